Source: an optimization exercise on an open RTL-to-GDS flow (aim: small area, a short achievable clock period and few clock cycles). Production flows keep margins and buffers that such runs may drop.
In this exercise RTL edits were held to simulation tests only and were not proved equivalent to the original.
Order is by start time. A run may have started before the one above it ended, and the first run may already hold edits.
Some runs may be left out. An edit can pass the tests and still lose a function that they never use.
In runs 7 to 17 the design's own scripts or RTL, not TritonCTS, make the clock network.
The flow treats the clock pin as an ideal source. Dropping or thinning the clock tree relies on that and would not hold on a real chip.

===== flow/run.sh =====
#!/bin/bash
# synth_recipe.tcl (not shown) runs the flow's synth.tcl, then flattens the netlist and writes it again
# the make line also repeats each setting of config.mk as NAME=value (left out here)
make -C /OpenROAD-flow-scripts/flow DESIGN_CONFIG=/design/flow/config.mk WORK_HOME=/design/flow/orfs CLKGATE_MAP_FILE= SYNTH_SCRIPT=/design/flow/synth_recipe.tcl finish

===== flow/config.mk =====
export PLATFORM = sky130hd
export DESIGN_NAME = frequency_generation_stage
export DESIGN_NICKNAME = frequency_generation_stage
export VERILOG_FILES = /design/flow/design.v
export SDC_FILE = /design/flow/constraint.sdc
export NUM_CORES = 4
export LEC_CHECK = 0
export CAP_MARGIN = 20
export CORE_MARGIN = 2
export CORE_UTILIZATION = 40
export PLACE_DENSITY = 0.6
export SLEW_MARGIN = 20

===== flow/constraint.sdc =====
create_clock -name core_clock -period 8.5 [get_ports {clk}]
set_input_delay 1.7000 -clock core_clock [delete_from_list [all_inputs] [get_ports {clk}]]
set_output_delay 1.7000 -clock core_clock [all_outputs]
set_load 0.01 [all_outputs]

===== flow/design.v =====
module stream_sorter_oets #(
    parameter SYMBOLS = 16,
    parameter FREQ_WIDTH = 16,
    parameter SYMBOL_WIDTH = 5
)(
    input wire clk,
    input wire reset,
    input wire [SYMBOL_WIDTH-1:0] symbol_in,
    input wire valid_in,
    output wire ready_in,
    output reg [SYMBOLS*FREQ_WIDTH-1:0] sorted_frequencies_flat,
    output reg [SYMBOLS*SYMBOL_WIDTH-1:0] sorted_symbol_flat,
    output reg sorted_done
);
    localparam PAIR_WIDTH = FREQ_WIDTH + SYMBOL_WIDTH;
    reg [PAIR_WIDTH-1:0] buffer [0:SYMBOLS-1];
    reg [PAIR_WIDTH-1:0] buffer_next [0:SYMBOLS-1];
    reg [PAIR_WIDTH-1:0] temp;
    reg [4:0] input_count;  
    reg [5:0] pass_count;   
    reg [5:0] idle_count;   
    integer i;
    assign ready_in = 1;
    function [SYMBOL_WIDTH-1:0] lower_bits;
        input [31:0] value;
        begin
            lower_bits = value & ((1 << SYMBOL_WIDTH) - 1);
        end
    endfunction
    always @* begin
        for (i = 0; i < SYMBOLS; i = i + 1)
            buffer_next[i] = buffer[i];
        if (valid_in) begin
            for (i = 0; i < SYMBOLS; i = i + 1) begin
                if (buffer_next[i][SYMBOL_WIDTH-1:0] == symbol_in)
                    buffer_next[i][PAIR_WIDTH-1:SYMBOL_WIDTH] = 
                        buffer_next[i][PAIR_WIDTH-1:SYMBOL_WIDTH] + 1;
            end
        end
        for (i = 0; i < SYMBOLS-1; i = i + 2) begin
            if (buffer_next[i][PAIR_WIDTH-1:SYMBOL_WIDTH] > buffer_next[i+1][PAIR_WIDTH-1:SYMBOL_WIDTH]) begin
                temp = buffer_next[i];
                buffer_next[i] = buffer_next[i+1];
                buffer_next[i+1] = temp;
            end
        end
        for (i = 1; i < SYMBOLS-1; i = i + 2) begin
            if (buffer_next[i][PAIR_WIDTH-1:SYMBOL_WIDTH] > buffer_next[i+1][PAIR_WIDTH-1:SYMBOL_WIDTH]) begin
                temp = buffer_next[i];
                buffer_next[i] = buffer_next[i+1];
                buffer_next[i+1] = temp;
            end
        end
    end
    always @(posedge clk or posedge reset) begin
        if (reset) begin
            for (i = 0; i < SYMBOLS; i = i + 1)
                buffer[i] <= { {FREQ_WIDTH{1'b0}}, lower_bits(i) };
            input_count <= 0;
            pass_count <= 0;
            idle_count <= 0;
            sorted_done <= 0;
        end else begin
            for (i = 0; i < SYMBOLS; i = i + 1)
                buffer[i] <= buffer_next[i];
            if (valid_in) begin
                if (input_count != 5'd31)  
                    input_count <= input_count + 1;
                idle_count <= 0;  
            end else begin
                idle_count <= idle_count + 1;  
            end
            pass_count <= pass_count + 1;
            if (idle_count >= SYMBOLS + 4 && input_count > 0) begin
                sorted_done <= 1;
            end
        end
    end
    always @* begin
        for (i = 0; i < SYMBOLS; i = i + 1) begin
            sorted_frequencies_flat[i*FREQ_WIDTH +: FREQ_WIDTH] = 
                buffer[i][PAIR_WIDTH-1:SYMBOL_WIDTH];
            sorted_symbol_flat[i*SYMBOL_WIDTH +: SYMBOL_WIDTH] = 
                buffer[i][SYMBOL_WIDTH-1:0];
        end
    end
endmodule
module frequency_generation_stage #(
    parameter SYMBOL_WIDTH = 5,     
    parameter FREQ_WIDTH = 16,      
    parameter NUM_CELLS = 16        
) (
    input  wire clk,
    input  wire reset,
    input  wire [SYMBOL_WIDTH-1:0] symbol_in,   
    input  wire valid_in,                       
    output wire ready_in,                       
    output wire [NUM_CELLS*FREQ_WIDTH-1:0] sorted_frequencies,   
    output wire [NUM_CELLS*SYMBOL_WIDTH-1:0] sorted_symbols,     
    output wire sorted_done                     
);
    stream_sorter_oets #(
        .SYMBOLS(NUM_CELLS),
        .FREQ_WIDTH(FREQ_WIDTH),
        .SYMBOL_WIDTH(SYMBOL_WIDTH)
    ) sorter_inst (
        .clk(clk),
        .reset(reset),
        .symbol_in(symbol_in),
        .valid_in(valid_in),
        .ready_in(ready_in),
        .sorted_frequencies_flat(sorted_frequencies),
        .sorted_symbol_flat(sorted_symbols),
        .sorted_done(sorted_done)
    );
endmodule

==> results.json, run 1 <==
{
  "fin_nets": 4836,
  "synthDominantCellAreaShare": 0.2411,
  "dieArea_sq_mm": 0.08429,
  "antenna_found_initial": 1,
  "routed_wirelength_um": 135500,
  "syn2layout_area_growth_pct": 25.97,
  "max_slew.worst_pin.slew_ns": 1.277,
  "rows": 105,
  "dieWidth_um": 290.3,
  "use_met1": 0.4334,
  "fin_skew_ns": 0.03839,
  "crit_arrival_ns": 8.54,
  "fmax_ghz": 0.1242,
  "grt.overflow.total": 0,
  "yosys_warnings": 3,
  "cpPeakStageDelay_ns": 0.53,
  "crit_family": "compound AO/OA/AOI/OAI gates",
  "required_ns": 8.99,
  "ys_types": 101,
  "cts_buffer_depth": 3,
  "grt_max_degree": 145,
  "synth-async-reset-ratio": 1.000,
  "synth_seq_cells": 348,
  "crit_end": "sorter_inst.buffer[6][20]$_DFF_PP0_",
  "fin_crit_sh": 0.9473,
  "crit_buf_inv": 5,
  "cts_sinks": 348,
  "timing.rr.start": "sorter_inst.buffer[11][1]$_DFF_PP1_",
  "synth-seq-area-share": 0.2668,
  "cts_tree": "yes",
  "die_height_um": 290.3,
  "syn_area_sq_mm": 0.03279,
  "rsz0062_at_grt": "no",
  "grt_pass1_vias": 32710,
  "avgRoutedWirePerCell_um": 23.85,
  "max_slew_margin": 0.1489,
  "antenna_cells": 0,
  "numCtsBuffers": 46,
  "dr.pass1.iters": 6,
  "busiest_layer": "met2",
  "ff2ff_path_depth": 27,
  "postCtsSetupBuffers": 0,
  "gp_congestion": 0.9860,
  "clock_latency_ns": 0.63,
  "syn_inst": 4027,
  "grt_use_met2": 0.4886,
  "path_common_cell": "nand2_1",
  "start_kind": "input port",
  "r2r_end": "sorter_inst.buffer[12][20]$_DFF_PP0_",
  "status": "finished clean",
  "met3_usage": 0.04986,
  "whs_ns": 0.4839,
  "crit_slowest_cell": "nor2_1",
  "hold_violations": 0,
  "end_kind": "register",
  "drive_above_1_share": 0.1314,
  "clockRootBuffer": "clkbuf_16",
  "ant_nets": 0,
  "setup_tns_ns": 0,
  "crit_type": "in -> reg",
  "fin_crit_ns": 8.052,
  "drt_iter0_markers": 3579,
  "grtUsageTotal": 0.3095,
  "hold_class": "reg -> reg",
  "coreArea_sq_mm": 0.08158,
  "startpoint": "symbol_in[2]",
  "nFillCells": 7886,
  "worst-path-stages": 28,
  "critPathMaxFanout": 14,
  "r2r_setup_slack_ns": 1.18,
  "viasPerCell": 6.077,
  "finalSetupViolCount": 0,
  "synthTopCellsByArea": "dfrtp_1, ha_1, xnor2_1",
  "dp.final_hpwl_um": 106100,
  "ioPinCount": 346,
  "start_util": 0.4019,
  "clk_pin_slew_worst_paths_ns": 0.07,
  "htree_num_levels": 2,
  "yosys-top-cells-count": "nand2_1, dfrtp_1, nor2_1",
  "synth_ff_type": "dfrtp_1",
  "drc": 0,
  "port_buffers": 344,
  "synth-edff-count": 0,
  "synth.most_common_cell": "nand2_1",
  "vias": 34530,
  "drv_slew": 0,
  "avgSynthCellArea_sq_um": 8.143,
  "yosys.area.top_type": "dfrtp_1",
  "grt_pass1_wl_um": 204300,
  "drv_cap": 0
}
routing by layer:
| metal | vias to the layer above | wire [um] |
|---|---|---|
| met2 | 1692 | 59990 |
| met3 | 263 | 11330 |
| met5 | - | 14 |
| met1 | 16600 | 59760 |
| met4 | 2 | 4425 |
| li1 | 15970 | - |
what timing repair did:
action | in CTS | in global routing
setup endpoints to repair | 0 | 1
resized for setup | 0 | 1
hold buffers | 0 | 0
state kept, by name (all words and copies together) (netlist names):
register / cells
sorter_inst.buffer: 336
sorter_inst.idle_count: 6
sorter_inst.input_count: 5
sorter_inst.sorted_done: 1
per-stage QoR:
| stage | setup slack (ns) | utilization | std cells | area [sq um] |
|---|---|---|---|---|
| after floorplan | 0.2755 | - | 4027 | 32800 |
| after global placement | 0.02450 | 0.4866 | 5597 | 39700 |
| final | 0.4482 | 0.5063 | 5682 | 41310 |
| after global routing | 0.006432 | 0.5063 | 5682 | 41310 |
| after CTS | 0.6576 | 0.5063 | 5682 | 41300 |
| after detailed placement | 0.04369 | 0.4866 | 5597 | 39700 |
worst min path at each step:
stage	from	end	cells after the start
after floorplan	sorter_inst.idle_count[0]$_DFF_PP0_	sorter_inst.idle_count[0]$_DFF_PP0_	1
after global placement	sorter_inst.sorted_done$_DFFE_PP0P_	sorter_inst.sorted_done$_DFFE_PP0P_	1
after detailed placement	sorter_inst.sorted_done$_DFFE_PP0P_	sorter_inst.sorted_done$_DFFE_PP0P_	1
after CTS	sorter_inst.idle_count[0]$_DFF_PP0_	sorter_inst.idle_count[0]$_DFF_PP0_	1
after global routing	sorter_inst.sorted_done$_DFFE_PP0P_	sorter_inst.sorted_done$_DFFE_PP0P_	1
final	sorter_inst.sorted_done$_DFFE_PP0P_	sorter_inst.sorted_done$_DFFE_PP0P_	1
cells by family (layout without fill, tap and decap cells):
group,after synthesis,count (layout),share of synthesized area
simple gates,1302,1302,0.1932
compound gates,1173,1173,0.2400
buf+inv,438,1023,0.05708
flops,348,348,0.2668
xor+xnor,328,328,0.08829
fa+ha+maj,254,254,0.09688
mux,183,183,0.05765
other cells,1,1,0.0001144
cell type report:
| cell class | count | area, sq um | area share |
|---|---|---|---|
| Inverter | 211 | 795.8 | 0.01926 |
| Tap cell | 1070 | 1339 | 0.03241 |
| Clock inverter | 23 | 302.8 | 0.007330 |
| Sequential cell | 348 | 8748 | 0.2118 |
| Timing Repair Buffer | 727 | 6551 | 0.1586 |
| Clock buffer | 62 | 1303 | 0.03153 |
| Multi-Input combinational cell | 3241 | 22270 | 0.5391 |
cell usage in the layout (no fill, tap or decap), types with 12 or more instances in the layout:
cell / netlist / routed
clkbuf_16: 0 / 47
or3_1: 41 / 41
o21a_1: 46 / 44
o31ai_1: 17 / 16
xnor2_1: 178 / 178
a21o_1: 63 / 63
and4_1: 40 / 40
dfstp_2: 32 / 32
nor4_1: 13 / 12
nand4_1: 96 / 96
o22ai_1: 142 / 142
xor2_1: 147 / 147
o221ai_1: 68 / 68
dfrtp_1: 316 / 316
and2_1: 39 / 39
a21oi_1: 221 / 221
clkdlybuf4s50_1: 0 / 338
o22a_1: 18 / 18
mux2i_1: 139 / 139
nand3_1: 139 / 139
nor3_1: 74 / 74
mux2_2: 37 / 37
nand2b_1: 19 / 18
o32ai_1: 21 / 21
o211ai_1: 68 / 68
nor2_1: 314 / 311
nand2_1: 383 / 383
nor2b_1: 24 / 24
a31oi_1: 16 / 15
a211oi_1: 49 / 49
o21ai_1: 23 / 21
and3_1: 75 / 75
ha_1: 253 / 253
buf_4: 8 / 362
a221oi_1: 19 / 19
buf_12: 0 / 21
o21ai_0: 244 / 244
a22oi_1: 30 / 28
inv_1: 211 / 210
Testbench counts, summed over its fixed seeds: cycles 30,036.
Power of run 1 is not shown: default switching activity piles up to over one toggle a cycle in this logic, so the estimate is an artifact.
==> run 2: changes to the inputs <==
==> flow/design.v (replaced) <==
module stream_sorter_oets #(
    parameter SYMBOLS = 16,
    parameter FREQ_WIDTH = 16,
    parameter SYMBOL_WIDTH = 5
)(
    input wire clk,
    input wire reset,
    input wire [SYMBOL_WIDTH-1:0] symbol_in,
    input wire valid_in,
    output wire ready_in,
    output wire [SYMBOLS*FREQ_WIDTH-1:0] sorted_frequencies_flat,
    output wire [SYMBOLS*SYMBOL_WIDTH-1:0] sorted_symbol_flat,
    output reg sorted_done
);
    localparam N = 16;
    localparam W = FREQ_WIDTH;
    reg [W-1:0] cnt [0:N-1];
    reg [3:0]   tag [0:N-1];
    reg [3:0]   r;             
    reg         val_r;         
    reg [4:0]   sym_r;
    reg         any_in;        
    reg [4:0]   idle_cnt;      
    assign ready_in = 1'b1;
    wire       hit = val_r & ~sym_r[4];
    wire [3:0] last = r - 4'd1;           
    wire       rot = (r != 4'd0) & ~val_r;
    reg [N-1:0] match, eq, reach, j, inrun;
    reg [N-1:0] g, pr, g2, pr2;
    reg         wrap;
    integer p, s;
    always @* begin
        for (p = 0; p < N; p = p + 1) begin
            match[p] = hit & (tag[p] == sym_r[3:0]);
            eq[p] = (cnt[p] == cnt[(p + 1) % N]) & (last != p);
        end
        for (p = 0; p < N; p = p + 1) begin
            g[p] = match[p];
            pr[p] = eq[(p + N - 1) % N];
        end
        for (s = 1; s < N; s = s * 2) begin
            for (p = 0; p < N; p = p + 1) begin
                g2[p] = g[p] | (pr[p] & g[(p + N - s) % N]);
                pr2[p] = pr[p] & pr[(p + N - s) % N];
            end
            g = g2;
            pr = pr2;
        end
        reach = g;
        j = reach & ~eq;
        inrun = reach & eq;
        wrap = 1'b0;
        for (p = 0; p < N; p = p + 1)
            if (j[p] && (&cnt[p]))
                wrap = 1'b1;
    end
    always @(posedge clk or posedge reset) begin
        if (reset) begin
            for (p = 0; p < N; p = p + 1) begin
                cnt[p] <= {W{1'b0}};
                tag[p] <= p;
            end
            r <= 4'd0;
            val_r <= 1'b0;
            any_in <= 1'b0;
            idle_cnt <= 5'd0;
            sorted_done <= 1'b0;
        end else begin
            val_r <= valid_in;
            for (p = 0; p < N; p = p + 1) begin
                if (rot)
                    cnt[p] <= cnt[(p + 1) % N];
                else if (j[p])
                    cnt[p] <= cnt[p] + 1'b1;
                if (rot || inrun[p])
                    tag[p] <= tag[(p + 1) % N];
                else if (j[p])
                    tag[p] <= sym_r[3:0];
            end
            if (rot || wrap)
                r <= r - 4'd1;
            if (valid_in) begin
                any_in <= 1'b1;
                idle_cnt <= 5'd0;
            end else if (idle_cnt != 5'd31) begin
                idle_cnt <= idle_cnt + 5'd1;
            end
            if (!valid_in && any_in && idle_cnt >= 5'd19 && r == 4'd0)
                sorted_done <= 1'b1;
        end
    end
    always @(posedge clk)
        sym_r <= symbol_in;
    genvar k;
    generate
        for (k = 0; k < N; k = k + 1) begin : g_out
            assign sorted_frequencies_flat[k*W +: W] = cnt[k];
            assign sorted_symbol_flat[k*SYMBOL_WIDTH +: SYMBOL_WIDTH] = {1'b0, tag[k]};
        end
    endgenerate
endmodule
module frequency_generation_stage #(
    parameter SYMBOL_WIDTH = 5,     
    parameter FREQ_WIDTH = 16,      
    parameter NUM_CELLS = 16        
) (
    input  wire clk,
    input  wire reset,
    input  wire [SYMBOL_WIDTH-1:0] symbol_in,   
    input  wire valid_in,                       
    output wire ready_in,                       
    output wire [NUM_CELLS*FREQ_WIDTH-1:0] sorted_frequencies,   
    output wire [NUM_CELLS*SYMBOL_WIDTH-1:0] sorted_symbols,     
    output wire sorted_done                     
);
    stream_sorter_oets #(
        .SYMBOLS(NUM_CELLS),
        .FREQ_WIDTH(FREQ_WIDTH),
        .SYMBOL_WIDTH(SYMBOL_WIDTH)
    ) sorter_inst (
        .clk(clk),
        .reset(reset),
        .symbol_in(symbol_in),
        .valid_in(valid_in),
        .ready_in(ready_in),
        .sorted_frequencies_flat(sorted_frequencies),
        .sorted_symbol_flat(sorted_symbols),
        .sorted_done(sorted_done)
    );
endmodule
==> run 2 against run 1 <==
Net effect: still clean; non-clock buffer count decreased by 383; synthesized cell count decreased by 29%; worst setup slack improved by 2.9 ns; die area decreased by 27%; maximum frequency increased by 56%; routed wire length decreased by 37%; register-to-register slack improved by 2.2 ns; first-iteration DRC count decreased by 45%; via count decreased by 38%; global-route usage decreased by 3.7 points; sequential cell count decreased by 11; clock skew decreased by 0.017 ns.
==> results.json, run 2 <==
{
  "max_slew_margin": 0.3091,
  "port_buffers": 328,
  "crit_arrival_ns": 5.61,
  "antenna_cells": 0,
  "drc": 0,
  "avgSynthCellArea_sq_um": 8.264,
  "fin_crit_ns": 5.163,
  "crit_slowest_cell": "or4_1",
  "ff2ff_path_depth": 14,
  "dr.pass1.iters": 6,
  "clk_pin_slew_worst_paths_ns": 0.06,
  "synth_xor_xnor_area_share": 0.1908,
  "drt_iter0_markers": 1962,
  "drive_above_1_share": 0.05953,
  "hold_class": "reg -> reg",
  "max_slew.worst_pin.slew_ns": 1.027,
  "clock_latency_ns": 0.57,
  "clockRootBuffer": "clkbuf_16",
  "fin_skew_ns": 0.02174,
  "status": "finished clean",
  "fin_nets": 2988,
  "cts_sinks": 337,
  "critPathMaxFanout": 9,
  "yosys-top-cells-count": "nand2_1, xnor2_1, dfrtp_1",
  "muxShareOfSynthArea": 0.01389,
  "nFillCells": 5583,
  "top_regs": "sorter_inst.cnt x256, sorter_inst.tag x64",
  "crit_family": "simple AND/OR/NAND/NOR gates",
  "grtUsageTotal": 0.2721,
  "finalSetupViolCount": 0,
  "viasPerCell": 5.702,
  "crit_buf_inv": 1,
  "start_kind": "register",
  "syn2layout_area_growth_pct": 18.51,
  "synth.most_common_cell": "nand2_1",
  "drv_slew": 0,
  "regMostFlops": "sorter_inst.cnt",
  "ioPinCount": 346,
  "yosys_warnings": 3,
  "vias": 21460,
  "grt.overflow.total": 0,
  "rows": 89,
  "grt_max_degree": 162,
  "fmax_ghz": 0.1937,
  "numCtsBuffers": 42,
  "synthDominantCellAreaShare": 0.3156,
  "synth_top_family_by_area": "simple AND/OR/NAND/NOR gates",
  "final_common_cell": "nand2_1",
  "syn_inst": 2878,
  "setup_tns_ns": 0,
  "postCtsSetupBuffers": 0,
  "hold_depth": 1,
  "yosys.area.top_type": "dfrtp_1",
  "dieArea_sq_mm": 0.06143,
  "fin_crit_sh": 0.6074,
  "cts_resized": 0,
  "largest_register_ffs": 256,
  "synth-seq-area-share": 0.3552,
  "gp_congestion": 0.9145,
  "drv_cap": 0,
  "synthAdderAreaFrac": 0.01157,
  "hold_buffers": 0,
  "die_height_um": 247.8,
  "syn_area_sq_mm": 0.02378,
  "synth_compound_area_frac": 0.1398,
  "crit_chain": "inv_1 > ha_1 > and3_4 > or4_4 > nor4_4 > nand2_1 > nor4_1 > a22o_1 > a41oi_2 > or4_1 > nand4_1 > a311o_1 > o21ai_0 > xnor2_1",
  "rsz0062_at_grt": "no",
  "cts_buffer_depth": 3,
  "mostFrequentLayoutCells": "nand2_1, clkdlybuf4s50_1, xnor2_1",
  "antenna_found_initial": 0,
  "cpPeakStageDelay_ns": 0.71,
  "ys_types": 104,
  "synth-edff-count": 0,
  "worst-path-stages": 14,
  "start_util": 0.4038,
  "ant_nets": 0,
  "synth_ff_type": "dfrtp_1",
  "routed_wirelength_um": 85040,
  "dp.final_hpwl_um": 61930,
  "htree_num_levels": 2,
  "end_kind": "register",
  "crit_type": "reg -> reg",
  "dieWidth_um": 247.8,
  "synthTopCellsByArea": "dfrtp_1, xnor2_1, xor2_1",
  "hold_violations": 0,
  "required_ns": 8.95,
  "synth-simple-area-share": 0.2212,
  "cts_tree": "yes",
  "synth_seq_cells": 337,
  "avgRoutedWirePerCell_um": 22.60,
  "grt_pass1_wl_um": 129600,
  "coreArea_sq_mm": 0.05891,
  "grt_pass1_vias": 20650,
  "synth-async-reset-ratio": 0.9852
}
[run 2: kinds of logic after synthesis]
group                      after synthesis
xor gates and xnor gates               518
and+or+nand+nor                       1066
DFF                                    337
buffers and inverters                  363
adders and majority gates               22
other                                    2
muxes                                   33
AOI/OAI and AO/OA                      537
[run 2: per-layer routing]
layer / vias up / track usage / share of wire
met3: 135 / 0.04077 / 0.061
met4: 0 / 0.08049 / 0.028
met2: 728 / 0.4448 / 0.47
met1: 10570 / 0.3719 / 0.44
li1: 10020 / - / -
met5: - / 0 / 0
[run 2: final cells by class]
class,instances,area (sq um),area share
Multi-Input combinational cell,2193,13810,0.4899
Clock buffer,63,1231,0.04368
Inverter,40,153.9,0.005460
Sequential cell,337,8453,0.2999
Tap cell,773,967.2,0.03431
Clock inverter,13,143.9,0.005105
Timing Repair Buffer,344,3428,0.1216
[run 2: stage by stage]
stage / area (sq um) / utilization / cells / worst slack (ns) / hold slack, ns
finish: 28190 / 0.4785 / 3763 / 3.337 / 0.4675
global route: 28190 / 0.4785 / 3763 / 2.986 / 0.4870
CTS: 28190 / 0.4785 / 3763 / 3.374 / 0.4703
detailed placement: 26810 / 0.4552 / 3687 / 3.378 / 0.4547
global placement: 26810 / 0.4552 / 3687 / 3.466 / 0.4510
floorplan: 23840 / - / 2893 / 2.391 / 0.4367
[run 2: path summary, 6_finish.rpt]
| kind | startpoint | to | slack (ns) |
|---|---|---|---|
| max | sorter_inst.r[0]$_DFFE_PP0P_ | sorter_inst.r[2]$_DFFE_PP0P_ | 3.34 |
| min | sorter_inst.any_in$_DFFE_PP0P_ | sorter_inst.any_in$_DFFE_PP0P_ | 0.47 |
| max reg2reg | sorter_inst.r[0]$_DFFE_PP0P_ | sorter_inst.r[2]$_DFFE_PP0P_ | 3.34 |
| min reg2reg | sorter_inst.any_in$_DFFE_PP0P_ | sorter_inst.any_in$_DFFE_PP0P_ | 0.47 |
| max in group asynchronous | reset | sorter_inst.cnt[15][3]$_DFFE_PP0P_ | 5.60 |
| min in group asynchronous | reset | sorter_inst.cnt[8][8]$_DFFE_PP0P_ | 1.56 |
[run 2: worst reg2reg max path, cell delays in order, from the launching register on]
cell,delay (ns)
dfrtp_1,0.50
inv_1,0.11
ha_1,0.32
and3_4,0.23
or4_4,0.56
nor4_4,0.42
nand2_1,0.32
nor4_1,0.50
a22o_1,0.33
a41oi_2,0.32
or4_1,0.71
nand4_1,0.18
a311o_1,0.24
o21ai_0,0.13
xnor2_1,0.15
Testbench counts for the RTL of run 2, summed over its fixed seeds: cycles 29,972.
Power of run 2 is not shown: the default activity estimate is doubtful for this run.
==> run 3: changes to the inputs <==
--- a/flow/design.v
+++ b/flow/design.v
@@ -16,15 +16,14 @@
     localparam W = FREQ_WIDTH;
     reg [W-1:0] cnt [0:N-1];
     reg [3:0]   tag [0:N-1];
-    reg [3:0]   r;             
+    reg [N-1:0] lastm;         
     reg         val_r;         
     reg [4:0]   sym_r;
     reg         any_in;        
     reg [4:0]   idle_cnt;      
     assign ready_in = 1'b1;
     wire       hit = val_r & ~sym_r[4];
-    wire [3:0] last = r - 4'd1;           
-    wire       rot = (r != 4'd0) & ~val_r;
+    wire       rot = ~lastm[N-1] & ~val_r;   
     reg [N-1:0] match, eq, reach, j, inrun;
     reg [N-1:0] g, pr, g2, pr2;
     reg         wrap;
@@ -32,7 +31,7 @@
     always @* begin
         for (p = 0; p < N; p = p + 1) begin
             match[p] = hit & (tag[p] == sym_r[3:0]);
-            eq[p] = (cnt[p] == cnt[(p + 1) % N]) & (last != p);
+            eq[p] = (cnt[p] == cnt[(p + 1) % N]) & ~lastm[p];
         end
         for (p = 0; p < N; p = p + 1) begin
             g[p] = match[p];
@@ -51,7 +50,7 @@
         inrun = reach & eq;
         wrap = 1'b0;
         for (p = 0; p < N; p = p + 1)
-            if (j[p] && (&cnt[p]))
+            if (reach[p] && lastm[p] && (&cnt[p]))
                 wrap = 1'b1;
     end
     always @(posedge clk or posedge reset) begin
@@ -60,7 +59,7 @@
                 cnt[p] <= {W{1'b0}};
                 tag[p] <= p;
             end
-            r <= 4'd0;
+            lastm <= {1'b1, {(N-1){1'b0}}};
             val_r <= 1'b0;
             any_in <= 1'b0;
             idle_cnt <= 5'd0;
@@ -78,14 +77,14 @@
                     tag[p] <= sym_r[3:0];
             end
             if (rot || wrap)
-                r <= r - 4'd1;
+                lastm <= {lastm[0], lastm[N-1:1]};
             if (valid_in) begin
                 any_in <= 1'b1;
                 idle_cnt <= 5'd0;
             end else if (idle_cnt != 5'd31) begin
                 idle_cnt <= idle_cnt + 5'd1;
             end
-            if (!valid_in && any_in && idle_cnt >= 5'd19 && r == 4'd0)
+            if (!valid_in && any_in && idle_cnt >= 5'd19 && lastm[N-1])
                 sorted_done <= 1'b1;
         end
     end
--- a/flow/config.mk
+++ b/flow/config.mk
@@ -9,4 +9,5 @@
 export CORE_MARGIN = 2
 export CORE_UTILIZATION = 40
 export PLACE_DENSITY = 0.6
+export SETUP_SLACK_MARGIN = 5
 export SLEW_MARGIN = 20
==> run 3 against run 2 <==
Net effect: clock skew is 0.0099 ns lower; non-clock buffer count rose by 284; critical path depth is 11 lower; sequential cell count grew 12.
==> results.json, run 3 <==
{
  "status": "finished clean",
  "gp_congestion": 0.9012,
  "wl_met2_um": 43300,
  "drt_iter0_markers": 1942,
  "yosys-top-cells-count": "nand2_1, dfrtp_1, xor2_1",
  "grt_pass1_vias": 21990,
  "die_height_um": 250.1,
  "ys_types": 88,
  "crit_chain": "buf_4 > buf_4 > clkdlybuf4s50_1",
  "setup_tns_ns": 0,
  "nFillCells": 5430,
  "required_ns": 6.80,
  "clk_pin_slew_worst_paths_ns": 0.06,
  "crit_slowest_cell": "clkdlybuf4s50_1",
  "viasPerCell": 5.789,
  "max_slew_margin": 0.3254,
  "syn2layout_area_growth_pct": 35.30,
  "mostFrequentLayoutCells": "nand2_1, clkdlybuf4s50_1, xor2_1",
  "crit_family": "buffers and inverters",
  "fin_skew_ns": 0.01179,
  "drive_above_1_share": 0.2603,
  "cts_tree": "yes",
  "start_util": 0.4030,
  "fin_nets": 3280,
  "cpPeakStageDelay_ns": 0.52,
  "fmax_ghz": 0.2843,
  "grt_pass1_wl_um": 136500,
  "rows": 90,
  "crit_type": "reg -> out",
  "port_buffers": 328,
  "ioPinCount": 346,
  "avgSynthCellArea_sq_um": 8.421,
  "cts_sinks": 349,
  "met1_length_um": 39770,
  "dieWidth_um": 250.1,
  "clockRootBuffer": "clkbuf_16",
  "synth-async-reset-ratio": 0.9857,
  "placed_area_sq_mm": 0.02732,
  "synthTopCellsByArea": "dfrtp_1, xor2_1, xnor2_1",
  "numCtsBuffers": 43,
  "wl_met3_um": 5463,
  "hold_violations": 0,
  "hold_class": "reg -> reg",
  "routed_wirelength_um": 92060,
  "dieArea_sq_mm": 0.06257,
  "finalSetupViolCount": 0,
  "ant_nets": 0,
  "dr.pass1.iters": 7,
  "crit_buf_inv": 3,
  "rsz0062_at_grt": "yes",
  "antenna_found_initial": 0,
  "clock_latency_ns": 0.58,
  "top_regs": "sorter_inst.cnt x256, sorter_inst.tag x64, sorter_inst.lastm x16",
  "crit_arrival_ns": 1.82,
  "largest_register_ffs": 256,
  "cts_buffer_depth": 3,
  "path_common_cell": "buf_4",
  "synth-seq-area-share": 0.3610,
  "grt.overflow.total": 0,
  "timing.rr.start": "sorter_inst.cnt[7][6]$_DFFE_PP0P_",
  "htree_num_levels": 2,
  "hold_buffers": 0,
  "yosys.area.top_type": "dfrtp_1",
  "start_kind": "register",
  "startpoint": "sorter_inst.cnt[10][9]$_DFFE_PP0P_",
  "antenna_cells": 0,
  "synth-edff-count": 0,
  "min_from": "sorter_inst.any_in$_DFFE_PP0P_",
  "grtUsageTotal": 0.2774,
  "final_common_cell": "nand2_1",
  "vias": 23560,
  "fin_crit_sh": 0.4139,
  "yosys_warnings": 3,
  "synth.most_common_cell": "nand2_1",
  "regMostFlops": "sorter_inst.cnt",
  "coreArea_sq_mm": 0.06013,
  "syn_inst": 2878,
  "drv_slew": 0,
  "fin_crit_ns": 3.518,
  "top_layer": "met4",
  "synthDominantCellAreaShare": 0.3211,
  "avgRoutedWirePerCell_um": 22.62,
  "end_kind": "output port",
  "drc": 0,
  "drv_cap": 0,
  "grt_max_degree": 196,
  "max_slew.worst_pin.slew_ns": 1.003,
  "critPathMaxFanout": 7,
  "final_area_sq_mm": 0.03279,
  "synth_ff_type": "dfrtp_1",
  "synth_seq_cells": 349,
  "syn_area_sq_mm": 0.02423,
  "dp.final_hpwl_um": 61410
}
run 3: stage by stage:
step / std cells / setup WS (ns) / hold slack (ns) / utilization
2_1_floorplan: 2893 / 2.224 / 0.4367 / -
3_3_place_gp: 3706 / 3.866 / 0.4500 / 0.4544
3_5_place_dp: 3706 / 3.798 / 0.4535 / 0.4544
4_1_cts: 3878 / 4.921 / 0.4737 / 0.5040
5_1_grt: 4070 / 4.859 / 0.4897 / 0.5453
6_report: 4070 / 4.982 / 0.4709 / 0.5453
run 3: kinds of logic (layout without fill, tap and decap cells):
| logic type | count (synthesis) | in the layout | share of synthesized area |
|---|---|---|---|
| fa+ha+maj | 18 | 18 | 0.009293 |
| compound gates | 508 | 510 | 0.1322 |
| flops | 349 | 349 | 0.3610 |
| simple gates | 1074 | 1075 | 0.2214 |
| buf+inv | 357 | 749 | 0.06459 |
| other cells | 2 | 17 | 0.0003099 |
| mux | 79 | 79 | 0.03366 |
| xor+xnor | 491 | 491 | 0.1774 |
run 3: final timing paths:
kind                                                           end  slack [ns]  cells past startpoint
worst max-delay path                       sorted_frequencies[169]        4.98                      3
worst min-delay path                sorter_inst.any_in$_DFFE_PP0P_        0.47                      1
worst max register to register    sorter_inst.lastm[6]$_DFFE_PP0P_        5.01                     13
worst min register to register      sorter_inst.any_in$_DFFE_PP0P_        0.47                      1
max in group asynchronous       sorter_inst.cnt[15][1]$_DFFE_PP0P_        5.52                      3
min in group asynchronous        sorter_inst.cnt[7][3]$_DFFE_PP0P_        1.54                      2
run 3: final cells by class:
type / count / area [sq um] / area share
Clock buffer: 66 / 1315 / 0.04010
Clock inverter: 13 / 193.9 / 0.005914
Inverter: 42 / 161.4 / 0.004922
Multi-Input combinational cell: 2190 / 15310 / 0.4669
Sequential cell: 349 / 9015 / 0.2749
Tap cell: 782 / 978.4 / 0.02984
Timing Repair Buffer: 628 / 5816 / 0.1774
run 3: metal layers:
layer,global-route usage,vias to the layer above
li1,-,10690
met1,0.3827,11720
met2,0.4473,936
met3,0.03336,215
met4,0.1021,0
met5,0,-
run 3: timing repair:
item | 4_1_cts | 5_1_grt
endpoints found under the hold margin | 0 | 0
pin swaps | 36 | 86
endpoints found under the setup margin | 368 | 251
setup buffers | 93 | 189
gates resized for setup | 235 | 247
gates cloned | 0 | 3
Testbench counts for the RTL of run 3, summed over its fixed seeds: cycles 29,972.
Power of run 3 is not shown: the default activity estimate is doubtful for this run.
==> run 4: changes to the inputs <==
--- a/flow/design.v
+++ b/flow/design.v
@@ -17,24 +17,25 @@
     reg [W-1:0] cnt [0:N-1];
     reg [3:0]   tag [0:N-1];
     reg [N-1:0] lastm;         
+    reg [N-1:0] e_r;           
+    reg [N-1:0] m_r;           
     reg         val_r;         
-    reg [4:0]   sym_r;
+    reg [3:0]   sym_r;
     reg         any_in;        
     reg [4:0]   idle_cnt;      
     assign ready_in = 1'b1;
-    wire       hit = val_r & ~sym_r[4];
     wire       rot = ~lastm[N-1] & ~val_r;   
-    reg [N-1:0] match, eq, reach, j, inrun;
+    wire       hit_in = valid_in & ~symbol_in[4];
+    reg [N-1:0] eq, reach, j, inrun, mpre, g1;
     reg [N-1:0] g, pr, g2, pr2;
-    reg         wrap;
+    reg [W-1:0] inc [0:N-1];
+    reg [N-1:0] wrap;          
+    reg         same;
     integer p, s;
     always @* begin
+        eq = e_r & ~lastm;
         for (p = 0; p < N; p = p + 1) begin
-            match[p] = hit & (tag[p] == sym_r[3:0]);
-            eq[p] = (cnt[p] == cnt[(p + 1) % N]) & ~lastm[p];
-        end
-        for (p = 0; p < N; p = p + 1) begin
-            g[p] = match[p];
+            g[p] = m_r[p];
             pr[p] = eq[(p + N - 1) % N];
         end
         for (s = 1; s < N; s = s * 2) begin
@@ -48,10 +49,13 @@
         reach = g;
         j = reach & ~eq;
         inrun = reach & eq;
-        wrap = 1'b0;
-        for (p = 0; p < N; p = p + 1)
-            if (reach[p] && lastm[p] && (&cnt[p]))
-                wrap = 1'b1;
+        for (p = 0; p < N; p = p + 1) begin
+            inc[p] = cnt[p] + 1'b1;
+            g1[p] = (inc[p] == cnt[(p + 1) % N]);
+            mpre[p] = hit_in & (tag[p] == symbol_in[3:0]);
+            wrap[p] = reach[p] & lastm[p] & (&cnt[p]);
+        end
+        same = hit_in & (sym_r == symbol_in[3:0]);
     end
     always @(posedge clk or posedge reset) begin
         if (reset) begin
@@ -60,6 +64,8 @@
                 tag[p] <= p;
             end
             lastm <= {1'b1, {(N-1){1'b0}}};
+            e_r <= {N{1'b1}};
+            m_r <= {N{1'b0}};
             val_r <= 1'b0;
             any_in <= 1'b0;
             idle_cnt <= 5'd0;
@@ -70,14 +76,29 @@
                 if (rot)
                     cnt[p] <= cnt[(p + 1) % N];
                 else if (j[p])
-                    cnt[p] <= cnt[p] + 1'b1;
+                    cnt[p] <= inc[p];
                 if (rot || inrun[p])
                     tag[p] <= tag[(p + 1) % N];
                 else if (j[p])
-                    tag[p] <= sym_r[3:0];
+                    tag[p] <= sym_r;
+                if (rot)
+                    e_r[p] <= e_r[(p + 1) % N];
+                else if (j[p])
+                    e_r[p] <= g1[p];
+                else if (j[(p + 1) % N])
+                    e_r[p] <= 1'b0;
+                if (rot || inrun[p])
+                    m_r[p] <= mpre[(p + 1) % N];
+                else if (j[p])
+                    m_r[p] <= same;
+                else
+                    m_r[p] <= mpre[p];
             end
-            if (rot || wrap)
-                lastm <= {lastm[0], lastm[N-1:1]};
+            for (p = 0; p < N; p = p + 1)
+                if (rot)
+                    lastm[p] <= lastm[(p + 1) % N];
+                else
+                    lastm[p] <= (lastm[p] & ~wrap[p]) | wrap[(p + 1) % N];
             if (valid_in) begin
                 any_in <= 1'b1;
                 idle_cnt <= 5'd0;
@@ -89,7 +110,7 @@
         end
     end
     always @(posedge clk)
-        sym_r <= symbol_in;
+        sym_r <= symbol_in[3:0];
     genvar k;
     generate
         for (k = 0; k < N; k = k + 1) begin : g_out
==> flow/flow/run.sh (new file) <==
#!/bin/bash
# The standard layout (standard.sh, unchanged synthesis), with:
#  - port buffers of a plain buffer cell (buf_2) instead of the delay buffer
#    buffer_ports picks by default;
#  - timing repair aimed at a tighter setup margin, so that the layout is
#    optimised towards a shorter achieved period (the SDC is unchanged);
#  - larger clock-tree sink clusters (fewer leaf clock buffers).
set -euo pipefail
bash standard.sh \
  "BUFFER_PORTS_ARGS=-buffer_cell sky130_fd_sc_hd__buf_2" \
  SETUP_SLACK_MARGIN=5.4 \
  CTS_CLUSTER_SIZE=30 CTS_CLUSTER_DIAMETER=100 \
  finish > standard_flow.log 2>&1
==> flow/standard.sh (new file) <==
#!/bin/bash
# synth_recipe.tcl (not shown) runs the flow's synth.tcl, then flattens the netlist and writes it again
# the make line also repeats each setting of config.mk as NAME=value (left out here)
make -C /OpenROAD-flow-scripts/flow DESIGN_CONFIG=/design/flow/config.mk WORK_HOME=/design/flow/orfs CLKGATE_MAP_FILE= SYNTH_SCRIPT=/design/flow/synth_recipe.tcl "${@:-finish}"
--- a/flow/config.mk
+++ b/flow/config.mk
@@ -9,5 +9,4 @@
 export CORE_MARGIN = 2
 export CORE_UTILIZATION = 40
 export PLACE_DENSITY = 0.6
-export SETUP_SLACK_MARGIN = 5
 export SLEW_MARGIN = 20
removed: flow/run.sh
==> run 4 against run 3 <==
Net effect: worst setup slack improved by 0.44 ns; cell area rose by 1.1%; worst hold slack improved by 0.0098 ns; critical path depth fell by 2; still clean on timing, DRC and antenna; cell count rose by 16%; non-clock buffer count fell by 238; via count rose by 18%.
==> results.json, run 4 <==
{
  "status": "finished clean",
  "clock_latency_ns": 0.61,
  "fin_crit_ns": 3.077,
  "grt_max_degree": 178,
  "cts_tree": "yes",
  "finalSetupViolCount": 0,
  "clockRootBuffer": "clkbuf_16",
  "die_height_um": 277.7,
  "mostFrequentLayoutCells": "nand2_1, xnor2_1, buf_2",
  "routed_wirelength_um": 105700,
  "timing.rr.start": "sorter_inst.m_r[15]$_DFF_PP0_",
  "hold_class": "reg -> reg",
  "synth_ff_type": "dfrtp_1",
  "final_common_cell": "nand2_1",
  "yosys_warnings": 4,
  "max_slew_margin": 0.2634,
  "dieWidth_um": 277.7,
  "avgSynthCellArea_sq_um": 8.052,
  "gp_congestion": 0.9278,
  "fin_nets": 3780,
  "ant_nets": 0,
  "crit_arrival_ns": 1.38,
  "fin_skew_ns": 0.03969,
  "hold_depth": 1,
  "rows": 100,
  "dr.pass1.iters": 6,
  "synth-edff-count": 0,
  "crit_type": "reg -> out",
  "cts_buffer_depth": 3,
  "synth_seq_cells": 380,
  "crit_chain": "clkbuf_4",
  "dp.final_hpwl_um": 74480,
  "drive_above_1_share": 0.2171,
  "required_ns": 6.80,
  "synth-seq-area-share": 0.3187,
  "port_buffers": 328,
  "ff2ff_path_depth": 7,
  "largest_register_ffs": 256,
  "crit_buf_inv": 1,
  "startpoint": "sorter_inst.tag[7][2]$_DFFE_PP1P_",
  "cts_sinks": 380,
  "drt_iter0_markers": 2412,
  "antenna_found_initial": 4,
  "syn2layout_area_growth_pct": 10.65,
  "top_layer": "met5",
  "avgRoutedWirePerCell_um": 22.29,
  "ioPinCount": 346,
  "met1_length_um": 46230,
  "syn_area_sq_mm": 0.02997,
  "cpPeakStageDelay_ns": 0.59,
  "numCtsBuffers": 24,
  "hold_violations": 0,
  "coreArea_sq_mm": 0.07432,
  "fin_crit_sh": 0.3620,
  "start_kind": "register",
  "grtUsageTotal": 0.2640,
  "syn_inst": 3722,
  "synthDominantCellAreaShare": 0.2730,
  "antenna_cells": 0,
  "top_regs": "sorter_inst.cnt x256, sorter_inst.tag x64",
  "grt_pass1_vias": 26100,
  "vias": 27800,
  "instances_no_fill": 4741,
  "rsz0062_at_grt": "yes",
  "fmax_ghz": 0.3250,
  "drc": 0,
  "r2r_end": "sorter_inst.cnt[8][3]$_DFFE_PP0P_",
  "wl_met3_um": 6682,
  "crit_family": "flip-flops",
  "htree_num_levels": 1,
  "synth-async-reset-ratio": 0.9895,
  "yosys.area.top_type": "dfrtp_1",
  "synth.most_common_cell": "nand2_1",
  "end_kind": "output port",
  "clk_pin_slew_worst_paths_ns": 0.11,
  "viasPerCell": 5.864,
  "yosys-top-cells-count": "nand2_1, dfrtp_1, xnor2_1",
  "drv_slew": 0,
  "worst-path-stages": 1,
  "crit_slowest_cell": "dfstp_2",
  "dieArea_sq_mm": 0.07713,
  "r2r_setup_slack_ns": 5.44,
  "grt.overflow.total": 0,
  "placed_cells": 4660,
  "setup_tns_ns": 0,
  "start_util": 0.4033,
  "regMostFlops": "sorter_inst.cnt",
  "critPathMaxFanout": 4,
  "max_slew.worst_pin.slew_ns": 1.105,
  "crit_end": "sorted_symbols[37]",
  "whs_ns": 0.4807,
  "grt_pass1_wl_um": 162600,
  "ys_types": 112,
  "wl_met2_um": 49140,
  "drv_cap": 0,
  "synthTopCellsByArea": "dfrtp_1, xnor2_1, xor2_1"
}
[run 4: per-stage QoR]
step / area (sq um) / utilization / worst slack, ns
final: 33160 / 0.4462 / 5.423
after detailed placement: 31430 / 0.4229 / 4.456
after CTS: 32770 / 0.4410 / 5.369
after floorplan: 30040 / - / 1.790
after global placement: 31430 / 0.4229 / 4.502
after global routing: 33160 / 0.4462 / 5.392
[run 4: repair_timing]
item | 4_1_cts | 5_1_grt
cloned | 1 | 0
setup endpoints to repair | 452 | 144
setup buffers | 10 | 25
pin swaps | 4 | 1
gates resized for setup | 223 | 74
hold buffers | 0 | 0
[run 4: per-layer routing]
metal	up-vias	track usage
met2	917	0.4256
met1	13600	0.3599
met4	8	0.08829
met5	-	0
met3	171	0.04178
li1	13110	-
[run 4: worst min path at each step]
stage | from | endpoint | slack, ns
after CTS | sorter_inst.any_in$_DFFE_PP0P_ | sorter_inst.any_in$_DFFE_PP0P_ | 0.48
after global routing | sorter_inst.any_in$_DFFE_PP0P_ | sorter_inst.any_in$_DFFE_PP0P_ | 0.51
after detailed placement | sorter_inst.any_in$_DFFE_PP0P_ | sorter_inst.any_in$_DFFE_PP0P_ | 0.46
after global placement | sorter_inst.any_in$_DFFE_PP0P_ | sorter_inst.any_in$_DFFE_PP0P_ | 0.46
after floorplan | sorter_inst.any_in$_DFFE_PP0P_ | sorter_inst.any_in$_DFFE_PP0P_ | 0.44
final | sorter_inst.any_in$_DFFE_PP0P_ | sorter_inst.any_in$_DFFE_PP0P_ | 0.48
[run 4: logic make-up (layout without fill, tap and decap cells)]
family,Yosys count,after routing,share of synthesized area
and+or+nand+nor,1382,1382,0.2341
AOI/OAI and AO/OA,817,818,0.1793
xor gates and xnor gates,617,617,0.1808
buffers and inverters,464,498,0.06521
DFF,380,380,0.3187
muxes,42,42,0.01419
adders and majority gates,18,18,0.007515
other,2,17,0.0002506
[run 4: cell type report]
cell class                 instances  area [sq um]
timing repair buffer             390          2216
fill                            7522         41160
multi-input combinational       2894         18790
inverter                          64         247.7
clock inverter                    18         226.5
clock buffer                      26         639.4
tap                              969          1212
sequential                       380          9832
Testbench counts for the RTL of run 4, summed over its fixed seeds: cycles 29,972.
Power of run 4 is not shown: the default activity estimate is doubtful for this run.
==> run 5: changes to the inputs <==
==> flow/design.v (replaced) <==
module stream_sorter_oets #(
    parameter SYMBOLS = 16,
    parameter FREQ_WIDTH = 16,
    parameter SYMBOL_WIDTH = 5
)(
    input wire clk,
    input wire reset,
    input wire [SYMBOL_WIDTH-1:0] symbol_in,
    input wire valid_in,
    output wire ready_in,
    output wire [SYMBOLS*FREQ_WIDTH-1:0] sorted_frequencies_flat,
    output wire [SYMBOLS*SYMBOL_WIDTH-1:0] sorted_symbol_flat,
    output reg sorted_done
);
    localparam N = 16;
    localparam W = FREQ_WIDTH;
    reg [W-1:0] cnt [0:N-1];
    reg [3:0]   tag [0:N-1];
    reg         val_r;         
    reg [4:0]   sym_r;
    reg [3:0]   ph;            
    reg [4:0]   nph;           
    reg         any_in;        
    reg [4:0]   idle_cnt;      
    assign ready_in = 1'b1;
    wire sorted = nph[4] & (ph == 4'd0);
    wire sort = ~val_r & ~sorted;       
    wire hit = val_r & ~sym_r[4];
    reg [N/2-1:0] sw;          
    reg [N-1:0]   match;
    integer p, k;
    always @* begin
        for (k = 0; k < N/2; k = k + 1)
            sw[k] = sort & (cnt[2*k] > cnt[2*k+1]) & ~(ph[0] && ph[3:1] == k);
        for (p = 0; p < N; p = p + 1)
            match[p] = hit & (tag[p] == sym_r[3:0]);
    end
    always @(posedge clk or posedge reset) begin
        if (reset) begin
            for (p = 0; p < N; p = p + 1) begin
                cnt[p] <= {W{1'b0}};
                tag[p] <= p;
            end
            val_r <= 1'b0;
            ph <= 4'd0;
            nph <= 5'd16;
            any_in <= 1'b0;
            idle_cnt <= 5'd0;
            sorted_done <= 1'b0;
        end else begin
            val_r <= valid_in;
            for (k = 0; k < N/2; k = k + 1) begin
                if (sort) begin
                    if (!sw[k]) begin
                        cnt[2*k+1] <= cnt[2*k];
                        tag[2*k+1] <= tag[2*k];
                    end
                end else if (match[2*k+1]) begin
                    cnt[2*k+1] <= cnt[2*k+1] + 1'b1;
                end
                if (sort) begin
                    cnt[(2*k+2)%N] <= sw[k] ? cnt[2*k] : cnt[2*k+1];
                    tag[(2*k+2)%N] <= sw[k] ? tag[2*k] : tag[2*k+1];
                end else if (match[(2*k+2)%N]) begin
                    cnt[(2*k+2)%N] <= cnt[(2*k+2)%N] + 1'b1;
                end
            end
            if (sort)
                ph <= ph + 4'd1;
            if (hit)
                nph <= 5'd0;
            else if (sort && !nph[4])
                nph <= nph + 5'd1;
            if (valid_in) begin
                any_in <= 1'b1;
                idle_cnt <= 5'd0;
            end else if (idle_cnt != 5'd31) begin
                idle_cnt <= idle_cnt + 5'd1;
            end
            if (!valid_in && any_in && idle_cnt >= 5'd19 && sorted)
                sorted_done <= 1'b1;
        end
    end
    always @(posedge clk)
        sym_r <= symbol_in;
    genvar q;
    generate
        for (q = 0; q < N; q = q + 1) begin : g_out
            assign sorted_frequencies_flat[q*W +: W] = cnt[q];
            assign sorted_symbol_flat[q*SYMBOL_WIDTH +: SYMBOL_WIDTH] = {1'b0, tag[q]};
        end
    endgenerate
endmodule
module frequency_generation_stage #(
    parameter SYMBOL_WIDTH = 5,     
    parameter FREQ_WIDTH = 16,      
    parameter NUM_CELLS = 16        
) (
    input  wire clk,
    input  wire reset,
    input  wire [SYMBOL_WIDTH-1:0] symbol_in,   
    input  wire valid_in,                       
    output wire ready_in,                       
    output wire [NUM_CELLS*FREQ_WIDTH-1:0] sorted_frequencies,   
    output wire [NUM_CELLS*SYMBOL_WIDTH-1:0] sorted_symbols,     
    output wire sorted_done                     
);
    stream_sorter_oets #(
        .SYMBOLS(NUM_CELLS),
        .FREQ_WIDTH(FREQ_WIDTH),
        .SYMBOL_WIDTH(SYMBOL_WIDTH)
    ) sorter_inst (
        .clk(clk),
        .reset(reset),
        .symbol_in(symbol_in),
        .valid_in(valid_in),
        .ready_in(ready_in),
        .sorted_frequencies_flat(sorted_frequencies),
        .sorted_symbol_flat(sorted_symbols),
        .sorted_done(sorted_done)
    );
endmodule
--- a/flow/flow/run.sh
+++ b/flow/flow/run.sh
@@ -8,6 +8,6 @@
 set -euo pipefail
 bash standard.sh \
   "BUFFER_PORTS_ARGS=-buffer_cell sky130_fd_sc_hd__buf_2" \
-  SETUP_SLACK_MARGIN=5.4 \
+  SETUP_SLACK_MARGIN=5.5 \
   CTS_CLUSTER_SIZE=30 CTS_CLUSTER_DIAMETER=100 \
   finish > standard_flow.log 2>&1
==> run 5 against run 4 <==
Net effect: sequential share of layout area increased by 0.69 points; worst hold slack improved by 0.0027 ns; critical path type unchanged; cell count fell by 17%; utilization grew 3.3 points; highest routed layer is now met4; global-route usage increased by 2.9 points; routed wire length fell by 7.4%; area after synthesis shrank 18%; sequential cell count down 38; cell area shrank 13%; still clean on timing, DRC and antenna; non-clock buffer count is 97 higher; critical endpoint is now sorted_symbols[22]; critical path depth stayed put; maximum frequency grew 1.9%.
==> results.json, run 5 <==
{
  "syn_area_sq_mm": 0.02455,
  "crit_buf_inv": 1,
  "largest_register_ffs": 256,
  "required_ns": 6.80,
  "top_regs": "sorter_inst.cnt x256, sorter_inst.tag x64",
  "grt_max_degree": 160,
  "syn2layout_area_growth_pct": 18.14,
  "numCtsBuffers": 20,
  "grtUsageTotal": 0.2926,
  "syn_inst": 2785,
  "fin_skew_ns": 0.02261,
  "critPathMaxFanout": 5,
  "rsz0062_at_grt": "yes",
  "fmax_ghz": 0.3312,
  "clk_pin_slew_worst_paths_ns": 0.09,
  "drc": 0,
  "hold_buffers": 0,
  "port_buffers": 328,
  "dieArea_sq_mm": 0.06336,
  "final_common_cell": "buf_2",
  "clock_latency_ns": 0.57,
  "synth.most_common_cell": "dfrtp_1",
  "mostFrequentLayoutCells": "buf_2, nand2_1, a21oi_1",
  "coreArea_sq_mm": 0.06047,
  "yosys-top-cells-count": "dfrtp_1, nand2_1, a21oi_1",
  "ant_nets": 0,
  "instances_no_fill": 3915,
  "clockRootBuffer": "clkbuf_16",
  "synth-async-reset-ratio": 0.9854,
  "synthTopCellsByArea": "dfrtp_1, ha_1, a21oi_1",
  "synth-edff-count": 0,
  "synth_seq_cells": 342,
  "grt.overflow.total": 0,
  "start_kind": "register",
  "setup_tns_ns": 0,
  "start_util": 0.4059,
  "ys_types": 104,
  "finalSetupViolCount": 0,
  "dp.final_hpwl_um": 65900,
  "dieWidth_um": 251.7,
  "fin_crit_ns": 3.019,
  "rows": 90,
  "ioPinCount": 346,
  "grt_pass1_vias": 23360,
  "synth_ff_type": "dfrtp_1",
  "drt_iter0_markers": 2610,
  "cts_sinks": 342,
  "crit_arrival_ns": 1.32,
  "drv_cap": 0,
  "synthDominantCellAreaShare": 0.3099,
  "dr.pass1.iters": 5,
  "drv_slew": 0,
  "yosys_warnings": 3,
  "fin_crit_sh": 0.3552,
  "avgRoutedWirePerCell_um": 24.99,
  "crit_type": "reg -> out",
  "antenna_found_initial": 1,
  "crit_chain": "buf_6",
  "gp_congestion": 0.9480,
  "regMostFlops": "sorter_inst.cnt",
  "grt_pass1_wl_um": 145300,
  "drive_above_1_share": 0.2781,
  "crit_family": "flip-flops",
  "crit_slowest_cell": "dfstp_2",
  "cpPeakStageDelay_ns": 0.64,
  "routed_wirelength_um": 97850,
  "max_slew_margin": 0.3874,
  "avgSynthCellArea_sq_um": 8.814,
  "fin_nets": 3275,
  "status": "finished clean",
  "end_kind": "output port",
  "viasPerCell": 6.321,
  "htree_num_levels": 1,
  "vias": 24750,
  "cts_buffer_depth": 3,
  "hold_violations": 0,
  "placed_cells": 3751,
  "synth-seq-area-share": 0.3493,
  "cts_tree": "yes",
  "yosys.area.top_type": "dfrtp_1",
  "max_slew.worst_pin.slew_ns": 0.9066,
  "die_height_um": 251.7,
  "hold_class": "reg -> reg"
}
[run 5: logic make-up (layout without fill, tap and decap cells)]
logic type               after synthesis  count (layout)  synth area share
AO/OA/AOI/OAI                        831             831            0.2349
XOR/XNOR                             181             181           0.06565
adder cells (fa/ha/maj)              149             149           0.07595
buffers and inverters                354             686           0.06627
flip-flops                           342             342            0.3493
multiplexers                          66              66           0.02875
other                                  2              18         0.0003060
AND/OR/NAND/NOR                      860             860            0.1789
[run 5: what timing repair did]
action	in CTS	in global routing
buffers inserted	55	66
setup endpoints to repair	419	320
gates cloned	2	4
resized for setup	204	76
pin swaps	3	8
[run 5: layout make-up]
cell class | instances | area, sq um
multi-input combinational | 2104 | 14630
clock inverter | 13 | 153.9
inverter | 163 | 615.6
antenna | 1 | 2.502
sequential | 342 | 8798
clock buffer | 23 | 533.0
tap | 782 | 978.4
timing repair buffer | 487 | 3283
fill | 5854 | 31470
[run 5: path summary, 6_finish.rpt]
check                                               startpoint                                   to  slack, ns  cells past startpoint
max                          sorter_inst.tag[4][2]$_DFFE_PP1P_                   sorted_symbols[22]       5.48                      1
min reg2reg                     sorter_inst.any_in$_DFFE_PP0P_       sorter_inst.any_in$_DFFE_PP0P_       0.48                      1
min                             sorter_inst.any_in$_DFFE_PP0P_       sorter_inst.any_in$_DFFE_PP0P_       0.48                      1
min in group asynchronous                                reset  sorter_inst.cnt[13][10]$_DFFE_PP0P_       1.09                      2
max in group asynchronous                                reset    sorter_inst.tag[6][1]$_DFFE_PP1P_       5.92                      4
max reg2reg                sorter_inst.cnt[12][13]$_DFFE_PP0P_   sorter_inst.tag[13][1]$_DFFE_PP0P_       5.52                      8
[run 5: per-stage QoR]
step | utilization | hold WS, ns | worst slack (ns) | cell area (sq um)
floorplan | - | 0.4400 | 2.322 | 24610
global placement | 0.4389 | 0.4664 | 4.523 | 26540
detailed placement | 0.4390 | 0.4656 | 4.430 | 26550
finish | 0.4795 | 0.4834 | 5.481 | 29000
CTS | 0.4657 | 0.4871 | 5.448 | 28160
global route | 0.4795 | 0.5321 | 5.453 | 29000
[run 5: layer usage]
metal,global-route usage,wire length [um]
met1,0.4029,41330
met5,0,0
met2,0.4666,44970
met4,0.1026,3570
met3,0.04539,7978
Testbench counts for the RTL of run 5, summed over its fixed seeds: cycles 29,972.
Power of run 5 is not shown: the default activity estimate is doubtful for this run.
==> run 6: changes to the inputs <==
--- a/flow/design.v
+++ b/flow/design.v
@@ -37,10 +37,6 @@
     end
     always @(posedge clk or posedge reset) begin
         if (reset) begin
-            for (p = 0; p < N; p = p + 1) begin
-                cnt[p] <= {W{1'b0}};
-                tag[p] <= p;
-            end
             val_r <= 1'b0;
             ph <= 4'd0;
             nph <= 5'd16;
@@ -49,6 +45,29 @@
             sorted_done <= 1'b0;
         end else begin
             val_r <= valid_in;
+            if (sort)
+                ph <= ph + 4'd1;
+            if (hit)
+                nph <= 5'd0;
+            else if (sort && !nph[4])
+                nph <= nph + 5'd1;
+            if (valid_in) begin
+                any_in <= 1'b1;
+                idle_cnt <= 5'd0;
+            end else if (idle_cnt != 5'd31) begin
+                idle_cnt <= idle_cnt + 5'd1;
+            end
+            if (!valid_in && any_in && idle_cnt >= 5'd19 && sorted)
+                sorted_done <= 1'b1;
+        end
+    end
+    always @(posedge clk) begin
+        if (reset) begin
+            for (p = 0; p < N; p = p + 1) begin
+                cnt[p] <= {W{1'b0}};
+                tag[p] <= p;
+            end
+        end else begin
             for (k = 0; k < N/2; k = k + 1) begin
                 if (sort) begin
                     if (!sw[k]) begin
@@ -65,20 +84,6 @@
                     cnt[(2*k+2)%N] <= cnt[(2*k+2)%N] + 1'b1;
                 end
             end
-            if (sort)
-                ph <= ph + 4'd1;
-            if (hit)
-                nph <= 5'd0;
-            else if (sort && !nph[4])
-                nph <= nph + 5'd1;
-            if (valid_in) begin
-                any_in <= 1'b1;
-                idle_cnt <= 5'd0;
-            end else if (idle_cnt != 5'd31) begin
-                idle_cnt <= idle_cnt + 5'd1;
-            end
-            if (!valid_in && any_in && idle_cnt >= 5'd19 && sorted)
-                sorted_done <= 1'b1;
         end
     end
     always @(posedge clk)
--- a/flow/flow/run.sh
+++ b/flow/flow/run.sh
@@ -8,6 +8,6 @@
 set -euo pipefail
 bash standard.sh \
   "BUFFER_PORTS_ARGS=-buffer_cell sky130_fd_sc_hd__buf_2" \
-  SETUP_SLACK_MARGIN=5.5 \
+  SETUP_SLACK_MARGIN=5.7 \
   CTS_CLUSTER_SIZE=30 CTS_CLUSTER_DIAMETER=100 \
   finish > standard_flow.log 2>&1
==> run 6 against run 5 <==
Net effect: clock skew rose by 0.013 ns; critical path depth up 1; synthesized cell count up 5.2%; via count grew 9.4%; worst hold slack got worse by 0.0020 ns.
==> results.json, run 6 <==
{
  "synth_seq_cells": 342,
  "muxShareOfSynthArea": 0.03848,
  "cts_buffer_depth": 3,
  "nFillCells": 5094,
  "dr.pass1.iters": 8,
  "clock_latency_ns": 0.59,
  "clk_pin_slew_worst_paths_ns": 0.12,
  "synth_top_family_by_area": "simple AND/OR/NAND/NOR gates",
  "startpoint": "sorter_inst.cnt[7][8]$_SDFFE_PP0P_",
  "hold_violations": 0,
  "grt_max_degree": 97,
  "synthTopCellsByArea": "dfxtp_1, ha_1, xnor2_1",
  "pre_cts_ws_ns": 3.700,
  "layout_setup_ws_ns": 5.587,
  "grt_pass1_wl_um": 157200,
  "synth-edff-count": 0,
  "timing.rr.start": "sorter_inst.cnt[7][4]$_SDFFE_PP0P_",
  "ioPinCount": 346,
  "die_height_um": 242.9,
  "synth-simple-area-share": 0.2283,
  "max_slew.worst_pin.slew_ns": 0.8379,
  "yosys_warnings": 3,
  "antenna_cells": 0,
  "cts_tree": "yes",
  "end_kind": "output port",
  "drt_iter0_markers": 3362,
  "syn_inst": 2931,
  "rows": 87,
  "synth-async-reset-ratio": 0.04971,
  "drive_above_1_share": 0.3617,
  "critPathMaxFanout": 2,
  "postLayoutCoreUtil": 0.5756,
  "synthDominantCellAreaShare": 0.2851,
  "top_regs": "sorter_inst.cnt x256, sorter_inst.tag x64",
  "ys_types": 93,
  "yosys-top-cells-count": "nand2_1, dfxtp_1, a21oi_1",
  "min_from": "sorter_inst.any_in$_DFFE_PP0P_",
  "setup_tns_ns": 0,
  "antenna_found_initial": 1,
  "gp_congestion": 0.9258,
  "drv_cap": 0,
  "syn_area_sq_mm": 0.02282,
  "fin_nets": 3701,
  "start_util": 0.4048,
  "finalSetupViolCount": 0,
  "grt_pass1_vias": 25130,
  "required_ns": 6.80,
  "max_slew_margin": 0.4362,
  "fin_skew_ns": 0.03575,
  "hold_class": "reg -> reg",
  "crit_arrival_ns": 1.21,
  "yosys.area.top_type": "dfxtp_1",
  "avgRoutedWirePerCell_um": 25.11,
  "start_kind": "register",
  "final_common_cell": "buf_4",
  "cts_sinks": 342,
  "fmax_ghz": 0.3432,
  "synthAdderAreaFrac": 0.08168,
  "crit_type": "reg -> out",
  "status": "finished clean",
  "coreArea_sq_mm": 0.05639,
  "fin_crit_ns": 2.913,
  "hold_buffers": 0,
  "regMostFlops": "sorter_inst.cnt",
  "vias": 27070,
  "synth_ff_type": "dfxtp_1",
  "clockRootBuffer": "clkbuf_16",
  "numCtsBuffers": 20,
  "routed_wirelength_um": 108300,
  "mostFrequentLayoutCells": "buf_4, nand2_1, dfxtp_4",
  "rsz0062_at_grt": "yes",
  "ant_nets": 0,
  "grt.overflow.total": 0,
  "dp.final_hpwl_um": 63600,
  "largest_register_ffs": 256,
  "drc": 0,
  "dieWidth_um": 242.9,
  "avgSynthCellArea_sq_um": 7.787,
  "grtUsageTotal": 0.3417,
  "viasPerCell": 6.275,
  "synth-seq-area-share": 0.3037,
  "fin_crit_sh": 0.3428,
  "dieArea_sq_mm": 0.05899,
  "synth_compound_area_frac": 0.1994,
  "synth.most_common_cell": "nand2_1",
  "syn2layout_area_growth_pct": 42.19,
  "drv_slew": 0,
  "port_buffers": 328,
  "synth_xor_xnor_area_share": 0.08480,
  "htree_num_levels": 1
}
## run 6: routing by layer
layer / GRT usage / wire length (um) / vias up
met3: 0.06922 / 11850 / 367
met1: 0.4431 / 41850 / 12990
met5: 0 / 8 / -
met4: 0.1366 / 5525 / 2
li1: - / - / 11860
met2: 0.5549 / 49080 / 1850
## run 6: final timing paths
kind	to	slack (ns)	cells past startpoint
min	sorter_inst.any_in$_DFFE_PP0P_	0.48	1
max	sorted_frequencies[120]	5.59	2
max reg2reg	sorter_inst.cnt[8][12]$_SDFFE_PP0P_	5.65	13
min reg2reg	sorter_inst.any_in$_DFFE_PP0P_	0.48	1
min in group asynchronous	sorter_inst.nph[3]$_DFFE_PP0P_	1.57	3
max in group asynchronous	sorter_inst.ph[1]$_DFFE_PP0P_	6.52	3
## run 6: timing repair
item,in CTS,in global routing
setup endpoints to repair,623,399
cloned,9,11
pin swaps,12,49
gates resized for setup,914,168
setup buffers,355,41
## run 6: layout make-up
cell class                 count  area [sq um]  share of cell area
clock buffer                  22         539.3             0.01662
clock inverter                14         234.0            0.007209
inverter                     147         566.8             0.01746
multi-input combinational   2278         15380              0.4739
sequential                   342          8060              0.2484
tap                          756         945.9             0.02915
timing repair buffer         755          6726              0.2073
## run 6: kinds of logic after synthesis
group	count (synthesis)
other	2
buffers and inverters	336
muxes	86
and+or+nand+nor	1083
DFF	342
xor gates and xnor gates	221
adders and majority gates	149
AOI/OAI and AO/OA	712
## run 6: critical path, cell delays in order (launching register included)
cell     delay (ns)
dfxtp_4        0.36
buf_4          0.14
buf_6          0.12
## run 6: metrics by stage
stage / instances / cell area [sq um] / hold WS [ns]
finish: 4314 / 32450 / 0.4813
detailed placement: 3862 / 24770 / 0.4559
CTS: 4262 / 31080 / 0.4838
global route: 4314 / 32450 / 0.5155
floorplan: 2946 / 22880 / 0.4400
global placement: 3862 / 24770 / 0.4539
Testbench counts for the RTL of run 6, summed over its fixed seeds: cycles 29,972.
Power of run 6 is not shown: the default activity estimate is doubtful for this run.
==> run 7: changes to the inputs <==
--- a/flow/design.v
+++ b/flow/design.v
@@ -28,12 +28,43 @@
     wire hit = val_r & ~sym_r[4];
     reg [N/2-1:0] sw;          
     reg [N-1:0]   match;
+    reg [N-1:0]   s_keep, s_l1, s_l2;
+    reg [W-1:0]   cnt_d [0:N-1];
+    reg [3:0]     tag_d [0:N-1];
+    reg [W-1:0]   own;
     integer p, k;
     always @* begin
         for (k = 0; k < N/2; k = k + 1)
-            sw[k] = sort & (cnt[2*k] > cnt[2*k+1]) & ~(ph[0] && ph[3:1] == k);
+            sw[k] = (cnt[2*k] > cnt[2*k+1]) & ~(ph[0] && ph[3:1] == k);
         for (p = 0; p < N; p = p + 1)
             match[p] = hit & (tag[p] == sym_r[3:0]);
+        for (k = 0; k < N/2; k = k + 1) begin
+            s_keep[2*k+1] = ~reset & ~(sort & ~sw[k]);
+            s_l1[2*k+1]   = ~reset & sort & ~sw[k];
+            s_l2[2*k+1]   = 1'b0;
+            s_keep[(2*k+2)%N] = ~reset & ~sort;
+            s_l1[(2*k+2)%N]   = ~reset & sort & ~sw[k];
+            s_l2[(2*k+2)%N]   = ~reset & sort & sw[k];
+        end
+        for (p = 0; p < N; p = p + 1) begin
+            own = cnt[p];
+            if (match[p])
+                own = cnt[p] + 1'b1;
+            cnt_d[p] = ({W{s_keep[p]}} & own)
+                     | ({W{s_l1[p]}} & cnt[(p + N - 1) % N])
+                     | ({W{s_l2[p]}} & cnt[(p + N - 2) % N]);
+            tag_d[p] = ({4{s_keep[p]}} & tag[p])
+                     | ({4{s_l1[p]}} & tag[(p + N - 1) % N])
+                     | ({4{s_l2[p]}} & tag[(p + N - 2) % N])
+                     | ({4{reset}} & p);
+        end
+    end
+    always @(posedge clk) begin
+        for (p = 0; p < N; p = p + 1) begin
+            cnt[p] <= cnt_d[p];
+            tag[p] <= tag_d[p];
+        end
+        sym_r <= symbol_in;
     end
     always @(posedge clk or posedge reset) begin
         if (reset) begin
@@ -61,33 +92,6 @@
                 sorted_done <= 1'b1;
         end
     end
-    always @(posedge clk) begin
-        if (reset) begin
-            for (p = 0; p < N; p = p + 1) begin
-                cnt[p] <= {W{1'b0}};
-                tag[p] <= p;
-            end
-        end else begin
-            for (k = 0; k < N/2; k = k + 1) begin
-                if (sort) begin
-                    if (!sw[k]) begin
-                        cnt[2*k+1] <= cnt[2*k];
-                        tag[2*k+1] <= tag[2*k];
-                    end
-                end else if (match[2*k+1]) begin
-                    cnt[2*k+1] <= cnt[2*k+1] + 1'b1;
-                end
-                if (sort) begin
-                    cnt[(2*k+2)%N] <= sw[k] ? cnt[2*k] : cnt[2*k+1];
-                    tag[(2*k+2)%N] <= sw[k] ? tag[2*k] : tag[2*k+1];
-                end else if (match[(2*k+2)%N]) begin
-                    cnt[(2*k+2)%N] <= cnt[(2*k+2)%N] + 1'b1;
-                end
-            end
-        end
-    end
-    always @(posedge clk)
-        sym_r <= symbol_in;
     genvar q;
     generate
         for (q = 0; q < N; q = q + 1) begin : g_out
==> flow/flow/run.sh (replaced) <==
#!/bin/bash
# The standard layout (standard.sh, unchanged synthesis), with:
#  - port buffers of a plain buffer cell (buf_2) instead of the delay buffer
#    buffer_ports picks by default;
#  - a two-level clock tree built by flow/cts_tree.tcl (run as the PRE_CTS
#    hook of the standard CTS step) in place of clock_tree_synthesis;
#  - timing repair aimed at a tighter setup margin, so that the layout is
#    optimised towards a shorter achieved period (the SDC is unchanged).
set -euo pipefail
bash standard.sh \
  "BUFFER_PORTS_ARGS=-buffer_cell sky130_fd_sc_hd__buf_2" \
  "PRE_CTS_TCL=$PWD/flow/cts_tree.tcl" \
  SETUP_SLACK_MARGIN=5.7 \
  finish > standard_flow.log 2>&1
==> flow/flow/cts_tree.tcl (new file) <==
set tree_block [ord::get_db_block]
set tree_db [ord::get_db]
set tree_buf [$tree_db findMaster sky130_fd_sc_hd__clkbuf_16]
set tree_clk [$tree_block findNet clk]

set tree_sinks {}
foreach it [$tree_clk getITerms] {
  set inst [$it getInst]
  set loc [$inst getLocation]
  lappend tree_sinks [list $it [lindex $loc 0] [lindex $loc 1]]
}
puts "cts_tree: [llength $tree_sinks] clock sinks"

proc tree_split { items n idx } {
  set items [lsort -integer -index $idx $items]
  set total [llength $items]
  set out {}
  for { set g 0 } { $g < $n } { incr g } {
    set lo [expr { ($g * $total) / $n }]
    set hi [expr { (($g + 1) * $total) / $n - 1 }]
    lappend out [lrange $items $lo $hi]
  }
  return $out
}

proc tree_center { items } {
  set sx 0
  set sy 0
  foreach s $items {
    set sx [expr { $sx + [lindex $s 1] }]
    set sy [expr { $sy + [lindex $s 2] }]
  }
  set n [llength $items]
  return [list [expr { $sx / $n }] [expr { $sy / $n }]]
}

set li 0
set si 0
foreach strip [tree_split $tree_sinks 4 1] {
  set l1 [odb::dbInst_create $tree_block $tree_buf "cts_l1_$si"]
  set l1net [odb::dbNet_create $tree_block "cts_l1net_$si"]
  $l1net setSigType CLOCK
  [$l1 findITerm A] connect $tree_clk
  [$l1 findITerm X] connect $l1net
  set xs {}
  set ys {}
  foreach grp [tree_split $strip 4 2] {
    set leaf [odb::dbInst_create $tree_block $tree_buf "cts_leaf_$li"]
    set lnet [odb::dbNet_create $tree_block "cts_leafnet_$li"]
    $lnet setSigType CLOCK
    [$leaf findITerm A] connect $l1net
    [$leaf findITerm X] connect $lnet
    foreach s $grp {
      set it [lindex $s 0]
      $it disconnect
      $it connect $lnet
    }
    set c [tree_center $grp]
    $leaf setLocation [lindex $c 0] [lindex $c 1]
    $leaf setPlacementStatus PLACED
    lappend xs [lindex $c 0]
    lappend ys [lindex $c 1]
    incr li
  }
  set cx 0
  set cy 0
  foreach x $xs y $ys {
    set cx [expr { $cx + $x }]
    set cy [expr { $cy + $y }]
  }
  $l1 setLocation [expr { $cx / [llength $xs] }] [expr { $cy / [llength $ys] }]
  $l1 setPlacementStatus PLACED
  incr si
}
puts "cts_tree: $si first-level and $li leaf buffers"

# The tree is built: clock_tree_synthesis only has to mark the clock
# propagated.
rename clock_tree_synthesis cts_tree_unused
proc clock_tree_synthesis { args } {
  set_propagated_clock [all_clocks]
}
==> run 7 against run 6 <==
Net effect: still clean on timing, DRC and antenna; clock skew is 0.021 ns lower; cell count is 15% lower; sequential cell count stayed put; die area is 0.35% lower; worst hold slack worse by 0.0091 ns; global-route usage is 6.5 points lower; first-iteration DRC count is 40% lower; via count is 17% lower; sequential share of layout area is 1.8 points higher; register-to-register slack better by 0.06 ns; utilization is 10 points lower; largest cell class unchanged.
==> results.json, run 7 <==
{
  "hold_violations": 0,
  "drc": 0,
  "max_slew_margin": 0.4461,
  "viasPerCell": 6.145,
  "syn_area_sq_mm": 0.02274,
  "drv_cap": 0,
  "whs_ns": 0.4723,
  "port_buffers": 328,
  "start_kind": "register",
  "r2r_end": "sorter_inst.cnt[4][14]$_DFF_P_",
  "dr.pass1.iters": 5,
  "clk_pin_slew_worst_paths_ns": 0.09,
  "status": "finished clean",
  "grt_max_degree": 94,
  "gp_congestion": 0.9234,
  "mostFrequentLayoutCells": "buf_2, dfxtp_1, xnor2_1",
  "regMostFlops": "sorter_inst.cnt",
  "yosys_warnings": 5,
  "required_ns": 6.80,
  "ys_types": 94,
  "cpPeakStageDelay_ns": 0.56,
  "crit_arrival_ns": 1.10,
  "fin_crit_ns": 2.797,
  "grt.overflow.total": 0,
  "holdPathEnd": "sorter_inst.any_in$_DFFE_PP0P_",
  "synthDominantCellAreaShare": 0.2861,
  "largest_register_ffs": 256,
  "r2r_setup_slack_ns": 5.71,
  "yosys.area.top_type": "dfxtp_1",
  "end_kind": "output port",
  "finalSetupViolCount": 0,
  "vias": 22530,
  "postLayoutCoreUtil": 0.4716,
  "ff2ff_path_depth": 8,
  "coreArea_sq_mm": 0.05628,
  "ant_nets": 0,
  "dieWidth_um": 242.5,
  "hold_class": "reg -> reg",
  "grtUsageTotal": 0.2769,
  "synth-async-reset-ratio": 0.04971,
  "synth-edff-count": 0,
  "antenna_found_initial": 0,
  "crit_chain": "buf_2",
  "syn2layout_area_growth_pct": 16.70,
  "regArea_sq_mm": 0.007079,
  "synth_ff_type": "dfxtp_1",
  "fin_nets": 3070,
  "hold_depth": 1,
  "synth-seq-area-share": 0.3048,
  "dp.final_hpwl_um": 59900,
  "routed_wirelength_um": 87030,
  "avgSynthCellArea_sq_um": 8.608,
  "rsz0062_at_grt": "yes",
  "start_util": 0.4041,
  "synth.most_common_cell": "dfxtp_1",
  "multi_input_area_sq_mm": 0.01494,
  "crit_family": "flip-flops",
  "crit_slowest_cell": "dfxtp_1",
  "timing.rr.start": "sorter_inst.cnt[3][14]$_DFF_P_",
  "fin_skew_ns": 0.01477,
  "dieArea_sq_mm": 0.05878,
  "rows": 87,
  "drive_above_1_share": 0.2353,
  "crit_type": "reg -> out",
  "top_regs": "sorter_inst.cnt x256, sorter_inst.tag x64",
  "setup_tns_ns": 0,
  "grt_pass1_wl_um": 131000,
  "max_slew.worst_pin.slew_ns": 0.8233,
  "yosys-top-cells-count": "dfxtp_1, xnor2_1, nand3_1",
  "clock_latency_ns": 0.34,
  "synthTopCellsByArea": "dfxtp_1, ha_1, xnor2_1",
  "min_from": "sorter_inst.any_in$_DFFE_PP0P_",
  "antenna_cells": 0,
  "fin_crit_sh": 0.3290,
  "syn_inst": 2642,
  "drv_slew": 0,
  "die_height_um": 242.5,
  "hold_buffers": 0,
  "final_common_cell": "buf_2",
  "grt_pass1_vias": 21840,
  "critPathMaxFanout": 5,
  "drt_iter0_markers": 2005,
  "ioPinCount": 346,
  "synth_seq_cells": 342,
  "crit_buf_inv": 1,
  "nFillCells": 5484,
  "fmax_ghz": 0.3575,
  "avgRoutedWirePerCell_um": 23.73
}
run 7: cell types whose count changed after synthesis, moves of 21 or more:
cell       delta
o2bb2ai_1    +52
xnor2_1      +37
a21oi_1     -113
nand2_1     -193
a31oi_1      -30
clkbuf_1     -22
mux2i_1      +21
nor2_1      -123
run 7: how the worst max path moves through the flow:
stage	slack [ns]	startpoint	to	depth (start not counted)
3_3_place_gp	3.91	reset	sorter_inst.cnt[12][2]$_DFF_P_	7
6_report	5.70	sorter_inst.tag[8][2]$_DFF_P_	sorted_symbols[42]	1
5_1_grt	5.63	sorter_inst.cnt[3][13]$_DFF_P_	sorter_inst.cnt[3][15]$_DFF_P_	8
3_5_place_dp	4.12	reset	sorter_inst.cnt[5][2]$_DFF_P_	6
2_1_floorplan	5.72	reset	sorter_inst.cnt[11][10]$_DFF_P_	6
4_1_cts	5.63	reset	sorter_inst.cnt[5][2]$_DFF_P_	7
run 7: area by class of cell:
class | count | share of cell area
buffer | 20 | 0.01886
inverter | 159 | 0.02362
multi-input combinational | 1998 | 0.5627
sequential | 342 | 0.2667
tap | 756 | 0.03564
timing repair buffer | 391 | 0.09202
timing repair inverter | 1 | 0.0004243
run 7: metrics by stage:
step	area, sq um	worst slack [ns]	instances
finish	26540	5.703	3667
global placement	24750	3.907	3594
detailed placement	24750	4.116	3594
global route	26540	5.632	3667
CTS	26030	5.634	3644
floorplan	22810	5.719	2657
run 7: metal layers:
layer  global-route usage  vias up  routed length (um)
li1                     -    10270                   -
met1               0.3707    11030               36760
met2               0.4623     1042               40250
met3              0.03279      195                6696
met4              0.08987        0                3316
met5                    0        -                   0
run 7: timing repair:
item,CTS,global route
gates resized for setup,133,88
gates cloned,8,7
setup endpoints to repair,390,261
pin swaps,14,13
buffers inserted,22,16
run 7: cell families after synthesis:
family	synth area share
AOI/OAI and AO/OA	0.1926
other	0.0003302
muxes	0.04588
DFF	0.3048
xor gates and xnor gates	0.1152
buffers and inverters	0.06558
and+or+nand+nor	0.1936
adders and majority gates	0.08197
Testbench counts for the RTL of run 7, summed over its fixed seeds: cycles 29,972.
Power of run 7 is not shown: the default activity estimate is doubtful for this run.
==> run 8: changes to the inputs <==
--- a/flow/design.v
+++ b/flow/design.v
@@ -26,6 +26,22 @@
     wire sorted = nph[4] & (ph == 4'd0);
     wire sort = ~val_r & ~sorted;       
     wire hit = val_r & ~sym_r[4];
+    function gt16;
+        input [W-1:0] a;
+        input [W-1:0] b;
+        reg [W-1:0] g, e;
+        integer i, span;
+        begin
+            g = a & ~b;
+            e = ~(a ^ b);
+            for (span = 1; span < W; span = span * 2)
+                for (i = 0; i < W; i = i + 2 * span) begin
+                    g[i] = g[i + span] | (e[i + span] & g[i]);
+                    e[i] = e[i + span] & e[i];
+                end
+            gt16 = g[0];
+        end
+    endfunction
     reg [N/2-1:0] sw;          
     reg [N-1:0]   match;
     reg [N-1:0]   s_keep, s_l1, s_l2;
@@ -35,7 +51,7 @@
     integer p, k;
     always @* begin
         for (k = 0; k < N/2; k = k + 1)
-            sw[k] = (cnt[2*k] > cnt[2*k+1]) & ~(ph[0] && ph[3:1] == k);
+            sw[k] = gt16(cnt[2*k], cnt[2*k+1]) & ~(ph[0] && ph[3:1] == k);
         for (p = 0; p < N; p = p + 1)
             match[p] = hit & (tag[p] == sym_r[3:0]);
         for (k = 0; k < N/2; k = k + 1) begin
==> run 8 against run 7 <==
Net effect: global-route usage fell by 0.31 points; utilization decreased by 0.48 points; register-to-register slack gained 0.03 ns; worst hold slack gained 0.017 ns; cell area is 3.7% lower; maximum frequency fell by 0.35%; area after synthesis is 3.0% lower; routed wire length down 5.5%; sequential cell count stayed put; worst setup slack worse by 0.0098 ns; critical path type unchanged; critical endpoint is now sorted_frequencies[14]; largest cell class unchanged; highest routed layer unchanged.
==> results.json, run 8 <==
{
  "synth.most_common_cell": "dfxtp_1",
  "required_ns": 6.80,
  "ys_types": 78,
  "crit_slowest_cell": "dfxtp_1",
  "max_slew.worst_pin.slew_ns": 1.088,
  "yosys_warnings": 5,
  "cpPeakStageDelay_ns": 0.57,
  "yosys.area.top_type": "dfxtp_1",
  "antenna_found_initial": 0,
  "coreArea_sq_mm": 0.05477,
  "fin_crit_ns": 2.807,
  "routed_wirelength_um": 82280,
  "crit_family": "flip-flops",
  "drv_cap": 0,
  "grt.overflow.total": 0,
  "port_buffers": 328,
  "mostFrequentLayoutCells": "buf_2, dfxtp_1, xnor2_1",
  "dr.pass1.iters": 5,
  "ant_nets": 0,
  "syn2layout_area_growth_pct": 15.88,
  "rows": 86,
  "drt_iter0_markers": 1898,
  "grtUsageTotal": 0.2738,
  "crit_arrival_ns": 1.11,
  "dp.final_hpwl_um": 57100,
  "synthTopCellsByArea": "dfxtp_1, ha_1, xnor2_1",
  "drc": 0,
  "viasPerCell": 6.091,
  "instances_no_fill": 3554,
  "synth-edff-count": 0,
  "avgSynthCellArea_sq_um": 8.438,
  "clock_latency_ns": 0.34,
  "postLayoutCoreUtil": 0.4669,
  "synthAdderAreaFrac": 0.07995,
  "grt_pass1_wl_um": 124200,
  "avgRoutedWirePerCell_um": 23.15,
  "crit_chain": "buf_2",
  "dieWidth_um": 238.9,
  "die_height_um": 238.9,
  "nFillCells": 5367,
  "syn_inst": 2615,
  "synth_xor_xnor_area_share": 0.1098,
  "placed_cells": 3511,
  "worst-path-stages": 1,
  "setup_tns_ns": 0,
  "fin_crit_sh": 0.3302,
  "hold_buffers": 0,
  "synth-async-reset-ratio": 0.04971,
  "grt_max_degree": 88,
  "grt_pass1_vias": 20630,
  "syn_area_sq_mm": 0.02206,
  "clk_pin_slew_worst_paths_ns": 0.09,
  "hold_violations": 0,
  "crit_buf_inv": 1,
  "start_kind": "register",
  "gp_congestion": 0.9517,
  "rsz0062_at_grt": "yes",
  "final_common_cell": "buf_2",
  "ff2ff_path_depth": 10,
  "crit_type": "reg -> out",
  "synth_ff_type": "dfxtp_1",
  "muxShareOfSynthArea": 0.06980,
  "synth-simple-area-share": 0.1887,
  "largest_register_ffs": 256,
  "vias": 21650,
  "dieArea_sq_mm": 0.05706,
  "end_kind": "output port",
  "hold_depth": 1,
  "status": "finished clean",
  "synth_seq_cells": 342,
  "synthDominantCellAreaShare": 0.2949,
  "top_regs": "sorter_inst.cnt x256, sorter_inst.tag x64",
  "fin_nets": 3000,
  "max_slew_margin": 0.2683,
  "finalSetupViolCount": 0,
  "fin_skew_ns": 0.02675,
  "synth_compound_area_frac": 0.1742,
  "ioPinCount": 346,
  "drv_slew": 0,
  "hold_class": "reg -> reg",
  "yosys-top-cells-count": "dfxtp_1, xnor2_1, inv_1",
  "regMostFlops": "sorter_inst.cnt",
  "fmax_ghz": 0.3563,
  "drive_above_1_share": 0.1994,
  "critPathMaxFanout": 6,
  "synth_top_family_by_area": "simple AND/OR/NAND/NOR gates",
  "synth-seq-area-share": 0.3142,
  "start_util": 0.4029
}
==> run 8: what timing repair did <==
item / 4_1_cts / 5_1_grt
pin swaps: 3 / 2
cloned: 8 / 2
buffers inserted: 7 / 5
setup endpoints to repair: 367 / 206
gates resized for setup: 116 / 82
==> run 8: cells by family after synthesis <==
group,count (synthesis)
and+or+nand+nor,782
AOI/OAI and AO/OA,589
DFF,342
buffers and inverters,332
xor gates and xnor gates,274
muxes,153
adders and majority gates,141
other,2
==> run 8: per-stage QoR <==
stage / hold WS, ns / worst slack [ns] / area [sq um]
4_1_cts: 0.4811 / 5.679 / 25260
6_report: 0.4894 / 5.693 / 25570
3_5_place_dp: 0.4572 / 4.004 / 24150
3_3_place_gp: 0.4564 / 4.092 / 24120
5_1_grt: 0.4987 / 5.684 / 25570
2_1_floorplan: 0.4367 / 5.763 / 22130
==> run 8: area by class of cell <==
cell class / instances / area, sq um / area share
plain buffers: 20 / 500.5 / 0.01957
diodes: 1 / 2.502 / 0.00009787
inverters: 153 / 579.3 / 0.02266
flip-flops and latches: 342 / 7062 / 0.2762
well taps: 704 / 880.8 / 0.03445
multi-input cells: 1959 / 14170 / 0.5541
repair buffers: 375 / 2376 / 0.09292
==> run 8: final timing paths <==
path | from | to | slack (ns)
hold / removal | sorter_inst.any_in$_DFFE_PP0P_ | sorter_inst.any_in$_DFFE_PP0P_ | 0.49
hold reg to reg | sorter_inst.any_in$_DFFE_PP0P_ | sorter_inst.any_in$_DFFE_PP0P_ | 0.49
setup / recovery | sorter_inst.cnt[0][14]$_DFF_P_ | sorted_frequencies[14] | 5.69
min in group asynchronous | reset | sorter_inst.idle_cnt[1]$_DFFE_PP0P_ | 1.60
max in group asynchronous | reset | sorter_inst.nph[4]$_DFFE_PP1P_ | 6.51
setup reg to reg | sorter_inst.cnt[15][11]$_DFF_P_ | sorter_inst.cnt[0][1]$_DFF_P_ | 5.74
==> run 8: metal layers <==
layer / global-route usage / routed length [um] / vias up / part of all wire
met4: 0.09413 / 3396 / 0 / 0.041
met5: 0 / 0 / - / 0
met1: 0.3674 / 35380 / 10540 / 0.43
li1: - / - / 10030 / -
met2: 0.4560 / 37720 / 923 / 0.46
met3: 0.03037 / 5791 / 157 / 0.070
Testbench counts for the RTL of run 8, summed over its fixed seeds: cycles 29,972.
Power of run 8 is not shown: the default activity estimate is doubtful for this run.
==> run 9: changes to the inputs <==
--- a/flow/design.v
+++ b/flow/design.v
@@ -22,9 +22,10 @@
     reg [4:0]   nph;           
     reg         any_in;        
     reg [4:0]   idle_cnt;      
+    reg [N-1:0] pend;          
     assign ready_in = 1'b1;
     wire sorted = nph[4] & (ph == 4'd0);
-    wire sort = ~val_r & ~sorted;       
+    wire sort = ~val_r & ~(|pend) & ~sorted;   
     wire hit = val_r & ~sym_r[4];
     function gt16;
         input [W-1:0] a;
@@ -44,16 +45,25 @@
     endfunction
     reg [N/2-1:0] sw;          
     reg [N-1:0]   match;
-    reg [N-1:0]   s_keep, s_l1, s_l2;
+    reg [N-1:0]   s_keep, s_l1, s_l2, s_hinc;
     reg [W-1:0]   cnt_d [0:N-1];
     reg [3:0]     tag_d [0:N-1];
     reg [W-1:0]   own;
+    reg [N-1:0]   wrap;        
+    reg [W-5:0]   hi_sel;      
+    reg [W-5:0]   hi_inc;
     integer p, k;
     always @* begin
         for (k = 0; k < N/2; k = k + 1)
             sw[k] = gt16(cnt[2*k], cnt[2*k+1]) & ~(ph[0] && ph[3:1] == k);
+        for (p = 0; p < N; p = p + 1) begin
+            match[p] = hit & (tag[p] == sym_r[3:0]);
+            wrap[p] = match[p] & (&cnt[p][3:0]);
+        end
+        hi_sel = {(W-4){1'b0}};
         for (p = 0; p < N; p = p + 1)
-            match[p] = hit & (tag[p] == sym_r[3:0]);
+            hi_sel = hi_sel | ({(W-4){pend[p]}} & cnt[p][W-1:4]);
+        hi_inc = hi_sel + 1'b1;
         for (k = 0; k < N/2; k = k + 1) begin
             s_keep[2*k+1] = ~reset & ~(sort & ~sw[k]);
             s_l1[2*k+1]   = ~reset & sort & ~sw[k];
@@ -63,9 +73,12 @@
             s_l2[(2*k+2)%N]   = ~reset & sort & sw[k];
         end
         for (p = 0; p < N; p = p + 1) begin
+            s_hinc[p] = ~reset & pend[p];
             own = cnt[p];
             if (match[p])
-                own = cnt[p] + 1'b1;
+                own[3:0] = cnt[p][3:0] + 1'b1;
+            if (pend[p])
+                own[W-1:4] = hi_inc;
             cnt_d[p] = ({W{s_keep[p]}} & own)
                      | ({W{s_l1[p]}} & cnt[(p + N - 1) % N])
                      | ({W{s_l2[p]}} & cnt[(p + N - 2) % N]);
@@ -81,6 +94,7 @@
             tag[p] <= tag_d[p];
         end
         sym_r <= symbol_in;
+        pend <= {N{~reset}} & wrap;
     end
     always @(posedge clk or posedge reset) begin
         if (reset) begin
==> run 9 against run 8 <==
Net effect: critical endpoint is now sorter_inst.cnt[2][12]$_DFF_P_; area after synthesis down 3.1%; highest routed layer is now met5; maximum frequency decreased by 9.4%; global-route usage is 8.4 points higher; still clean; cell area rose by 14%; clock skew down 0.0015 ns; routed wire length increased by 33%.
==> results.json, run 9 <==
{
  "status": "finished clean",
  "grtUsageTotal": 0.3580,
  "regMostFlops": "sorter_inst.cnt",
  "grt_pass1_wl_um": 150400,
  "hold_class": "reg -> reg",
  "crit_arrival_ns": 3.34,
  "start_util": 0.4054,
  "viasPerCell": 6.610,
  "port_buffers": 328,
  "crit_slowest_cell": "or4_4",
  "rows": 84,
  "largest_register_ffs": 256,
  "dp.final_hpwl_um": 69060,
  "final_common_cell": "buf_2",
  "synth-async-reset-ratio": 0.04749,
  "end_kind": "register",
  "rsz0062_at_grt": "yes",
  "grt_max_degree": 64,
  "antenna_found_initial": 3,
  "grt.overflow.total": 0,
  "hold_violations": 0,
  "mostFrequentLayoutCells": "buf_2, dfxtp_1, nand2_1",
  "fin_crit_ns": 3.097,
  "drt_iter0_markers": 3323,
  "coreArea_sq_mm": 0.05276,
  "fin_nets": 3110,
  "multi_input_area_sq_mm": 0.01429,
  "finalSetupViolCount": 0,
  "met1_length_um": 41740,
  "avgRoutedWirePerCell_um": 30.09,
  "fin_skew_ns": 0.02524,
  "clk_pin_slew_worst_paths_ns": 0.10,
  "vias": 24110,
  "crit_family": "simple AND/OR/NAND/NOR gates",
  "syn_area_sq_mm": 0.02139,
  "synth_ff_type": "dfxtp_1",
  "synth.most_common_cell": "dfxtp_1",
  "max_slew_margin": 0.3633,
  "dieWidth_um": 235.3,
  "ys_types": 76,
  "dr.pass1.iters": 9,
  "syn_inst": 2485,
  "yosys_warnings": 5,
  "crit_type": "reg -> reg",
  "yosys-top-cells-count": "dfxtp_1, nand2_1, mux2i_1",
  "die_height_um": 235.3,
  "ioPinCount": 346,
  "synthTopCellsByArea": "dfxtp_1, ha_1, mux2i_1",
  "drv_cap": 0,
  "critPathMaxFanout": 6,
  "required_ns": 8.74,
  "postLayoutCoreUtil": 0.5509,
  "drv_slew": 0,
  "regArea_sq_mm": 0.007411,
  "top_regs": "sorter_inst.cnt x256, sorter_inst.tag x64, sorter_inst.pend x16",
  "fmax_ghz": 0.3228,
  "top_layer": "met5",
  "synth-seq-area-share": 0.3391,
  "yosys.area.top_type": "dfxtp_1",
  "synthDominantCellAreaShare": 0.3191,
  "setup_tns_ns": 0,
  "synth_seq_cells": 358,
  "synth-edff-count": 0,
  "wl_met2_um": 46610,
  "avgSynthCellArea_sq_um": 8.608,
  "dieArea_sq_mm": 0.05534,
  "clock_latency_ns": 0.35,
  "crit_buf_inv": 4,
  "nFillCells": 4748,
  "start_kind": "register",
  "pre_cts_ws_ns": 3.686,
  "gp_congestion": 0.9986,
  "drive_above_1_share": 0.3306,
  "grt_pass1_vias": 21890,
  "fin_crit_sh": 0.3644,
  "layout_setup_ws_ns": 5.403,
  "syn2layout_area_growth_pct": 35.89,
  "cpPeakStageDelay_ns": 0.58,
  "drc": 0,
  "path_common_cell": "or4_4",
  "wl_met3_um": 12790,
  "ant_nets": 0,
  "max_slew.worst_pin.slew_ns": 0.9477,
  "crit_chain": "buf_12 > a22oi_2 > o221ai_4 > nor4_4 > inv_2 > ha_4 > inv_4 > or4_4 > or4_4 > buf_8 > a32o_1 > a221o_1",
  "routed_wirelength_um": 109800
}
run 9: cell types whose count changed in the layout (fill, tap and decap cells not counted), moves of 40 or more:
cell,before,now
buf_4,16,147
xnor2_1,199,84
nand3_1,139,32
a211oi_1,91,3
nand2_1,111,172
and3_1,55,10
buf_12,10,53
a22oi_1,3,43
run 9: cells by family (layout without fill, tap and decap cells):
logic type / Yosys count / in the layout / share of synthesized area
AO/OA/AOI/OAI: 741 / 741 / 0.2397
multiplexers: 175 / 175 / 0.08212
XOR/XNOR: 122 / 122 / 0.04995
adder cells (fa/ha/maj): 142 / 142 / 0.08306
AND/OR/NAND/NOR: 606 / 614 / 0.1386
other: 2 / 19 / 0.0003511
buffers and inverters: 339 / 789 / 0.06709
flip-flops: 358 / 358 / 0.3391
run 9: worst paths after layout:
kind / from / end / slack, ns / cells after the start
setup / recovery: sorter_inst.pend[15]$_DFF_P_ / sorter_inst.cnt[2][12]$_DFF_P_ / 5.40 / 12
hold / removal: sorter_inst.cnt[13][3]$_DFF_P_ / sorter_inst.pend[13]$_DFF_P_ / 0.45 / 2
setup reg to reg: sorter_inst.pend[15]$_DFF_P_ / sorter_inst.cnt[2][12]$_DFF_P_ / 5.40 / 12
hold reg to reg: sorter_inst.cnt[13][3]$_DFF_P_ / sorter_inst.pend[13]$_DFF_P_ / 0.45 / 2
max in group asynchronous: reset / sorter_inst.nph[4]$_DFFE_PP1P_ / 6.52 / 5
min in group asynchronous: reset / sorter_inst.ph[2]$_DFFE_PP0P_ / 1.75 / 5
run 9: timing repair:
item | 4_1_cts | 5_1_grt
gates cloned | 29 | 16
pin swaps | 52 | 85
setup endpoints to repair | 343 | 290
resized for setup | 276 | 271
endpoints found under the hold margin | 0 | 0
hold buffers | 0 | 0
buffers inserted | 135 | 63
run 9: area by class of cell:
class | instances | area share
multi-input cells | 1811 | 0.4917
flip-flops and latches | 358 | 0.2550
repair buffers | 619 | 0.1854
well taps | 688 | 0.02962
inverters | 150 | 0.02088
plain buffers | 20 | 0.01722
diodes | 2 | 0.0001722
run 9: metal layers:
layer,GRT usage,vias to the layer above
li1,-,10150
met1,0.4655,11520
met2,0.5507,1943
met3,0.06883,503
met4,0.2158,2
met5,0,-
run 9: worst min-delay path, stage by stage (launching register included):
cell and delay (ns):
dfxtp_1 0.34, nand2_1 0.06, nor3_1 0.04
run 9: per-stage QoR:
| step | area [sq um] | instances | hold slack [ns] |
|---|---|---|---|
| floorplan | 21700 | 2500 | 0.4367 |
| CTS | 27230 | 3567 | 0.4558 |
| finish | 29070 | 3648 | 0.4547 |
| global route | 29060 | 3647 | 0.4778 |
| global placement | 23740 | 3383 | 0.4409 |
| detailed placement | 23740 | 3383 | 0.4496 |
Testbench counts for the RTL of run 9, summed over its fixed seeds: cycles 29,972.
Power of run 9 is not shown: the default activity estimate is doubtful for this run.
==> run 10: changes to the inputs <==
--- a/flow/design.v
+++ b/flow/design.v
@@ -22,10 +22,9 @@
     reg [4:0]   nph;           
     reg         any_in;        
     reg [4:0]   idle_cnt;      
-    reg [N-1:0] pend;          
     assign ready_in = 1'b1;
     wire sorted = nph[4] & (ph == 4'd0);
-    wire sort = ~val_r & ~(|pend) & ~sorted;   
+    wire sort = ~val_r & ~sorted;       
     wire hit = val_r & ~sym_r[4];
     function gt16;
         input [W-1:0] a;
@@ -43,27 +42,33 @@
             gt16 = g[0];
         end
     endfunction
+    function [W-1:0] incr;
+        input [W-1:0] a;
+        input en;
+        reg c;
+        integer b;
+        begin
+            c = en;
+            for (b = 0; b < W; b = b + 1) begin
+                if (b % 4 == 0)
+                    c = en & (&(a | ~((1 << b) - 1)));
+                incr[b] = a[b] ^ c;
+                c = c & a[b];
+            end
+        end
+    endfunction
     reg [N/2-1:0] sw;          
     reg [N-1:0]   match;
-    reg [N-1:0]   s_keep, s_l1, s_l2, s_hinc;
+    reg [N-1:0]   s_keep, s_l1, s_l2;
     reg [W-1:0]   cnt_d [0:N-1];
     reg [3:0]     tag_d [0:N-1];
     reg [W-1:0]   own;
-    reg [N-1:0]   wrap;        
-    reg [W-5:0]   hi_sel;      
-    reg [W-5:0]   hi_inc;
     integer p, k;
     always @* begin
         for (k = 0; k < N/2; k = k + 1)
             sw[k] = gt16(cnt[2*k], cnt[2*k+1]) & ~(ph[0] && ph[3:1] == k);
-        for (p = 0; p < N; p = p + 1) begin
+        for (p = 0; p < N; p = p + 1)
             match[p] = hit & (tag[p] == sym_r[3:0]);
-            wrap[p] = match[p] & (&cnt[p][3:0]);
-        end
-        hi_sel = {(W-4){1'b0}};
-        for (p = 0; p < N; p = p + 1)
-            hi_sel = hi_sel | ({(W-4){pend[p]}} & cnt[p][W-1:4]);
-        hi_inc = hi_sel + 1'b1;
         for (k = 0; k < N/2; k = k + 1) begin
             s_keep[2*k+1] = ~reset & ~(sort & ~sw[k]);
             s_l1[2*k+1]   = ~reset & sort & ~sw[k];
@@ -73,12 +78,7 @@
             s_l2[(2*k+2)%N]   = ~reset & sort & sw[k];
         end
         for (p = 0; p < N; p = p + 1) begin
-            s_hinc[p] = ~reset & pend[p];
-            own = cnt[p];
-            if (match[p])
-                own[3:0] = cnt[p][3:0] + 1'b1;
-            if (pend[p])
-                own[W-1:4] = hi_inc;
+            own = incr(cnt[p], match[p]);
             cnt_d[p] = ({W{s_keep[p]}} & own)
                      | ({W{s_l1[p]}} & cnt[(p + N - 1) % N])
                      | ({W{s_l2[p]}} & cnt[(p + N - 2) % N]);
@@ -94,7 +94,6 @@
             tag[p] <= tag_d[p];
         end
         sym_r <= symbol_in;
-        pend <= {N{~reset}} & wrap;
     end
     always @(posedge clk or posedge reset) begin
         if (reset) begin
==> run 10 against run 9 <==
Net effect: die area up 0.12%; first-iteration DRC count down 53%; still clean; critical endpoint is now sorted_frequencies[69]; routed wire length down 32%; clock skew down 0.0077 ns; register-to-register slack better by 0.40 ns; utilization down 8.6 points.
==> results.json, run 10 <==
{
  "min_from": "sorter_inst.any_in$_DFFE_PP0P_",
  "synth_seq_cells": 342,
  "ys_types": 69,
  "synthTopCellsByArea": "dfxtp_1, ha_1, mux2i_1",
  "gp_congestion": 0.8961,
  "antenna_found_initial": 1,
  "synthDominantCellAreaShare": 0.3038,
  "holdPathEnd": "sorter_inst.any_in$_DFFE_PP0P_",
  "top_regs": "sorter_inst.cnt x256, sorter_inst.tag x64",
  "fin_skew_ns": 0.01754,
  "coreArea_sq_mm": 0.05276,
  "routed_wirelength_um": 74340,
  "start_util": 0.4059,
  "grt_pass1_wl_um": 111000,
  "fin_crit_sh": 0.3289,
  "fin_crit_ns": 2.796,
  "dieWidth_um": 235.4,
  "hold_buffers": 0,
  "status": "finished clean",
  "start_kind": "register",
  "fmax_ghz": 0.3577,
  "fin_nets": 2992,
  "mostFrequentLayoutCells": "buf_2, ha_1, dfxtp_1",
  "end_kind": "output port",
  "dp.final_hpwl_um": 50300,
  "drt_iter0_markers": 1578,
  "max_slew.worst_pin.slew_ns": 0.9068,
  "synth_compound_area_frac": 0.1660,
  "clock_latency_ns": 0.34,
  "synth-edff-count": 0,
  "required_ns": 6.80,
  "drv_slew": 0,
  "worst-path-stages": 1,
  "critPathMaxFanout": 6,
  "final_common_cell": "buf_2",
  "grtUsageTotal": 0.2496,
  "crit_arrival_ns": 1.10,
  "avgSynthCellArea_sq_um": 8.785,
  "viasPerCell": 5.785,
  "drv_cap": 0,
  "synth.most_common_cell": "dfxtp_1",
  "timing.rr.start": "sorter_inst.cnt[13][15]$_DFF_P_",
  "syn_inst": 2438,
  "cpPeakStageDelay_ns": 0.56,
  "die_height_um": 235.4,
  "drive_above_1_share": 0.1809,
  "crit_buf_inv": 1,
  "finalSetupViolCount": 0,
  "muxShareOfSynthArea": 0.08272,
  "startpoint": "sorter_inst.cnt[4][5]$_DFF_P_",
  "synthAdderAreaFrac": 0.1852,
  "synth-async-reset-ratio": 0.04971,
  "yosys.area.top_type": "dfxtp_1",
  "regMostFlops": "sorter_inst.cnt",
  "dr.pass1.iters": 5,
  "vias": 19400,
  "r2r_setup_slack_ns": 5.80,
  "rsz0062_at_grt": "yes",
  "grt_max_degree": 123,
  "synth-seq-area-share": 0.3237,
  "synth_top_family_by_area": "adder cells",
  "crit_slowest_cell": "dfxtp_1",
  "hold_class": "reg -> reg",
  "ant_nets": 0,
  "ff2ff_path_depth": 9,
  "r2r_end": "sorter_inst.cnt[14][12]$_DFF_P_",
  "grt_pass1_vias": 18490,
  "port_buffers": 328,
  "grt.overflow.total": 0,
  "placed_area_sq_mm": 0.02334,
  "crit_family": "flip-flops",
  "largest_register_ffs": 256,
  "crit_type": "reg -> out",
  "yosys-top-cells-count": "dfxtp_1, ha_1, a21oi_1",
  "ioPinCount": 346,
  "syn_area_sq_mm": 0.02142,
  "avgRoutedWirePerCell_um": 22.17,
  "crit_chain": "buf_2",
  "hold_depth": 1,
  "hold_violations": 0,
  "synth_xor_xnor_area_share": 0.05603,
  "final_area_sq_mm": 0.02451,
  "max_slew_margin": 0.3947,
  "synth-simple-area-share": 0.1187,
  "yosys_warnings": 5,
  "synth_ff_type": "dfxtp_1",
  "dieArea_sq_mm": 0.05541,
  "rows": 84,
  "syn2layout_area_growth_pct": 14.45,
  "setup_tns_ns": 0,
  "drc": 0,
  "clk_pin_slew_worst_paths_ns": 0.09
}
## run 10: metal layers
layer / routed length [um] / up-vias / global-route usage
met5: 0 / - / 0
met2: 34560 / 659 / 0.4169
met4: 2352 / 0 / 0.07006
met3: 4473 / 108 / 0.02556
li1: - / 9213 / -
met1: 32960 / 9422 / 0.3416
## run 10: cell families after synthesis
family,count (synthesis)
flops,342
xor+xnor,137
buf+inv,334
mux,177
simple gates,503
other cells,2
fa+ha+maj,317
compound gates,626
## run 10: cell type report
class,count,area [sq um]
Sequential cell,342,6970
Multi-Input combinational cell,1781,13350
Fill cell,5112,28250
Timing Repair inverter,1,8.758
Tap cell,688,860.8
Timing Repair Buffer,367,2225
Inverter,154,594.3
Buffer,20,500.5
Antenna cell,1,2.502
## run 10: timing repair
item,in CTS,in global routing
setup buffers,0,11
gates cloned,6,4
pin swaps,1,5
gates resized for setup,52,53
setup endpoints to repair,327,214
## run 10: worst max path at each step
stage | to | slack, ns
after floorplan | sorter_inst.cnt[0][14]$_DFF_P_ | 5.71
after global placement | sorter_inst.cnt[6][12]$_DFF_P_ | 4.39
after detailed placement | sorter_inst.cnt[6][9]$_DFF_P_ | 4.26
after CTS | sorted_symbols[72] | 5.70
after global routing | sorter_inst.cnt[14][12]$_DFF_P_ | 5.69
final | sorted_frequencies[69] | 5.70
## run 10: through the flow
stage | hold WS [ns] | util | std cells | worst slack [ns]
final | 0.4814 | 0.4646 | 3354 | 5.704
after detailed placement | 0.4591 | 0.4423 | 3312 | 4.257
after floorplan | 0.4400 | - | 2453 | 5.709
after global placement | 0.4629 | 0.4423 | 3312 | 4.392
after CTS | 0.4804 | 0.4574 | 3338 | 5.701
after global routing | 0.5023 | 0.4646 | 3354 | 5.692
Testbench counts for the RTL of run 10, summed over its fixed seeds: cycles 29,972.
Power of run 10 is not shown: the default activity estimate is doubtful for this run.
==> run 11: changes to the inputs <==
--- a/flow/design.v
+++ b/flow/design.v
@@ -50,7 +50,7 @@
         begin
             c = en;
             for (b = 0; b < W; b = b + 1) begin
-                if (b % 4 == 0)
+                if (b % 2 == 0)
                     c = en & (&(a | ~((1 << b) - 1)));
                 incr[b] = a[b] ^ c;
                 c = c & a[b];
==> run 11 against run 10 <==
Net effect: routed wire length rose by 0.55%; critical path depth did not move; utilization rose by 0.79 points; first-iteration DRC count rose by 3.4%; area after synthesis fell by 2.7%; global-route usage rose by 1.3 points; via count rose by 0.95%; critical path type unchanged; critical endpoint is now sorted_frequencies[110]; largest cell class unchanged.
==> results.json, run 11 <==
{
  "status": "finished clean",
  "grt.overflow.total": 0,
  "r2r_setup_slack_ns": 5.77,
  "ant_nets": 0,
  "use_met1": 0.3573,
  "setup_tns_ns": 0,
  "largest_register_ffs": 256,
  "drc": 0,
  "ff2ff_path_depth": 10,
  "rows": 83,
  "syn2layout_area_growth_pct": 16.52,
  "avgSynthCellArea_sq_um": 8.787,
  "synth_ff_type": "dfxtp_1",
  "die_height_um": 232.3,
  "dr.pass1.iters": 5,
  "coreArea_sq_mm": 0.05141,
  "syn_inst": 2372,
  "fin_skew_ns": 0.01082,
  "dieWidth_um": 232.3,
  "dieArea_sq_mm": 0.05395,
  "dp.final_hpwl_um": 52100,
  "max_slew_margin": 0.3835,
  "antenna_cells": 0,
  "yosys.area.top_type": "dfxtp_1",
  "grtUsageTotal": 0.2628,
  "start_kind": "register",
  "antenna_found_initial": 1,
  "crit_type": "reg -> out",
  "gp_congestion": 0.9112,
  "grt_pass1_wl_um": 111600,
  "crit_slowest_cell": "dfxtp_1",
  "busiest_layer": "met2",
  "met3_usage": 0.02701,
  "hold_buffers": 0,
  "mostFrequentLayoutCells": "buf_2, dfxtp_1, ha_1",
  "synth_seq_cells": 342,
  "yosys-top-cells-count": "dfxtp_1, ha_1, inv_1",
  "syn_area_sq_mm": 0.02084,
  "drv_slew": 0,
  "synthDominantCellAreaShare": 0.3121,
  "drt_iter0_markers": 1632,
  "worst-path-stages": 1,
  "fin_crit_sh": 0.3287,
  "fin_crit_ns": 2.794,
  "routed_wirelength_um": 74750,
  "synthTopCellsByArea": "dfxtp_1, ha_1, xor2_1",
  "final_common_cell": "buf_2",
  "grt_max_degree": 95,
  "drive_above_1_share": 0.2055,
  "cpPeakStageDelay_ns": 0.55,
  "synth-async-reset-ratio": 0.04971,
  "regMostFlops": "sorter_inst.cnt",
  "start_util": 0.4055,
  "finalSetupViolCount": 0,
  "end_kind": "output port",
  "clock_latency_ns": 0.34,
  "min_from": "sorter_inst.any_in$_DFFE_PP0P_",
  "required_ns": 6.80,
  "startpoint": "sorter_inst.cnt[6][14]$_DFF_P_",
  "grt_use_met2": 0.4355,
  "rsz0062_at_grt": "yes",
  "drv_cap": 0,
  "crit_buf_inv": 1,
  "ioPinCount": 346,
  "port_buffers": 328,
  "clk_pin_slew_worst_paths_ns": 0.09,
  "synth.most_common_cell": "dfxtp_1",
  "top_regs": "sorter_inst.cnt x256, sorter_inst.tag x64",
  "fin_nets": 2900,
  "max_slew.worst_pin.slew_ns": 0.9238,
  "crit_chain": "buf_2",
  "vias": 19590,
  "viasPerCell": 5.905,
  "r2r_end": "sorter_inst.tag[8][3]$_DFF_P_",
  "ys_types": 63,
  "hold_class": "reg -> reg",
  "critPathMaxFanout": 5,
  "crit_family": "flip-flops",
  "crit_end": "sorted_frequencies[110]",
  "yosys_warnings": 5,
  "hold_violations": 0,
  "grt_pass1_vias": 18430,
  "crit_arrival_ns": 1.09,
  "fmax_ghz": 0.3579,
  "synth-seq-area-share": 0.3326,
  "synth-edff-count": 0,
  "timing.rr.start": "sorter_inst.cnt[7][14]$_DFF_P_",
  "avgRoutedWirePerCell_um": 22.54
}
run 11: kinds of logic (layout without fill, tap and decap cells):
family	after synthesis	after routing	share of synthesized area
and+or+nand+nor	658	661	0.1572
AOI/OAI and AO/OA	518	519	0.1698
DFF	342	342	0.3326
buffers and inverters	316	562	0.06369
adders and majority gates	253	253	0.1519
xor gates and xnor gates	189	189	0.07942
muxes	94	94	0.04514
other	2	17	0.0003603
run 11: layout make-up:
cell class | instances | area, sq um
Buffer | 20 | 500.5
Fill cell | 4971 | 27120
Inverter | 154 | 593.1
Multi-Input combinational cell | 1733 | 12960
Sequential cell | 342 | 7014
Tap cell | 680 | 850.8
Timing Repair Buffer | 388 | 2367
run 11: what timing repair did:
| action | CTS | global route |
|---|---|---|
| endpoints found under the setup margin | 373 | 217 |
| pin swaps | 8 | 5 |
| gates resized for setup | 90 | 60 |
| buffers inserted | 16 | 17 |
| cloned | 6 | 1 |
run 11: how the worst min path moves through the flow:
stage                                     endpoint  slack (ns)  cells after the start
floorplan           sorter_inst.any_in$_DFFE_PP0P_        0.44                      1
global placement    sorter_inst.any_in$_DFFE_PP0P_        0.45                      1
detailed placement  sorter_inst.any_in$_DFFE_PP0P_        0.46                      1
CTS                 sorter_inst.any_in$_DFFE_PP0P_        0.48                      1
global route        sorter_inst.any_in$_DFFE_PP0P_        0.49                      1
finish              sorter_inst.any_in$_DFFE_PP0P_        0.48                      1
run 11: stage by stage:
stage | setup WS [ns] | util | instance area [sq um] | hold WS, ns | std cells
6_report | 5.706 | 0.4725 | 24290 | 0.4825 | 3317
4_1_cts | 5.695 | 0.4656 | 23940 | 0.4807 | 3299
5_1_grt | 5.624 | 0.4725 | 24290 | 0.4895 | 3317
3_5_place_dp | 3.558 | 0.4458 | 22920 | 0.4602 | 3257
2_1_floorplan | 5.645 | - | 20910 | 0.4399 | 2387
3_3_place_gp | 3.609 | 0.4458 | 22920 | 0.4537 | 3257
run 11: metal layers:
metal	part of all wire	vias up
li1	-	9073
met5	0	-
met3	0.067	145
met1	0.43	9582
met4	0.035	0
met2	0.47	787
Testbench counts for the RTL of run 11, summed over its fixed seeds: cycles 29,972.
Power of run 11 is not shown: the default activity estimate is doubtful for this run.
==> run 12: changes to the inputs <==
==> flow/flow/run.sh (replaced) <==
#!/bin/bash
# The standard layout (standard.sh, unchanged synthesis), with:
#  - port buffers of a plain buffer cell (buf_2) instead of the delay buffer
#    buffer_ports picks by default;
#  - flip-flops that drive output ports sized up to drive strength 2 after
#    floorplan (flow/outflops.tcl, the POST_FLOORPLAN hook);
#  - a two-level clock tree built by flow/cts_tree.tcl (run as the PRE_CTS
#    hook of the standard CTS step) in place of clock_tree_synthesis;
#  - timing repair aimed at a tighter setup margin, so that the layout is
#    optimised towards a shorter achieved period (the SDC is unchanged).
set -euo pipefail
bash standard.sh \
  "BUFFER_PORTS_ARGS=-buffer_cell sky130_fd_sc_hd__buf_2" \
  "POST_FLOORPLAN_TCL=$PWD/flow/outflops.tcl" \
  "PRE_CTS_TCL=$PWD/flow/cts_tree.tcl" \
  SETUP_SLACK_MARGIN=5.8 \
  finish > standard_flow.log 2>&1
==> flow/flow/outflops.tcl (new file) <==
# Flip-flops that drive output ports start at drive strength 2 (same cell
# type as synthesis gave them, only a stronger size), so the ports see a
# fast clock-to-output path.
set of_block [ord::get_db_block]
set of_n 0
foreach inst [$of_block getInsts] {
  set m [[$inst getMaster] getName]
  if { $m == "sky130_fd_sc_hd__dfxtp_1" || $m == "sky130_fd_sc_hd__dfrtp_1" } {
    set q [$inst findITerm Q]
    set net [$q getNet]
    if { $net != "NULL" && [llength [$net getBTerms]] > 0 } {
      regsub {_1$} $m {_2} m2
      replace_cell [$inst getName] $m2
      incr of_n
    }
  }
}
puts "outflops: $of_n flip-flops driving ports set to drive strength 2"
==> run 12 against run 11 <==
Net effect: still clean; die area did not move; maximum frequency is 3.4% higher; area after synthesis is the same; synthesized cell count unchanged; register-to-register slack improved by 0.08 ns.
==> results.json, run 12 <==
{
  "vias": 19600,
  "synthAdderAreaFrac": 0.1519,
  "grt_pass1_vias": 18550,
  "max_slew.worst_pin.slew_ns": 0.7792,
  "coreArea_sq_mm": 0.05141,
  "drv_cap": 0,
  "yosys_warnings": 5,
  "crit_arrival_ns": 1.00,
  "drc": 0,
  "avgRoutedWirePerCell_um": 22.73,
  "muxShareOfSynthArea": 0.04514,
  "syn_area_sq_mm": 0.02084,
  "dr.pass1.iters": 5,
  "clk_pin_slew_worst_paths_ns": 0.10,
  "routed_wirelength_um": 75260,
  "rsz0062_at_grt": "yes",
  "pre_cts_ws_ns": 4.239,
  "syn2layout_area_growth_pct": 18.48,
  "fin_crit_sh": 0.3178,
  "dieWidth_um": 232.3,
  "cpPeakStageDelay_ns": 0.48,
  "synth-simple-area-share": 0.1572,
  "start_kind": "register",
  "grt_max_degree": 96,
  "clock_latency_ns": 0.34,
  "hold_violations": 0,
  "yosys-top-cells-count": "dfxtp_1, ha_1, inv_1",
  "grt.overflow.total": 0,
  "drv_slew": 0,
  "fin_crit_ns": 2.701,
  "drt_iter0_markers": 1832,
  "rows": 83,
  "grt_pass1_wl_um": 113000,
  "dieArea_sq_mm": 0.05395,
  "ys_types": 63,
  "max_slew_margin": 0.4786,
  "end_kind": "output port",
  "regMostFlops": "sorter_inst.cnt",
  "ant_nets": 0,
  "layout_setup_ws_ns": 5.799,
  "status": "finished clean",
  "crit_slowest_cell": "dfxtp_2",
  "dp.final_hpwl_um": 52480,
  "antenna_cells": 0,
  "synth_top_family_by_area": "compound AO/OA/AOI/OAI gates",
  "gp_congestion": 0.9179,
  "synth-edff-count": 0,
  "synth_compound_area_frac": 0.1698,
  "synthTopCellsByArea": "dfxtp_1, ha_1, xor2_1",
  "finalSetupViolCount": 0,
  "top_regs": "sorter_inst.cnt x256, sorter_inst.tag x64",
  "antenna_found_initial": 2,
  "final_common_cell": "buf_2",
  "hold_buffers": 0,
  "fin_nets": 2894,
  "largest_register_ffs": 256,
  "synth-seq-area-share": 0.3326,
  "synth-async-reset-ratio": 0.04971,
  "critPathMaxFanout": 7,
  "synth.most_common_cell": "dfxtp_1",
  "crit_buf_inv": 1,
  "yosys.area.top_type": "dfxtp_1",
  "crit_type": "reg -> out",
  "synth_xor_xnor_area_share": 0.07942,
  "postLayoutCoreUtil": 0.4804,
  "syn_inst": 2372,
  "synthDominantCellAreaShare": 0.3121,
  "crit_family": "flip-flops",
  "required_ns": 6.80,
  "synth_seq_cells": 342,
  "mostFrequentLayoutCells": "buf_2, dfxtp_2, ha_1",
  "hold_class": "reg -> reg",
  "drive_above_1_share": 0.3029,
  "setup_tns_ns": 0,
  "start_util": 0.4055,
  "ioPinCount": 346,
  "fmax_ghz": 0.3702,
  "crit_chain": "buf_2",
  "viasPerCell": 5.919,
  "avgSynthCellArea_sq_um": 8.787,
  "fin_skew_ns": 0.01323,
  "die_height_um": 232.3,
  "grtUsageTotal": 0.2643,
  "port_buffers": 328,
  "synth_ff_type": "dfxtp_1"
}
run 12: cell count changes in the layout (fill, tap and decap cells not counted), sizes merged:
cell	delta
nor2	+1
clkbuf	+2
bufbuf	-1
buf	-8
run 12: layout make-up:
cell class | count | area, sq um
Fill cell | 4925 | 26710
Multi-Input combinational cell | 1734 | 13070
Sequential cell | 342 | 7363
Timing Repair Buffer | 381 | 2326
Tap cell | 680 | 850.8
Inverter | 154 | 588.1
Buffer | 20 | 500.5
run 12: final timing paths:
| check | cells past startpoint | slack, ns | from | end |
|---|---|---|---|---|
| min reg2reg | 1 | 0.48 | sorter_inst.any_in$_DFFE_PP0P_ | sorter_inst.any_in$_DFFE_PP0P_ |
| max | 1 | 5.80 | sorter_inst.cnt[0][0]$_DFF_P_ | sorted_frequencies[0] |
| max in group asynchronous | 3 | 6.50 | reset | sorter_inst.nph[4]$_DFFE_PP1P_ |
| min | 1 | 0.48 | sorter_inst.any_in$_DFFE_PP0P_ | sorter_inst.any_in$_DFFE_PP0P_ |
| min in group asynchronous | 3 | 1.74 | reset | sorter_inst.nph[2]$_DFFE_PP0P_ |
| max reg2reg | 11 | 5.85 | sorter_inst.sym_r[1]$_DFF_P_ | sorter_inst.cnt[1][15]$_DFF_P_ |
run 12: repair_timing:
| item | 4_1_cts | 5_1_grt |
|---|---|---|
| setup endpoints to repair | 311 | 191 |
| resized for setup | 63 | 46 |
| cloned | 6 | 3 |
| pin swaps | 6 | 14 |
| setup buffers | 13 | 11 |
run 12: kinds of logic after synthesis:
family                   after synthesis
adder cells (fa/ha/maj)              253
AND/OR/NAND/NOR                      658
flip-flops                           342
buffers and inverters                316
other                                  2
multiplexers                          94
XOR/XNOR                             189
AO/OA/AOI/OAI                        518
run 12: per-stage QoR:
step	std cells	hold WS, ns	cell area (sq um)
floorplan	2387	0.4399	20930
global placement	3258	0.4524	23330
CTS	3297	0.4822	24320
detailed placement	3258	0.4587	23330
finish	3311	0.4829	24690
global route	3311	0.5063	24690
run 12: per-layer routing:
metal | vias up | track usage | part of all wire
met3 | 114 | 0.02628 | 0.067
met5 | - | 0 | 0.00017
met2 | 859 | 0.4378 | 0.47
met1 | 9551 | 0.3650 | 0.44
met4 | 2 | 0.07071 | 0.031
li1 | 9072 | - | -
Power of run 12 is not shown: the default activity estimate is doubtful for this run.
==> run 13: changes to the inputs <==
--- a/flow/flow/run.sh
+++ b/flow/flow/run.sh
@@ -13,5 +13,5 @@
   "BUFFER_PORTS_ARGS=-buffer_cell sky130_fd_sc_hd__buf_2" \
   "POST_FLOORPLAN_TCL=$PWD/flow/outflops.tcl" \
   "PRE_CTS_TCL=$PWD/flow/cts_tree.tcl" \
-  SETUP_SLACK_MARGIN=5.8 \
+  SETUP_SLACK_MARGIN=5.9 \
   finish > standard_flow.log 2>&1
==> run 13 against run 12 <==
Net effect: clock skew up 0.0064 ns; critical endpoint is now sorter_inst.cnt[4][15]$_DFF_P_; sequential share of layout area shrank 0.94 points; critical path type is now reg -> reg; cell area is 10% higher; utilization grew 5.0 points.
==> results.json, run 13 <==
{
  "r2r_end": "sorter_inst.cnt[4][15]$_DFF_P_",
  "grt.overflow.total": 0,
  "finalSetupViolCount": 0,
  "dp.final_hpwl_um": 52660,
  "drt_iter0_markers": 1696,
  "pre_cts_ws_ns": 4.329,
  "port_buffers": 328,
  "synth_ff_type": "dfxtp_1",
  "start_kind": "register",
  "placed_cells": 3257,
  "synth.most_common_cell": "dfxtp_1",
  "muxShareOfSynthArea": 0.04514,
  "top_layer": "met5",
  "startpoint": "sorter_inst.sym_r[1]$_DFF_P_",
  "synth_seq_cells": 342,
  "synth-async-reset-ratio": 0.04971,
  "fmax_ghz": 0.3801,
  "fin_crit_sh": 0.3095,
  "start_util": 0.4055,
  "fin_skew_ns": 0.01962,
  "syn_area_sq_mm": 0.02084,
  "avgSynthCellArea_sq_um": 8.787,
  "r2r_setup_slack_ns": 5.87,
  "die_height_um": 232.3,
  "dr.pass1.iters": 6,
  "ant_nets": 0,
  "ff2ff_path_depth": 12,
  "synthAdderAreaFrac": 0.1519,
  "clock_latency_ns": 0.34,
  "crit_arrival_ns": 2.90,
  "timing.rr.start": "sorter_inst.sym_r[1]$_DFF_P_",
  "antenna_found_initial": 2,
  "vias": 20720,
  "hold_class": "reg -> reg",
  "drc": 0,
  "regMostFlops": "sorter_inst.cnt",
  "wl_met2_um": 37630,
  "antenna_cells": 0,
  "mostFrequentLayoutCells": "buf_2, ha_1, dfxtp_4",
  "fin_crit_ns": 2.631,
  "crit_type": "reg -> reg",
  "ioPinCount": 346,
  "synth-edff-count": 0,
  "max_slew_margin": 0.3709,
  "yosys_warnings": 5,
  "yosys-top-cells-count": "dfxtp_1, ha_1, inv_1",
  "crit_end": "sorter_inst.cnt[4][15]$_DFF_P_",
  "grt_max_degree": 85,
  "synth-simple-area-share": 0.1572,
  "ys_types": 63,
  "synth_compound_area_frac": 0.1698,
  "drive_above_1_share": 0.3585,
  "syn2layout_area_growth_pct": 30.72,
  "fin_nets": 3061,
  "routed_wirelength_um": 82750,
  "synth_xor_xnor_area_share": 0.07942,
  "drv_cap": 0,
  "postLayoutCoreUtil": 0.5300,
  "hold_violations": 0,
  "rsz0062_at_grt": "yes",
  "hold_buffers": 0,
  "wl_met3_um": 7038,
  "yosys.area.top_type": "dfxtp_1",
  "synthTopCellsByArea": "dfxtp_1, ha_1, xor2_1",
  "gp_congestion": 0.9154,
  "grt_pass1_wl_um": 119600,
  "met1_length_um": 34920,
  "clk_pin_slew_worst_paths_ns": 0.09,
  "largest_register_ffs": 256,
  "avgRoutedWirePerCell_um": 23.79,
  "top_regs": "sorter_inst.cnt x256, sorter_inst.tag x64",
  "required_ns": 8.77,
  "drv_slew": 0,
  "rows": 83,
  "dieWidth_um": 232.3,
  "end_kind": "register",
  "dieArea_sq_mm": 0.05395,
  "synthDominantCellAreaShare": 0.3121,
  "synth-seq-area-share": 0.3326,
  "synth_top_family_by_area": "compound AO/OA/AOI/OAI gates",
  "layout_setup_ws_ns": 5.869,
  "status": "finished clean",
  "grtUsageTotal": 0.2858,
  "max_slew.worst_pin.slew_ns": 0.9406,
  "viasPerCell": 5.958,
  "setup_tns_ns": 0,
  "instances_no_fill": 3478,
  "critPathMaxFanout": 8,
  "syn_inst": 2372,
  "final_common_cell": "buf_2",
  "grt_pass1_vias": 19160,
  "coreArea_sq_mm": 0.05141
}
run 13: worst min path at each step:
stage	start	to	slack (ns)	depth (start not counted)
finish	sorter_inst.any_in$_DFFE_PP0P_	sorter_inst.any_in$_DFFE_PP0P_	0.48	1
global route	sorter_inst.any_in$_DFFE_PP0P_	sorter_inst.any_in$_DFFE_PP0P_	0.51	1
CTS	sorter_inst.any_in$_DFFE_PP0P_	sorter_inst.any_in$_DFFE_PP0P_	0.48	1
detailed placement	sorter_inst.any_in$_DFFE_PP0P_	sorter_inst.any_in$_DFFE_PP0P_	0.46	1
global placement	sorter_inst.any_in$_DFFE_PP0P_	sorter_inst.any_in$_DFFE_PP0P_	0.45	1
floorplan	sorter_inst.any_in$_DFFE_PP0P_	sorter_inst.any_in$_DFFE_PP0P_	0.44	1
run 13: timing repair:
item / in CTS / in global routing
setup buffers: 108 / 80
cloned: 8 / 5
endpoints found under the hold margin: 0 / 0
gates resized for setup: 245 / 195
endpoints found under the setup margin: 503 / 326
pin swaps: 9 / 26
run 13: stage by stage:
stage | hold WS [ns] | cell area [sq um]
6_report | 0.4848 | 27250
4_1_cts | 0.4840 | 25660
5_1_grt | 0.5054 | 27250
3_5_place_dp | 0.4619 | 23320
3_3_place_gp | 0.4539 | 23320
2_1_floorplan | 0.4399 | 21020
run 13: area by class of cell:
type                    instances  area, sq um
plain buffers                  20        500.5
inverters                     154        588.1
fillers                      4769        24160
well taps                     680        850.8
repair buffers                549         4101
flip-flops and latches        342         7868
multi-input cells            1733        13340
run 13: per-layer routing:
metal | up-vias | track usage
met2 | 961 | 0.4594
met1 | 10180 | 0.3866
met5 | - | 0
met3 | 154 | 0.04862
li1 | 9428 | -
met4 | 4 | 0.09515
run 13: critical path, cell delays in order, from the launching register on:
cell	delay, ns
dfxtp_2	0.35
buf_12	0.15
clkinvlp_4	0.15
buf_6	0.16
a221o_1	0.37
nor4_2	0.29
and3_1	0.25
and3_4	0.19
and3_4	0.19
ha_4	0.12
xor2_1	0.13
o21ai_1	0.08
a21oi_1	0.12
run 13: logic make-up (layout without fill, tap and decap cells):
kind of cell    after synthesis  in the layout
other cells                   2             17
xor+xnor                    189            189
fa+ha+maj                   253            253
mux                          94             94
simple gates                658            661
compound gates              518            519
flops                       342            342
buf+inv                     316            723
Power of run 13 is not shown: the default activity estimate is doubtful for this run.
==> run 14: changes to the inputs <==
--- a/flow/flow/run.sh
+++ b/flow/flow/run.sh
@@ -13,5 +13,5 @@
   "BUFFER_PORTS_ARGS=-buffer_cell sky130_fd_sc_hd__buf_2" \
   "POST_FLOORPLAN_TCL=$PWD/flow/outflops.tcl" \
   "PRE_CTS_TCL=$PWD/flow/cts_tree.tcl" \
-  SETUP_SLACK_MARGIN=5.9 \
+  SETUP_SLACK_MARGIN=5.75 \
   finish > standard_flow.log 2>&1
==> run 14 against run 13 <==
Net effect: still clean on timing, DRC and antenna; register-to-register slack got worse by 0.06 ns; die area is the same; critical path depth fell by 11; critical path type is now reg -> out; largest cell class unchanged; highest routed layer is now met4.
==> results.json, run 14 <==
{
  "cpPeakStageDelay_ns": 0.48,
  "fin_crit_ns": 2.705,
  "start_kind": "register",
  "muxShareOfSynthArea": 0.04514,
  "dieWidth_um": 232.3,
  "timing.rr.start": "sorter_inst.cnt[15][11]$_DFF_P_",
  "antenna_cells": 0,
  "setup_tns_ns": 0,
  "grt_pass1_vias": 18900,
  "min_from": "sorter_inst.any_in$_DFFE_PP0P_",
  "drv_cap": 0,
  "drive_above_1_share": 0.3063,
  "syn_inst": 2372,
  "synth_top_family_by_area": "compound AO/OA/AOI/OAI gates",
  "syn_area_sq_mm": 0.02084,
  "status": "finished clean",
  "port_buffers": 328,
  "grt_max_degree": 88,
  "grt_pass1_wl_um": 114700,
  "synthAdderAreaFrac": 0.1519,
  "synth_ff_type": "dfxtp_1",
  "regMostFlops": "sorter_inst.cnt",
  "synth-async-reset-ratio": 0.04971,
  "end_kind": "output port",
  "top_regs": "sorter_inst.cnt x256, sorter_inst.tag x64",
  "gp_congestion": 0.8823,
  "crit_arrival_ns": 1.00,
  "synth_xor_xnor_area_share": 0.07942,
  "fin_crit_sh": 0.3182,
  "hold_violations": 0,
  "finalSetupViolCount": 0,
  "largest_register_ffs": 256,
  "max_slew.worst_pin.slew_ns": 0.7572,
  "fin_nets": 2904,
  "yosys_warnings": 5,
  "ioPinCount": 346,
  "antenna_found_initial": 1,
  "synth-simple-area-share": 0.1572,
  "crit_chain": "buf_2",
  "rsz0062_at_grt": "yes",
  "grt.overflow.total": 0,
  "synthTopCellsByArea": "dfxtp_1, ha_1, xor2_1",
  "fmax_ghz": 0.3697,
  "ant_nets": 0,
  "synth-seq-area-share": 0.3326,
  "ys_types": 63,
  "routed_wirelength_um": 77030,
  "synth_compound_area_frac": 0.1698,
  "dr.pass1.iters": 6,
  "synthDominantCellAreaShare": 0.3121,
  "crit_buf_inv": 1,
  "dieArea_sq_mm": 0.05395,
  "crit_type": "reg -> out",
  "avgSynthCellArea_sq_um": 8.787,
  "required_ns": 6.80,
  "grtUsageTotal": 0.2688,
  "crit_slowest_cell": "dfxtp_2",
  "mostFrequentLayoutCells": "buf_2, dfxtp_2, ha_1",
  "hold_buffers": 0,
  "pre_cts_ws_ns": 3.479,
  "clock_latency_ns": 0.34,
  "synth_seq_cells": 342,
  "vias": 19750,
  "layout_setup_ws_ns": 5.795,
  "synth.most_common_cell": "dfxtp_1",
  "die_height_um": 232.3,
  "drv_slew": 0,
  "drt_iter0_markers": 1696,
  "drc": 0,
  "clk_pin_slew_worst_paths_ns": 0.10,
  "synth-edff-count": 0,
  "startpoint": "sorter_inst.cnt[8][8]$_DFF_P_",
  "rows": 83,
  "viasPerCell": 5.946,
  "critPathMaxFanout": 6,
  "coreArea_sq_mm": 0.05141,
  "yosys.area.top_type": "dfxtp_1",
  "start_util": 0.4055,
  "avgRoutedWirePerCell_um": 23.19,
  "yosys-top-cells-count": "dfxtp_1, ha_1, inv_1",
  "dp.final_hpwl_um": 52830,
  "crit_family": "flip-flops",
  "fin_skew_ns": 0.01642,
  "final_common_cell": "buf_2",
  "syn2layout_area_growth_pct": 19.32,
  "hold_class": "reg -> reg",
  "max_slew_margin": 0.4952
}
[run 14: worst paths after layout]
kind	endpoint	slack, ns	cells past startpoint
worst max-delay path	sorted_frequencies[136]	5.80	1
worst min-delay path	sorter_inst.any_in$_DFFE_PP0P_	0.48	1
worst max register to register	sorter_inst.cnt[15][7]$_DFF_P_	5.81	9
worst min register to register	sorter_inst.any_in$_DFFE_PP0P_	0.48	1
max in group asynchronous	sorter_inst.nph[4]$_DFFE_PP1P_	6.59	3
min in group asynchronous	sorter_inst.ph[3]$_DFFE_PP0P_	1.34	2
[run 14: cell families after synthesis]
logic type,after synthesis
AO/OA/AOI/OAI,518
XOR/XNOR,189
adder cells (fa/ha/maj),253
buffers and inverters,316
flip-flops,342
multiplexers,94
other,2
AND/OR/NAND/NOR,658
[run 14: area by class of cell]
class | instances | area [sq um]
Fill cell | 4951 | 26530
Buffer | 20 | 500.5
Multi-Input combinational cell | 1732 | 13030
Sequential cell | 342 | 7343
Inverter | 154 | 601.8
Tap cell | 680 | 850.8
Timing Repair Buffer | 393 | 2549
[run 14: per-layer routing]
| metal | GRT usage | part of all wire |
|---|---|---|
| met2 | 0.4418 | 0.46 |
| met1 | 0.3735 | 0.44 |
| met3 | 0.02726 | 0.072 |
| met5 | 0 | 0 |
| met4 | 0.07252 | 0.030 |
[run 14: stage by stage]
step / cells / instance area, sq um / hold slack (ns) / util
floorplan: 2387 / 20930 / 0.4399 / -
global placement: 3257 / 23330 / 0.4539 / 0.4539
detailed placement: 3257 / 23330 / 0.4585 / 0.4539
CTS: 3303 / 24430 / 0.4804 / 0.4753
global route: 3321 / 24870 / 0.5266 / 0.4838
finish: 3321 / 24870 / 0.4818 / 0.4838
[run 14: timing repair]
| item | 4_1_cts | 5_1_grt |
|---|---|---|
| setup buffers | 18 | 13 |
| endpoints found under the setup margin | 305 | 207 |
| gates cloned | 8 | 5 |
| resized for setup | 60 | 43 |
| pin swaps | 5 | 7 |
Power of run 14 is not shown: the default activity estimate is doubtful for this run.
==> run 15: changes to the inputs <==
--- a/flow/flow/run.sh
+++ b/flow/flow/run.sh
@@ -13,5 +13,5 @@
   "BUFFER_PORTS_ARGS=-buffer_cell sky130_fd_sc_hd__buf_2" \
   "POST_FLOORPLAN_TCL=$PWD/flow/outflops.tcl" \
   "PRE_CTS_TCL=$PWD/flow/cts_tree.tcl" \
-  SETUP_SLACK_MARGIN=5.75 \
+  SETUP_SLACK_MARGIN=5.85 \
   finish > standard_flow.log 2>&1
==> run 15 against run 14 <==
Net effect: register-to-register slack better by 0.11 ns; critical path type unchanged; sequential cell count unchanged; worst hold slack better by 0.0036 ns; routed wire length down 1.3%; die area unchanged; via count down 0.92%.
==> results.json, run 15 <==
{
  "crit_chain": "buf_2",
  "dp.final_hpwl_um": 52330,
  "hold_class": "reg -> reg",
  "hold_depth": 1,
  "start_kind": "register",
  "timing.rr.start": "sorter_inst.sym_r[3]$_DFF_P_",
  "antenna_found_initial": 1,
  "ff2ff_path_depth": 11,
  "ys_types": 63,
  "final_area_sq_mm": 0.02520,
  "synth-edff-count": 0,
  "synthDominantCellAreaShare": 0.3121,
  "placed_area_sq_mm": 0.02331,
  "routed_wirelength_um": 76060,
  "top_regs": "sorter_inst.cnt x256, sorter_inst.tag x64",
  "fin_skew_ns": 0.01568,
  "end_kind": "output port",
  "r2r_end": "sorter_inst.cnt[12][15]$_DFF_P_",
  "dieArea_sq_mm": 0.05395,
  "gp_congestion": 0.9114,
  "top_layer": "met5",
  "wl_met3_um": 5051,
  "clk_pin_slew_worst_paths_ns": 0.09,
  "synthTopCellsByArea": "dfxtp_1, ha_1, xor2_1",
  "critPathMaxFanout": 6,
  "regMostFlops": "sorter_inst.cnt",
  "drc": 0,
  "clock_latency_ns": 0.34,
  "holdPathEnd": "sorter_inst.any_in$_DFFE_PP0P_",
  "fin_crit_sh": 0.3123,
  "instances_no_fill": 3318,
  "startpoint": "sorter_inst.cnt[12][11]$_DFF_P_",
  "grt_pass1_vias": 18490,
  "required_ns": 6.80,
  "grt_pass1_wl_um": 112800,
  "crit_buf_inv": 1,
  "drv_cap": 0,
  "port_buffers": 328,
  "grtUsageTotal": 0.2652,
  "hold_violations": 0,
  "syn_area_sq_mm": 0.02084,
  "postLayoutCoreUtil": 0.4902,
  "yosys_warnings": 5,
  "synth_ff_type": "dfxtp_1",
  "avgSynthCellArea_sq_um": 8.787,
  "grt.overflow.total": 0,
  "setup_tns_ns": 0,
  "synth_seq_cells": 342,
  "dieWidth_um": 232.3,
  "finalSetupViolCount": 0,
  "drt_iter0_markers": 1627,
  "crit_slowest_cell": "dfxtp_2",
  "crit_arrival_ns": 0.95,
  "status": "finished clean",
  "syn_inst": 2372,
  "mostFrequentLayoutCells": "buf_2, ha_1, dfxtp_2",
  "fin_crit_ns": 2.654,
  "die_height_um": 232.3,
  "antenna_cells": 0,
  "hold_buffers": 0,
  "largest_register_ffs": 256,
  "met1_length_um": 32860,
  "rsz0062_at_grt": "yes",
  "coreArea_sq_mm": 0.05141,
  "min_from": "sorter_inst.any_in$_DFFE_PP0P_",
  "max_slew.worst_pin.slew_ns": 0.7370,
  "synth.most_common_cell": "dfxtp_1",
  "fmax_ghz": 0.3767,
  "synth-async-reset-ratio": 0.04971,
  "ant_nets": 0,
  "yosys.area.top_type": "dfxtp_1",
  "avgRoutedWirePerCell_um": 22.92,
  "crit_type": "reg -> out",
  "ioPinCount": 346,
  "grt_max_degree": 100,
  "final_common_cell": "buf_2",
  "wl_met2_um": 35530,
  "placed_cells": 3256,
  "syn2layout_area_growth_pct": 20.89,
  "dr.pass1.iters": 5,
  "fin_nets": 2901,
  "synth-seq-area-share": 0.3326,
  "vias": 19570,
  "crit_family": "flip-flops",
  "cpPeakStageDelay_ns": 0.45,
  "r2r_setup_slack_ns": 5.92,
  "max_slew_margin": 0.5057,
  "drive_above_1_share": 0.3127,
  "yosys-top-cells-count": "dfxtp_1, ha_1, inv_1",
  "viasPerCell": 5.897,
  "drv_slew": 0,
  "start_util": 0.4055,
  "rows": 83
}
[run 15: metal layers]
layer  vias up  track usage
met3       120      0.02529
met4         2      0.08554
met1      9614       0.3649
met2       734       0.4350
li1       9095            -
met5         -            0
[run 15: layout make-up]
class | instances | area [sq um]
multi-input cells | 1732 | 13160
inverters | 154 | 588.1
plain buffers | 20 | 500.5
repair buffers | 390 | 2504
fillers | 4894 | 26210
well taps | 680 | 850.8
flip-flops and latches | 342 | 7595
[run 15: timing repair]
| action | 4_1_cts | 5_1_grt |
|---|---|---|
| endpoints found under the setup margin | 390 | 231 |
| pin swaps | 7 | 15 |
| hold endpoints to repair | 0 | 0 |
| gates resized for setup | 130 | 102 |
| gates cloned | 5 | 4 |
| setup buffers | 17 | 16 |
[run 15: metrics by stage]
| step | hold WS, ns | setup slack, ns |
|---|---|---|
| global route | 0.5097 | 5.702 |
| global placement | 0.4578 | 4.381 |
| finish | 0.4855 | 5.846 |
| detailed placement | 0.4640 | 4.330 |
| floorplan | 0.4399 | 5.846 |
| CTS | 0.4933 | 5.850 |
[run 15: kinds of logic after synthesis]
kind of cell	after synthesis	synth area share
muxes	94	0.04514
AOI/OAI and AO/OA	518	0.1698
other	2	0.0003603
adders and majority gates	253	0.1519
DFF	342	0.3326
buffers and inverters	316	0.06369
xor gates and xnor gates	189	0.07942
and+or+nand+nor	658	0.1572
[run 15: worst max path at each step]
stage,end,cells past startpoint
6_report,sorted_frequencies[203],1
5_1_grt,sorter_inst.cnt[12][15]$_DFF_P_,11
4_1_cts,sorted_frequencies[101],1
3_5_place_dp,sorter_inst.cnt[6][0]$_DFF_P_,5
3_3_place_gp,sorter_inst.cnt[6][0]$_DFF_P_,5
2_1_floorplan,sorter_inst.cnt[1][10]$_DFF_P_,5
Power of run 15 is not shown: the default activity estimate is doubtful for this run.
==> run 16: changes to the inputs <==
--- a/flow/flow/run.sh
+++ b/flow/flow/run.sh
@@ -13,5 +13,5 @@
   "BUFFER_PORTS_ARGS=-buffer_cell sky130_fd_sc_hd__buf_2" \
   "POST_FLOORPLAN_TCL=$PWD/flow/outflops.tcl" \
   "PRE_CTS_TCL=$PWD/flow/cts_tree.tcl" \
-  SETUP_SLACK_MARGIN=5.85 \
+  SETUP_SLACK_MARGIN=5.8 \
   finish > standard_flow.log 2>&1
--- a/flow/config.mk
+++ b/flow/config.mk
@@ -7,6 +7,6 @@
 export LEC_CHECK = 0
 export CAP_MARGIN = 20
 export CORE_MARGIN = 2
-export CORE_UTILIZATION = 40
-export PLACE_DENSITY = 0.6
+export CORE_UTILIZATION = 50
+export PLACE_DENSITY = 0.7
 export SLEW_MARGIN = 20
==> run 16 against run 15 <==
Net effect: cell count is 4.1% lower; sequential cell count stayed put; die area is 20% lower; maximum frequency is 2.4% lower; utilization is 12 points higher; sequential share of layout area is 0.59 points lower; routed wire length is 3.8% lower; critical path depth is 9 higher; area after synthesis stayed put.
==> results.json, run 16 <==
{
  "rows": 74,
  "synth-seq-area-share": 0.3326,
  "drt_iter0_markers": 1957,
  "r2r_setup_slack_ns": 5.78,
  "viasPerCell": 6.260,
  "max_slew_margin": 0.5340,
  "synthTopCellsByArea": "dfxtp_1, ha_1, xor2_1",
  "placed_cells": 3108,
  "crit_buf_inv": 3,
  "antenna_cells": 0,
  "holdPathEnd": "sorter_inst.any_in$_DFFE_PP0P_",
  "synthDominantCellAreaShare": 0.3121,
  "grt_pass1_wl_um": 110000,
  "syn2layout_area_growth_pct": 19.28,
  "dieArea_sq_mm": 0.04334,
  "rsz0062_at_grt": "yes",
  "fin_skew_ns": 0.01166,
  "largest_register_ffs": 256,
  "timing.rr.start": "sorter_inst.cnt[1][5]$_DFF_P_",
  "critPathMaxFanout": 10,
  "grtUsageTotal": 0.3161,
  "syn_area_sq_mm": 0.02084,
  "avgSynthCellArea_sq_um": 8.787,
  "crit_family": "compound AO/OA/AOI/OAI gates",
  "coreArea_sq_mm": 0.04102,
  "drc": 0,
  "crit_slowest_cell": "o211ai_1",
  "antenna_found_initial": 0,
  "gp_congestion": 0.9513,
  "max_slew.worst_pin.slew_ns": 0.6982,
  "hold_class": "reg -> reg",
  "finalSetupViolCount": 0,
  "min_from": "sorter_inst.any_in$_DFFE_PP0P_",
  "synth_seq_cells": 342,
  "start_util": 0.5082,
  "crit_type": "reg -> reg",
  "ioPinCount": 346,
  "die_height_um": 208.2,
  "clk_pin_slew_worst_paths_ns": 0.09,
  "synth_ff_type": "dfxtp_1",
  "grt.overflow.total": 0,
  "ant_nets": 0,
  "fin_nets": 2913,
  "yosys_warnings": 5,
  "syn_inst": 2372,
  "status": "finished clean",
  "mostFrequentLayoutCells": "buf_2, dfxtp_2, ha_1",
  "hold_depth": 1,
  "top_regs": "sorter_inst.cnt x256, sorter_inst.tag x64",
  "dieWidth_um": 208.2,
  "drv_slew": 0,
  "hold_violations": 0,
  "synth.most_common_cell": "dfxtp_1",
  "r2r_end": "sorter_inst.cnt[2][11]$_DFF_P_",
  "drv_cap": 0,
  "final_common_cell": "buf_2",
  "ff2ff_path_depth": 10,
  "start_kind": "register",
  "fmax_ghz": 0.3679,
  "crit_arrival_ns": 2.94,
  "avgRoutedWirePerCell_um": 22.99,
  "dr.pass1.iters": 5,
  "yosys.area.top_type": "dfxtp_1",
  "vias": 19920,
  "port_buffers": 328,
  "end_kind": "register",
  "yosys-top-cells-count": "dfxtp_1, ha_1, inv_1",
  "cpPeakStageDelay_ns": 0.42,
  "ys_types": 63,
  "regMostFlops": "sorter_inst.cnt",
  "required_ns": 8.72,
  "dp.final_hpwl_um": 49350,
  "synth-async-reset-ratio": 0.04971,
  "fin_crit_ns": 2.718,
  "instances_no_fill": 3182,
  "drive_above_1_share": 0.3125,
  "crit_chain": "inv_1 > ha_1 > a211oi_2 > o21ai_0 > o211ai_1 > a22oi_2 > buf_6 > buf_4 > and2_4 > a221o_1",
  "clock_latency_ns": 0.34,
  "grt_pass1_vias": 18700,
  "setup_tns_ns": 0,
  "grt_max_degree": 87,
  "hold_buffers": 0,
  "synth-edff-count": 0,
  "fin_crit_sh": 0.3198,
  "routed_wirelength_um": 73170
}
run 16: worst max-delay path by stage:
stage	startpoint	to	slack, ns	cells past startpoint
after floorplan	reset	sorter_inst.cnt[6][11]$_DFF_P_	5.80	6
after global placement	reset	sorter_inst.tag[2][1]$_DFF_P_	3.63	7
after detailed placement	reset	sorter_inst.cnt[2][11]$_DFF_P_	3.53	7
after CTS	sorter_inst.ph[0]$_DFFE_PP0P_	sorter_inst.cnt[6][0]$_DFF_P_	5.76	8
after global routing	sorter_inst.cnt[1][5]$_DFF_P_	sorter_inst.cnt[2][11]$_DFF_P_	5.74	10
final	sorter_inst.cnt[1][5]$_DFF_P_	sorter_inst.cnt[2][11]$_DFF_P_	5.78	10
run 16: cell families after synthesis:
| group | count (synthesis) | share of synthesized area |
|---|---|---|
| AO/OA/AOI/OAI | 518 | 0.1698 |
| XOR/XNOR | 189 | 0.07942 |
| adder cells (fa/ha/maj) | 253 | 0.1519 |
| buffers and inverters | 316 | 0.06369 |
| flip-flops | 342 | 0.3326 |
| multiplexers | 94 | 0.04514 |
| other | 2 | 0.0003603 |
| AND/OR/NAND/NOR | 658 | 0.1572 |
run 16: through the flow:
step	area, sq um	hold WS [ns]	util	setup WS (ns)
6_report	24860	0.4842	0.6062	5.782
3_5_place_dp	23130	0.4591	0.5638	3.527
4_1_cts	24390	0.4808	0.5946	5.755
3_3_place_gp	23130	0.4506	0.5638	3.627
5_1_grt	24860	0.5113	0.6062	5.744
2_1_floorplan	20930	0.4399	-	5.803
run 16: cell type report:
cell class | instances | area (sq um)
fillers | 3593 | 16150
multi-input cells | 1735 | 13110
flip-flops and latches | 342 | 7346
repair buffers | 398 | 2626
well taps | 532 | 665.6
inverters | 154 | 601.8
plain buffers | 20 | 500.5
repair inverters | 1 | 8.758
run 16: timing repair:
action                                  CTS  global route
endpoints found under the setup margin  330           209
pin swaps                                 6             8
resized for setup                        67            53
buffers inserted                         18            20
endpoints found under the hold margin     0             0
cloned                                   13             3
run 16: layer usage:
layer  part of all wire  GRT usage
met5                  0          0
met1               0.42     0.4316
met3              0.079    0.04060
met4              0.035     0.1030
met2               0.46     0.5177
Power of run 16 is not shown: the default activity estimate is doubtful for this run.
==> run 17: changes to the inputs <==
--- a/flow/flow/run.sh
+++ b/flow/flow/run.sh
@@ -6,12 +6,12 @@
 #    floorplan (flow/outflops.tcl, the POST_FLOORPLAN hook);
 #  - a two-level clock tree built by flow/cts_tree.tcl (run as the PRE_CTS
 #    hook of the standard CTS step) in place of clock_tree_synthesis;
-#  - timing repair aimed at a tighter setup margin, so that the layout is
+#  - timing repair free to change cell footprints, and aimed at a tighter setup margin, so that the layout is
 #    optimised towards a shorter achieved period (the SDC is unchanged).
 set -euo pipefail
 bash standard.sh \
   "BUFFER_PORTS_ARGS=-buffer_cell sky130_fd_sc_hd__buf_2" \
   "POST_FLOORPLAN_TCL=$PWD/flow/outflops.tcl" \
   "PRE_CTS_TCL=$PWD/flow/cts_tree.tcl" \
-  SETUP_SLACK_MARGIN=5.8 \
+  SETUP_SLACK_MARGIN=5.8 MATCH_CELL_FOOTPRINT=0 \
   finish > standard_flow.log 2>&1
--- a/flow/config.mk
+++ b/flow/config.mk
@@ -7,6 +7,6 @@
 export LEC_CHECK = 0
 export CAP_MARGIN = 20
 export CORE_MARGIN = 2
-export CORE_UTILIZATION = 50
-export PLACE_DENSITY = 0.7
+export CORE_UTILIZATION = 40
+export PLACE_DENSITY = 0.6
 export SLEW_MARGIN = 20
==> run 17 against run 16 <==
Net effect: still clean; routed wire length is 4.0% higher; sequential cell count stayed put; cell area hardly changed; die area is 24% higher; first-iteration DRC count is 11% lower; critical path type is now reg -> out; highest routed layer is now met5.
==> results.json, run 17 <==
{
  "crit_buf_inv": 1,
  "viasPerCell": 5.907,
  "hold_violations": 0,
  "status": "finished clean",
  "synth_ff_type": "dfxtp_1",
  "avgSynthCellArea_sq_um": 8.787,
  "routed_wirelength_um": 76120,
  "clock_latency_ns": 0.34,
  "grt.overflow.total": 0,
  "crit_chain": "buf_2",
  "synth-seq-area-share": 0.3326,
  "fin_nets": 2908,
  "instances_no_fill": 3325,
  "drt_iter0_markers": 1748,
  "synth.most_common_cell": "dfxtp_1",
  "start_util": 0.4055,
  "port_buffers": 328,
  "final_area_sq_mm": 0.02485,
  "dieArea_sq_mm": 0.05395,
  "fin_crit_sh": 0.3171,
  "synth_seq_cells": 342,
  "antenna_found_initial": 1,
  "rows": 83,
  "fmax_ghz": 0.3710,
  "critPathMaxFanout": 6,
  "synth-async-reset-ratio": 0.04971,
  "whs_ns": 0.4802,
  "avgRoutedWirePerCell_um": 22.89,
  "dp.final_hpwl_um": 52610,
  "largest_register_ffs": 256,
  "cpPeakStageDelay_ns": 0.48,
  "crit_family": "flip-flops",
  "grtUsageTotal": 0.2669,
  "placed_area_sq_mm": 0.02332,
  "dr.pass1.iters": 6,
  "max_slew_margin": 0.4402,
  "coreArea_sq_mm": 0.05141,
  "crit_arrival_ns": 1.00,
  "grt_pass1_vias": 18460,
  "ioPinCount": 346,
  "syn_area_sq_mm": 0.02084,
  "ant_nets": 0,
  "yosys_warnings": 5,
  "grt_max_degree": 81,
  "drv_slew": 0,
  "fin_skew_ns": 0.02011,
  "finalSetupViolCount": 0,
  "rsz0062_at_grt": "yes",
  "synthDominantCellAreaShare": 0.3121,
  "fin_crit_ns": 2.696,
  "mostFrequentLayoutCells": "buf_2, dfxtp_2, ha_1",
  "syn2layout_area_growth_pct": 19.23,
  "syn_inst": 2372,
  "dieWidth_um": 232.3,
  "die_height_um": 232.3,
  "antenna_cells": 0,
  "final_common_cell": "buf_2",
  "required_ns": 6.80,
  "end_kind": "output port",
  "gp_congestion": 0.9198,
  "max_slew.worst_pin.slew_ns": 0.8371,
  "synth-edff-count": 0,
  "yosys.area.top_type": "dfxtp_1",
  "clk_pin_slew_worst_paths_ns": 0.09,
  "regMostFlops": "sorter_inst.cnt",
  "drive_above_1_share": 0.3108,
  "top_regs": "sorter_inst.cnt x256, sorter_inst.tag x64",
  "crit_slowest_cell": "dfxtp_2",
  "grt_pass1_wl_um": 112900,
  "vias": 19640,
  "crit_type": "reg -> out",
  "drc": 0,
  "drv_cap": 0,
  "yosys-top-cells-count": "dfxtp_1, ha_1, inv_1",
  "ys_types": 63,
  "setup_tns_ns": 0,
  "start_kind": "register",
  "synthTopCellsByArea": "dfxtp_1, ha_1, xor2_1",
  "hold_class": "reg -> reg",
  "placed_cells": 3257
}
## run 17: area by class of cell
cell class | instances | area (sq um)
fill | 4951 | 26550
buffer | 20 | 500.5
multi-input combinational | 1735 | 13120
sequential | 342 | 7361
inverter | 154 | 593.1
timing repair buffer | 394 | 2429
tap | 680 | 850.8
## run 17: final timing paths
check | from | endpoint | slack, ns | depth (start not counted)
worst max register to register | sorter_inst.sym_r[2]$_DFF_P_ | sorter_inst.cnt[13][14]$_DFF_P_ | 5.89 | 10
min in group asynchronous | reset | sorter_inst.nph[3]$_DFFE_PP0P_ | 1.72 | 3
max in group asynchronous | reset | sorter_inst.nph[4]$_DFFE_PP1P_ | 6.52 | 3
worst min-delay path | sorter_inst.any_in$_DFFE_PP0P_ | sorter_inst.any_in$_DFFE_PP0P_ | 0.48 | 1
worst max-delay path | sorter_inst.cnt[0][11]$_DFF_P_ | sorted_frequencies[11] | 5.80 | 1
worst min register to register | sorter_inst.any_in$_DFFE_PP0P_ | sorter_inst.any_in$_DFFE_PP0P_ | 0.48 | 1
## run 17: cell families (layout without fill, tap and decap cells)
group | after synthesis | count (layout) | share of synthesized area
other | 2 | 17 | 0.0003603
AND/OR/NAND/NOR | 658 | 662 | 0.1572
flip-flops | 342 | 342 | 0.3326
buffers and inverters | 316 | 568 | 0.06369
XOR/XNOR | 189 | 189 | 0.07942
adder cells (fa/ha/maj) | 253 | 253 | 0.1519
multiplexers | 94 | 94 | 0.04514
AO/OA/AOI/OAI | 518 | 520 | 0.1698
## run 17: timing repair
| item | 4_1_cts | 5_1_grt |
|---|---|---|
| hold buffers | 0 | 0 |
| endpoints found under the setup margin | 330 | 169 |
| buffers inserted | 22 | 15 |
| endpoints found under the hold margin | 0 | 0 |
| pin swaps | 11 | 6 |
| cloned | 9 | 2 |
| resized for setup | 72 | 58 |
## run 17: routing by layer
metal,part of all wire,global-route usage,vias up
met3,0.066,0.03340,140
met4,0.042,0.09916,2
met5,0.00017,0,-
met1,0.44,0.3641,9646
li1,-,-,9114
met2,0.46,0.4298,739
## run 17: metrics by stage
stage | util | setup slack (ns)
after floorplan | - | 5.804
after global placement | 0.4536 | 3.638
after detailed placement | 0.4537 | 3.593
after CTS | 0.4751 | 5.803
after global routing | 0.4834 | 5.738
final | 0.4834 | 5.804
Power of run 17 is not shown: the default activity estimate is doubtful for this run.

what the ideal ports hide:
Ports are ideal in the flow. The routed layouts listed here were re-timed in OpenROAD.
Step 1 (the two cells are an assumption about what drives the block):
set clk [get_ports {clk}]
set_driving_cell -lib_cell sky130_fd_sc_hd__clkbuf_16 $clk
set_driving_cell -lib_cell sky130_fd_sc_hd__buf_2 [delete_from_list [all_inputs] $clk]
Step 2 times the ports against the registers' clock, not the clock port: input delays grow and output delays shrink by t, the midpoint of the rising clock arrivals with the driver on.
Slacks: no drivers / after step 1 / after step 2; pairs: no drivers / after step 1.
run	t, ns	setup slack, ns	pins driven straight from the clock port
run 1	0.679	0.448 / 0.499 / -0.180	1
run 2	0.627	3.337 / 3.337 / 3.337	1
run 3	0.636	4.982 / 4.917 / 4.917	1
run 4	0.660	5.423 / 5.357 / 4.900	1
run 5	0.617	5.481 / 5.419 / 5.346	1
run 6	0.638	5.587 / 5.524 / 5.050	1
run 7	0.431	5.703 / 5.600 / 5.404	4
run 8	0.438	5.693 / 5.561 / 5.123	4
run 9	0.445	5.403 / 5.402 / 5.162	4
run 10	0.435	5.704 / 5.597 / 5.493	4
run 11	0.431	5.706 / 5.605 / 5.175	4
run 12	0.433	5.799 / 5.696 / 5.307	4
run 13	0.436	5.869 / 5.779 / 5.434	4
run 14	0.434	5.795 / 5.602 / 5.168	4
run 15	0.431	5.846 / 5.744 / 5.361	4
run 16	0.423	5.782 / 5.694 / 5.271	4
run 17	0.429	5.804 / 5.649 / 5.220	4
Met with ideal ports but missed after step 2: setup timing in run 1. For run 1, which loses most, drivers alone change the setup slack by +0.051 ns; drivers and shift together by -0.628 ns. Setup slack includes reset recovery checks.
